This is an optimization exercise on Yosys and OpenROAD, whose aim is small area and a short achievable clock period, not a production implementation. Where RTL was checked, it was by simulation tests only, not by an equivalence proof against the original. Runs are listed by start time; runs that overlapped did not see each other's results, and the first one shown may already differ from the original design. Some runs may be left out. An edit can pass the tests and still lose a function that they never use. Only the layout flow was run in runs 1, 2 and 4 to 6; the RTL was not checked for function there. No activity file was given, so power comes from the tool's default toggle rates.

<file path="config.mk">
export PLATFORM = sky130hd
export DESIGN_NAME = ACC_CPU_32BITS
export DESIGN_NICKNAME = ACC_CPU_32BITS
export VERILOG_FILES = /design/flow/design.v
export SDC_FILE = /design/flow/constraint.sdc
export NUM_CORES = 4
export LEC_CHECK = 0
export CAP_MARGIN = 20
export CORE_MARGIN = 2
export CORE_UTILIZATION = 40
export SLEW_MARGIN = 20
</file>
<file path="design.v">
module seven_seg_hex(
	input [3:0] in,
	output reg [6:0] out
	);
always@(*)
begin
	case(in)
		4'b0000: out=7'b1000000;
		4'b0001: out=7'b1111001;
		4'b0010: out=7'b0100100;
		4'b0011: out=7'b0110000;
		4'b0100: out=7'b0011001;
		4'b0101: out=7'b0010010;
		4'b0110: out=7'b0000010;
		4'b0111: out=7'b1111000;
		4'b1000: out=7'b0000000;
		4'b1001: out=7'b0010000;
		4'b1010: out=7'b0001000;
		4'b1011: out=7'b0000011;
		4'b1100: out=7'b1000110;
		4'b1101: out=7'b0100001;
		4'b1110: out=7'b0000110;
		4'b1111: out=7'b0001110;
	default
		out=7'b1111111;
	endcase
end
endmodule
module ACC_CPU_32BITS(
	input button_clock_in,
	input [16:0] Input,
	output wire [0:27] Output7Segments,
	input clock,
	output wire WaitingInput,
	input reset_in,
	output wire Negative,
	output wire [0:20] OutputPC,
	output wire [14:0] mem_addr,
	output wire [31:0] mem_wdata,
	output wire mem_we,
	input [31:0] mem_rdata
	);
	wire rst = ~reset_in;
	reg [2:0] st;
	reg [31:0] IR, Acc, X, Y, SP, SR, Aux, PC, sPC, MDR;
	reg [14:0] Base;
	reg BaseHi;           
	reg [16:0] InReg;     
	reg [15:0] OutReg;
	reg NegReg;
	reg subiu, desceu, bprev;
	reg [5:0] cnt;
	reg pre;
	reg pend;             
	wire [5:0] op = IR[31:26];
	wire [31:0] Imm = {6'd0, IR[25:0]};
	wire S0 = (st == 3'd0);
	wire S1 = (st == 3'd1);
	wire S2 = (st == 3'd2);
	wire S3 = (st == 3'd3);
	wire S4 = (st == 3'd4);
	wire S5 = (st == 3'd5);
	reg dDef;                   
	reg dAY, dAX;               
	reg dBM, dBI;               
	reg dSub, dAnd, dOr, dXor, dMul, dShl, dShr, dLd;
	reg dFlags, dAcc, dX, dY;
	always @(*) begin
		dDef = 1'b1; dAY = 1'b0; dAX = 1'b0; dBM = 1'b0; dBI = 1'b0;
		dSub = 1'b0; dAnd = 1'b0; dOr = 1'b0; dXor = 1'b0; dMul = 1'b0;
		dShl = 1'b0; dShr = 1'b0; dLd = 1'b0;
		dFlags = 1'b0; dAcc = 1'b0; dX = 1'b0; dY = 1'b0;
		case (op)
			6'd0:  begin dAY = 1; dBM = 1; dSub = 1; dFlags = 1; end
			6'd1:  begin dBI = 1; dSub = 1; dFlags = 1; end
			6'd2:  begin dBM = 1; dSub = 1; dFlags = 1; end
			6'd3:  begin dBI = 1; dShl = 1; dAcc = 1; end
			6'd4:  begin dBI = 1; dAnd = 1; dAcc = 1; end
			6'd5:  begin dBM = 1; dAnd = 1; dAcc = 1; end
			6'd6:  begin dBI = 1; dAcc = 1; end
			6'd7:  begin dBM = 1; dAcc = 1; end
			6'd9:  begin dBI = 1; dSub = 1; dAcc = 1; end
			6'd10: begin dBM = 1; dSub = 1; dAcc = 1; end
			6'd11: begin dBI = 1; dOr = 1; dAcc = 1; end
			6'd12: begin dBM = 1; dOr = 1; dAcc = 1; end
			6'd13: begin dBI = 1; dShr = 1; dAcc = 1; end
			6'd14: begin dBI = 1; dXor = 1; dAcc = 1; end
			6'd15: begin dBM = 1; dXor = 1; dAcc = 1; end
			6'd18: begin dBI = 1; dLd = 1; dY = 1; end
			6'd19: begin dBM = 1; dLd = 1; dY = 1; end
			6'd20: begin dBI = 1; dLd = 1; dX = 1; end
			6'd21: begin dBM = 1; dLd = 1; dX = 1; end
			6'd22: begin dBI = 1; dLd = 1; dAcc = 1; end
			6'd23: begin dBM = 1; dLd = 1; dAcc = 1; end
			6'd41: begin dBI = 1; dMul = 1; dAcc = 1; end
			6'd42: begin dBM = 1; dMul = 1; dAcc = 1; end
			6'd43: begin dBI = 1; dMul = 1; dAcc = 1; end
			6'd44: begin dBM = 1; dMul = 1; dAcc = 1; end
			6'd52: begin dAY = 1; dY = 1; end
			6'd53: begin dAX = 1; dX = 1; end
			6'd54: begin dAY = 1; dSub = 1; dY = 1; end
			6'd55: begin dAX = 1; dSub = 1; dX = 1; end
			default: dDef = 1'b0;
		endcase
	end
	wire oPush = (op == 6'd29) | (op == 6'd30) | (op == 6'd32) | (op == 6'd34);
	wire oPull = (op == 6'd27) | (op == 6'd28) | (op == 6'd33) | (op == 6'd40);
	wire oBr   = (op[5:2] == 4'b1001);    
	wire brTaken = (op[1:0] == 2'd0) ? (~SR[0] & ~SR[1]) :
	               (op[1:0] == 2'd1) ? ~SR[1] :
	               (op[1:0] == 2'd2) ? SR[0] : SR[1];
	wire oWait = (op == 6'd60) | (op == 6'd63);
	wire oTo4  = oPush | oPull | (op == 6'd31);
	wire IO0   = (op == 6'd60) & (S3 | S4);
	wire BRK   = (op == 6'd63) & (S3 | S4);
	wire exe = S0 & pend;
	reg [31:0] addA, addB;
	reg addSub;
	always @(*) begin
		addA = SP; addB = 32'd1; addSub = 1'b0;
		if (S0) begin
			addA = dAY ? Y : (dAX ? X : Acc);
			addB = dBM ? MDR : (dBI ? Imm : 32'd1);
			addSub = dSub;
		end else if (S1) begin
			addA = PC;
		end else if (S3) begin
			if (oBr) begin
				addA = PC; addB = Imm;
			end else begin
				addSub = 1'b1;       
			end
		end else if (S4) begin
			if (op == 6'd31) begin
				addA = X; addSub = 1'b1;    
			end
		end
	end
	wire [31:0] sum = addSub ? (addA - addB) : (addA + addB);
	function [31:0] rev32(input [31:0] v);
		integer i;
		for (i = 0; i < 32; i = i + 1) rev32[i] = v[31 - i];
	endfunction
	wire [31:0] shOne = (IR[25:5] == 21'd0) ? (32'd1 << IR[4:0]) : 32'd0;
	wire [31:0] mulA = dShr ? rev32(Acc) : Acc;
	wire [31:0] mulB = (dShl | dShr) ? shOne : (dBM ? MDR : Imm);
	wire [31:0] mulP = mulA * mulB;
	wire [31:0] mulR = dShr ? rev32(mulP) : mulP;
	wire [31:0] opB = dBM ? MDR : Imm;
	reg [31:0] R;
	always @(*) begin
		if (dMul | dShl | dShr) R = mulR;
		else if (dAnd) R = Acc & opB;
		else if (dOr)  R = Acc | opB;
		else if (dXor) R = Acc ^ opB;
		else if (dLd)  R = opB;
		else R = sum;
	end
	reg [2:0] nst;
	always @(*) begin
		case (st)
			3'd0: nst = 3'd1;
			3'd1: nst = 3'd2;
			3'd2: nst = 3'd3;
			3'd3: nst = oTo4 ? 3'd4 : (oWait ? ((subiu == desceu) ? 3'd3 : 3'd4) : 3'd0);
			3'd4: nst = (op == 6'd34) ? 3'd5 : (oWait ? ((subiu != desceu) ? 3'd4 : 3'd0) : 3'd0);
			default: nst = 3'd0;
		endcase
	end
	always @(posedge clock) begin
		if (rst) begin
			st <= 3'd0;
			pend <= 1'b0;
		end else begin
			st <= nst;
			pend <= S3 & dDef;
		end
	end
	always @(posedge clock) MDR <= mem_rdata;
	always @(posedge clock) begin
		if (rst) begin
			Acc <= 32'd0;
			X <= 32'd0;
			Y <= 32'd0;
			SP <= 32'd9497;
			SR <= 32'd0;
			Aux <= 32'd0;
			Base <= 15'd0;
			BaseHi <= 1'b0;
			PC <= 32'd0;
			sPC <= 32'd0;
			IR <= 32'd0;
		end else begin
			if (exe) begin
				if (dAcc) Acc <= R;
				if (dX) X <= R;
				if (dY) Y <= R;
				if (dFlags) SR[2:0] <= {1'b0, (R == 32'd0), R[31]};
			end
			if (S1) begin
				IR <= pre ? 32'hF8000000 : mem_rdata;
				PC <= pre ? 32'd198 : sum;
				if (pre) begin
					sPC <= PC;
					Base <= 15'd0;
					BaseHi <= 1'b0;
				end
			end
			if (S3) begin
				case (op)
					6'd8:  Aux <= X;
					6'd16: X <= Aux;
					6'd24, 6'd56: begin Base <= Aux[14:0]; BaseHi <= |Aux[31:15]; end
					6'd25: SP <= X;
					6'd26: X <= SP;
					6'd29, 6'd30, 6'd32, 6'd34: SP <= sum;
					6'd35: PC <= Imm;
					6'd48: Acc <= Y;
					6'd49: Acc <= X;
					6'd50: Y <= Acc;
					6'd51: X <= Acc;
					6'd57: SR[3] <= 1'b1;
					6'd58: Y <= {31'd0, SR[3]};
					default: ;
				endcase
				if (oBr & brTaken) PC <= sum;
				if (op == 6'd56) PC <= sPC;
			end
			if (S4) begin
				case (op)
					6'd27: begin SR <= mem_rdata; SP <= sum; end
					6'd28: begin Acc <= mem_rdata; SP <= sum; end
					6'd31: X <= sum;
					6'd33: begin PC <= mem_rdata; SP <= sum; end
					6'd40: begin sPC <= mem_rdata; SP <= sum; end
					6'd60: Y <= {InReg[16], 15'd0, InReg[15:0]};
					default: ;
				endcase
			end
			if (S5) PC <= Imm;
		end
	end
	wire countSig = S0 & (BaseHi | (|Base));
	always @(posedge clock) begin
		if (rst) begin
			cnt <= 6'd0;
			pre <= 1'b0;
		end else if (countSig) begin
			if (cnt == 6'd63) begin
				pre <= 1'b1;
				cnt <= 6'd0;
			end else begin
				cnt <= cnt + 6'd1;
				pre <= 1'b0;
			end
		end else begin
			pre <= 1'b0;
		end
	end
	wire bclk = ~button_clock_in;
	wire brise = bclk & ~bprev;
	wire bfall = ~bclk & bprev;
	always @(posedge clock) begin
		if (rst) begin
			bprev <= 1'b0;
			InReg <= 17'd0;
			subiu <= 1'b0;
			desceu <= 1'b0;
			OutReg <= 16'd0;
			NegReg <= 1'b0;
		end else begin
			bprev <= bclk;
			if (brise & IO0) InReg <= Input;
			if (brise & (IO0 | BRK)) subiu <= ~subiu;
			if (bfall & (IO0 | BRK) & (subiu != desceu)) desceu <= ~desceu;
			if (S3 & (op == 6'd59)) begin
				NegReg <= Y[31];
				OutReg <= Y[31] ? (16'd0 - Y[15:0]) : Y[15:0];
			end
		end
	end
	assign Negative = NegReg;
	assign WaitingInput = S3 & (op == 6'd60);
	wire addrImmX = S2 | (S3 & ((op >= 6'd17 && op <= 6'd23) | (op == 6'd31)));
	wire addrPC = S0 | S1;
	wire [14:0] addrSel = addrPC ? PC[14:0] : (addrImmX ? (IR[14:0] + X[14:0]) : SP[14:0]);
	assign mem_addr = Base + addrSel;
	assign mem_we = (S3 & ((op == 6'd17) | (op == 6'd31))) |
	                (S4 & ((op == 6'd29) | (op == 6'd30) | (op == 6'd32) | (op == 6'd34)));
	assign mem_wdata = (op == 6'd31) ? Y :
	                   (op == 6'd29) ? SR :
	                   (op == 6'd32) ? sPC :
	                   (op == 6'd34) ? PC : Acc;
	seven_seg_hex sevenSegs1(OutReg[3:0], Output7Segments[0:6]);
	seven_seg_hex sevenSegs2(OutReg[7:4], Output7Segments[7:13]);
	seven_seg_hex sevenSegs3(OutReg[11:8], Output7Segments[14:20]);
	seven_seg_hex sevenSegs4(OutReg[15:12], Output7Segments[21:27]);
	seven_seg_hex sevenSegs5(PC[3:0], OutputPC[0:6]);
	seven_seg_hex sevenSegs6(PC[7:4], OutputPC[7:13]);
	seven_seg_hex sevenSegs7(PC[11:8], OutputPC[14:20]);
endmodule
</file>
<file path="constraint.sdc">
create_clock -name core_clock -period 105.0 [get_ports {clock}]
set_input_delay 21.0000 -clock core_clock [delete_from_list [all_inputs] [get_ports {clock}]]
set_output_delay 21.0000 -clock core_clock [all_outputs]
set_load 0.01 [all_outputs]
</file>
<file path="run.sh">
#!/bin/bash
# synth_recipe.tcl (not shown) runs the flow's synth.tcl, then flattens the netlist and writes it again
# the make line also repeats each setting of config.mk as NAME=value (left out here)
make -C /OpenROAD-flow-scripts/flow DESIGN_CONFIG=/design/flow/config.mk WORK_HOME=/design/flow/orfs CLKGATE_MAP_FILE= SYNTH_SCRIPT=/design/flow/synth_recipe.tcl finish
</file>
==> results of run 1 <==
==> cell families after synthesis <==
family	count (synthesis)	synth area share, %
DFF	450	18.5
xor gates and xnor gates	178	3.58
AOI/OAI and AO/OA	1721	23.0
muxes	161	3.46
and+or+nand+nor	2109	18.9
buffers and inverters	1021	8.01
adders and majority gates	708	24.6
==> flip-flops by register name, indices dropped and copies added (netlist names), 15 cells and up <==
| register | cells |
|---|---|
| IR | 32 |
| PC | 32 |
| X | 32 |
| sPC | 32 |
| Acc | 32 |
| SR | 32 |
| MDR | 32 |
| Aux | 32 |
| InReg | 17 |
| Y | 32 |
| Base | 15 |
| OutReg | 16 |
| SP | 32 |
==> power by group through the flow <==
stage,registers [W],logic (W),clock network [W]
after CTS,0.000187,0.000278,0.000196
after global placement,0.000191,0.000277,0
final,0.000188,0.000294,0.000197
after floorplan,0.000188,0.000152,0
after global routing,0.000189,0.000303,0.000202
after detailed placement,0.000191,0.000277,0
==> how the worst max path moves through the flow <==
stage          startpoint           end  slack (ns)  cells after the start
2_1_floorplan       st[2]  mem_addr[14]       79.44                     24
3_3_place_gp       IR[30]  mem_addr[14]       77.47                     24
3_5_place_dp       IR[30]  mem_addr[14]       77.39                     24
4_1_cts            IR[30]  mem_addr[14]       76.72                     24
5_1_grt            IR[30]  mem_addr[14]       76.09                     24
6_report           IR[30]  mem_addr[14]       76.69                     24
==> layer usage <==
layer  up-vias  global-route usage, %  share of wire (%)
li1      21686                      -                  -
met5         -                      0              0.032
met2      3428                   54.1                 41
met1     24394                   45.5                 38
met3       888                   11.0                 12
met4        12                   24.3                8.3
==> placed cells by master, fill, tap and decap left out, drive strengths merged, types with 106 or more instances in the layout <==
cell | netlist | layout
inv | 566 | 569
o211ai | 106 | 106
buf | 46 | 215
nand2 | 825 | 825
o21ai | 367 | 367
a21oi | 498 | 498
nor2 | 784 | 784
a211oi | 113 | 113
xnor2 | 112 | 112
clkdlybuf4s50 | 0 | 149
mux2i | 144 | 144
fa | 411 | 411
ha | 297 | 297
dfxtp | 450 | 450
==> cell type report <==
type	count	area, um^2
clock inverters	27	364
well taps	1612	2020
clock buffers	65	1420
fillers	12244	66100
inverters	569	2140
diodes	3	7.51
flip-flops and latches	450	9020
multi-input cells	4877	36000
repair buffers	365	3150
==> per-stage QoR <==
stage	area, um^2	instances	total power [W]	worst slack (ns)	hold WS [ns]
final	54100	7968	0.000679	76.69	0.455
after global routing	54100	7965	0.000694	76.09	0.473
after CTS	54000	7965	0.000662	76.72	0.455
after floorplan	48600	6348	0.000341	79.44	0.431
after detailed placement	52300	7873	0.000468	77.39	0.447
after global placement	52200	7871	0.000468	77.47	0.444
==> worst min-delay path: cells and delay by family (launching register included) <==
kind            cells  cell delay, ns
flops               1            0.31
simple gates        1            0.05
compound gates      1            0.05
==> impl_metrics.toml, run 1 <==
[synthesis]
yosys_warnings = 2
syn-num-nets = 7108
synthTopCellsByCount = "824 x nand2_1, 784 x nor2_1, 561 x inv_1"
async_flop_share_pct = 0
synth_edf_count = 0
synth_top_area_cell = "dfxtp_1"
yosys_register_bits = 450
syn_area_per_cell_um2 = 7.65
synthCells = 6348
yosysMostFrequentCell = "nand2_1"
seq_area_frac_synth_pct = 18.5
yosysTopAreaCellShare_pct = 18.5
synth_ff_type = "dfxtp_1"
synth_cell_type_count = 105
synth_area_leaders = "dfxtp_1 19%, fa_1 17%, ha_1 7.6%"
synthesis.area_um2 = 48600

[floorplanning]
io_pins = 151
die_width_um = 353
core_um2 = 120000
rows = 127
die_area_um2 = 124000
die_h_um = 353
start_util_pct = 40.4

[setup_path]
crit_arrival_ns = 7.31
crit_family = "compound AO/OA/AOI/OAI gates"
cpPeakStageDelay_ns = 0.77
cp_slowest_cell = "dfxtp_1"
critical_path_buf_inv_count = 3
crit_path_cell_trace = "nand4b_1, nor2_4, buf_4, o21ai_0, o31ai_4, buf_4, mux2i_1, o21ai_0, ha_1, fa_1, a21o_1, a21oi_1, o21bai_1, a21oi_1, o21bai_1, a21oi_1, o21bai_1, a21oi_1, o21bai_1, a21oi_1, mux2i_1, o2111ai_1, xnor2_1, clkdlybuf4s50_1"
r2r_start = "IR[21]"
critPathKind = "flop to output pin"
cp_common_cell = "a21oi_1"
crit_path_start_kind = "flop"
r2r_cells = 31
rrSetupSlack_ns = 93.07
r2r-end = "SR[1]"
end_kind = "output pin"
cp.required_ns = 84.00
path_max_fanout = 68

[worst_hold_path]
min_path_type = "flop to flop"
min_to = "SR[9]"
holdPathStages = 2
hold_path_startpoint = "SR[9]"

[placed_design]
place.gp.congestion = 1.06
place_hpwl_um = 174000
io_buffers = 150

[pwr]
power_frac_clock_pct = 28.9
intPower_w = 0.000383
seq_power_share_pct = 27.7
ir_drop_mv = 0.0150
p_switching_w = 0.000296
power_frac_comb_pct = 43.4
leakagePower_nw = 22.6
powerDensity_nw_per_um2 = 12.6
switching_share_pct = 43.6

[sta]
slew_headroom_pct = 15.9
skew_ns = 0.0550
layout_min_cycle_time_ns = 28.31
hold_viol_final = 0
finalSetupViolCount = 0
worst_pin_slew_ns = 1.26
tns_ns = 0
rsz0062_at_grt = "false"
drv_slew = 0
fmax_mhz = 35.3
fin_crit_sh_pct = 27.0

[clock_tree]
cts_buffer_depth = 3
clkTransAtPathRegs_ns = 0.06
postCtsHoldBufs = 0
cts_buffers = 51
cts-root-buf = "clkbuf_16"
insertion_delay_ns = 0.66
htree_levels = 2
postCtsSetupBuffers = 0
ctsResizeCount = 0
cts_tree = "yes"
cts_sinks = 450

[global_route]
grt_pass1_wl_um = 336000
grt_pass1_vias = 48007
grt_max_degree = 138
overflow = 0
grt.total_usage_pct = 36.4
grt_antenna_before_repair = 12

[run_status]
status = "timing/DRC/antenna clean"

[route]
wl_um = 233000
viasPerCell = 6.33
drtIter0Drc = 7072
drc = 0
dr.pass1.iters = 10
post_drt_wl_per_cell_um = 29.3
ant_nets = 0
vias = 50408

[job]
cap_violations = 0

[layout]
synthToLayoutAreaGrowth_pct = 11.3
final_core_util_pct = 45.0
final_nets = 7074
drive_above_1_share_pct = 7.29
==> inputs of run 2 (changes only) <==
==> design.v (replaced) <==
module ACC_CPU_32BITS(
	input button_clock_in,
	input [16:0] Input,
	output wire [0:27] Output7Segments,
	input clock,
	output wire WaitingInput,
	input reset_in,
	output wire Negative,
	output wire [0:20] OutputPC,
	output wire [14:0] mem_addr,
	output wire [31:0] mem_wdata,
	output wire mem_we,
	input [31:0] mem_rdata
	);
	localparam [63:0] M_DEF  = 64'h00f0010018fcdef7;  
	localparam [63:0] M_MULC = 64'h00001e0000002008;  
	localparam [63:0] M_AY   = 64'h0050000000000001;  
	localparam [63:0] M_AX   = 64'h00a0000000000000;  
	localparam [63:0] M_BM   = 64'h0000140010a894a5;  
	localparam [63:0] M_BI   = 64'h00000a0000546a5a;  
	localparam [63:0] M_SUB  = 64'h00c0000000000607;
	localparam [63:0] M_AND  = 64'h0000000000000030;
	localparam [63:0] M_OR   = 64'h0000000000001800;
	localparam [63:0] M_XOR  = 64'h000000000000c000;
	localparam [63:0] M_LD   = 64'h0000000010fc0000;
	localparam [63:0] M_FLAGS= 64'h0000000000000007;  
	localparam [63:0] M_DACC = 64'h0000000010c0def0;
	localparam [63:0] M_DX   = 64'h00a0000000300000;
	localparam [63:0] M_DY   = 64'h00500000000c0000;
	localparam [63:0] M_PUSH = 64'h0000000560000000;
	localparam [63:0] M_PULL = 64'h0000010218000000;
	localparam [63:0] M_TO4  = 64'h00000107f8000000;  
	localparam [63:0] M_WAIT = 64'h9000000000000000;  
	localparam [63:0] M_IMMX = 64'h0000000080fe0000;  
	function [6:0] seg7(input [3:0] in);
		case (in)
			4'h0: seg7 = 7'b1000000; 4'h1: seg7 = 7'b1111001;
			4'h2: seg7 = 7'b0100100; 4'h3: seg7 = 7'b0110000;
			4'h4: seg7 = 7'b0011001; 4'h5: seg7 = 7'b0010010;
			4'h6: seg7 = 7'b0000010; 4'h7: seg7 = 7'b1111000;
			4'h8: seg7 = 7'b0000000; 4'h9: seg7 = 7'b0010000;
			4'ha: seg7 = 7'b0001000; 4'hb: seg7 = 7'b0000011;
			4'hc: seg7 = 7'b1000110; 4'hd: seg7 = 7'b0100001;
			4'he: seg7 = 7'b0000110; default: seg7 = 7'b0001110;
		endcase
	endfunction
	function [31:0] rev32(input [31:0] v);
		integer i;
		for (i = 0; i < 32; i = i + 1) rev32[i] = v[31 - i];
	endfunction
	function [31:0] rca32(input [31:0] a, input [31:0] b, input ci);
		integer i;
		reg c;
		begin
			c = ci;
			for (i = 0; i < 32; i = i + 1) begin
				rca32[i] = a[i] ^ b[i] ^ c;
				c = (a[i] & b[i]) | (c & (a[i] ^ b[i]));
			end
		end
	endfunction
	wire rst = ~reset_in;
	wire [31:0] Mem = mem_rdata;
	reg [2:0] st;
	reg pend;             
	reg mact;             
	reg mshr;             
	reg [31:0] IR, Acc, X, Y, SP, SR, Aux, PC, sPC, MDR;
	reg [20:0] P;
	reg [14:0] Base;
	reg BaseHi;           
	reg [14:0] PM;        
	reg [16:0] InReg;     
	reg [0:27] segR;
	reg [0:20] pcsegR;
	reg NegR, WIR, WER;
	reg [14:0] RA;
	reg subiu, desceu, bprev;
	reg [5:0] cnt;
	reg pre;
	wire [5:0] op = IR[31:26];
	wire [31:0] Imm = {6'd0, IR[25:0]};
	wire S0 = (st == 3'd0);
	wire S1 = (st == 3'd1);
	wire S2 = (st == 3'd2);
	wire S3 = (st == 3'd3);
	wire S4 = (st == 3'd4);
	wire S5 = (st == 3'd5);
	wire cDEF = M_DEF[op], cMULC = M_MULC[op], cAY = M_AY[op], cAX = M_AX[op];
	wire cBM = M_BM[op], cBI = M_BI[op], cSUB = M_SUB[op], cAND = M_AND[op];
	wire cOR = M_OR[op], cXOR = M_XOR[op], cLD = M_LD[op], cFLAGS = M_FLAGS[op];
	wire cDACC = M_DACC[op], cDX = M_DX[op], cDY = M_DY[op];
	wire cPUSH = M_PUSH[op], cPULL = M_PULL[op], cTO4 = M_TO4[op];
	wire cWAIT = M_WAIT[op], cIMMX = M_IMMX[op];
	wire cBR = (op[5:2] == 4'b1001);    
	wire brTaken = (op[1:0] == 2'd0) ? (~SR[0] & ~SR[1]) :
	               (op[1:0] == 2'd1) ? ~SR[1] :
	               (op[1:0] == 2'd2) ? SR[0] : SR[1];
	wire IO0 = (op == 6'd60) & (S3 | S4);
	wire BRK = (op == 6'd63) & (S3 | S4);
	reg [2:0] nst;
	always @(*) begin
		case (st)
			3'd0: nst = 3'd1;
			3'd1: nst = 3'd2;
			3'd2: nst = 3'd3;
			3'd3: nst = cTO4 ? 3'd4 : (cWAIT ? ((subiu == desceu) ? 3'd3 : 3'd4) : 3'd0);
			3'd4: nst = (op == 6'd34) ? 3'd5 : (cWAIT ? ((subiu != desceu) ? 3'd4 : 3'd0) : 3'd0);
			default: nst = 3'd0;
		endcase
	end
	wire exe = S0 & pend;
	wire [31:0] defA = cAY ? Y : (cAX ? X : Acc);
	wire [31:0] defB = cBM ? MDR : (cBI ? Imm : 32'd1);
	wire [31:0] addA = S0 ? defA : ((S1 | (S3 & cBR)) ? PC : ((S4 & (op == 6'd31)) ? X : SP));
	wire [31:0] addB = S0 ? defB : ((S3 & cBR) ? Imm : 32'd1);
	wire addSub = S0 ? cSUB : ((S3 & ~cBR) | (S4 & (op == 6'd31)));
	wire [31:0] sum = rca32(addA, addB ^ {32{addSub}}, addSub);
	reg [31:0] R;
	always @(*) begin
		if (cAND) R = Acc & defB;
		else if (cOR) R = Acc | defB;
		else if (cXOR) R = Acc ^ defB;
		else if (cLD) R = defB;
		else R = sum;
	end
	wire [31:0] shOne = (IR[25:5] == 21'd0) ? (32'd1 << IR[4:0]) : 32'd0;
	wire [31:0] mulB = (op == 6'd3 || op == 6'd13) ? shOne : Imm;
	wire [10:0] chunk = S0 ? {1'b0, MDR[31:22]} : (S1 ? MDR[21:11] : MDR[10:0]);
	wire [31:0] mulA = mshr ? rev32(Acc) : Acc;
	wire [31:0] T = {P, 11'd0} + mulA * chunk;
	wire [31:0] Tfin = mshr ? rev32(T) : T;
	wire mfin = mact & S2;
	reg [31:0] Acc_n, X_n, Y_n, SP_n, SR_n, Aux_n, PCo_n, sPC_n;
	reg [14:0] Base_n;
	reg BaseHi_n;
	always @(*) begin
		Acc_n = Acc; X_n = X; Y_n = Y; SP_n = SP; SR_n = SR; Aux_n = Aux;
		PCo_n = PC; sPC_n = sPC; Base_n = Base; BaseHi_n = BaseHi;
		if (exe) begin
			if (cDACC) Acc_n = R;
			if (cDX) X_n = R;
			if (cDY) Y_n = R;
			if (cFLAGS) SR_n[2:0] = {1'b0, (R == 32'd0), R[31]};
			if (op == 6'd27) SR_n = MDR;
			if (op == 6'd40) sPC_n = MDR;
		end
		if (mfin) Acc_n = Tfin;
		if (S1) begin
			PCo_n = pre ? 32'd198 : sum;
			if (pre) begin
				sPC_n = PC;
				Base_n = 15'd0;
				BaseHi_n = 1'b0;
			end
		end
		if (S3) begin
			case (op)
				6'd8:  Aux_n = X;
				6'd16: X_n = Aux;
				6'd24, 6'd56: begin Base_n = Aux[14:0]; BaseHi_n = |Aux[31:15]; end
				6'd25: SP_n = X;
				6'd26: X_n = SP;
				6'd35: PCo_n = Imm;
				6'd48: Acc_n = Y;
				6'd49: Acc_n = X;
				6'd50: Y_n = Acc;
				6'd51: X_n = Acc;
				6'd57: SR_n[3] = 1'b1;
				6'd58: Y_n = {31'd0, SR[3]};
				default: ;
			endcase
			if (cPUSH) SP_n = sum;
			if (cBR & brTaken) PCo_n = sum;
			if (op == 6'd56) PCo_n = sPC;
		end
		if (S4) begin
			if (op == 6'd31) X_n = sum;
			if (op == 6'd60) Y_n = {InReg[16], 15'd0, InReg[15:0]};
			if (cPULL) SP_n = sum;
		end
		if (S5) PCo_n = Imm;
	end
	wire rts = S4 & (op == 6'd33);
	wire [31:0] PC_n = rts ? Mem : PCo_n;
	wire [31:0] IR_n = S1 ? (pre ? 32'hF8000000 : Mem) : IR;
	wire pre_n = S0 & (BaseHi | (|Base)) & (cnt == 6'd63);
	wire [14:0] PM_n = (Base_n & {15{~(S0 & pre_n)}}) + (X_n[14:0] & {15{~S3}});
	wire fastSel = (S1 & ~pre) | rts;
	wire [14:0] fastSum = PM + Mem[14:0];
	reg [14:0] slP, slQ;
	always @(*) begin
		if (S1 | (S2 & cIMMX)) begin
			slP = PM;
			slQ = S1 ? 15'd0 : IR[14:0];
		end else begin
			slP = Base_n;
			slQ = (nst == 3'd0 || nst == 3'd1) ? PCo_n[14:0] : SP_n[14:0];
		end
	end
	wire [14:0] slowSum = slP + slQ;
	wire [14:0] RA_n = fastSel ? fastSum : slowSum;
	wire mdrOther = (S3 & cMULC & ~cBM) | (mact & (S0 | S1)) |
	                (S2 & ((op == 6'd17) | (op == 6'd31))) | (S3 & cPUSH);
	reg [31:0] mdrO;
	always @(*) begin
		if (S0 | S1) mdrO = MDR;
		else if (S2) mdrO = (op == 6'd31) ? Y : (mfin ? Tfin : Acc);
		else if (cMULC) mdrO = mulB;
		else if (op == 6'd29) mdrO = SR;
		else if (op == 6'd32) mdrO = sPC;
		else if (op == 6'd34) mdrO = PC;
		else mdrO = Acc;
	end
	wire [31:0] MDR_n = mdrOther ? mdrO : Mem;
	wire WE_n = ((nst == 3'd3) & ((op == 6'd17) | (op == 6'd31))) |
	            ((nst == 3'd4) & cPUSH);
	wire WI_n = (nst == 3'd3) & (op == 6'd60);
	wire [15:0] outv = Y[31] ? (16'd0 - Y[15:0]) : Y[15:0];
	always @(posedge clock) begin
		MDR <= MDR_n;
		P <= S3 ? 21'd0 : T[20:0];
		PM <= PM_n;
		IR <= IR_n;       
	end
	always @(posedge clock) begin
		if (rst) begin
			st <= 3'd0;
			pend <= 1'b0;
			mact <= 1'b0;
			mshr <= 1'b0;
			Acc <= 32'd0;
			X <= 32'd0;
			Y <= 32'd0;
			SP <= 32'd9497;
			SR <= 32'd0;
			Aux <= 32'd0;
			Base <= 15'd0;
			BaseHi <= 1'b0;
			PC <= 32'd0;
			sPC <= 32'd0;
			RA <= 15'd0;
			WER <= 1'b0;
			WIR <= 1'b0;
			pcsegR <= {seg7(4'd0), seg7(4'd0), seg7(4'd0)};
		end else begin
			st <= nst;
			pend <= (S3 | S4) & cDEF;
			mact <= S3 ? cMULC : (S2 ? 1'b0 : mact);
			if (S3) mshr <= (op == 6'd13);
			Acc <= Acc_n;
			X <= X_n;
			Y <= Y_n;
			SP <= SP_n;
			SR <= SR_n;
			Aux <= Aux_n;
			Base <= Base_n;
			BaseHi <= BaseHi_n;
			PC <= PC_n;
			sPC <= sPC_n;
			RA <= RA_n;
			WER <= WE_n;
			WIR <= WI_n;
			pcsegR <= {seg7(PC_n[3:0]), seg7(PC_n[7:4]), seg7(PC_n[11:8])};
		end
	end
	wire countSig = S0 & (BaseHi | (|Base));
	always @(posedge clock) begin
		if (rst) begin
			cnt <= 6'd0;
			pre <= 1'b0;
		end else begin
			pre <= pre_n;
			if (countSig) cnt <= cnt + 6'd1;
		end
	end
	wire bclk = ~button_clock_in;
	wire brise = bclk & ~bprev;
	wire bfall = ~bclk & bprev;
	always @(posedge clock) begin
		if (rst) begin
			bprev <= 1'b0;
			InReg <= 17'd0;
			subiu <= 1'b0;
			desceu <= 1'b0;
			segR <= {seg7(4'd0), seg7(4'd0), seg7(4'd0), seg7(4'd0)};
			NegR <= 1'b0;
		end else begin
			bprev <= bclk;
			if (brise & IO0) InReg <= Input;
			if (brise & (IO0 | BRK)) subiu <= ~subiu;
			if (bfall & (IO0 | BRK) & (subiu != desceu)) desceu <= ~desceu;
			if (S3 & (op == 6'd59)) begin
				NegR <= Y[31];
				segR <= {seg7(outv[3:0]), seg7(outv[7:4]), seg7(outv[11:8]), seg7(outv[15:12])};
			end
		end
	end
	assign Output7Segments = segR;
	assign OutputPC = pcsegR;
	assign Negative = NegR;
	assign WaitingInput = WIR;
	assign mem_addr = RA;
	assign mem_we = WER;
	assign mem_wdata = MDR;
endmodule
==> run 2 against run 1 <==
Against the previous run: total power is 17% lower; count of clock-buffer cells in the layout is 8 higher; routed wire length is 1.5% higher; non-clock buffer count is 9 higher; synthesized area is 10% lower; critical path depth is 12 lower; combinational power is about 50% lower; design area is 9.1% lower.
==> impl_metrics.toml, run 2 <==
[sta]
layout_min_cycle_time_ns = 23.42
worst_pin_slew_ns = 1.36
fin_hold_ws_ns = 0.454
final_critical_path_setup_slack_ns = 81.58
fmax_mhz = 42.7
tns_ns = 0
rsz0062_at_grt = "false"
drv_slew = 0
slew_headroom_pct = 9.22
fin_crit_sh_pct = 22.3
finalSetupViolCount = 0
hold_viol_final = 0
skew_ns = 0.0440

[synthesis]
syn-num-nets = 6221
seq_area_frac_synth_pct = 23.2
async_flop_share_pct = 0
synthTopCellsByCount = "887 x nand2_1, 595 x nor2_1, 483 x a21oi_1"
yosys_warnings = 1
yosys_register_bits = 472
synth_edf_count = 64
synth_ff_type = "dfxtp_1"
synthesis.area_um2 = 43500
synth_area_leaders = "dfxtp_1 19%, fa_1 13%, nand2_1 7.6%"
yosysMostFrequentCell = "nand2_1"
yosysTopAreaCellShare_pct = 18.8
synth_cell_type_count = 103
syn_area_per_cell_um2 = 7.66
synth_top_area_cell = "dfxtp_1"
synthCells = 5686

[clock_tree]
postCtsSetupBuffers = 0
cts-root-buf = "clkbuf_16"
insertion_delay_ns = 0.70
clkTransAtPathRegs_ns = 0.07
htree_levels = 2
cts_buffers = 56
cts_buffer_depth = 3
postCtsHoldBufs = 0
cts_sinks = 472
cts_tree = "yes"
ctsResizeCount = 0

[run_status]
status = "timing/DRC/antenna clean"

[layout]
drive_above_1_share_pct = 8.09
mostFrequentLayoutCell = "nand2_1"
fin_cells = 7158
synthToLayoutAreaGrowth_pct = 12.9
final_cell_mix = "880 x nand2_1, 583 x nor2_1, 478 x a21oi_1, 406 x dfxtp_1, 376 x inv_1"
final_nets = 6214

[floorplanning]
rows = 121
die_width_um = 334
core_um2 = 108000
io_pins = 151
start_util_pct = 40.2
die_h_um = 334
die_area_um2 = 111000

[placed_design]
pre_cts_ws_ns = 80.92
dp.cells = 7035
place_hpwl_um = 168000
place.gp.congestion = 1.07
io_buffers = 150

[route]
drc = 0
post_drt_wl_per_cell_um = 33.1
ant_nets = 0
dr.pass1.iters = 9
viasPerCell = 6.69
drtIter0Drc = 8326
wl_um = 237000
vias = 47870

[pwr]
fin_total_pwr_w = 0.000566
ir_drop_mv = 0.0123
powerDensity_nw_per_um2 = 11.5
leakagePower_nw = 18.9

[setup_path]
cp.required_ns = 105.58
cp_common_cell = "a21o_1"
crit_path_cell_trace = "clkdlybuf4s50_1, ha_1, a21o_1, a21oi_1, o21ai_0, a211oi_1, o311ai_0, a21o_1, a21o_1, a31oi_1, mux2i_1, o211ai_1"
crit_path_start_kind = "input pin"
cpPeakStageDelay_ns = 0.49
crit_arrival_ns = 24.00
critPathKind = "input pin to flop"
end_kind = "flop"
cp_slowest_cell = "clkdlybuf4s50_1"
path_max_fanout = 4

[global_route]
grt.total_usage_pct = 41.2
grt_pass1_wl_um = 333000
grt_antenna_before_repair = 29
grt_pass1_vias = 44594
overflow = 0
grt_max_degree = 156

[job]
cap_violations = 0

[worst_hold_path]
min_path_type = "flop to flop"
==> run 2: cell count changes after synthesis, sizes merged, moves of 37 or more <==
| cell | previous run | this run |
|---|---|---|
| a211oi | 113 | 150 |
| fa | 411 | 272 |
| ha | 297 | 211 |
| nand2 | 825 | 887 |
| dfxtp | 450 | 408 |
| o211ai | 106 | 58 |
| nor2 | 784 | 596 |
| inv | 566 | 378 |
| edfxtp | 0 | 64 |
==> run 2: where the power goes <==
group	switching (W)	leakage (nW)	internal [W]	total (W)
sequential	0.00000886	3.94	0.000189	0.000198
clock	0.0000945	0.988	0.000128	0.000223
combinational	0.000103	14.0	0.0000432	0.000146
total	0.000206	18.9	0.000360	0.000566
==> run 2: cell families (layout without fill, tap and decap cells) <==
family	count (synthesis)	in the layout	synth area share, %
muxes	168	168	4.01
xor gates and xnor gates	127	127	2.68
and+or+nand+nor	1965	1965	19.5
DFF	472	472	23.2
adders and majority gates	483	483	18.6
AOI/OAI and AO/OA	1651	1651	24.8
buffers and inverters	820	860	7.23
other	0	18	0
==> run 2: path summary, 6_finish.rpt <==
check / from / endpoint / slack (ns) / cells past startpoint
max: mem_rdata[1] / RA[13] / 81.58 / 12
min: segR[13] / segR[13] / 0.45 / 2
max reg2reg: IR[26] / SR[1] / 87.06 / 49
min reg2reg: segR[13] / segR[13] / 0.45 / 2
==> run 2: cell type report <==
| cell class | instances | area, um^2 |
|---|---|---|
| Multi-Input combinational cell | 4394 | 30600 |
| Inverter | 381 | 1440 |
| Antenna cell | 18 | 45.0 |
| Tap cell | 1414 | 1770 |
| Sequential cell | 472 | 10100 |
| Timing Repair Buffer | 374 | 3190 |
| Fill cell | 10984 | 59300 |
| Clock inverter | 32 | 445 |
| Clock buffer | 73 | 1570 |
==> run 2: per-stage QoR <==
stage | utilization (%) | area [um^2]
2_1_floorplan | - | 43500
3_3_place_gp | 43.4 | 47000
3_5_place_dp | 43.4 | 47000
4_1_cts | 45.2 | 49000
5_1_grt | 45.3 | 49100
6_report | 45.3 | 49100
==> run 2: routing by layer <==
layer	track usage, %	part of all wire [%]	vias up
met5	0.174	0.066	-
met4	30.9	9.5	26
met3	17.5	15	1129
met2	58.1	40	4113
met1	49.6	36	22734
li1	-	-	19868
==> run 2: worst max-delay path, delay by kind of cell <==
kind | cells | cell delay, ns
fa+ha+maj | 1 | 0.33
compound gates | 9 | 1.95
mux | 1 | 0.22
buf+inv | 1 | 0.49
==> inputs of run 3 (changes only) <==
--- a/design.v
+++ b/design.v
@@ -13,19 +13,23 @@
 	input [31:0] mem_rdata
 	);
-	localparam [63:0] M_DEF  = 64'h00f0010018fcdef7;  
+	localparam [63:0] M_DEF  = 64'h04ff01009efddff7;  
 	localparam [63:0] M_MULC = 64'h00001e0000002008;  
-	localparam [63:0] M_AY   = 64'h0050000000000001;  
-	localparam [63:0] M_AX   = 64'h00a0000000000000;  
-	localparam [63:0] M_BM   = 64'h0000140010a894a5;  
+	localparam [63:0] M_AY   = 64'h0051000000000001;  
+	localparam [63:0] M_AX   = 64'h00a2000082000100;  
+	localparam [63:0] M_ASP  = 64'h0000000004000000;  
+	localparam [63:0] M_AAUX = 64'h0000000000010000;  
+	localparam [63:0] M_ASR3 = 64'h0400000000000000;  
+	localparam [63:0] M_AZ   = 64'h0000010018fc0000;  
+	localparam [63:0] M_BM   = 64'h0000150018a894a5;  
 	localparam [63:0] M_BI   = 64'h00000a0000546a5a;  
-	localparam [63:0] M_SUB  = 64'h00c0000000000607;
+	localparam [63:0] M_BZ   = 64'h040f000006010100;  
+	localparam [63:0] M_SUB  = 64'h00c0000080000607;
 	localparam [63:0] M_AND  = 64'h0000000000000030;
 	localparam [63:0] M_OR   = 64'h0000000000001800;
 	localparam [63:0] M_XOR  = 64'h000000000000c000;
-	localparam [63:0] M_LD   = 64'h0000000010fc0000;
 	localparam [63:0] M_FLAGS= 64'h0000000000000007;  
-	localparam [63:0] M_DACC = 64'h0000000010c0def0;
-	localparam [63:0] M_DX   = 64'h00a0000000300000;
-	localparam [63:0] M_DY   = 64'h00500000000c0000;
+	localparam [63:0] M_DACC = 64'h0003000010c0def0;
+	localparam [63:0] M_DX   = 64'h00a8000084310000;
+	localparam [63:0] M_DY   = 64'h04540000000c0000;
 	localparam [63:0] M_PUSH = 64'h0000000560000000;
 	localparam [63:0] M_PULL = 64'h0000010218000000;
@@ -33,15 +37,8 @@
 	localparam [63:0] M_WAIT = 64'h9000000000000000;  
 	localparam [63:0] M_IMMX = 64'h0000000080fe0000;  
-	function [6:0] seg7(input [3:0] in);
-		case (in)
-			4'h0: seg7 = 7'b1000000; 4'h1: seg7 = 7'b1111001;
-			4'h2: seg7 = 7'b0100100; 4'h3: seg7 = 7'b0110000;
-			4'h4: seg7 = 7'b0011001; 4'h5: seg7 = 7'b0010010;
-			4'h6: seg7 = 7'b0000010; 4'h7: seg7 = 7'b1111000;
-			4'h8: seg7 = 7'b0000000; 4'h9: seg7 = 7'b0010000;
-			4'ha: seg7 = 7'b0001000; 4'hb: seg7 = 7'b0000011;
-			4'hc: seg7 = 7'b1000110; 4'hd: seg7 = 7'b0100001;
-			4'he: seg7 = 7'b0000110; default: seg7 = 7'b0001110;
-		endcase
+	localparam [15:0] SG6 = 16'h1083, SG5 = 16'h208e, SG4 = 16'h02ba, SG3 = 16'h8492,
+	                  SG2 = 16'hd004, SG1 = 16'hd860, SG0 = 16'h2812;
+	function [6:0] seg7(input [3:0] v);
+		seg7 = {SG6[v], SG5[v], SG4[v], SG3[v], SG2[v], SG1[v], SG0[v]};
 	endfunction
 	function [31:0] rev32(input [31:0] v);
@@ -72,6 +69,6 @@
 	reg [14:0] PM;        
 	reg [16:0] InReg;     
-	reg [0:27] segR;
-	reg [0:20] pcsegR;
+	reg [15:0] OutR;
+	reg selY, selSR, selSPC, selPC;
 	reg NegR, WIR, WER;
 	reg [14:0] RA;
@@ -88,6 +85,7 @@
 	wire S5 = (st == 3'd5);
 	wire cDEF = M_DEF[op], cMULC = M_MULC[op], cAY = M_AY[op], cAX = M_AX[op];
-	wire cBM = M_BM[op], cBI = M_BI[op], cSUB = M_SUB[op], cAND = M_AND[op];
-	wire cOR = M_OR[op], cXOR = M_XOR[op], cLD = M_LD[op], cFLAGS = M_FLAGS[op];
+	wire cASP = M_ASP[op], cAAUX = M_AAUX[op], cASR3 = M_ASR3[op], cAZ = M_AZ[op];
+	wire cBM = M_BM[op], cBI = M_BI[op], cBZ = M_BZ[op], cSUB = M_SUB[op], cAND = M_AND[op];
+	wire cOR = M_OR[op], cXOR = M_XOR[op], cFLAGS = M_FLAGS[op];
 	wire cDACC = M_DACC[op], cDX = M_DX[op], cDY = M_DY[op];
 	wire cPUSH = M_PUSH[op], cPULL = M_PULL[op], cTO4 = M_TO4[op];
@@ -111,9 +109,21 @@
 	end
 	wire exe = S0 & pend;
-	wire [31:0] defA = cAY ? Y : (cAX ? X : Acc);
-	wire [31:0] defB = cBM ? MDR : (cBI ? Imm : 32'd1);
-	wire [31:0] addA = S0 ? defA : ((S1 | (S3 & cBR)) ? PC : ((S4 & (op == 6'd31)) ? X : SP));
+	reg [31:0] defA, defB;
+	always @(*) begin
+		if (cAZ) defA = 32'd0;
+		else if (cAY) defA = Y;
+		else if (cAX) defA = X;
+		else if (cASP) defA = SP;
+		else if (cAAUX) defA = Aux;
+		else if (cASR3) defA = {31'd0, SR[3]};
+		else defA = Acc;
+		if (cBZ) defB = 32'd0;
+		else if (cBM) defB = MDR;
+		else if (cBI) defB = Imm;
+		else defB = 32'd1;
+	end
+	wire [31:0] addA = S0 ? defA : ((S1 | (S3 & cBR)) ? PC : SP);
 	wire [31:0] addB = S0 ? defB : ((S3 & cBR) ? Imm : 32'd1);
-	wire addSub = S0 ? cSUB : ((S3 & ~cBR) | (S4 & (op == 6'd31)));
+	wire addSub = S0 ? cSUB : (S3 & ~cBR);
 	wire [31:0] sum = rca32(addA, addB ^ {32{addSub}}, addSub);
 	reg [31:0] R;
@@ -122,5 +132,4 @@
 		else if (cOR) R = Acc | defB;
 		else if (cXOR) R = Acc ^ defB;
-		else if (cLD) R = defB;
 		else R = sum;
 	end
@@ -143,6 +152,8 @@
 			if (cDY) Y_n = R;
 			if (cFLAGS) SR_n[2:0] = {1'b0, (R == 32'd0), R[31]};
-			if (op == 6'd27) SR_n = MDR;
-			if (op == 6'd40) sPC_n = MDR;
+			if (op == 6'd25) SP_n = R;
+			if (op == 6'd8) Aux_n = R;
+			if (op == 6'd27) SR_n = R;
+			if (op == 6'd40) sPC_n = R;
 		end
 		if (mfin) Acc_n = Tfin;
@@ -157,16 +168,7 @@
 		if (S3) begin
 			case (op)
-				6'd8:  Aux_n = X;
-				6'd16: X_n = Aux;
 				6'd24, 6'd56: begin Base_n = Aux[14:0]; BaseHi_n = |Aux[31:15]; end
-				6'd25: SP_n = X;
-				6'd26: X_n = SP;
 				6'd35: PCo_n = Imm;
-				6'd48: Acc_n = Y;
-				6'd49: Acc_n = X;
-				6'd50: Y_n = Acc;
-				6'd51: X_n = Acc;
 				6'd57: SR_n[3] = 1'b1;
-				6'd58: Y_n = {31'd0, SR[3]};
 				default: ;
 			endcase
@@ -176,5 +178,4 @@
 		end
 		if (S4) begin
-			if (op == 6'd31) X_n = sum;
 			if (op == 6'd60) Y_n = {InReg[16], 15'd0, InReg[15:0]};
 			if (cPULL) SP_n = sum;
@@ -201,17 +202,6 @@
 	wire [14:0] slowSum = slP + slQ;
 	wire [14:0] RA_n = fastSel ? fastSum : slowSum;
-	wire mdrOther = (S3 & cMULC & ~cBM) | (mact & (S0 | S1)) |
-	                (S2 & ((op == 6'd17) | (op == 6'd31))) | (S3 & cPUSH);
-	reg [31:0] mdrO;
-	always @(*) begin
-		if (S0 | S1) mdrO = MDR;
-		else if (S2) mdrO = (op == 6'd31) ? Y : (mfin ? Tfin : Acc);
-		else if (cMULC) mdrO = mulB;
-		else if (op == 6'd29) mdrO = SR;
-		else if (op == 6'd32) mdrO = sPC;
-		else if (op == 6'd34) mdrO = PC;
-		else mdrO = Acc;
-	end
-	wire [31:0] MDR_n = mdrOther ? mdrO : Mem;
+	wire [31:0] MDR_n = (mact & (S0 | S1)) ? MDR : ((S3 & cMULC & ~cBM) ? mulB : Mem);
+	wire selY_n = (op == 6'd31), selSR_n = (op == 6'd29), selSPC_n = (op == 6'd32), selPC_n = (op == 6'd34);
 	wire WE_n = ((nst == 3'd3) & ((op == 6'd17) | (op == 6'd31))) |
 	            ((nst == 3'd4) & cPUSH);
@@ -223,4 +213,8 @@
 		PM <= PM_n;
 		IR <= IR_n;       
+		selY <= selY_n;
+		selSR <= selSR_n;
+		selSPC <= selSPC_n;
+		selPC <= selPC_n;
 	end
 	always @(posedge clock) begin
@@ -243,5 +237,4 @@
 			WER <= 1'b0;
 			WIR <= 1'b0;
-			pcsegR <= {seg7(4'd0), seg7(4'd0), seg7(4'd0)};
 		end else begin
 			st <= nst;
@@ -262,5 +255,4 @@
 			WER <= WE_n;
 			WIR <= WI_n;
-			pcsegR <= {seg7(PC_n[3:0]), seg7(PC_n[7:4]), seg7(PC_n[11:8])};
 		end
 	end
@@ -284,5 +276,5 @@
 			subiu <= 1'b0;
 			desceu <= 1'b0;
-			segR <= {seg7(4'd0), seg7(4'd0), seg7(4'd0), seg7(4'd0)};
+			OutR <= 16'd0;
 			NegR <= 1'b0;
 		end else begin
@@ -293,14 +285,14 @@
 			if (S3 & (op == 6'd59)) begin
 				NegR <= Y[31];
-				segR <= {seg7(outv[3:0]), seg7(outv[7:4]), seg7(outv[11:8]), seg7(outv[15:12])};
+				OutR <= outv;
 			end
 		end
 	end
-	assign Output7Segments = segR;
-	assign OutputPC = pcsegR;
+	assign Output7Segments = {seg7(OutR[3:0]), seg7(OutR[7:4]), seg7(OutR[11:8]), seg7(OutR[15:12])};
+	assign OutputPC = {seg7(PC[3:0]), seg7(PC[7:4]), seg7(PC[11:8])};
 	assign Negative = NegR;
 	assign WaitingInput = WIR;
 	assign mem_addr = RA;
 	assign mem_we = WER;
-	assign mem_wdata = MDR;
+	assign mem_wdata = selY ? Y : (selSR ? SR : (selSPC ? sPC : (selPC ? PC : Acc)));
 endmodule
==> run 3 against run 2 <==
Against the previous run: non-clock buffer count down 63; worst setup slack got worse by 0.80 ns; maximum frequency down 3.3%; global-route usage decreased by 7.8 points; cell count decreased by 6.8%; die area is 7.3% lower; sequential cell count is 29 lower; first-iteration DRC count fell by 40%; combinational power is 12% lower; critical path type is now flop to output pin; highest routed layer unchanged.
==> impl_metrics.toml, run 3 <==
[sta]
tns_ns = 0
rsz0062_at_grt = "false"
worst_pin_slew_ns = 1.20
hold_viol_final = 0
skew_ns = 0.0259
final_critical_path_setup_slack_ns = 80.78
slew_headroom_pct = 19.6
layout_min_cycle_time_ns = 24.22
fin_crit_sh_pct = 23.1
drv_slew = 0
fmax_mhz = 41.3
finalSetupViolCount = 0

[synthesis]
synth_area_leaders = "dfxtp_1 19%, fa_1 14%, nand2_1 7.5%"
synth_edf_count = 64
yosys_register_bits = 443
seq_area_frac_synth_pct = 23.6
yosysMostFrequentCell = "nand2_1"
synthSimpleGateAreaFrac_pct = 21.4
synth_ff_type = "dfxtp_1"
synth_compound_area_share_pct = 21.7
synth_top_family_by_area = "compound AO/OA/AOI/OAI gates"
synthCells = 5345
syn_area_per_cell_um2 = 7.54
synth_top_area_cell = "dfxtp_1"
syn-num-nets = 5881
synth-xor-area-share_pct = 2.84
async_flop_share_pct = 0
yosysTopAreaCellShare_pct = 18.8
synth_cell_type_count = 103
yosys_warnings = 1
synthesis.area_um2 = 40300
synthTopCellsByCount = "807 x nand2_1, 733 x nor2_1, 526 x a21oi_1"
synthMuxAreaShare_pct = 3.28
synthAdderAreaFrac_pct = 20.1

[route]
routed-wl-met3_um = 15600
ant_nets = 0
drtIter0Drc = 5031
dr_wl_met2_um = 76300
post_drt_wl_per_cell_um = 26.4
met1_length_um = 69100
drc = 0
top_layer = "met5"
viasPerCell = 6.06
dr.pass1.iters = 6
wl_um = 176000
vias = 40394

[layout]
drive_above_1_share_pct = 6.79
fin_cells = 6671
final_nets = 5866
final_area_um2 = 45200
synthToLayoutAreaGrowth_pct = 12.0
final_cell_mix = "804 x nand2_1, 723 x nor2_1, 524 x a21oi_1, 373 x dfxtp_1, 363 x inv_1"
antennaDiodeCount = 0
nFillCells = 10041
mostFrequentLayoutCell = "nand2_1"

[setup_path]
end_kind = "output pin"
cpPeakStageDelay_ns = 1.08
critPathKind = "flop to output pin"
crit_path_cell_trace = "mux2i_1, nor2_1, a21oi_1, nor2_1, a211oi_1, a21oi_1, clkdlybuf4s50_1"
path_max_fanout = 32
crit_arrival_ns = 3.22
cp_slowest_cell = "dfxtp_2"
crit_path_start_kind = "flop"
cp.required_ns = 84.00

[floorplanning]
rows = 116
die_h_um = 322
core_um2 = 100000
die_width_um = 322
start_util_pct = 40.3
die_area_um2 = 103000
io_pins = 151

[clock_tree]
cts_tree = "yes"
cts_buffer_depth = 3
cts_sinks = 443
cts_buffers = 53
clkTransAtPathRegs_ns = 0.06
postCtsSetupBuffers = 0
ctsResizeCount = 0
postCtsHoldBufs = 0
htree_levels = 2
insertion_delay_ns = 0.64
cts-root-buf = "clkbuf_16"

[pwr]
leakagePower_nw = 17.5
fin_total_pwr_w = 0.000500
powerDensity_nw_per_um2 = 11.1
ir_drop_mv = 0.0117

[global_route]
grt_antenna_before_repair = 11
grt_pass1_wl_um = 257000
grt_max_degree = 132
grt.total_usage_pct = 33.4
overflow = 0
grt_pass1_vias = 38001

[placed_design]
place_hpwl_um = 131000
place.gp.congestion = 1.03
io_buffers = 150
pre_cts_ws_ns = 80.70
dp.cells = 6573
dpl_cell_area_um2 = 43400

[job]
cap_violations = 0

[worst_hold_path]
min_path_type = "flop to flop"

[run_status]
status = "timing/DRC/antenna clean"
## run 3: routing by layer
layer	GRT usage [%]	vias to the layer above
met5	0.0946	-
met4	23.9	18
met3	5.49	590
met2	51.1	2171
met1	42.7	19441
li1	-	18174
## run 3: final timing paths
kind            start            to  slack (ns)  depth (start not counted)
max             selPC  mem_wdata[1]       80.78                          7
min          InReg[3]          Y[3]        0.46                          2
max reg2reg    IR[27]         SR[1]       85.94                         48
min reg2reg  InReg[3]          Y[3]        0.46                          2
## run 3: kinds of logic (layout without fill, tap and decap cells)
family                   after synthesis  after routing
AO/OA/AOI/OAI                       1412           1412
multiplexers                         124            124
adder cells (fa/ha/maj)              484            484
XOR/XNOR                             129            129
flip-flops                           443            443
AND/OR/NAND/NOR                     2005           2005
buffers and inverters                748            776
## run 3: metrics by stage
step	hold slack (ns)	utilization, %
finish	0.455	45.2
global placement	0.444	43.4
global route	0.480	45.2
detailed placement	0.446	43.4
floorplan	0.432	-
CTS	0.456	45.1
## run 3: final cells by class
| cell class | count | area [um^2] | share of cell area [%] |
|---|---|---|---|
| inverter | 367 | 1390 | 3.07 |
| clock buffer | 80 | 1570 | 3.47 |
| multi-input combinational | 4154 | 28200 | 62.4 |
| timing repair buffer | 311 | 2730 | 6.05 |
| tap | 1298 | 1620 | 3.60 |
| clock inverter | 18 | 143 | 0.316 |
| sequential | 443 | 9520 | 21.1 |
## run 3: power by group
| part | internal (W) | switching [W] |
|---|---|---|
| sequential | 0.000176 | 0.00000707 |
| combinational | 0.0000413 | 0.0000880 |
| clock | 0.000105 | 0.0000816 |
## run 3: critical path, delay by kind of cell (launching register included)
kind                   cells  cell delay, ns
AOI/OAI and AO/OA          3            0.57
muxes                      1            0.28
DFF                        1            1.08
and+or+nand+nor            2            0.13
buffers and inverters      1            0.52
==> inputs of run 4 (changes only) <==
--- a/design.v
+++ b/design.v
@@ -67,8 +67,8 @@
 	reg [14:0] Base;
 	reg BaseHi;           
-	reg [14:0] PM;        
 	reg [16:0] InReg;     
-	reg [15:0] OutR;
-	reg selY, selSR, selSPC, selPC;
+	reg [0:27] segR;
+	reg [0:20] pcsegR;
+	reg [31:0] WD;
 	reg NegR, WIR, WER;
 	reg [14:0] RA;
@@ -187,11 +187,13 @@
 	wire [31:0] IR_n = S1 ? (pre ? 32'hF8000000 : Mem) : IR;
 	wire pre_n = S0 & (BaseHi | (|Base)) & (cnt == 6'd63);
-	wire [14:0] PM_n = (Base_n & {15{~(S0 & pre_n)}}) + (X_n[14:0] & {15{~S3}});
+	wire [14:0] BX = Base + X[14:0];
+	wire [14:0] PM = S4 ? Base : (pre ? X[14:0] : BX);
 	wire fastSel = (S1 & ~pre) | rts;
-	wire [14:0] fastSum = PM + Mem[14:0];
+	wire [14:0] fastSum;
+	FastAdd15 fadd(PM, Mem[14:0], fastSum);
 	reg [14:0] slP, slQ;
 	always @(*) begin
 		if (S1 | (S2 & cIMMX)) begin
-			slP = PM;
+			slP = S1 ? X[14:0] : BX;
 			slQ = S1 ? 15'd0 : IR[14:0];
 		end else begin
@@ -203,5 +205,8 @@
 	wire [14:0] RA_n = fastSel ? fastSum : slowSum;
 	wire [31:0] MDR_n = (mact & (S0 | S1)) ? MDR : ((S3 & cMULC & ~cBM) ? mulB : Mem);
-	wire selY_n = (op == 6'd31), selSR_n = (op == 6'd29), selSPC_n = (op == 6'd32), selPC_n = (op == 6'd34);
+	wire [31:0] WD_n = (op == 6'd31) ? Y :
+	                   (op == 6'd29) ? SR :
+	                   (op == 6'd32) ? sPC :
+	                   (op == 6'd34) ? PC : (mfin ? Tfin : Acc);
 	wire WE_n = ((nst == 3'd3) & ((op == 6'd17) | (op == 6'd31))) |
 	            ((nst == 3'd4) & cPUSH);
@@ -211,10 +216,6 @@
 		MDR <= MDR_n;
 		P <= S3 ? 21'd0 : T[20:0];
-		PM <= PM_n;
 		IR <= IR_n;       
-		selY <= selY_n;
-		selSR <= selSR_n;
-		selSPC <= selSPC_n;
-		selPC <= selPC_n;
+		WD <= WD_n;
 	end
 	always @(posedge clock) begin
@@ -235,4 +236,5 @@
 			sPC <= 32'd0;
 			RA <= 15'd0;
+			pcsegR <= {seg7(4'd0), seg7(4'd0), seg7(4'd0)};
 			WER <= 1'b0;
 			WIR <= 1'b0;
@@ -253,4 +255,5 @@
 			sPC <= sPC_n;
 			RA <= RA_n;
+			pcsegR <= {seg7(PC_n[3:0]), seg7(PC_n[7:4]), seg7(PC_n[11:8])};
 			WER <= WE_n;
 			WIR <= WI_n;
@@ -276,5 +279,5 @@
 			subiu <= 1'b0;
 			desceu <= 1'b0;
-			OutR <= 16'd0;
+			segR <= {seg7(4'd0), seg7(4'd0), seg7(4'd0), seg7(4'd0)};
 			NegR <= 1'b0;
 		end else begin
@@ -285,14 +288,17 @@
 			if (S3 & (op == 6'd59)) begin
 				NegR <= Y[31];
-				OutR <= outv;
+				segR <= {seg7(outv[3:0]), seg7(outv[7:4]), seg7(outv[11:8]), seg7(outv[15:12])};
 			end
 		end
 	end
-	assign Output7Segments = {seg7(OutR[3:0]), seg7(OutR[7:4]), seg7(OutR[11:8]), seg7(OutR[15:12])};
-	assign OutputPC = {seg7(PC[3:0]), seg7(PC[7:4]), seg7(PC[11:8])};
+	assign Output7Segments = segR;
+	assign OutputPC = pcsegR;
 	assign Negative = NegR;
 	assign WaitingInput = WIR;
 	assign mem_addr = RA;
 	assign mem_we = WER;
-	assign mem_wdata = selY ? Y : (selSR ? SR : (selSPC ? sPC : (selPC ? PC : Acc)));
+	assign mem_wdata = WD;
+endmodule
+module FastAdd15(input [14:0] a, input [14:0] b, output [14:0] s);
+	assign s = a + b;
 endmodule
--- a/config.mk
+++ b/config.mk
@@ -10,2 +10,4 @@
 export CORE_UTILIZATION = 40
 export SLEW_MARGIN = 20
+export SYNTH_HIERARCHICAL = 1
+export SYNTH_MINIMUM_KEEP_SIZE = 0
==> run 4 against run 3 <==
Against the previous run: sequential power is 13% higher; largest cell class unchanged; synthesized cell count is 0.13% lower; critical path type is now input pin to flop; first-iteration DRC count is 6.6% higher; critical path depth is 3 higher.
==> impl_metrics.toml, run 4 <==
[route]
ant_nets = 0
post_drt_wl_per_cell_um = 28.2
viasPerCell = 6.24
drtIter0Drc = 5363
drc = 0
vias = 42051
wl_um = 190000
dr.pass1.iters = 7

[synthesis]
synth_area_leaders = "dfxtp_1 20%, fa_1 13%, nor2_1 6.9%"
syn-num-nets = 5873
synthesis.area_um2 = 41900
yosys_register_bits = 489
yosys_warnings = 7
yosysTopAreaCellShare_pct = 20.3
synthTopCellsByCount = "766 x nor2_1, 601 x nand2_1, 425 x dfxtp_1"
synth_top_area_cell = "dfxtp_1"
yosysMostFrequentCell = "nor2_1"
synth_ff_type = "dfxtp_1"
synth_edf_count = 64
async_flop_share_pct = 0
syn_area_per_cell_um2 = 7.85
synthCells = 5338
synth_cell_type_count = 108
seq_area_frac_synth_pct = 24.9

[setup_path]
end_kind = "flop"
cp_slowest_cell = "clkdlybuf4s50_1"
cp.required_ns = 105.60
crit_arrival_ns = 23.54
crit_path_start_kind = "input pin"
path_max_fanout = 5
cpPeakStageDelay_ns = 0.70
rrSetupSlack_ns = 85.03
crit_path_cell_trace = "clkdlybuf4s50_1, ha_1, o21ai_1, o21ai_1, a21oi_1, o21bai_1, or4b_1, nand3_1, nand2_1, a21oi_1"
critPathKind = "input pin to flop"

[clock_tree]
cts-root-buf = "clkbuf_16"
cts_sinks = 489
ctsResizeCount = 0
insertion_delay_ns = 0.68
postCtsSetupBuffers = 0
cts_buffers = 56
clkTransAtPathRegs_ns = 0.06
htree_levels = 2
cts_tree = "yes"
cts_buffer_depth = 3
postCtsHoldBufs = 0

[worst_hold_path]
min_path_type = "flop to flop"

[sta]
rsz0062_at_grt = "false"
finalSetupViolCount = 0
final_critical_path_setup_slack_ns = 82.06
skew_ns = 0.0432
slew_headroom_pct = 20.2
drv_slew = 0
worst_pin_slew_ns = 1.20
layout_min_cycle_time_ns = 22.94
fmax_mhz = 43.6
fin_crit_sh_pct = 21.9
tns_ns = 0
hold_viol_final = 0

[pwr]
fin_total_pwr_w = 0.000571
seq_power_share_pct = 36.0
power_frac_comb_pct = 26.2
powerDensity_nw_per_um2 = 12.2
switching_share_pct = 35.3
power_frac_clock_pct = 37.8
leakagePower_nw = 18.0
intPower_w = 0.000369
ir_drop_mv = 0.0136
p_switching_w = 0.000202

[layout]
drive_above_1_share_pct = 6.65
final_nets = 5843
synthToLayoutAreaGrowth_pct = 12.1
nFillCells = 10426
mostFrequentLayoutCell = "nor2_1"
final_cell_mix = "756 x nor2_1, 599 x nand2_1, 423 x dfxtp_1, 399 x a21oi_1, 357 x inv_1"

[placed_design]
place.gp.congestion = 1.05
place_hpwl_um = 139000
pre_cts_ws_ns = 81.37
io_buffers = 150

[global_route]
grt_pass1_vias = 39920
overflow = 0
grt_max_degree = 164
grt_pass1_wl_um = 274000
grt.total_usage_pct = 34.5
grt_antenna_before_repair = 12

[floorplanning]
die_area_um2 = 107000
rows = 118
start_util_pct = 40.4
die_width_um = 328
io_pins = 151
core_um2 = 104000
die_h_um = 328

[job]
cap_violations = 0

[run_status]
status = "timing/DRC/antenna clean"
[run 4: changes by cell type in the layout (fill, tap and decap cells not counted), sizes merged, moves of 13 or more]
cell and delta:
nand3 -45, nor3b -13, a21oi -125, o221ai +17
nand2 -207, and3 +23, a22oi +31, o22ai +34
dfxtp +46, a221oi -28, nor2 +32, a211oi +144
nor2b +13, and2 +15
[run 4: cells by family after synthesis]
group	Yosys count	share of synthesized area, %
xor gates and xnor gates	137	2.96
DFF	489	24.9
buffers and inverters	750	6.87
adders and majority gates	483	19.3
muxes	126	3.18
and+or+nand+nor	1811	18.9
AOI/OAI and AO/OA	1542	23.9
[run 4: power by group through the flow]
stage	sequential, W	combinational (W)	clock, W
after floorplan	0.000205	0.0000820	0
after global placement	0.000209	0.000142	0
after detailed placement	0.000209	0.000143	0
after CTS	0.000205	0.000144	0.000217
after global routing	0.000205	0.000156	0.000223
final	0.000206	0.000149	0.000216
[run 4: worst paths after layout]
check        cells after the start       end          from
min reg2reg                      2  InReg[0]      InReg[0]
max reg2reg                     57     SR[1]        IR[27]
min                              2  InReg[0]      InReg[0]
max                             10     RA[9]  mem_rdata[2]
[run 4: worst max-delay path: cells and delay by family]
family,cells,cell delay [ns]
compound gates,5,0.85
buf+inv,1,0.70
simple gates,3,0.62
fa+ha+maj,1,0.37
[run 4: layer usage]
| layer | share of wire, % | track usage (%) |
|---|---|---|
| met5 | 0.021 | 0 |
| met4 | 9.4 | 26.9 |
| met3 | 11 | 8.12 |
| met2 | 43 | 52.6 |
| met1 | 37 | 42.2 |
[run 4: final cells by class]
| class | instances | area [um^2] | share of cell area [%] |
|---|---|---|---|
| multi-input cells | 4099 | 28800 | 61.3 |
| flip-flops and latches | 489 | 10400 | 22.2 |
| repair buffers | 301 | 2630 | 5.60 |
| well taps | 1380 | 1730 | 3.68 |
| clock buffers | 70 | 1530 | 3.27 |
| inverters | 361 | 1370 | 2.91 |
| clock inverters | 35 | 448 | 0.954 |
| diodes | 4 | 10.0 | 0.0213 |
[run 4: through the flow]
step	cell area [um^2]	cells	utilization (%)	hold WS [ns]
after global routing	46900	6735	45.3	0.485
final	47000	6739	45.3	0.458
after CTS	46900	6735	45.3	0.459
after detailed placement	45000	6630	43.4	0.450
after floorplan	41900	5338	-	0.432
after global placement	44900	6630	43.4	0.443
[run 4: Yosys stat by module, one instance, submodules excluded]
module | copies in the design | area [um^2] | flip-flops and latches | cells
ACC_CPU_32BITS | 1 | 41200 | 489 | 5249
FastAdd15 | 1 | 714 | 0 | 89
==> inputs of run 5 (changes only) <==
--- a/design.v
+++ b/design.v
@@ -57,5 +57,11 @@
 		end
 	endfunction
-	wire rst = ~reset_in;
+	wire [20:0] rr;
+	genvar gi;
+	generate
+		for (gi = 0; gi < 21; gi = gi + 1) begin : rg
+			RstInv ri(.a(reset_in), .y(rr[gi]));
+		end
+	endgenerate
 	wire [31:0] Mem = mem_rdata;
 	reg [2:0] st;
@@ -220,21 +226,9 @@
 	end
 	always @(posedge clock) begin
-		if (rst) begin
+		if (rr[0]) begin
 			st <= 3'd0;
 			pend <= 1'b0;
 			mact <= 1'b0;
 			mshr <= 1'b0;
-			Acc <= 32'd0;
-			X <= 32'd0;
-			Y <= 32'd0;
-			SP <= 32'd9497;
-			SR <= 32'd0;
-			Aux <= 32'd0;
-			Base <= 15'd0;
-			BaseHi <= 1'b0;
-			PC <= 32'd0;
-			sPC <= 32'd0;
-			RA <= 15'd0;
-			pcsegR <= {seg7(4'd0), seg7(4'd0), seg7(4'd0)};
 			WER <= 1'b0;
 			WIR <= 1'b0;
@@ -244,23 +238,41 @@
 			mact <= S3 ? cMULC : (S2 ? 1'b0 : mact);
 			if (S3) mshr <= (op == 6'd13);
-			Acc <= Acc_n;
-			X <= X_n;
-			Y <= Y_n;
-			SP <= SP_n;
-			SR <= SR_n;
-			Aux <= Aux_n;
+			WER <= WE_n;
+			WIR <= WI_n;
+		end
+	end
+	always @(posedge clock) if (rr[1]) Acc[15:0] <= 16'd0; else Acc[15:0] <= Acc_n[15:0];
+	always @(posedge clock) if (rr[2]) Acc[31:16] <= 16'd0; else Acc[31:16] <= Acc_n[31:16];
+	always @(posedge clock) if (rr[3]) X[15:0] <= 16'd0; else X[15:0] <= X_n[15:0];
+	always @(posedge clock) if (rr[4]) X[31:16] <= 16'd0; else X[31:16] <= X_n[31:16];
+	always @(posedge clock) if (rr[5]) Y[15:0] <= 16'd0; else Y[15:0] <= Y_n[15:0];
+	always @(posedge clock) if (rr[6]) Y[31:16] <= 16'd0; else Y[31:16] <= Y_n[31:16];
+	always @(posedge clock) if (rr[7]) SP[15:0] <= 16'd9497; else SP[15:0] <= SP_n[15:0];
+	always @(posedge clock) if (rr[8]) SP[31:16] <= 16'd0; else SP[31:16] <= SP_n[31:16];
+	always @(posedge clock) if (rr[9]) SR[15:0] <= 16'd0; else SR[15:0] <= SR_n[15:0];
+	always @(posedge clock) if (rr[10]) SR[31:16] <= 16'd0; else SR[31:16] <= SR_n[31:16];
+	always @(posedge clock) if (rr[11]) Aux[15:0] <= 16'd0; else Aux[15:0] <= Aux_n[15:0];
+	always @(posedge clock) if (rr[12]) Aux[31:16] <= 16'd0; else Aux[31:16] <= Aux_n[31:16];
+	always @(posedge clock) if (rr[13]) PC[15:0] <= 16'd0; else PC[15:0] <= PC_n[15:0];
+	always @(posedge clock) if (rr[14]) PC[31:16] <= 16'd0; else PC[31:16] <= PC_n[31:16];
+	always @(posedge clock) if (rr[15]) sPC[15:0] <= 16'd0; else sPC[15:0] <= sPC_n[15:0];
+	always @(posedge clock) if (rr[16]) sPC[31:16] <= 16'd0; else sPC[31:16] <= sPC_n[31:16];
+	always @(posedge clock) begin
+		if (rr[17]) begin
+			Base <= 15'd0;
+			BaseHi <= 1'b0;
+			RA <= 15'd0;
+		end else begin
 			Base <= Base_n;
 			BaseHi <= BaseHi_n;
-			PC <= PC_n;
-			sPC <= sPC_n;
 			RA <= RA_n;
-			pcsegR <= {seg7(PC_n[3:0]), seg7(PC_n[7:4]), seg7(PC_n[11:8])};
-			WER <= WE_n;
-			WIR <= WI_n;
 		end
 	end
+	always @(posedge clock)
+		if (rr[18]) pcsegR <= {seg7(4'd0), seg7(4'd0), seg7(4'd0)};
+		else pcsegR <= {seg7(PC_n[3:0]), seg7(PC_n[7:4]), seg7(PC_n[11:8])};
 	wire countSig = S0 & (BaseHi | (|Base));
 	always @(posedge clock) begin
-		if (rst) begin
+		if (rr[0]) begin
 			cnt <= 6'd0;
 			pre <= 1'b0;
@@ -274,11 +286,9 @@
 	wire bfall = ~bclk & bprev;
 	always @(posedge clock) begin
-		if (rst) begin
+		if (rr[20]) begin
 			bprev <= 1'b0;
 			InReg <= 17'd0;
 			subiu <= 1'b0;
 			desceu <= 1'b0;
-			segR <= {seg7(4'd0), seg7(4'd0), seg7(4'd0), seg7(4'd0)};
-			NegR <= 1'b0;
 		end else begin
 			bprev <= bclk;
@@ -286,8 +296,13 @@
 			if (brise & (IO0 | BRK)) subiu <= ~subiu;
 			if (bfall & (IO0 | BRK) & (subiu != desceu)) desceu <= ~desceu;
-			if (S3 & (op == 6'd59)) begin
-				NegR <= Y[31];
-				segR <= {seg7(outv[3:0]), seg7(outv[7:4]), seg7(outv[11:8]), seg7(outv[15:12])};
-			end
+		end
+	end
+	always @(posedge clock) begin
+		if (rr[19]) begin
+			segR <= {seg7(4'd0), seg7(4'd0), seg7(4'd0), seg7(4'd0)};
+			NegR <= 1'b0;
+		end else if (S3 & (op == 6'd59)) begin
+			NegR <= Y[31];
+			segR <= {seg7(outv[3:0]), seg7(outv[7:4]), seg7(outv[11:8]), seg7(outv[15:12])};
 		end
 	end
@@ -303,2 +318,5 @@
 	assign s = a + b;
 endmodule
+module RstInv(input a, output y);
+	assign y = ~a;
+endmodule
==> run 5 against run 4 <==
Against the previous run: still clean on timing, DRC and antenna; total power decreased by 1.3%; sequential cell count stayed put; first-iteration DRC count rose by 17%; critical endpoint is now RA[14]; largest power group unchanged.
==> impl_metrics.toml, run 5 <==
[synthesis]
synthCells = 5383
syn-num-nets = 5918
synthesis.area_um2 = 42200
synth_top_area_cell = "dfxtp_1"
yosysMostFrequentCell = "nor2_1"
yosys_warnings = 7
synth_area_leaders = "dfxtp_1 20%, fa_1 13%, nor2_1 6.5%"
yosysTopAreaCellShare_pct = 20.2
synth_cell_type_count = 113
syn_area_per_cell_um2 = 7.83
seq_area_frac_synth_pct = 24.7
synth_ff_type = "dfxtp_1"
yosys_register_bits = 489
synthTopCellsByCount = "726 x nor2_1, 671 x nand2_1, 444 x a21oi_1"
synth_edf_count = 64
async_flop_share_pct = 0

[placed_design]
place.gp.congestion = 1.00
place_hpwl_um = 142000
io_buffers = 150
pre_cts_ws_ns = 81.32

[global_route]
grt.total_usage_pct = 34.4
grt_pass1_wl_um = 273000
grt_max_degree = 65
grt_pass1_vias = 38785
overflow = 0
grt_antenna_before_repair = 7

[setup_path]
crit_arrival_ns = 23.56
crit_family = "compound AO/OA/AOI/OAI gates"
crit_path_start_kind = "input pin"
crit_path_cell_trace = "clkdlybuf4s50_1, ha_1, fa_1, a21oi_2, nor2_2, nor4b_4, o21ai_2, o31ai_2, xnor2_1, nor2_1, a211oi_1"
cp_slowest_cell = "clkdlybuf4s50_1"
critical_path_buf_inv_count = 1
critPathKind = "input pin to flop"
cpPeakStageDelay_ns = 0.53
end_kind = "flop"
path_max_fanout = 5
cp.required_ns = 105.55

[sta]
drv_slew = 0
tns_ns = 0
hold_viol_final = 0
slew_headroom_pct = 15.9
final_critical_path_setup_slack_ns = 81.99
worst_pin_slew_ns = 1.25
rsz0062_at_grt = "false"
layout_min_cycle_time_ns = 23.01
fin_hold_ws_ns = 0.456
skew_ns = 0.0452
finalSetupViolCount = 0
fmax_mhz = 43.5
fin_crit_sh_pct = 21.9

[floorplanning]
die_width_um = 329
die_area_um2 = 108000
core_um2 = 105000
die_h_um = 329
start_util_pct = 40.2
io_pins = 151
rows = 119

[route]
post_drt_wl_per_cell_um = 28.0
wl_um = 191000
ant_nets = 0
vias = 42208
dr.pass1.iters = 7
drc = 0
viasPerCell = 6.21
drtIter0Drc = 6280

[layout]
drive_above_1_share_pct = 7.01
mostFrequentLayoutCell = "nor2_1"
final_nets = 5895
antennaDiodeCount = 0
nFillCells = 10496
final_cell_mix = "717 x nor2_1, 671 x nand2_1, 438 x a21oi_1, 423 x dfxtp_1, 377 x inv_1"
synthToLayoutAreaGrowth_pct = 11.8

[pwr]
ir_drop_mv = 0.0124
leakagePower_nw = 17.9
fin_total_pwr_w = 0.000563
powerDensity_nw_per_um2 = 11.9

[clock_tree]
cts_sinks = 489
cts_buffers = 57
insertion_delay_ns = 0.68
ctsResizeCount = 0
postCtsHoldBufs = 0
htree_levels = 2
cts_buffer_depth = 3
cts-root-buf = "clkbuf_16"
clkTransAtPathRegs_ns = 0.06
postCtsSetupBuffers = 0
cts_tree = "yes"

[job]
cap_violations = 0

[worst_hold_path]
min_path_type = "flop to flop"

[run_status]
status = "timing/DRC/antenna clean"
run 5: cell families after synthesis:
logic type,count (synthesis),synth area share [%]
AND/OR/NAND/NOR,1859,19.3
flip-flops,489,24.7
multiplexers,102,2.59
AO/OA/AOI/OAI,1541,24.1
XOR/XNOR,138,2.93
adder cells (fa/ha/maj),483,19.2
buffers and inverters,771,7.19
run 5: cell type report:
class / instances / area [um^2] / area share, %
well taps: 1391 / 1740 / 3.69
inverters: 381 / 1430 / 3.03
flip-flops and latches: 489 / 10400 / 22.1
multi-input cells: 4123 / 28900 / 61.3
clock inverters: 30 / 380 / 0.807
repair buffers: 308 / 2690 / 5.71
clock buffers: 74 / 1580 / 3.35
run 5: metrics by stage:
step / instance area, um^2 / instances / util, %
floorplan: 42200 / 5383 / -
global placement: 45200 / 6691 / 43.0
detailed placement: 45200 / 6691 / 43.0
CTS: 47100 / 6795 / 44.9
global route: 47200 / 6796 / 44.9
finish: 47200 / 6796 / 44.9
run 5: Yosys stat by module (local to each module, per instance):
module | times used | cells | area, um^2 | flip-flops and latches
FastAdd15 | 1 | 89 | 714 | 0
RstInv | 21 | 1 | 3.75 | 0
ACC_CPU_32BITS | 1 | 5273 | 41400 | 489
run 5: path summary, 6_finish.rpt:
check                    start  endpoint  slack [ns]  cells past startpoint
setup / recovery  mem_rdata[0]    RA[14]       81.99                     11
hold / removal        InReg[0]  InReg[0]        0.46                      2
setup reg to reg        IR[27]   Acc[31]       85.24                     56
hold reg to reg       InReg[0]  InReg[0]        0.46                      2
run 5: power by group:
part	switching [W]	internal (W)	total, W
Clock	0.0000917	0.000124	0.000215
Sequential	0.00000915	0.000196	0.000205
Combinational	0.0000976	0.0000452	0.000143
run 5: worst min-delay path, stage by stage, from the launching register on:
cell and delay, ns:
dfxtp_1 0.31, nand2_1 0.05, a21oi_1 0.05
run 5: per-layer routing:
layer  wire length (um)  track usage [%]
met4              11500             16.9
met5                124            0.621
met3              25100             9.84
met1              76800             47.5
met2              77000             48.7
==> inputs of run 6 (changes only) <==
--- a/design.v
+++ b/design.v
@@ -57,8 +57,8 @@
 		end
 	endfunction
-	wire [20:0] rr;
+	wire [21:0] rr;
 	genvar gi;
 	generate
-		for (gi = 0; gi < 21; gi = gi + 1) begin : rg
+		for (gi = 0; gi < 22; gi = gi + 1) begin : rg
 			RstInv ri(.a(reset_in), .y(rr[gi]));
 		end
@@ -129,7 +129,20 @@
 		else defB = 32'd1;
 	end
-	wire [31:0] addA = S0 ? defA : ((S1 | (S3 & cBR)) ? PC : SP);
-	wire [31:0] addB = S0 ? defB : ((S3 & cBR) ? Imm : 32'd1);
-	wire addSub = S0 ? cSUB : (S3 & ~cBR);
+	wire jmp = S3 & (op == 6'd35);
+	wire rti = S3 & (op == 6'd56);
+	wire wdY = (op == 6'd31), wdSR = (op == 6'd29), wdSPC = (op == 6'd32), wdPC = (op == 6'd34);
+	wire wdAcc = ~(wdY | wdSR | wdSPC | wdPC);
+	wire aPC  = (S1 & ~pre) | (S3 & cBR) | (S2 & wdPC);
+	wire aSP  = (S3 & ~cBR & ~jmp & ~rti) | S4;
+	wire aSPC = rti | (S2 & wdSPC);
+	wire aSR  = S2 & wdSR;
+	wire aY   = S2 & wdY;
+	wire aAcc = S2 & wdAcc;
+	wire [31:0] addA = S0 ? defA :
+		(({32{aPC}} & PC) | ({32{aSP}} & SP) | ({32{aSPC}} & sPC) |
+		 ({32{aSR}} & SR) | ({32{aY}} & Y) | ({32{aAcc}} & Acc));
+	wire [31:0] addB = S0 ? defB : (((S3 & (cBR | jmp)) | S5) ? Imm :
+		((S1 & pre) ? 32'd198 : ((S2 | rti) ? 32'd0 : 32'd1)));
+	wire addSub = S0 ? cSUB : aSP & S3;
 	wire [31:0] sum = rca32(addA, addB ^ {32{addSub}}, addSub);
 	reg [31:0] R;
@@ -155,15 +168,15 @@
 		if (exe) begin
 			if (cDACC) Acc_n = R;
-			if (cDX) X_n = R;
-			if (cDY) Y_n = R;
-			if (cFLAGS) SR_n[2:0] = {1'b0, (R == 32'd0), R[31]};
-			if (op == 6'd25) SP_n = R;
-			if (op == 6'd8) Aux_n = R;
-			if (op == 6'd27) SR_n = R;
-			if (op == 6'd40) sPC_n = R;
+			if (cDX) X_n = sum;
+			if (cDY) Y_n = sum;
+			if (cFLAGS) SR_n[2:0] = {1'b0, (sum == 32'd0), sum[31]};
+			if (op == 6'd25) SP_n = sum;
+			if (op == 6'd8) Aux_n = sum;
+			if (op == 6'd27) SR_n = sum;
+			if (op == 6'd40) sPC_n = sum;
 		end
 		if (mfin) Acc_n = Tfin;
 		if (S1) begin
-			PCo_n = pre ? 32'd198 : sum;
+			PCo_n = sum;
 			if (pre) begin
 				sPC_n = PC;
@@ -175,5 +188,5 @@
 			case (op)
 				6'd24, 6'd56: begin Base_n = Aux[14:0]; BaseHi_n = |Aux[31:15]; end
-				6'd35: PCo_n = Imm;
+				6'd35: PCo_n = sum;
 				6'd57: SR_n[3] = 1'b1;
 				default: ;
@@ -181,5 +194,5 @@
 			if (cPUSH) SP_n = sum;
 			if (cBR & brTaken) PCo_n = sum;
-			if (op == 6'd56) PCo_n = sPC;
+			if (op == 6'd56) PCo_n = sum;
 		end
 		if (S4) begin
@@ -187,5 +200,5 @@
 			if (cPULL) SP_n = sum;
 		end
-		if (S5) PCo_n = Imm;
+		if (S5) PCo_n = sum;
 	end
 	wire rts = S4 & (op == 6'd33);
@@ -196,6 +209,4 @@
 	wire [14:0] PM = S4 ? Base : (pre ? X[14:0] : BX);
 	wire fastSel = (S1 & ~pre) | rts;
-	wire [14:0] fastSum;
-	FastAdd15 fadd(PM, Mem[14:0], fastSum);
 	reg [14:0] slP, slQ;
 	always @(*) begin
@@ -209,10 +220,8 @@
 	end
 	wire [14:0] slowSum = slP + slQ;
-	wire [14:0] RA_n = fastSel ? fastSum : slowSum;
+	wire [14:0] RA_d;
+	RaNext ran(.pm(PM), .mem(Mem[14:0]), .slow(slowSum), .fast(fastSel), .rst(rr[21]), .d(RA_d));
 	wire [31:0] MDR_n = (mact & (S0 | S1)) ? MDR : ((S3 & cMULC & ~cBM) ? mulB : Mem);
-	wire [31:0] WD_n = (op == 6'd31) ? Y :
-	                   (op == 6'd29) ? SR :
-	                   (op == 6'd32) ? sPC :
-	                   (op == 6'd34) ? PC : (mfin ? Tfin : Acc);
+	wire [31:0] WD_n = S2 ? ((mfin & wdAcc) ? Tfin : sum) : WD;
 	wire WE_n = ((nst == 3'd3) & ((op == 6'd17) | (op == 6'd31))) |
 	            ((nst == 3'd4) & cPUSH);
@@ -262,11 +271,10 @@
 			Base <= 15'd0;
 			BaseHi <= 1'b0;
-			RA <= 15'd0;
 		end else begin
 			Base <= Base_n;
 			BaseHi <= BaseHi_n;
-			RA <= RA_n;
 		end
 	end
+	always @(posedge clock) RA <= RA_d;    
 	always @(posedge clock)
 		if (rr[18]) pcsegR <= {seg7(4'd0), seg7(4'd0), seg7(4'd0)};
@@ -315,6 +323,8 @@
 	assign mem_wdata = WD;
 endmodule
-module FastAdd15(input [14:0] a, input [14:0] b, output [14:0] s);
-	assign s = a + b;
+module RaNext(input [14:0] pm, input [14:0] mem, input [14:0] slow, input fast,
+	input rst, output [14:0] d);
+	wire [14:0] s = pm + mem;
+	assign d = rst ? 15'd0 : (fast ? s : slow);
 endmodule
 module RstInv(input a, output y);
==> run 6 against run 5 <==
Against the previous run: still clean; global-route usage down 2.7 points; synthesized area fell by 2.9%; die area fell by 2.9%; total power is 22% higher; non-clock buffer count down 41; count of clock-buffer cells in the layout grew 5; utilization is 0.15 points higher.
==> impl_metrics.toml, run 6 <==
[floorplanning]
core_um2 = 102000
die_width_um = 324
die_h_um = 324
io_pins = 151
start_util_pct = 40.3
die_area_um2 = 105000
rows = 117

[route]
drc = 0
viasPerCell = 6.04
wl_um = 170000
vias = 38850
ant_nets = 0
dr.pass1.iters = 8
post_drt_wl_per_cell_um = 26.4
drtIter0Drc = 4866

[setup_path]
cpPeakStageDelay_ns = 0.61
crit_family = "compound AO/OA/AOI/OAI gates"
path_max_fanout = 4
end_kind = "flop"
cp.required_ns = 105.53
rrSetupSlack_ns = 86.62
crit_path_start_kind = "input pin"
critical_path_buf_inv_count = 2
critPathKind = "input pin to flop"
cp_slowest_cell = "clkdlybuf4s50_1"
crit_path_cell_trace = "clkdlybuf4s50_1, ha_1, inv_1, fa_1, nor2b_4, o31ai_4, a211oi_2, o21a_1, o211ai_1"
crit_arrival_ns = 23.28

[clock_tree]
cts_sinks = 489
cts_buffers = 58
clkTransAtPathRegs_ns = 0.06
cts-root-buf = "clkbuf_16"
ctsResizeCount = 0
postCtsHoldBufs = 0
postCtsSetupBuffers = 0
cts_buffer_depth = 3
cts_tree = "yes"
insertion_delay_ns = 0.67
htree_levels = 2

[global_route]
grt.total_usage_pct = 31.7
grt_util_met3_pct = 7.72
grt_max_degree = 64
gr-usage-met1_pct = 40.7
grt_antenna_before_repair = 5
overflow = 0
busiest_layer = "met2"
grt_pass1_wl_um = 247000
grtUsageMet2_pct = 48.4
grt_pass1_vias = 36902

[synthesis]
yosys_register_bits = 489
synthTopCellsByCount = "719 x nand2_1, 620 x nor2_1, 393 x dfxtp_1"
synth_edf_count = 96
async_flop_share_pct = 0
yosysMostFrequentCell = "nand2_1"
synthesis.area_um2 = 41000
synth_cell_type_count = 102
syn-num-nets = 5589
syn_area_per_cell_um2 = 8.11
synthCells = 5053
yosys_warnings = 7
synth_area_leaders = "dfxtp_1 19%, fa_1 13%, edfxtp_1 7.0%"
seq_area_frac_synth_pct = 26.2
synth_ff_type = "dfxtp_1"
synth_top_area_cell = "dfxtp_1"
yosysTopAreaCellShare_pct = 19.2

[sta]
tns_ns = 0
drv_slew = 0
layout_min_cycle_time_ns = 22.75
rsz0062_at_grt = "false"
fmax_mhz = 44.0
skew_ns = 0.0356
fin_crit_sh_pct = 21.7
slew_headroom_pct = 18.7
finalSetupViolCount = 0
hold_viol_final = 0
worst_pin_slew_ns = 1.22
final_critical_path_setup_slack_ns = 82.25

[run_status]
status = "timing/DRC/antenna clean"

[job]
cap_violations = 0

[pwr]
power_frac_comb_pct = 36.5
switching_share_pct = 39.9
powerDensity_nw_per_um2 = 15.0
leakagePower_nw = 18.3
intPower_w = 0.000412
ir_drop_mv = 0.0139
seq_power_share_pct = 31.7
p_switching_w = 0.000274
power_frac_clock_pct = 31.9

[placed_design]
place.gp.congestion = 0.982
pre_cts_ws_ns = 81.59
place_hpwl_um = 126000
io_buffers = 150

[layout]
final_nets = 5551
drive_above_1_share_pct = 6.75
synthToLayoutAreaGrowth_pct = 11.8
final_cell_mix = "716 x nand2_1, 617 x nor2_1, 391 x dfxtp_1, 377 x a21oi_1, 375 x inv_1"
mostFrequentLayoutCell = "nand2_1"

[worst_hold_path]
min_path_type = "flop to flop"
==> run 6: cell types whose count changed after synthesis, sizes merged, moves of 36 or more <==
| cell | delta |
|---|---|
| o211ai | -36 |
| nor2 | -109 |
| a22oi | -64 |
| mux2i | +79 |
| a221oi | +36 |
| a211oi | -161 |
| nand2 | +48 |
| a21oi | -65 |
==> run 6: path summary, 6_finish.rpt <==
check,from,depth (start not counted),to
worst max-delay path,mem_rdata[0],9,RA[14]
worst min-delay path,InReg[5],2,InReg[5]
worst max register to register,IR[26],52,SR[0]
worst min register to register,InReg[5],2,InReg[5]
==> run 6: Yosys stat by module, one instance, submodules excluded <==
module	area, um^2	cells inside	flops+latches
ACC_CPU_32BITS	39900	4895	489
RaNext	998	136	0
RstInv	3.75	1	0
==> run 6: per-layer routing <==
| metal | up-vias | part of all wire, % |
|---|---|---|
| met3 | 536 | 11 |
| li1 | 17273 | - |
| met1 | 18635 | 39 |
| met2 | 2402 | 43 |
| met4 | 4 | 6.8 |
| met5 | - | 0.015 |
==> run 6: area by class of cell <==
class	count	area [um^2]
diodes	1	2.50
clock buffers	79	1690
clock inverters	29	328
fillers	10139	55800
inverters	378	1420
multi-input cells	3821	27500
flip-flops and latches	489	10800
well taps	1368	1710
repair buffers	267	2390
==> run 6: logic make-up (layout without fill, tap and decap cells) <==
family | count (synthesis) | count (layout) | synth area share [%]
flops | 489 | 489 | 26.2
mux | 212 | 212 | 5.45
compound gates | 1225 | 1225 | 19.7
simple gates | 1766 | 1766 | 18.8
xor+xnor | 134 | 134 | 2.93
buf+inv | 743 | 753 | 7.03
fa+ha+maj | 484 | 484 | 19.8
other cells | 0 | 1 | 0
==> run 6: stage by stage <==
step | area (um^2) | std cells | power [W] | util, % | hold slack, ns
floorplan | 41000 | 5053 | 0.000352 | - | 0.431
global placement | 43700 | 6322 | 0.000460 | 43.1 | 0.441
detailed placement | 43800 | 6323 | 0.000460 | 43.1 | 0.447
CTS | 45800 | 6431 | 0.000678 | 45.1 | 0.456
global route | 45800 | 6431 | 0.000705 | 45.1 | 0.471
finish | 45800 | 6432 | 0.000686 | 45.1 | 0.453
==> run 6: power groups by stage <==
stage               combinational [W]  sequential, W  clock [W]
floorplan                    0.000134       0.000218          0
global placement             0.000238       0.000221          0
detailed placement           0.000239       0.000221          0
CTS                          0.000240       0.000217   0.000221
global route                 0.000259       0.000218   0.000227
finish                       0.000250       0.000217   0.000219
==> run 6: worst reg2reg max path, delay by kind of cell, from the launching register on <==
kind / cells / cell delay [ns]
adders and majority gates: 31 / 13.31
buffers and inverters: 8 / 1.10
and+or+nand+nor: 4 / 0.92
xor gates and xnor gates: 4 / 0.91
AOI/OAI and AO/OA: 2 / 0.81
muxes: 3 / 0.63
DFF: 1 / 0.61
==> inputs of run 7 (changes only) <==
--- a/design.v
+++ b/design.v
@@ -134,8 +134,9 @@
 	wire wdAcc = ~(wdY | wdSR | wdSPC | wdPC);
 	wire aPC  = (S1 & ~pre) | (S3 & cBR) | (S2 & wdPC);
-	wire aSP  = (S3 & ~cBR & ~jmp & ~rti) | S4;
+	wire oup  = S3 & (op == 6'd59);
+	wire aSP  = (S3 & ~cBR & ~jmp & ~rti & ~oup) | S4;
 	wire aSPC = rti | (S2 & wdSPC);
 	wire aSR  = S2 & wdSR;
-	wire aY   = S2 & wdY;
+	wire aY   = (S2 & wdY) | oup;
 	wire aAcc = S2 & wdAcc;
 	wire [31:0] addA = S0 ? defA :
@@ -144,5 +145,5 @@
 	wire [31:0] addB = S0 ? defB : (((S3 & (cBR | jmp)) | S5) ? Imm :
 		((S1 & pre) ? 32'd198 : ((S2 | rti) ? 32'd0 : 32'd1)));
-	wire addSub = S0 ? cSUB : aSP & S3;
+	wire addSub = S0 ? cSUB : (aSP & S3) | oup;     
 	wire [31:0] sum = rca32(addA, addB ^ {32{addSub}}, addSub);
 	reg [31:0] R;
@@ -157,5 +158,17 @@
 	wire [10:0] chunk = S0 ? {1'b0, MDR[31:22]} : (S1 ? MDR[21:11] : MDR[10:0]);
 	wire [31:0] mulA = mshr ? rev32(Acc) : Acc;
-	wire [31:0] T = {P, 11'd0} + mulA * chunk;
+	reg [31:0] T, ms, mc, mr, mn;
+	integer mi;
+	always @(*) begin
+		ms = {P, 11'd0};
+		mc = 32'd0;
+		for (mi = 0; mi < 11; mi = mi + 1) begin
+			mr = chunk[mi] ? (mulA << mi) : 32'd0;
+			mn = ms ^ mc ^ mr;
+			mc = ((ms & mc) | (ms & mr) | (mc & mr)) << 1;
+			ms = mn;
+		end
+		T = ms + mc;
+	end
 	wire [31:0] Tfin = mshr ? rev32(T) : T;
 	wire mfin = mact & S2;
@@ -227,5 +240,5 @@
 	            ((nst == 3'd4) & cPUSH);
 	wire WI_n = (nst == 3'd3) & (op == 6'd60);
-	wire [15:0] outv = Y[31] ? (16'd0 - Y[15:0]) : Y[15:0];
+	wire [15:0] outv = Y[31] ? ~sum[15:0] : Y[15:0];
 	always @(posedge clock) begin
 		MDR <= MDR_n;
==> run 7 against run 6 <==
Against the previous run: still clean; maximum frequency shrank 1.1%; worst setup slack lost 0.25 ns; non-clock buffer count shrank 2; first-iteration DRC count shrank 22%; largest power group unchanged; highest routed layer unchanged; cell count shrank 3.8%; synthesized area shrank 2.3%.
==> impl_metrics.toml, run 7 <==
[clock_tree]
cts_buffer_depth = 3
htree_levels = 2
postCtsSetupBuffers = 0
cts_buffers = 58
postCtsHoldBufs = 0
clkTransAtPathRegs_ns = 0.06
cts_tree = "yes"
cts-root-buf = "clkbuf_16"
insertion_delay_ns = 0.67
cts_sinks = 489
ctsResizeCount = 0

[synthesis]
async_flop_share_pct = 0
synthMuxAreaShare_pct = 4.73
synthTopCellsByCount = "651 x nand2_1, 632 x nor2_1, 393 x dfxtp_1"
yosys_register_bits = 489
synth-xor-area-share_pct = 2.28
synth_cell_type_count = 99
yosysTopAreaCellShare_pct = 19.7
synth_top_area_cell = "dfxtp_1"
synthSimpleGateAreaFrac_pct = 18.3
synthCells = 4878
synth_edf_count = 96
synthesis.area_um2 = 40000
seq_area_frac_synth_pct = 26.9
syn_area_per_cell_um2 = 8.20
yosysMostFrequentCell = "nand2_1"
yosys_warnings = 7
synth_compound_area_share_pct = 20.8
synth_ff_type = "dfxtp_1"
synth_area_leaders = "dfxtp_1 20%, fa_1 14%, edfxtp_1 7.2%"
synthAdderAreaFrac_pct = 20.6
syn-num-nets = 5422
synth_top_family_by_area = "compound AO/OA/AOI/OAI gates"

[floorplanning]
core_um2 = 99600
die_width_um = 320
io_pins = 151
die_area_um2 = 103000
die_h_um = 320
start_util_pct = 40.2
rows = 116

[placed_design]
io_buffers = 150
place_hpwl_um = 123000
place.gp.congestion = 1.02
pre_cts_ws_ns = 81.36

[route]
dr.pass1.iters = 8
drtIter0Drc = 3814
post_drt_wl_per_cell_um = 26.4
wl_um = 163000
viasPerCell = 6.09
drc = 0
ant_nets = 0
vias = 37699

[sta]
worst_pin_slew_ns = 1.15
slew_headroom_pct = 23.1
drv_slew = 0
fin_crit_sh_pct = 21.9
tns_ns = 0
fmax_mhz = 43.5
skew_ns = 0.0271
rsz0062_at_grt = "false"
hold_viol_final = 0
final_critical_path_setup_slack_ns = 82.00
finalSetupViolCount = 0
layout_min_cycle_time_ns = 23.00

[setup_path]
end_kind = "flop"
path_max_fanout = 7
r2r_start = "IR[27]"
rrSetupSlack_ns = 88.46
worstSetupStartpoint = "mem_rdata[5]"
critPathKind = "input pin to flop"
crit_arrival_ns = 23.52
crit_path_start_kind = "input pin"
cp.required_ns = 105.52

[layout]
final_nets = 5384
drive_above_1_share_pct = 6.36
multi_input_area_um2 = 26900
synthToLayoutAreaGrowth_pct = 11.9
final_cell_mix = "647 x nand2_1, 628 x nor2_1, 391 x dfxtp_1, 351 x a21oi_1, 296 x inv_1"
ff_latch_area_um2 = 10800
mostFrequentLayoutCell = "nand2_1"
final_core_util_pct = 45.0
nFillCells = 10037

[worst_hold_path]
min_path_type = "flop to flop"
hold_path_startpoint = "cnt[5]"

[job]
cap_violations = 0

[pwr]
powerDensity_nw_per_um2 = 17.0
ir_drop_mv = 0.0135
leakagePower_nw = 17.0
fin_total_pwr_w = 0.000763

[global_route]
grt.total_usage_pct = 31.2
grt_antenna_before_repair = 6
grt_pass1_wl_um = 240000
grt_max_degree = 67
grt_pass1_vias = 36538
overflow = 0

[run_status]
status = "timing/DRC/antenna clean"
-- run 7: area by class of cell --
type	count	share of cell area [%]
well taps	1298	3.63
diodes	2	0.0112
clock inverters	23	0.729
multi-input cells	3729	60.0
clock buffers	85	3.83
inverters	297	2.49
flip-flops and latches	489	24.0
repair buffers	265	5.29
-- run 7: worst paths after layout --
check          endpoint  depth (start not counted)
min                 pre                          2
max reg2reg       SR[1]                         49
min reg2reg         pre                          2
max          pcsegR[10]                          6
-- run 7: critical path: stages --
cell	delay, ns
clkdlybuf4s50_1	0.54
o21ai_0	0.81
inv_1	0.21
ha_1	0.35
mux4_2	0.47
nor2b_1	0.14
-- run 7: per-stage QoR --
step / instances / cell area, um^2 / hold slack (ns)
after floorplan: 4878 / 40000 / 0.429
after global placement: 6077 / 42700 / 0.440
after detailed placement: 6077 / 42700 / 0.437
after CTS: 6185 / 44700 / 0.447
after global routing: 6186 / 44800 / 0.473
final: 6188 / 44800 / 0.448
-- run 7: kinds of logic (layout without fill, tap and decap cells) --
kind of cell    after synthesis  in the layout
simple gates               1694           1694
buf+inv                     660            670
mux                         183            183
flops                       489            489
other cells                   0              2
compound gates             1262           1262
xor+xnor                     98             98
fa+ha+maj                   492            492
-- run 7: per-layer routing --
| layer | track usage [%] | share of wire (%) | vias to the layer above |
|---|---|---|---|
| met2 | 49.9 | 45 | 1948 |
| met4 | 20.9 | 7.7 | 2 |
| met3 | 6.63 | 9.0 | 520 |
| met1 | 37.9 | 38 | 18367 |
| li1 | - | - | 16862 |
| met5 | 0 | 0.0080 | - |
-- run 7: Yosys stat by module (local to each module, per instance) --
module          flip-flops and latches  cells  copies in the design  area [um^2]
ACC_CPU_32BITS                     489   4720                     1        38900
RaNext                               0    136                     1          998
RstInv                               0      1                    22         3.75
-- run 7: power by group --
part           leakage [nW]  total, W  internal (W)  switching, W
Combinational          11.9  0.000322     0.0000996      0.000222
Sequential             4.11  0.000221      0.000209     0.0000125
Clock                  1.00  0.000220      0.000130     0.0000898
Total                  17.0  0.000763      0.000439      0.000324
==> inputs of run 8 (changes only) <==
--- a/config.mk
+++ b/config.mk
@@ -9,4 +9,6 @@
 export CORE_MARGIN = 2
 export CORE_UTILIZATION = 40
+export CTS_CLUSTER_DIAMETER = 100
+export CTS_CLUSTER_SIZE = 18
 export SLEW_MARGIN = 20
 export SYNTH_HIERARCHICAL = 1
==> run 8 against run 7 <==
Against the previous run: combinational power about the same; register-to-register slack worse by 0.03 ns; sequential power about the same; design area down 2.1%; largest cell class unchanged; first-iteration DRC count up 6.4%; worst setup slack better by 0.039 ns; non-clock buffer count unchanged; routed wire length down 0.33%; sequential share of layout area up 0.51 points; largest power group unchanged; synthesized cell count unchanged; critical path type unchanged; still clean on timing, DRC and antenna.
==> impl_metrics.toml, run 8 <==
[clock_tree]
htree_levels = 2
clkTransAtPathRegs_ns = 0.09
cts_tree = "yes"
cts-root-buf = "clkbuf_16"
cts_buffers = 36
cts_sinks = 489
ctsResizeCount = 0
insertion_delay_ns = 0.63
postCtsHoldBufs = 0
cts_buffer_depth = 3
postCtsSetupBuffers = 0

[placed_design]
io_buffers = 150
place_hpwl_um = 123000
place.gp.congestion = 1.02

[route]
drtIter0Drc = 4060
viasPerCell = 6.12
vias = 37556
dr.pass1.iters = 8
wl_um = 163000
ant_nets = 0
drc = 0
post_drt_wl_per_cell_um = 26.5

[global_route]
grt_pass1_vias = 36300
grtUsageMet2_pct = 49.7
grt_pass1_wl_um = 239000
gr-usage-met1_pct = 38.2
grt_antenna_before_repair = 7
grt_util_met3_pct = 6.21
busiest_layer = "met2"
grt.total_usage_pct = 31.1
overflow = 0
grt_max_degree = 67

[sta]
skew_ns = 0.0522
hold_viol_final = 0
slew_headroom_pct = 23.7
tns_ns = 0
drv_slew = 0
fin_crit_sh_pct = 21.9
fmax_mhz = 43.6
rsz0062_at_grt = "false"
worst_pin_slew_ns = 1.14
layout_min_cycle_time_ns = 22.96
finalSetupViolCount = 0

[floorplanning]
rows = 116
die_h_um = 320
die_width_um = 320
core_um2 = 99600
die_area_um2 = 103000
start_util_pct = 40.2
io_pins = 151

[synthesis]
synthTopCellsByCount = "651 x nand2_1, 632 x nor2_1, 393 x dfxtp_1"
synth_area_leaders = "dfxtp_1 20%, fa_1 14%, edfxtp_1 7.2%"
yosysMostFrequentCell = "nand2_1"
synthCells = 4878
synth_cell_type_count = 99
seq_area_frac_synth_pct = 26.9
synth_top_area_cell = "dfxtp_1"
yosys_warnings = 7
synth_ff_type = "dfxtp_1"
synth_edf_count = 96
synthesis.area_um2 = 40000
async_flop_share_pct = 0
yosysTopAreaCellShare_pct = 19.7
syn-num-nets = 5422
syn_area_per_cell_um2 = 8.20
yosys_register_bits = 489

[setup_path]
crit_path_start_kind = "input pin"
cpPeakStageDelay_ns = 0.75
crit_arrival_ns = 23.46
critPathKind = "input pin to flop"
cp_slowest_cell = "o21ai_0"
path_max_fanout = 7
crit_path_cell_trace = "clkdlybuf4s50_1, o21ai_0, inv_1, ha_1, mux4_2, nor2b_1"
cp.required_ns = 105.50
critical_path_buf_inv_count = 2
crit_family = "buffers and inverters"
end_kind = "flop"

[pwr]
fin_total_pwr_w = 0.000692
powerDensity_nw_per_um2 = 15.8
seq_power_share_pct = 31.9
ir_drop_mv = 0.0134
intPower_w = 0.000378
leakagePower_nw = 16.6
switching_share_pct = 45.3
power_frac_clock_pct = 21.6
p_switching_w = 0.000314
power_frac_comb_pct = 46.5

[layout]
synthToLayoutAreaGrowth_pct = 9.56
multi_input_area_um2 = 26900
drive_above_1_share_pct = 5.52
final_nets = 5362
final_cell_mix = "647 x nand2_1, 628 x nor2_1, 391 x dfxtp_1, 351 x a21oi_1, 296 x inv_1"
ff_latch_area_um2 = 10800
final_core_util_pct = 44.0
mostFrequentLayoutCell = "nand2_1"
nFillCells = 10095

[run_status]
status = "timing/DRC/antenna clean"

[worst_hold_path]
min_path_type = "flop to flop"

[job]
cap_violations = 0
[run 8: path summary, 6_finish.rpt]
kind / startpoint / end / slack [ns] / depth (start not counted)
worst max-delay path: mem_rdata[5] / pcsegR[10] / 82.04 / 6
worst min-delay path: segR[12] / segR[12] / 0.45 / 2
worst max register to register: IR[27] / SR[1] / 88.43 / 49
worst min register to register: segR[12] / segR[12] / 0.45 / 2
[run 8: per-stage QoR]
stage	hold slack (ns)	std cells	setup slack, ns	cell area [um^2]
floorplan	0.429	4878	82.37	40000
global placement	0.440	6077	81.41	42700
detailed placement	0.437	6077	81.36	42700
CTS	0.451	6133	82.01	43800
global route	0.477	6134	81.86	43800
finish	0.452	6135	82.04	43800
[run 8: area by class of cell]
class                           count  area share, %
Antenna cell                        1        0.00571
Clock buffer                       47           2.25
Clock inverter                      9          0.280
Inverter                          297           2.54
Multi-Input combinational cell   3729           61.3
Sequential cell                   489           24.5
Tap cell                         1298           3.70
Timing Repair Buffer              265           5.40
[run 8: logic make-up (layout without fill, tap and decap cells)]
logic type	Yosys count	in the layout	synth area share [%]
compound gates	1262	1262	20.8
xor+xnor	98	98	2.28
fa+ha+maj	492	492	20.6
buf+inv	660	618	6.39
flops	489	489	26.9
mux	183	183	4.73
other cells	0	1	0
simple gates	1694	1694	18.3
[run 8: layer usage]
metal  share of wire (%)  vias up  routed length (um)
li1                    -    16786                   -
met5               0.034        -                  55
met3                 9.1      507               14800
met2                  45     1924               73000
met4                 7.9        6               12800
met1                  38    18333               62000
[run 8: Yosys stat by module (local to each module, per instance)]
| module | times used | cells inside | cell area, um^2 | flip-flops and latches |
|---|---|---|---|---|
| RstInv | 22 | 1 | 3.75 | 0 |
| RaNext | 1 | 136 | 998 | 0 |
| ACC_CPU_32BITS | 1 | 4720 | 38900 | 489 |
[run 8: tightest hold or removal path: stages (launching register included)]
cell and delay (ns):
dfxtp_1 0.31, nand2_1 0.05, a21oi_1 0.05
[run 8: power groups by stage]
stage | logic, W | clock network, W | registers [W]
6_report | 0.000321 | 0.000150 | 0.000221
5_1_grt | 0.000336 | 0.000157 | 0.000222
4_1_cts | 0.000310 | 0.000151 | 0.000220
3_5_place_dp | 0.000308 | 0 | 0.000225
3_3_place_gp | 0.000307 | 0 | 0.000225
2_1_floorplan | 0.000169 | 0 | 0.000222
==> inputs of run 9 (changes only) <==
==> flow/run.sh (new file) <==
#!/bin/bash
# Layout flow: the standard flow (standard.sh: ORFS synthesis through
# finish), with the port buffers that ORFS inserts at global placement made
# sky130_fd_sc_hd__buf_2 cells instead of the cell buffer_ports picks by
# default.  Every port still gets its own buffer.  The ORFS logs stay under
# orfs/logs; the output of the make run goes to standard.log.
set -euo pipefail
cd "$(dirname "$0")/.."
bash standard.sh "BUFFER_PORTS_ARGS=-buffer_cell sky130_fd_sc_hd__buf_2" finish > standard.log 2>&1
==> standard.sh (new file) <==
#!/bin/bash
# synth_recipe.tcl (not shown) runs the flow's synth.tcl, then flattens the netlist and writes it again
# the make line also repeats each setting of config.mk as NAME=value (left out here)
make -C /OpenROAD-flow-scripts/flow DESIGN_CONFIG=/design/flow/config.mk WORK_HOME=/design/flow/orfs CLKGATE_MAP_FILE= SYNTH_SCRIPT=/design/flow/synth_recipe.tcl "${@:-finish}"
--- a/config.mk
+++ b/config.mk
@@ -9,6 +9,4 @@
 export CORE_MARGIN = 2
 export CORE_UTILIZATION = 40
-export CTS_CLUSTER_DIAMETER = 100
-export CTS_CLUSTER_SIZE = 18
 export SLEW_MARGIN = 20
 export SYNTH_HIERARCHICAL = 1
removed: run.sh
==> run 9 against run 8 <==
Against the previous run: worst hold slack got worse by 0.0018 ns; worst setup slack improved by 0.46 ns; still clean; sequential power about the same; maximum frequency increased by 2.0%; synthesized area unchanged; critical endpoint is now RA[7]; clock power increased by 46%.
==> impl_metrics.toml, run 9 <==
[floorplanning]
die_width_um = 320
start_util_pct = 40.2
io_pins = 151
die_area_um2 = 103000
die_h_um = 320
rows = 116
core_um2 = 99600

[clock_tree]
cts-root-buf = "clkbuf_16"
clkTransAtPathRegs_ns = 0.06
postCtsSetupBuffers = 0
htree_levels = 2
postCtsHoldBufs = 0
cts_tree = "yes"
insertion_delay_ns = 0.69
cts_sinks = 489
cts_buffers = 58
ctsResizeCount = 0
cts_buffer_depth = 3

[setup_path]
crit_path_start_kind = "input pin"
rrSetupSlack_ns = 88.35
r2r-end = "SR[1]"
crit_arrival_ns = 23.12
critPathKind = "input pin to flop"
path_max_fanout = 22
r2r_cells = 49
endpoint = "RA[7]"
end_kind = "flop"
cp.required_ns = 105.62
worstSetupStartpoint = "reset_in"
r2r_start = "IR[27]"

[synthesis]
yosys_warnings = 7
synthCells = 4878
yosys_register_bits = 489
seq_area_frac_synth_pct = 26.9
synth_area_leaders = "dfxtp_1 20%, fa_1 14%, edfxtp_1 7.2%"
yosysMostFrequentCell = "nand2_1"
synth_top_area_cell = "dfxtp_1"
synthTopCellsByCount = "651 x nand2_1, 632 x nor2_1, 393 x dfxtp_1"
synth_cell_type_count = 99
yosysTopAreaCellShare_pct = 19.7
synthesis.area_um2 = 40000
syn-num-nets = 5422
syn_area_per_cell_um2 = 8.20
synth_ff_type = "dfxtp_1"
synth_edf_count = 96
async_flop_share_pct = 0

[route]
routed-wl-met3_um = 14300
met1_length_um = 62600
dr_wl_met2_um = 73900
drtIter0Drc = 4551
ant_nets = 0
vias = 37628
viasPerCell = 6.08
post_drt_wl_per_cell_um = 26.4
dr.pass1.iters = 8
wl_um = 164000
drc = 0
top_layer = "met5"

[pwr]
power_frac_comb_pct = 41.8
switching_share_pct = 43.7
intPower_w = 0.000425
p_switching_w = 0.000330
powerDensity_nw_per_um2 = 17.2
seq_power_share_pct = 29.3
fin_total_pwr_w = 0.000755
ir_drop_mv = 0.0152
leakagePower_nw = 17.1
power_frac_clock_pct = 29.0

[sta]
drv_slew = 0
slew_headroom_pct = 21.7
rsz0062_at_grt = "false"
skew_ns = 0.0385
fmax_mhz = 44.4
finalSetupViolCount = 0
fin_crit_sh_pct = 21.4
hold_viol_final = 0
tns_ns = 0
worst_pin_slew_ns = 1.17
layout_min_cycle_time_ns = 22.50

[placed_design]
io_buffers = 150
place_hpwl_um = 122000
dp.cells = 6079
place.gp.congestion = 1.01

[layout]
final_cell_mix = "647 x nand2_1, 628 x nor2_1, 391 x dfxtp_1, 351 x a21oi_1, 296 x inv_1"
fin_cells = 6192
mostFrequentLayoutCell = "nand2_1"
synthToLayoutAreaGrowth_pct = 9.95
final_core_util_pct = 44.2
final_nets = 5388
drive_above_1_share_pct = 9.59

[global_route]
grt_max_degree = 67
grt_pass1_wl_um = 240000
grt_antenna_before_repair = 10
overflow = 0
grt_pass1_vias = 36244
grt.total_usage_pct = 31.2

[worst_hold_path]
min_path_type = "flop to flop"

[run_status]
status = "timing/DRC/antenna clean"

[job]
cap_violations = 0
run 9: cell counts after synthesis:
Identical to the previous run, type by type.
run 9: worst max-delay path: stages:
cell	delay, ns
buf_2	0.71
inv_1	0.38
nor2b_1	0.49
nand3b_1	0.10
or3_1	0.32
nand3_1	0.09
run 9: cell families after synthesis:
group	after synthesis	synth area share, %
AND/OR/NAND/NOR	1694	18.3
AO/OA/AOI/OAI	1262	20.8
buffers and inverters	660	6.39
adder cells (fa/ha/maj)	492	20.6
flip-flops	489	26.9
multiplexers	183	4.73
XOR/XNOR	98	2.28
run 9: metal layers:
| layer | GRT usage (%) | vias up |
|---|---|---|
| li1 | - | 16860 |
| met1 | 38.7 | 18244 |
| met2 | 49.9 | 1953 |
| met3 | 5.78 | 563 |
| met4 | 20.1 | 8 |
| met5 | 0 | - |
run 9: worst min path at each step:
stage | depth (start not counted) | slack [ns] | start | end
finish | 2 | 0.45 | cnt[5] | pre
global route | 2 | 0.47 | segR[5] | segR[5]
CTS | 2 | 0.45 | NegR | NegR
detailed placement | 2 | 0.44 | cnt[5] | pre
global placement | 2 | 0.44 | cnt[5] | pre
floorplan | 2 | 0.43 | InReg[0] | InReg[0]
run 9: stage by stage:
stage	worst slack [ns]	hold WS [ns]	instance area (um^2)
3_3_place_gp	81.79	0.436	42000
6_report	82.50	0.450	44000
4_1_cts	82.53	0.454	44000
2_1_floorplan	82.37	0.429	40000
5_1_grt	82.39	0.471	44000
3_5_place_dp	81.85	0.443	42000
run 9: power by group through the flow:
| stage | registers [W] | clock network, W | logic (W) |
|---|---|---|---|
| finish | 0.000221 | 0.000219 | 0.000315 |
| global route | 0.000222 | 0.000227 | 0.000327 |
| CTS | 0.000221 | 0.000220 | 0.000302 |
| detailed placement | 0.000225 | 0 | 0.000300 |
| global placement | 0.000225 | 0 | 0.000299 |
| floorplan | 0.000222 | 0 | 0.000169 |
run 9: final cells by class:
| class | instances | area, um^2 |
|---|---|---|
| Clock buffer | 80 | 1690 |
| Clock inverter | 29 | 314 |
| Sequential cell | 489 | 10800 |
| Tap cell | 1298 | 1620 |
| Inverter | 297 | 1110 |
| Fill cell | 10076 | 55600 |
| Multi-Input combinational cell | 3729 | 26900 |
| Timing Repair Buffer | 269 | 1640 |
| Antenna cell | 1 | 2.50 |
run 9: per-module statistics from Yosys, one instance, submodules excluded:
module          times used  cells inside  cell area (um^2)  flops+latches
ACC_CPU_32BITS           1          4720             38900            489
RaNext                   1           136               998              0
RstInv                  22             1              3.75              0
==> inputs of run 10 (changes only) <==
--- a/design.v
+++ b/design.v
@@ -234,5 +234,5 @@
 	wire [14:0] slowSum = slP + slQ;
 	wire [14:0] RA_d;
-	RaNext ran(.pm(PM), .mem(Mem[14:0]), .slow(slowSum), .fast(fastSel), .rst(rr[21]), .d(RA_d));
+	RaNext ran(.pm(PM), .mem(Mem[14:0]), .slow(slowSum), .fast(fastSel), .d(RA_d));
 	wire [31:0] MDR_n = (mact & (S0 | S1)) ? MDR : ((S3 & cMULC & ~cBM) ? mulB : Mem);
 	wire [31:0] WD_n = S2 ? ((mfin & wdAcc) ? Tfin : sum) : WD;
@@ -289,8 +289,10 @@
 		end
 	end
-	always @(posedge clock) RA <= RA_d;    
+	always @(posedge clock) if (rr[21]) RA <= 15'd0; else RA <= RA_d;
+	wire [20:0] pcseg_d;
+	PcSegNext psn(.pco(PCo_n[11:0]), .mem(Mem[11:0]), .rts(rts), .seg(pcseg_d));
 	always @(posedge clock)
 		if (rr[18]) pcsegR <= {seg7(4'd0), seg7(4'd0), seg7(4'd0)};
-		else pcsegR <= {seg7(PC_n[3:0]), seg7(PC_n[7:4]), seg7(PC_n[11:8])};
+		else pcsegR <= pcseg_d;
 	wire countSig = S0 & (BaseHi | (|Base));
 	always @(posedge clock) begin
@@ -337,7 +339,16 @@
 endmodule
 module RaNext(input [14:0] pm, input [14:0] mem, input [14:0] slow, input fast,
-	input rst, output [14:0] d);
+	output [14:0] d);
 	wire [14:0] s = pm + mem;
-	assign d = rst ? 15'd0 : (fast ? s : slow);
+	assign d = fast ? s : slow;
+endmodule
+module PcSegNext(input [11:0] pco, input [11:0] mem, input rts, output [20:0] seg);
+	localparam [15:0] SG6 = 16'h1083, SG5 = 16'h208e, SG4 = 16'h02ba, SG3 = 16'h8492,
+	                  SG2 = 16'hd004, SG1 = 16'hd860, SG0 = 16'h2812;
+	function [6:0] seg7(input [3:0] v);
+		seg7 = {SG6[v], SG5[v], SG4[v], SG3[v], SG2[v], SG1[v], SG0[v]};
+	endfunction
+	wire [11:0] p = rts ? mem : pco;
+	assign seg = {seg7(p[3:0]), seg7(p[7:4]), seg7(p[11:8])};
 endmodule
 module RstInv(input a, output y);
--- a/config.mk
+++ b/config.mk
@@ -9,4 +9,6 @@
 export CORE_MARGIN = 2
 export CORE_UTILIZATION = 40
+export CTS_CLUSTER_DIAMETER = 100
+export CTS_CLUSTER_SIZE = 18
 export SLEW_MARGIN = 20
 export SYNTH_HIERARCHICAL = 1
==> run 10 against run 9 <==
Against the previous run: still clean; critical path depth rose by 4; worst hold slack improved by 0.0062 ns; total power fell by 35%; sequential power decreased by 6%; worst setup slack worse by 0.079 ns; clock skew fell by 0.0036 ns; critical endpoint is now RA[14]; highest routed layer unchanged.
==> impl_metrics.toml, run 10 <==
[run_status]
status = "timing/DRC/antenna clean"

[route]
post_drt_wl_per_cell_um = 26.6
viasPerCell = 6.05
drtIter0Drc = 4732
dr.pass1.iters = 8
ant_nets = 0
drc = 0
vias = 37504
wl_um = 165000

[worst_hold_path]
min_path_type = "flop to flop"
min_to = "segR[22]"
holdPathStages = 2
hold_path_startpoint = "segR[22]"

[layout]
drive_above_1_share_pct = 8.91
final_cell_mix = "820 x nand2_1, 502 x nor2_1, 391 x dfxtp_1, 337 x a21oi_1, 290 x inv_1"
final_nets = 5429
antennaDiodeCount = 0
synthToLayoutAreaGrowth_pct = 7.31
nFillCells = 10171
mostFrequentLayoutCell = "nand2_1"

[setup_path]
end_kind = "flop"
r2r_cells = 50
cp.required_ns = 105.52
crit_arrival_ns = 23.10
r2r-end = "SR[1]"
r2r_start = "IR[26]"
rrSetupSlack_ns = 86.29
path_max_fanout = 5
crit_path_start_kind = "input pin"
critPathKind = "input pin to flop"

[global_route]
grt_pass1_wl_um = 241000
grt_pass1_vias = 35423
grt_antenna_before_repair = 8
grt_util_met3_pct = 6.45
busiest_layer = "met2"
gr-usage-met1_pct = 41.3
grt_max_degree = 66
grt.total_usage_pct = 31.2
grtUsageMet2_pct = 47.2
overflow = 0

[placed_design]
pre_cts_ws_ns = 81.82
place.gp.congestion = 1.01
io_buffers = 150
place_hpwl_um = 122000

[synthesis]
yosysTopAreaCellShare_pct = 19.5
seq_area_frac_synth_pct = 26.6
synth_ff_type = "dfxtp_1"
yosys_warnings = 8
synth_top_area_cell = "dfxtp_1"
syn-num-nets = 5503
yosysMostFrequentCell = "nand2_1"
syn_area_per_cell_um2 = 8.15
async_flop_share_pct = 0
synthCells = 4960
synth_area_leaders = "dfxtp_1 19%, fa_1 14%, nand2_1 7.6%"
synthesis.area_um2 = 40400
synthTopCellsByCount = "824 x nand2_1, 505 x nor2_1, 393 x dfxtp_1"
synth_edf_count = 96
yosys_register_bits = 489
synth_cell_type_count = 110

[floorplanning]
die_h_um = 322
core_um2 = 100000
rows = 116
die_area_um2 = 104000
start_util_pct = 40.4
die_width_um = 322
io_pins = 151

[job]
cap_violations = 0

[clock_tree]
postCtsHoldBufs = 0
cts_buffer_depth = 3
cts_tree = "yes"
insertion_delay_ns = 0.62
cts_sinks = 489
cts-root-buf = "clkbuf_16"
htree_levels = 2
clkTransAtPathRegs_ns = 0.08
cts_buffers = 36
ctsResizeCount = 0
postCtsSetupBuffers = 0

[sta]
worst_pin_slew_ns = 1.28
final_critical_path_setup_slack_ns = 82.42
finalSetupViolCount = 0
skew_ns = 0.0349
hold_viol_final = 0
rsz0062_at_grt = "false"
layout_min_cycle_time_ns = 22.58
fin_crit_sh_pct = 21.5
slew_headroom_pct = 13.7
fmax_mhz = 44.3
drv_slew = 0
tns_ns = 0

[pwr]
leakagePower_nw = 16.6
ir_drop_mv = 0.00998
powerDensity_nw_per_um2 = 11.3
==> run 10: cell types whose count changed after synthesis, moves of 27 or more <==
cell      previous run  this run
a311oi_1             7        50
o211ai_1            37         8
nor2_1             632       505
o21ai_0            189       216
nand3_1             67       105
a211oi_1           198       135
and2_1              19        85
nand2_1            651       824
a22oi_1            102        48
a222oi_1             1        31
==> run 10: routing by layer <==
metal	up-vias	part of all wire (%)	wire [um]
met5	-	0.022	37
met4	6	6.7	11100
met3	450	10	17300
met2	2032	43	70400
met1	18107	40	66000
li1	16909	-	-
==> run 10: area by class of cell <==
type / instances / area (um^2) / area share (%)
clock inverter: 11 / 88.8 / 0.205
timing repair buffer: 270 / 1660 / 3.83
inverter: 296 / 1110 / 2.56
multi-input combinational: 3793 / 27200 / 62.7
tap: 1298 / 1620 / 3.74
clock buffer: 44 / 952 / 2.19
sequential: 489 / 10800 / 24.8
==> run 10: logic make-up after synthesis <==
kind of cell             Yosys count  synth area share, %
AO/OA/AOI/OAI                   1152                 18.9
multiplexers                     180                 4.70
buffers and inverters            678                 6.71
XOR/XNOR                         105                 2.34
adder cells (fa/ha/maj)          491                 20.4
AND/OR/NAND/NOR                 1865                 20.4
flip-flops                       489                 26.6
==> run 10: critical path, cell delays in order <==
cell and delay (ns):
buf_2 0.18, ha_1 0.23, inv_1 0.07, fa_1 0.43, nor2b_4 0.15, o2111ai_2 0.21
a2111oi_2 0.38, o21ai_0 0.15, a31oi_1 0.16, nor2b_1 0.13
==> run 10: how the worst max path moves through the flow <==
stage,end,from,slack (ns)
global placement,RA[14],mem_rdata[0],81.75
floorplan,RA[14],mem_rdata[0],82.27
detailed placement,RA[14],mem_rdata[0],81.82
CTS,RA[14],mem_rdata[0],82.44
finish,RA[14],mem_rdata[0],82.42
global route,RA[14],mem_rdata[0],82.30
==> run 10: modules after synthesis, one instance, submodules excluded <==
module | area [um^2] | flops+latches | cells inside
RstInv | 3.75 | 0 | 1
PcSegNext | 926 | 0 | 99
RaNext | 966 | 0 | 128
ACC_CPU_32BITS | 38500 | 489 | 4711
==> run 10: power breakdown <==
group | total, W | internal (W) | switching, W | leakage (nW)
clock | 0.000142 | 0.0000656 | 0.0000767 | 0.510
sequential | 0.000207 | 0.000199 | 0.00000757 | 4.11
combinational | 0.000142 | 0.0000431 | 0.0000987 | 11.9
==> run 10: stage by stage <==
step                std cells  util, %  area (um^2)  hold WS [ns]  total power, W
floorplan                4960        -        40400         0.432        0.000287
global placement         6145     42.3        42300         0.440        0.000346
detailed placement       6145     42.3        42300         0.444        0.000347
CTS                      6200     43.3        43400         0.457        0.000487
global route             6201     43.3        43400         0.477        0.000505
finish                   6201     43.3        43400         0.456        0.000491
==> inputs of run 11 (changes only) <==
==> run.sh (new file) <==
#!/bin/bash
# synth_recipe.tcl (not shown) runs the flow's synth.tcl, then flattens the netlist and writes it again
# the make line also repeats each setting of config.mk as NAME=value (left out here)
make -C /OpenROAD-flow-scripts/flow DESIGN_CONFIG=/design/flow/config.mk WORK_HOME=/design/flow/orfs CLKGATE_MAP_FILE= SYNTH_SCRIPT=/design/flow/synth_recipe.tcl finish
removed: flow/run.sh
removed: standard.sh
==> run 11 against run 10 <==
Against the previous run: total power up 2.9%; design area rose by 2.1%; die area did not move; register-to-register slack got worse by 0.33 ns; routed wire length up 0.40%; global-route usage increased by 0.19 points; critical path depth unchanged; sequential share of layout area fell by 0.50 points; utilization up 0.90 points; via count is 0.93% higher; cell count grew 0.21%; critical path type unchanged; critical endpoint unchanged; largest cell class unchanged.
==> impl_metrics.toml, run 11 <==
[clock_tree]
cts_tree = "yes"
cts_sinks = 489
postCtsSetupBuffers = 0
htree_levels = 2
insertion_delay_ns = 0.63
postCtsHoldBufs = 0
clkTransAtPathRegs_ns = 0.09
ctsResizeCount = 0
cts-root-buf = "clkbuf_16"
cts_buffer_depth = 3
cts_buffers = 37

[layout]
nFillCells = 10019
final_cell_mix = "821 x nand2_1, 502 x nor2_1, 391 x dfxtp_1, 337 x a21oi_1, 290 x inv_1"
synthToLayoutAreaGrowth_pct = 9.55
drive_above_1_share_pct = 6.04
fin_cells = 6214
mostFrequentLayoutCell = "nand2_1"
final_nets = 5434

[synthesis]
yosys_warnings = 8
yosysMostFrequentCell = "nand2_1"
seq_area_frac_synth_pct = 26.6
synthCells = 4960
synth_cell_type_count = 110
synth_ff_type = "dfxtp_1"
async_flop_share_pct = 0
synth_edf_count = 96
synthTopCellsByCount = "824 x nand2_1, 505 x nor2_1, 393 x dfxtp_1"
synth_top_area_cell = "dfxtp_1"
yosys_register_bits = 489
synth_area_leaders = "dfxtp_1 19%, fa_1 14%, nand2_1 7.6%"
yosysTopAreaCellShare_pct = 19.5
syn-num-nets = 5503
syn_area_per_cell_um2 = 8.15
synthesis.area_um2 = 40400

[setup_path]
end_kind = "flop"
critical_path_buf_inv_count = 2
crit_path_start_kind = "input pin"
rrSetupSlack_ns = 85.96
cp_slowest_cell = "clkdlybuf4s50_1"
r2r_cells = 50
crit_family = "compound AO/OA/AOI/OAI gates"
cp.required_ns = 105.56
path_max_fanout = 5
critPathKind = "input pin to flop"
r2r-end = "SR[1]"
r2r_start = "IR[26]"
crit_path_cell_trace = "clkdlybuf4s50_1, ha_1, inv_1, fa_1, nor2b_4, o2111ai_2, a2111oi_2, o21ai_0, a31oi_1, nor2b_1"
cpPeakStageDelay_ns = 0.65
crit_arrival_ns = 23.59

[route]
vias = 37854
drtIter0Drc = 5082
dr.pass1.iters = 10
drc = 0
viasPerCell = 6.09
ant_nets = 0
post_drt_wl_per_cell_um = 26.6
wl_um = 165000

[pwr]
leakagePower_nw = 16.5
ir_drop_mv = 0.0106
powerDensity_nw_per_um2 = 11.4

[sta]
tns_ns = 0
hold_viol_final = 0
layout_min_cycle_time_ns = 23.03
slew_headroom_pct = 27.9
fin_crit_sh_pct = 21.9
skew_ns = 0.0311
fmax_mhz = 43.4
worst_pin_slew_ns = 1.07
rsz0062_at_grt = "false"
finalSetupViolCount = 0
drv_slew = 0

[global_route]
overflow = 0
grt_pass1_vias = 35546
grt.total_usage_pct = 31.4
grt_pass1_wl_um = 242000
grt_max_degree = 66
grt_antenna_before_repair = 8

[job]
cap_violations = 0

[floorplanning]
core_um2 = 100000
start_util_pct = 40.4
rows = 116
die_area_um2 = 104000
die_h_um = 322
io_pins = 151
die_width_um = 322

[worst_hold_path]
min_path_type = "flop to flop"
hold_path_startpoint = "SR[27]"
min_to = "SR[27]"
holdPathStages = 2

[placed_design]
place.gp.congestion = 1.01
place_hpwl_um = 121000
io_buffers = 150
dp.cells = 6149

[run_status]
status = "timing/DRC/antenna clean"
[run 11: changes by cell type in the layout (fill, tap and decap cells not counted), moves of 2 or more]
| cell | before | now |
|---|---|---|
| buf_2 | 150 | 0 |
| buf_4 | 119 | 123 |
| clkbuf_1 | 7 | 10 |
| clkbuf_16 | 37 | 39 |
| clkbuf_8 | 0 | 2 |
| clkdlybuf4s50_1 | 0 | 150 |
| clkinv_8 | 0 | 2 |
| diode_2 | 0 | 2 |
| nand3_1 | 100 | 98 |
| nand3_2 | 5 | 7 |
| o21ai_0 | 208 | 210 |
| o21ai_1 | 15 | 13 |
[run 11: metal layers]
metal | vias up | track usage [%] | wire length (um)
li1 | 16930 | - | -
met1 | 18321 | 42.2 | 66700
met2 | 2150 | 48.0 | 71200
met3 | 447 | 5.89 | 17100
met4 | 6 | 16.5 | 10400
met5 | - | 0 | 35
[run 11: kinds of logic (layout without fill, tap and decap cells)]
kind of cell             after synthesis  after routing  synth area share (%)
adder cells (fa/ha/maj)              491            491                  20.4
flip-flops                           489            489                  26.6
AO/OA/AOI/OAI                       1152           1152                  18.9
buffers and inverters                678            632                  6.71
multiplexers                         180            180                  4.70
XOR/XNOR                             105            105                  2.34
AND/OR/NAND/NOR                     1865           1865                  20.4
other                                  0              2                     0
[run 11: layout make-up]
class	instances	area (um^2)	share of cell area, %
multi-input cells	3793	27200	61.4
flip-flops and latches	489	10800	24.3
repair buffers	274	2440	5.51
well taps	1298	1620	3.67
inverters	296	1110	2.51
clock buffers	51	1040	2.35
clock inverters	11	114	0.257
diodes	2	5.00	0.0113
[run 11: metrics by stage]
| step | utilization [%] | area [um^2] | worst slack [ns] | power, W | hold WS [ns] |
|---|---|---|---|---|---|
| 2_1_floorplan | - | 40400 | 82.27 | 0.000287 | 0.432 |
| 3_3_place_gp | 43.0 | 43100 | 81.28 | 0.000350 | 0.441 |
| 3_5_place_dp | 43.1 | 43100 | 81.32 | 0.000351 | 0.445 |
| 4_1_cts | 44.2 | 44300 | 81.98 | 0.000500 | 0.455 |
| 5_1_grt | 44.2 | 44300 | 81.73 | 0.000518 | 0.473 |
| 6_report | 44.2 | 44300 | 81.97 | 0.000505 | 0.458 |
[run 11: modules after synthesis, one instance, submodules excluded]
module | copies in the design | flops+latches
PcSegNext | 1 | 0
RaNext | 1 | 0
ACC_CPU_32BITS | 1 | 489
RstInv | 22 | 0
[run 11: worst register-to-register path, delay by kind of cell, from the launching register on]
family / cells / cell delay, ns
AO/OA/AOI/OAI: 5 / 1.28
adder cells (fa/ha/maj): 31 / 13.74
XOR/XNOR: 1 / 0.24
multiplexers: 1 / 0.62
buffers and inverters: 6 / 0.97
flip-flops: 1 / 0.68
AND/OR/NAND/NOR: 6 / 1.45
[run 11: where the power goes]
group	internal, W	total, W	switching [W]
Combinational	0.0000470	0.000146	0.0000994
Clock	0.0000713	0.000152	0.0000808
Sequential	0.000199	0.000206	0.00000728
Total	0.000318	0.000505	0.000187
[run 11: how the worst max path moves through the flow]
stage,endpoint,cells past startpoint,slack [ns],from
2_1_floorplan,RA[14],9,82.27,mem_rdata[0]
3_3_place_gp,RA[14],10,81.28,mem_rdata[0]
3_5_place_dp,RA[14],10,81.32,mem_rdata[0]
4_1_cts,RA[14],10,81.98,mem_rdata[0]
5_1_grt,RA[14],10,81.73,mem_rdata[0]
6_report,RA[14],10,81.97,mem_rdata[0]
==> inputs of run 12 (changes only) <==
==> flow/run.sh (new file) <==
#!/bin/bash
# Layout flow: the standard flow (standard.sh: ORFS synthesis through
# finish), with the port buffers that ORFS inserts at global placement made
# sky130_fd_sc_hd__buf_2 cells instead of the cell buffer_ports picks by
# default.  Every port still gets its own buffer.  The ORFS logs stay under
# orfs/logs; the output of the make run goes to standard.log.
set -euo pipefail
cd "$(dirname "$0")/.."
bash standard.sh "BUFFER_PORTS_ARGS=-buffer_cell sky130_fd_sc_hd__buf_2" finish > standard.log 2>&1
==> standard.sh (new file) <==
#!/bin/bash
# synth_recipe.tcl (not shown) runs the flow's synth.tcl, then flattens the netlist and writes it again
# the make line also repeats each setting of config.mk as NAME=value (left out here)
make -C /OpenROAD-flow-scripts/flow DESIGN_CONFIG=/design/flow/config.mk WORK_HOME=/design/flow/orfs CLKGATE_MAP_FILE= SYNTH_SCRIPT=/design/flow/synth_recipe.tcl "${@:-finish}"
--- a/config.mk
+++ b/config.mk
@@ -11,4 +11,5 @@
 export CTS_CLUSTER_DIAMETER = 100
 export CTS_CLUSTER_SIZE = 18
+export GPL_TIMING_DRIVEN = 0
 export SLEW_MARGIN = 20
 export SYNTH_HIERARCHICAL = 1
removed: run.sh
==> run 12 against run 11 <==
Against the previous run: via count rose by 5.5%; still clean; register-to-register slack got worse by 0.65 ns; synthesized area did not move; largest power group unchanged; synthesized cell count stayed put; count of clock-buffer cells in the layout shrank 5.
==> impl_metrics.toml, run 12 <==
[synthesis]
synthCells = 4960
synth-xor-area-share_pct = 2.34
synthAdderAreaFrac_pct = 20.4
synth_cell_type_count = 110
synthTopCellsByCount = "824 x nand2_1, 505 x nor2_1, 393 x dfxtp_1"
synth_area_leaders = "dfxtp_1 19%, fa_1 14%, nand2_1 7.6%"
synth_top_family_by_area = "simple AND/OR/NAND/NOR gates"
syn_area_per_cell_um2 = 8.15
yosys_warnings = 8
synth_compound_area_share_pct = 18.9
synth_top_area_cell = "dfxtp_1"
yosysTopAreaCellShare_pct = 19.5
synthSimpleGateAreaFrac_pct = 20.4
synth_ff_type = "dfxtp_1"
syn-num-nets = 5503
async_flop_share_pct = 0
yosysMostFrequentCell = "nand2_1"
seq_area_frac_synth_pct = 26.6
synth_edf_count = 96
yosys_register_bits = 489
synthMuxAreaShare_pct = 4.70
synthesis.area_um2 = 40400

[sta]
drv_slew = 0
finalSetupViolCount = 0
worst_pin_slew_ns = 1.30
tns_ns = 0
fin_crit_sh_pct = 21.8
skew_ns = 0.0405
rsz0062_at_grt = "false"
layout_min_cycle_time_ns = 22.93
fmax_mhz = 43.6
hold_viol_final = 0
slew_headroom_pct = 13.2

[setup_path]
crit_arrival_ns = 23.52
r2r_cells = 49
crit_path_start_kind = "input pin"
end_kind = "flop"
path_max_fanout = 5
cp.required_ns = 105.58
critPathKind = "input pin to flop"

[floorplanning]
die_area_um2 = 104000
core_um2 = 100000
rows = 116
die_h_um = 322
io_pins = 151
die_width_um = 322
start_util_pct = 40.4

[clock_tree]
cts_buffers = 37
cts_tree = "yes"
clkTransAtPathRegs_ns = 0.08
cts_buffer_depth = 3
htree_levels = 2
postCtsHoldBufs = 0
postCtsSetupBuffers = 0
ctsResizeCount = 0
cts-root-buf = "clkbuf_16"
insertion_delay_ns = 0.66
cts_sinks = 489

[global_route]
grt_pass1_vias = 36784
grt.total_usage_pct = 35.8
grt_pass1_wl_um = 267000
overflow = 0
grt_max_degree = 42
grt_antenna_before_repair = 13

[route]
vias = 39951
drc = 0
ant_nets = 0
drtIter0Drc = 5655
wl_um = 190000
post_drt_wl_per_cell_um = 29.3
viasPerCell = 6.17
dr.pass1.iters = 7

[worst_hold_path]
min_path_type = "flop to flop"
holdPathStages = 2

[placed_design]
place_hpwl_um = 152000
io_buffers = 150
place.gp.congestion = 1.08

[pwr]
leakagePower_nw = 16.7
ir_drop_mv = 0.0103
fin_total_pwr_w = 0.000517
powerDensity_nw_per_um2 = 11.7

[layout]
final_cell_mix = "823 x nand2_1, 505 x nor2_1, 393 x dfxtp_1, 339 x a21oi_1, 298 x clkbuf_1"
drive_above_1_share_pct = 6.84
nFillCells = 10226
final_nets = 5699
synthToLayoutAreaGrowth_pct = 9.21
mostFrequentLayoutCell = "nand2_1"

[run_status]
status = "timing/DRC/antenna clean"

[job]
cap_violations = 0
-- run 12: changes by cell type in the layout (fill, tap and decap cells not counted), moves of 5 or more --
cell,previous run,this run
o21ai_0,210,215
nand3_1,98,105
buf_4,123,11
o21ai_2,10,3
buf_2,0,179
buf_1,0,35
clkbuf_2,0,8
nand3_2,7,0
buf_6,0,13
clkbuf_1,10,298
clkdlybuf4s50_1,150,0
-- run 12: worst paths after layout --
kind / to / from / slack (ns)
hold / removal: segR[24] / segR[24] / 0.46
setup / recovery: RA[14] / mem_rdata[0] / 82.07
setup reg to reg: SR[1] / IR[27] / 85.31
hold reg to reg: segR[24] / segR[24] / 0.46
-- run 12: per-module statistics from Yosys, one instance, submodules excluded --
module / cells inside / flops+latches / copies in the design / area, um^2
RaNext: 128 / 0 / 1 / 966
PcSegNext: 99 / 0 / 1 / 926
RstInv: 1 / 0 / 22 / 3.75
ACC_CPU_32BITS: 4711 / 489 / 1 / 38500
-- run 12: worst max-delay path: stages --
cell	delay, ns
buf_2	0.28
ha_1	0.26
inv_1	0.06
fa_1	0.44
nor2b_4	0.15
o2111ai_2	0.23
a2111oi_2	0.46
o21ai_0	0.15
a31oi_1	0.29
nor2b_1	0.17
-- run 12: kinds of logic (layout without fill, tap and decap cells) --
group	after synthesis	count (layout)
buf+inv	678	895
other cells	0	5
flops	489	489
fa+ha+maj	491	491
simple gates	1865	1865
mux	180	180
compound gates	1152	1152
xor+xnor	105	105
-- run 12: report_power, final --
part           leakage [nW]  switching, W  internal (W)
Clock                 0.593     0.0000826     0.0000767
Combinational          12.0      0.000110     0.0000418
Sequential             4.11    0.00000695      0.000199
-- run 12: metrics by stage --
step           util [%]  setup slack, ns  cell area, um^2  hold WS (ns)  cells
6_report           44.1            82.07            44200         0.458   6480
2_1_floorplan         -            82.27            40400         0.432   4960
5_1_grt            44.1            82.02            44100         0.471   6475
3_3_place_gp       42.7            81.43            42800         0.439   6408
4_1_cts            44.1            82.09            44100         0.457   6475
3_5_place_dp       42.9            81.43            42900         0.446   6415
-- run 12: area by class of cell --
| class | instances | area [um^2] | area share (%) |
|---|---|---|---|
| well taps | 1298 | 1620 | 3.68 |
| clock buffers | 46 | 992 | 2.25 |
| inverters | 296 | 1110 | 2.52 |
| diodes | 5 | 12.5 | 0.0283 |
| plain buffers | 382 | 1610 | 3.65 |
| multi-input cells | 3793 | 27000 | 61.2 |
| flip-flops and latches | 489 | 10800 | 24.3 |
| repair buffers | 157 | 802 | 1.82 |
| clock inverters | 14 | 226 | 0.513 |
-- run 12: per-layer routing --
layer  global-route usage [%]  vias up  part of all wire (%)
met4                     19.7       16                   6.5
met1                     47.3    19522                    40
met2                     53.8     2433                    43
li1                         -    17469                     -
met5                        0        -                 0.052
met3                     8.28      511                    11
==> inputs of run 13 (changes only) <==
--- a/config.mk
+++ b/config.mk
@@ -6,4 +6,5 @@
 export NUM_CORES = 4
 export LEC_CHECK = 0
+export ABC_AREA = 1
 export CAP_MARGIN = 20
 export CORE_MARGIN = 2
@@ -11,5 +12,4 @@
 export CTS_CLUSTER_DIAMETER = 100
 export CTS_CLUSTER_SIZE = 18
-export GPL_TIMING_DRIVEN = 0
 export SLEW_MARGIN = 20
 export SYNTH_HIERARCHICAL = 1
==> run 13 against run 12 <==
Against the previous run: worst hold slack improved by 0.0089 ns; design area decreased by 1.4%; still clean on timing, DRC and antenna; non-clock buffer count down 298.
==> impl_metrics.toml, run 13 <==
[setup_path]
crit_arrival_ns = 1.23
cp_slowest_cell = "edfxtp_1"
rrSetupSlack_ns = 85.78
r2r_cells = 53
cp.required_ns = 84.00
critical_path_buf_inv_count = 1
endpoint = "mem_wdata[4]"
crit_path_start_kind = "flop"
r2r_start = "IR[27]"
worstSetupStartpoint = "WD[4]"
crit_family = "flip-flops"
critPathKind = "flop to output pin"
r2r-end = "SR[1]"
crit_path_cell_trace = "buf_2"
end_kind = "output pin"
path_max_fanout = 1
cpPeakStageDelay_ns = 0.43
path_depth = 1

[sta]
hold_viol_final = 0
slew_headroom_pct = 19.6
skew_ns = 0.0560
finalSetupViolCount = 0
final_critical_path_setup_slack_ns = 82.77
rsz0062_at_grt = "false"
drv_slew = 0
fin_crit_sh_pct = 21.2
fmax_mhz = 45.0
tns_ns = 0
worst_pin_slew_ns = 1.19
layout_min_cycle_time_ns = 22.23

[pwr]
fin_total_pwr_w = 0.000527
ir_drop_mv = 0.0116
powerDensity_nw_per_um2 = 12.1
leakagePower_nw = 17.9

[synthesis]
syn_area_per_cell_um2 = 7.32
synth_top_family_by_area = "simple AND/OR/NAND/NOR gates"
synth_compound_area_share_pct = 19.9
synthAdderAreaFrac_pct = 20.4
syn-num-nets = 6061
synthCells = 5518
yosys_warnings = 8
synth_top_area_cell = "dfxtp_1"
synth_area_leaders = "dfxtp_1 19%, fa_1 14%, nand2_1 10%"
synthMuxAreaShare_pct = 0.155
yosysMostFrequentCell = "nand2_1"
synth-xor-area-share_pct = 1.73
synthSimpleGateAreaFrac_pct = 21.1
seq_area_frac_synth_pct = 26.6
synthTopCellsByCount = "1123 x nand2_1, 738 x inv_1, 527 x nor2_1"
yosys_register_bits = 489
synth_edf_count = 96
synthesis.area_um2 = 40400
synth_ff_type = "dfxtp_1"
async_flop_share_pct = 0
yosysTopAreaCellShare_pct = 19.5
synth_cell_type_count = 77

[clock_tree]
insertion_delay_ns = 0.68
cts_buffer_depth = 3
cts-root-buf = "clkbuf_16"
postCtsSetupBuffers = 0
clkTransAtPathRegs_ns = 0.08
postCtsHoldBufs = 0
htree_levels = 2
cts_buffers = 37
ctsResizeCount = 0
cts_tree = "yes"
cts_sinks = 489

[placed_design]
place.gp.congestion = 1.02
pre_cts_ws_ns = 82.27
io_buffers = 150
dp.cells = 6772
place_hpwl_um = 132000

[route]
vias = 39941
drtIter0Drc = 5524
post_drt_wl_per_cell_um = 25.2
wl_um = 172000
ant_nets = 0
drc = 0
viasPerCell = 5.85
dr.pass1.iters = 6

[layout]
fin_cells = 6833
final_nets = 6056
synthToLayoutAreaGrowth_pct = 7.73
drive_above_1_share_pct = 7.48
final_cell_mix = "1122 x nand2_1, 736 x inv_1, 521 x nor2_1, 453 x o21ai_0, 392 x dfxtp_1"
antennaDiodeCount = 0
mostFrequentLayoutCell = "nand2_1"

[run_status]
status = "timing/DRC/antenna clean"

[floorplanning]
die_h_um = 322
rows = 116
die_area_um2 = 104000
core_um2 = 100000
die_width_um = 322
start_util_pct = 40.4
io_pins = 151

[worst_hold_path]
min_path_type = "flop to flop"

[job]
cap_violations = 0

[global_route]
grt_pass1_vias = 36631
overflow = 0
grt_max_degree = 74
grt_pass1_wl_um = 249000
grt_antenna_before_repair = 10
grt.total_usage_pct = 32.6
## run 13: cell types whose count changed in the layout (fill, tap and decap cells not counted), sizes merged, moves of 104 or more
cell    previous run  this run
o21ai            233       505
mux2i            155         4
o211ai             8       112
nand3            105       253
inv              297       768
nand2            824      1139
clkbuf           346        46
## run 13: cell families (layout without fill, tap and decap cells)
group                      after synthesis  count (layout)
and+or+nand+nor                       2065            2065
adders and majority gates              491             491
xor gates and xnor gates                80              80
AOI/OAI and AO/OA                     1316            1316
buffers and inverters                 1071            1088
muxes                                    6               6
DFF                                    489             489
## run 13: final cells by class
type	count	area (um^2)
clock buffers	46	981
clock inverters	15	178
fillers	10432	56600
inverters	786	2950
multi-input cells	3958	25600
flip-flops and latches	489	10800
well taps	1298	1620
repair buffers	241	1430
## run 13: report_power, final
| group | switching (W) | total, W | internal (W) |
|---|---|---|---|
| combinational | 0.000125 | 0.000166 | 0.0000415 |
| sequential | 0.00000635 | 0.000207 | 0.000200 |
| clock | 0.0000849 | 0.000154 | 0.0000691 |
## run 13: through the flow
step	hold WS, ns	area [um^2]	utilization, %
finish	0.467	43500	43.5
global route	0.477	43500	43.5
CTS	0.467	43500	43.5
detailed placement	0.454	42400	42.3
global placement	0.458	42400	42.3
floorplan	0.437	40400	-
## run 13: per-module statistics from Yosys, one instance, submodules excluded
| module | times used | flops+latches |
|---|---|---|
| ACC_CPU_32BITS | 1 | 489 |
| PcSegNext | 1 | 0 |
| RaNext | 1 | 0 |
| RstInv | 22 | 0 |
## run 13: worst register-to-register path: cells and delay by family (launching register included)
kind            cells  cell delay [ns]
compound gates      4             1.03
fa+ha+maj          31            13.46
buf+inv             9             1.71
flops               1             0.61
simple gates        9             2.37
## run 13: routing by layer
layer  routed length (um)  track usage [%]
met5                   70                0
met4                 9740             15.7
met3                18600             7.33
met2                71500             47.7
met1                72200             45.3
## run 13: worst min path at each step
stage | from | to | slack, ns | depth (start not counted)
final | segR[18] | segR[18] | 0.47 | 2
after global routing | segR[4] | segR[4] | 0.48 | 2
after CTS | segR[18] | segR[18] | 0.47 | 2
after detailed placement | segR[18] | segR[18] | 0.45 | 2
after global placement | cnt[4] | pre | 0.46 | 2
after floorplan | SR[2] | SR[2] | 0.44 | 2
==> inputs of run 14 (changes only) <==
--- a/config.mk
+++ b/config.mk
@@ -9,5 +9,5 @@
 export CAP_MARGIN = 20
 export CORE_MARGIN = 2
-export CORE_UTILIZATION = 40
+export CORE_UTILIZATION = 60
 export CTS_CLUSTER_DIAMETER = 100
 export CTS_CLUSTER_SIZE = 18
==> run 14 against run 13 <==
Against the previous run: first-iteration DRC count grew 2.0%; clock skew down 0.020 ns; count of clock-buffer cells in the layout decreased by 1; die area is 33% lower; critical path depth up 4; non-clock buffer count shrank 11; worst setup slack got worse by 0.23 ns; register-to-register slack better by 0.33 ns; sequential cell count stayed put; routed wire length decreased by 8.5%; highest routed layer unchanged.
==> impl_metrics.toml, run 14 <==
[run_status]
status = "timing/DRC/antenna clean"

[layout]
fin_cells = 6403
final_cell_mix = "1120 x nand2_1, 737 x inv_1, 521 x nor2_1, 454 x o21ai_0, 391 x dfxtp_1"
final_nets = 6045
final_area_um2 = 42900
synthToLayoutAreaGrowth_pct = 6.28
mostFrequentLayoutCell = "nand2_1"
drive_above_1_share_pct = 7.37

[synthesis]
synthCells = 5518
synth_ff_type = "dfxtp_1"
yosysMostFrequentCell = "nand2_1"
yosys_register_bits = 489
syn-num-nets = 6061
seq_area_frac_synth_pct = 26.6
synth_cell_type_count = 77
synthTopCellsByCount = "1123 x nand2_1, 738 x inv_1, 527 x nor2_1"
synth_edf_count = 96
synthesis.area_um2 = 40400
synth_area_leaders = "dfxtp_1 19%, fa_1 14%, nand2_1 10%"
yosys_warnings = 8
yosysTopAreaCellShare_pct = 19.5
syn_area_per_cell_um2 = 7.32
synth_top_area_cell = "dfxtp_1"
async_flop_share_pct = 0

[sta]
final_critical_path_setup_slack_ns = 82.54
fin_crit_sh_pct = 21.4
worst_pin_slew_ns = 1.20
skew_ns = 0.0360
finalSetupViolCount = 0
fmax_mhz = 44.5
slew_headroom_pct = 19.1
layout_min_cycle_time_ns = 22.46
tns_ns = 0
rsz0062_at_grt = "false"
hold_viol_final = 0
drv_slew = 0

[setup_path]
cp_common_cell = "inv_1"
r2r_cells = 55
crit_arrival_ns = 23.00
cp.required_ns = 105.54
path_depth = 5
path_max_fanout = 22
cp_slowest_cell = "buf_2"
crit_path_start_kind = "input pin"
cpPeakStageDelay_ns = 0.69
crit_family = "buffers and inverters"
end_kind = "flop"
critPathKind = "input pin to flop"
critical_path_buf_inv_count = 3
crit_path_cell_trace = "buf_2, inv_1, inv_1, o21ai_0, a31oi_1"

[pwr]
power_frac_clock_pct = 29.1
switching_share_pct = 39.4
power_frac_comb_pct = 30.9
powerDensity_nw_per_um2 = 12.0
p_switching_w = 0.000203
ir_drop_mv = 0.0116
intPower_w = 0.000313
leakagePower_nw = 17.8
seq_power_share_pct = 40.1

[clock_tree]
cts_tree = "yes"
insertion_delay_ns = 0.62
clkTransAtPathRegs_ns = 0.08
cts_buffer_depth = 3
cts_buffers = 37
ctsResizeCount = 0
cts_sinks = 489
postCtsHoldBufs = 0
postCtsSetupBuffers = 0
htree_levels = 2
cts-root-buf = "clkbuf_16"

[worst_hold_path]
min_path_type = "flop to flop"
holdPathStages = 2

[floorplanning]
die_h_um = 264
rows = 95
die_area_um2 = 69400
start_util_pct = 60.4
die_width_um = 264
core_um2 = 66900
io_pins = 151

[route]
post_drt_wl_per_cell_um = 24.6
drtIter0Drc = 5634
viasPerCell = 6.32
vias = 40447
ant_nets = 0
wl_um = 158000
dr.pass1.iters = 8
drc = 0

[placed_design]
pre_cts_ws_ns = 82.03
io_buffers = 150
dp.cells = 6334
place_hpwl_um = 121000
place.gp.congestion = 1.07
dpl_cell_area_um2 = 41800

[global_route]
grt_antenna_before_repair = 13
grt.total_usage_pct = 45.1
grt_max_degree = 74
grt_pass1_vias = 38093
grt_pass1_wl_um = 236000
overflow = 0

[job]
cap_violations = 0
## run 14: cell counts after synthesis
No cell type changed its count.
## run 14: worst min-delay path: stages (launching register included)
cell and delay, ns:
dfxtp_1 0.31, nand3_1 0.07, nor2_1 0.04
## run 14: Yosys stat by module (local to each module, per instance)
module          flops+latches  cell area, um^2  times used
RstInv                      0             3.75          22
PcSegNext                   0             1070           1
ACC_CPU_32BITS            489            38200           1
RaNext                      0             1040           1
## run 14: per-stage QoR
stage                     total power [W]  hold slack, ns  util [%]
final                            0.000516           0.462      64.2
after global routing             0.000531           0.479      64.2
after CTS                        0.000506           0.464      64.1
after detailed placement         0.000360           0.453      62.4
after global placement           0.000359           0.449      62.4
after floorplan                  0.000299           0.437         -
## run 14: final timing paths
path	from	endpoint	slack [ns]
max	reset_in	segR[8]	82.54
min	cnt[4]	pre	0.46
max reg2reg	IR[27]	SR[1]	86.11
min reg2reg	cnt[4]	pre	0.46
## run 14: cell families after synthesis
family	share of synthesized area, %
adders and majority gates	20.4
AOI/OAI and AO/OA	19.9
DFF	26.6
muxes	0.155
xor gates and xnor gates	1.73
and+or+nand+nor	21.1
buffers and inverters	10.2
## run 14: final cells by class
type	instances	area, um^2
Multi-Input combinational cell	3958	25600
Timing Repair Buffer	230	1360
Sequential cell	489	10800
Tap cell	873	1090
Clock inverter	13	156
Fill cell	6121	24000
Inverter	786	2950
Clock buffer	45	987
Antenna cell	9	22.5
## run 14: power by group through the flow
stage / logic (W) / registers, W / clock network [W]
2_1_floorplan: 0.0000892 / 0.000209 / 0
3_3_place_gp: 0.000149 / 0.000210 / 0
3_5_place_dp: 0.000150 / 0.000210 / 0
4_1_cts: 0.000150 / 0.000206 / 0.000150
5_1_grt: 0.000167 / 0.000207 / 0.000157
6_report: 0.000159 / 0.000207 / 0.000150
## run 14: metal layers
layer	GRT usage (%)	part of all wire (%)	up-vias
met5	0	0.082	-
met4	33.9	9.1	16
met3	11.8	12	713
met2	65.9	42	2519
met1	57.2	37	18945
li1	-	-	18254
==> inputs of run 15 (changes only) <==
--- a/config.mk
+++ b/config.mk
@@ -9,7 +9,8 @@
 export CAP_MARGIN = 20
 export CORE_MARGIN = 2
-export CORE_UTILIZATION = 60
+export CORE_UTILIZATION = 50
 export CTS_CLUSTER_DIAMETER = 100
 export CTS_CLUSTER_SIZE = 18
+export PLACE_DENSITY = 0.75
 export SLEW_MARGIN = 20
 export SYNTH_HIERARCHICAL = 1
==> run 15 against run 14 <==
Against the previous run: still clean on timing, DRC and antenna; first-iteration DRC count is 3.9% higher; clock power decreased by 3%; via count is essentially flat; sequential power about the same; critical endpoint unchanged.
==> impl_metrics.toml, run 15 <==
[global_route]
grt_antenna_before_repair = 11
grt.total_usage_pct = 38.5
overflow = 0
grt_pass1_wl_um = 238000
grt_pass1_vias = 36742
grt_max_degree = 67

[synthesis]
synth_top_area_cell = "dfxtp_1"
yosys_warnings = 8
syn_area_per_cell_um2 = 7.32
async_flop_share_pct = 0
synthesis.area_um2 = 40400
synthCells = 5518
synth_edf_count = 96
synth_area_leaders = "dfxtp_1 19%, fa_1 14%, nand2_1 10%"
syn-num-nets = 6061
seq_area_frac_synth_pct = 26.6
yosysMostFrequentCell = "nand2_1"
yosysTopAreaCellShare_pct = 19.5
synthTopCellsByCount = "1123 x nand2_1, 738 x inv_1, 527 x nor2_1"
synth_cell_type_count = 77
synth_ff_type = "dfxtp_1"
yosys_register_bits = 489

[floorplanning]
start_util_pct = 50.3
die_h_um = 288
die_width_um = 288
io_pins = 151
rows = 104
core_um2 = 80300
die_area_um2 = 83100

[worst_hold_path]
min_path_type = "flop to flop"

[route]
ant_nets = 0
vias = 40448
dr.pass1.iters = 8
drc = 0
viasPerCell = 6.13
drtIter0Drc = 5853
post_drt_wl_per_cell_um = 24.6
wl_um = 162000

[sta]
hold_viol_final = 0
finalSetupViolCount = 0
skew_ns = 0.0379
final_critical_path_setup_slack_ns = 82.56
slew_headroom_pct = 20.8
layout_min_cycle_time_ns = 22.44
fin_crit_sh_pct = 21.4
rsz0062_at_grt = "false"
worst_pin_slew_ns = 1.17
drv_slew = 0
fmax_mhz = 44.6
fin_hold_ws_ns = 0.453
tns_ns = 0

[clock_tree]
insertion_delay_ns = 0.62
ctsResizeCount = 0
cts_buffer_depth = 3
clkTransAtPathRegs_ns = 0.08
cts_sinks = 489
cts_buffers = 35
postCtsSetupBuffers = 0
cts-root-buf = "clkbuf_16"
cts_tree = "yes"
postCtsHoldBufs = 0
htree_levels = 2

[layout]
nFillCells = 7807
final_cell_mix = "1122 x nand2_1, 737 x inv_1, 521 x nor2_1, 454 x o21ai_0, 392 x dfxtp_1"
ff_latch_area_um2 = 10800
mostFrequentLayoutCell = "nand2_1"
drive_above_1_share_pct = 7.21
final_nets = 6043
fin_cells = 6594
multi_input_area_um2 = 25600
synthToLayoutAreaGrowth_pct = 6.77
final_core_util_pct = 53.7

[pwr]
ir_drop_mv = 0.00936
powerDensity_nw_per_um2 = 11.9
leakagePower_nw = 17.8

[setup_path]
crit_arrival_ns = 22.98
critPathKind = "input pin to flop"
path_max_fanout = 24
crit_path_start_kind = "input pin"
cp.required_ns = 105.54
end_kind = "flop"

[placed_design]
pre_cts_ws_ns = 82.02
dp.cells = 6522
place.gp.congestion = 1.06
place_hpwl_um = 124000
io_buffers = 150

[run_status]
status = "timing/DRC/antenna clean"

[job]
cap_violations = 0
run 15: cell counts after synthesis:
Identical to the previous run, type by type.
run 15: routing by layer:
metal | vias up | track usage [%] | share of wire (%)
li1 | 18218 | - | -
met5 | - | 0 | 0.024
met4 | 6 | 22.8 | 7.0
met2 | 2661 | 55.0 | 41
met3 | 553 | 11.6 | 13
met1 | 19010 | 51.2 | 39
run 15: cell type report:
| class | count | share of cell area [%] |
|---|---|---|
| clock inverter | 8 | 0.241 |
| timing repair buffer | 230 | 3.18 |
| antenna | 16 | 0.0928 |
| tap | 1060 | 3.07 |
| multi-input combinational | 3958 | 59.4 |
| inverter | 786 | 6.84 |
| clock buffer | 47 | 2.28 |
| sequential | 489 | 24.9 |
run 15: logic make-up after synthesis:
group	Yosys count	synth area share [%]
AND/OR/NAND/NOR	2065	21.1
AO/OA/AOI/OAI	1316	19.9
buffers and inverters	1071	10.2
adder cells (fa/ha/maj)	491	20.4
flip-flops	489	26.6
XOR/XNOR	80	1.73
multiplexers	6	0.155
run 15: metrics by stage:
stage | instance area (um^2) | power [W]
2_1_floorplan | 40400 | 0.000299
3_3_place_gp | 42000 | 0.000363
3_5_place_dp | 42000 | 0.000364
4_1_cts | 43100 | 0.000505
5_1_grt | 43100 | 0.000529
6_report | 43100 | 0.000514
run 15: critical path: stages:
cell,delay [ns]
buf_2,0.69
inv_1,0.46
inv_1,0.45
o21ai_0,0.16
a31oi_1,0.15
run 15: power breakdown:
| part | leakage (nW) | internal [W] | switching [W] | total [W] |
|---|---|---|---|---|
| clock network | 0.528 | 0.0000673 | 0.0000776 | 0.000145 |
| registers | 4.12 | 0.000200 | 0.00000620 | 0.000207 |
| logic | 13.1 | 0.0000410 | 0.000121 | 0.000162 |
| total | 17.8 | 0.000309 | 0.000205 | 0.000514 |
run 15: Yosys stat by module, one instance, submodules excluded:
module	flops+latches	copies in the design	cell area [um^2]	cells inside
RstInv	0	22	3.75	1
PcSegNext	0	1	1070	219
ACC_CPU_32BITS	489	1	38200	5062
RaNext	0	1	1040	215
run 15: final timing paths:
check                           startpoint       to  slack [ns]  cells after the start
worst min-delay path                cnt[4]      pre        0.45                      2
worst max-delay path              reset_in  segR[8]       82.56                      5
worst min register to register      cnt[4]      pre        0.45                      2
worst max register to register      IR[27]    SR[1]       86.18                     54

==> port drivers added, routing unchanged <==
No port has a modelled driver above. Below, the same layouts with a new extraction and two added sets of constraints. Step 1 (the two cells are an assumption about what drives the block):
set clk [get_ports {clock}]
set_driving_cell -lib_cell sky130_fd_sc_hd__clkbuf_16 $clk
set_driving_cell -lib_cell sky130_fd_sc_hd__buf_2 [delete_from_list [all_inputs] $clk]
Step 2 adds t to the input delays and takes it off the output delays; t is the mean of the earliest and latest rising clock arrival at the registers after step 1. Input paths then give back, and output paths get back, about the clock's delay inside the block. Three values: no drivers, after step 1, after step 2; two values: the first two.
| run | t, ns | setup slack, ns | worst setup path at the end |
|---|---|---|---|
| run 1 | 0.704 | 76.687 / 76.613 / 77.317 | register to output |
| run 2 | 0.759 | 81.584 / 81.634 / 80.875 | input to register |
| run 3 | 0.693 | 80.784 / 80.716 / 80.480 | input to register |
| run 4 | 0.730 | 82.057 / 82.109 / 81.379 | input to register |
| run 5 | 0.726 | 81.989 / 82.027 / 81.302 | input to register |
| run 6 | 0.727 | 82.255 / 82.186 / 81.578 | input to register |
| run 7 | 0.732 | 82.002 / 82.054 / 81.323 | input to register |
| run 8 | 0.677 | 82.041 / 82.093 / 81.416 | input to register |
| run 9 | 0.742 | 82.501 / 82.550 / 81.808 | input to register |
| run 10 | 0.669 | 82.422 / 82.467 / 81.798 | input to register |
| run 11 | 0.683 | 81.973 / 82.024 / 81.341 | input to register |
| run 12 | 0.720 | 82.067 / 82.124 / 81.404 | input to register |
| run 13 | 0.728 | 82.774 / 82.699 / 82.245 | input to register |
| run 14 | 0.668 | 82.541 / 82.587 / 81.919 | input to register |
| run 15 | 0.677 | 82.564 / 82.613 / 81.936 | input to register |
After both steps setup and hold are still met in every run listed. The setup slack of run 2, which loses most, moves by +0.050 ns with the drivers and by -0.709 ns with both steps.
